Context: an optimization exercise on an open-source flow, tuned for small area. The choices shown serve that exercise and are no tape-out recipe. Where RTL was checked, it was by simulation tests only, not by an equivalence proof against the original. The runs stand in the order in which they began. Some may have run side by side, so a run need not build on the results above it, and the first need not be the original design. Not every run is shown, and edits may drop behaviour that the tests do not exercise. For run 2, only the layout was checked, not whether the RTL still works. In run 14 the design's own scripts or RTL, not TritonCTS, make the clock network. The flow treats the clock pin as an ideal source. Dropping or thinning the clock tree relies on that and would not hold on a real chip. Power figures rest on the tool's default switching activity, not on a simulated workload.

==> design/flow/design.v <==
`default_nettype none
`timescale 1ns/1ns
module clkdivider (
    input clk, rst,
    output clk_en
    );
parameter terminalcount = (3);
parameter counter_width = 16;
reg [counter_width-1:0] count;
reg clk_div;
wire tc;
assign tc = (count == terminalcount);	 
assign clk_en = tc & !clk_div;
always @ (posedge(clk))
begin
    if (rst) count <= 0;
    else if (tc) count <= 0;		 
    else count <= count + 1;
end
always @ (posedge(clk))
begin
    if (rst) clk_div <= 0;
    else if (tc) clk_div <= !clk_div;	 
end
endmodule
`default_nettype none
`timescale 1ns/1ns
module debounce #(
    parameter HIST_LEN = 8
    )(
    input wire clk,
    input wire en,
    input wire reset,
    input wire button,
    output reg debounced
     );
    localparam on_value = 2 ** HIST_LEN - 1;
    reg [HIST_LEN-1:0] button_hist;
    always @(posedge clk) begin
        if(reset) begin
            button_hist <= 0;
            debounced <= 1'b0;
        end else if(en) begin
            button_hist <= {button_hist[HIST_LEN-2:0], button};
            if(button_hist == on_value)
                debounced <= 1'b1;
            else if(button_hist == {HIST_LEN{1'b0}})
                debounced <= 1'b0;
       end
    end
endmodule
`default_nettype none
`timescale 1ns/1ns
module encoder #(
    parameter WIDTH = 8,
    parameter INCREMENT = 1'b1
    )(
    input clk,
    input en,
    input reset,
    input a,
    input b,
    output reg [WIDTH-1:0] value
    );
    reg old_a;
    reg old_b;
    always @(posedge clk) 
     begin
        if(reset) 
         begin
            old_a <= 0;
            old_b <= 0;
            value <= 0;
         end 
        else if (en)
         begin
            old_a <= a;
            old_b <= b;
           if ((value > 8'b00000000) && (value < 8'b11111111))
            begin         
             case ({a,old_a,b,old_b})
                4'b1000: value <= value + INCREMENT;
                4'b0111: value <= value + INCREMENT;
                4'b0010: value <= value - INCREMENT;
                4'b1101: value <= value - INCREMENT;
                default: value <= value;
             endcase
            end 
            if (value == 8'b00000000)
            begin         
             case ({a,old_a,b,old_b})
                4'b1000: value <= value + INCREMENT;
                4'b0111: value <= value + INCREMENT;
                default: value <= value;
             endcase
            end 
            if (value == 8'b11111111)
            begin         
             case ({a,old_a,b,old_b})
                4'b0010: value <= value - INCREMENT;
                4'b1101: value <= value - INCREMENT;   
                default: value <= value;
             endcase
            end 
         end
    end
endmodule
`default_nettype none
`timescale 1ns/1ns
module pwm #(
    parameter WIDTH = 8,
    parameter INVERT = 0
    ) 
    (
    input wire clk,
    input wire en,
    input wire reset,
    output wire out,
    input wire [WIDTH-1:0] level
    );
    reg [WIDTH-1:0] count;
    wire pwm_on = count < level;
    always @(posedge clk) begin
        if(reset)
            count <= 1'b0;
        else if(en)
            count <= count + 1'b1;
    end
    assign out = reset ? 1'b0:
        INVERT == 1'b0 ? pwm_on : ! pwm_on;
endmodule
`default_nettype none
`timescale 1ns/1ns
module rgb_mixer (
    input clk,
    input reset,
    input enc0_a,
    input enc0_b,
    input enc1_a,
    input enc1_b,
    input enc2_a,
    input enc2_b,
    output pwm0_out,
    output pwm1_out,
    output pwm2_out
);
    wire clk_en;
    wire enc0_a_db, enc0_b_db;
    wire enc1_a_db, enc1_b_db;
    wire enc2_a_db, enc2_b_db;
    wire [7:0] enc0, enc1, enc2;
    debounce #(.HIST_LEN(8)) debounce0_a(.clk(clk), .en(clk_en), .reset(reset), .button(enc0_a), .debounced(enc0_a_db));
    debounce #(.HIST_LEN(8)) debounce0_b(.clk(clk), .en(clk_en), .reset(reset), .button(enc0_b), .debounced(enc0_b_db));
    debounce #(.HIST_LEN(8)) debounce1_a(.clk(clk), .en(clk_en), .reset(reset), .button(enc1_a), .debounced(enc1_a_db));
    debounce #(.HIST_LEN(8)) debounce1_b(.clk(clk), .en(clk_en), .reset(reset), .button(enc1_b), .debounced(enc1_b_db));
    debounce #(.HIST_LEN(8)) debounce2_a(.clk(clk), .en(clk_en), .reset(reset), .button(enc2_a), .debounced(enc2_a_db));
    debounce #(.HIST_LEN(8)) debounce2_b(.clk(clk), .en(clk_en), .reset(reset), .button(enc2_b), .debounced(enc2_b_db));
    encoder #(.WIDTH(8)) encoder0(.clk(clk), .en(clk_en), .reset(reset), .a(enc0_a_db), .b(enc0_b_db), .value(enc0));
    encoder #(.WIDTH(8)) encoder1(.clk(clk), .en(clk_en), .reset(reset), .a(enc1_a_db), .b(enc1_b_db), .value(enc1));
    encoder #(.WIDTH(8)) encoder2(.clk(clk), .en(clk_en), .reset(reset), .a(enc2_a_db), .b(enc2_b_db), .value(enc2));
    pwm #(.WIDTH(8)) pwm0(.clk(clk), .en(clk_en), .reset(reset), .out(pwm0_out), .level(enc0));
    pwm #(.WIDTH(8)) pwm1(.clk(clk), .en(clk_en), .reset(reset), .out(pwm1_out), .level(enc1));
    pwm #(.WIDTH(8)) pwm2(.clk(clk), .en(clk_en), .reset(reset), .out(pwm2_out), .level(enc2));
    clkdivider #(.counter_width(16)) clkdivider0(.clk(clk), .rst(reset), .clk_en(clk_en));
endmodule
==> design/flow/run.sh <==
#!/bin/bash
# synth_recipe.tcl (not shown) runs the flow's synth.tcl, then flattens the netlist and writes it again
# the make line also repeats each setting of config.mk as NAME=value (left out here)
make -C /OpenROAD-flow-scripts/flow DESIGN_CONFIG=/design/flow/config.mk WORK_HOME=/design/flow/orfs CLKGATE_MAP_FILE= SYNTH_SCRIPT=/design/flow/synth_recipe.tcl finish
==> design/flow/config.mk <==
export PLATFORM = sky130hd
export DESIGN_NAME = rgb_mixer
export DESIGN_NICKNAME = rgb_mixer
export VERILOG_FILES = /design/flow/design.v
export SDC_FILE = /design/flow/constraint.sdc
export NUM_CORES = 4
export LEC_CHECK = 0
export CAP_MARGIN = 20
export CORE_MARGIN = 2
export CORE_UTILIZATION = 40
export SLEW_MARGIN = 20
==> design/flow/constraint.sdc <==
create_clock -name core_clock -period 10.0 [get_ports {clk}]
set_input_delay 2.0000 -clock core_clock [delete_from_list [all_inputs] [get_ports {clk}]]
set_output_delay 2.0000 -clock core_clock [all_outputs]
set_load 0.01 [all_outputs]
==> results of run 1 <==
==> logic make-up (layout without fill, tap and decap cells) <==
group                    Yosys count  in the layout  share of synthesized area [%]
AO/OA/AOI/OAI                    156            156                           14.5
AND/OR/NAND/NOR                  372            372                           28.0
adder cells (fa/ha/maj)           34             34                           6.65
multiplexers                      14             14                           2.47
buffers and inverters             66             73                           4.13
XOR/XNOR                          37             37                           5.07
flip-flops                       125            125                           39.1
==> state kept, by name, indices dropped and copies added, names as in the netlist, 8 cells and up <==
| signal | count |
|---|---|
| clkdivider0.count | 16 |
| debounce0_a.button_hist | 8 |
| debounce0_b.button_hist | 8 |
| debounce1_a.button_hist | 8 |
| debounce1_b.button_hist | 8 |
| debounce2_a.button_hist | 8 |
| debounce2_b.button_hist | 8 |
| encoder0.value | 8 |
| encoder1.value | 8 |
| encoder2.value | 8 |
| pwm0.count | 8 |
| pwm1.count | 8 |
| pwm2.count | 8 |
==> where the power goes <==
part           leakage, nW  total, mW  internal, mW  switching [mW]
logic                 1.16     0.0376       0.00995          0.0276
registers             1.01      0.508         0.502         0.00521
clock network        0.273      0.581         0.368           0.213
total                 2.44       1.13         0.880           0.246
==> routing by layer <==
layer  vias to the layer above  part of all wire, %
met5                         -                    0
met2                        40                   45
li1                       2837                    -
met1                      2460                   52
met4                         0                  1.1
met3                         9                  2.3
==> synth_stat cells (2+ instances only) <==
library cell,instances
sky130_fd_sc_hd__a21o_1,8
sky130_fd_sc_hd__mux2_2,10
sky130_fd_sc_hd__nor2b_1,4
sky130_fd_sc_hd__a32oi_1,2
sky130_fd_sc_hd__nand4_1,31
sky130_fd_sc_hd__a21oi_1,82
sky130_fd_sc_hd__o2111ai_1,3
sky130_fd_sc_hd__o21ai_0,29
sky130_fd_sc_hd__o211ai_1,7
sky130_fd_sc_hd__nor2_1,70
sky130_fd_sc_hd__o22ai_1,3
sky130_fd_sc_hd__ha_1,34
sky130_fd_sc_hd__buf_6,2
sky130_fd_sc_hd__nor4_2,2
sky130_fd_sc_hd__dfxtp_1,125
sky130_fd_sc_hd__clkbuf_1,34
sky130_fd_sc_hd__o21a_1,2
sky130_fd_sc_hd__and2_1,3
sky130_fd_sc_hd__nand2b_1,5
sky130_fd_sc_hd__or4b_1,2
sky130_fd_sc_hd__xor2_1,17
sky130_fd_sc_hd__and4_1,4
sky130_fd_sc_hd__or2_2,2
sky130_fd_sc_hd__or3_1,12
sky130_fd_sc_hd__nand2_1,143
sky130_fd_sc_hd__xnor2_1,20
sky130_fd_sc_hd__inv_1,28
sky130_fd_sc_hd__or4_1,7
sky130_fd_sc_hd__a211oi_1,3
sky130_fd_sc_hd__mux2i_1,3
sky130_fd_sc_hd__nor3_1,24
sky130_fd_sc_hd__nor4b_1,2
sky130_fd_sc_hd__o31ai_1,3
sky130_fd_sc_hd__and3_1,8
sky130_fd_sc_hd__nand3_1,30
sky130_fd_sc_hd__o311ai_0,3
sky130_fd_sc_hd__nand4b_1,2
sky130_fd_sc_hd__nor4_1,16
==> critical path: stages <==
cell and delay [ps]:
sky130_fd_sc_hd__buf_4 260, sky130_fd_sc_hd__or4_1 560, sky130_fd_sc_hd__o311ai_0 100, sky130_fd_sc_hd__clkdlybuf4s50_1 600
==> layout make-up <==
type                    count  area [µm²]
well taps                 216         270
fillers                  1639        8580
multi-input cells         613        3630
repair buffers             14         128
clock inverters             8        93.8
flip-flops and latches    125        2500
clock buffers              22         454
inverters                  29         109
==> through the flow <==
stage	util, %	worst slack (ps)	hold slack (ps)	std cells
4_1_cts	45.6	4450	465	1027
2_1_floorplan	-	5090	440	804
5_1_grt	45.6	4410	482	1027
6_report	45.6	4480	463	1027
3_3_place_gp	42.1	4490	453	997
3_5_place_dp	42.1	4450	458	997
==> worst min path at each step <==
stage	start	end	slack (ps)
3_3_place_gp	debounce2_a.button_hist[7]	debounce2_a.button_hist[7]	450
3_5_place_dp	encoder2.old_b	encoder2.old_b	460
6_report	encoder2.old_b	encoder2.old_b	460
2_1_floorplan	encoder2.old_a	encoder2.old_a	440
4_1_cts	encoder2.old_b	encoder2.old_b	470
5_1_grt	debounce2_a.button_hist[7]	debounce2_a.button_hist[7]	480
==> tab_implementation.tex, run 1 <==
\begin{tabular}{lr}
\hline
Metric & Value \\
\hline
\multicolumn{2}{l}{\textbf{Final layout}} \\
Most common cell after layout, fill and taps aside & sky130\_fd\_sc\_hd\_\_nand2\_1 \\
Non-Filler Cell Area, Final & 7190 µm² \\
Highest-count cells in the layout ignoring fill and taps & 143 x sky130\_fd\_sc\_hd\_\_nand2\_1, 125 x sky130\_fd\_sc\_hd\_\_dfxtp\_1, 82 x sky130\_fd\_sc\_hd\_\_a21oi\_1, 69 x sky130\_fd\_sc\_hd\_\_nor2\_1, 34 x sky130\_fd\_sc\_hd\_\_ha\_1 \\
Fraction of final layout cells sized beyond drive strength 1 & 6.41\% \\
Layout area overhead & 12.5\% \\
Final antenna diode count & 0 \\
Final-stage net count & 842 \\
\multicolumn{2}{l}{\textbf{Routing}} \\
Number of DRC violations after detailed-routing iteration 0 & 345 \\
Routed length per placed instance & 12.6 µm \\
Drt total wl & 13000 µm \\
Number of vias after detailed routing & 5346 \\
Vias per inst & 5.21 \\
Drt drc & 0 \\
Post-DRT Antenna Nets & 0 \\
Number of detailed-route iterations in the first pass & 5 \\
\multicolumn{2}{l}{\textbf{STA}} \\
Final Critical Period & 5520 ps \\
Setup repair after global routing missed its margin & no \\
Final slew viol count & 0 \\
Worst max-slew margin expressed relative to the limit & 43.1\% \\
Fin Setup TNS & 0 ps \\
Achievable clock frequency & 181 MHz \\
Number of setup violations in the final report & 0 \\
Final hold viol count & 0 \\
Actual transition at the worst max-transition pin & 854 ps \\
Maximum clock skew at final layout & 4.96 ps \\
Share of the clock period used by the worst path & 55.2\% \\
\multicolumn{2}{l}{\textbf{Global route}} \\
Initial antenna violation count & 0 \\
Global routing usage on met3 & 3.66\% \\
Vias in the first global route & 4881 \\
Peak-usage layer in the global routing report & met2 \\
Global routing usage on met1 & 21.7\% \\
Maximum number of pins on one net before global-route repair & 82 \\
Global routing met2 resource utilization & 26.1\% \\
First-pass GRT wire length & 22500 µm \\
Remaining global-route overflow & 0 \\
Global-route usage over all layers & 16.3\% \\
\multicolumn{2}{l}{\textbf{Floorplanning}} \\
Area inside the core boundary & 15800 µm² \\
Chip height & 130 µm \\
I/O pins & 11 \\
Std-Cell Rows & 46 \\
Starting density of the core & 40.5\% \\
Total Die Area & 17000 µm² \\
Die X-Extent & 130 µm \\
\multicolumn{2}{l}{\textbf{Power}} \\
Largest vdd supply drop & 0.128 mV \\
Leakage dissipation & 2.44 nW \\
Total Power Consumption & 1.13 mW \\
Power per standard cell area & 157 nW/µm² \\
\multicolumn{2}{l}{\textbf{Critical path}} \\
Required time at the worst-slack endpoint & 8000 ps \\
Sort of element at the start of the critical path & input port \\
Maximum net fanout on the critical path & 47 \\
Launching element of the worst setup path & reset \\
Worst reg2reg setup slack & 6330 ps \\
Worst Reg2Reg Path Length in Cells & 9 \\
R2R Path Start & clkdivider0.count[0] \\
Worst Path Arrival & 3520 ps \\
Endpoint kind of the worst setup timing path & primary output \\
Path type of the worst setup path & input port to primary output \\
Critical path endpoint & pwm0\_out \\
Endpoint of the worst register-to-register path & encoder0.value[4] \\
\multicolumn{2}{l}{\textbf{Clock tree}} \\
Number of buffers added by the clock tree synthesis step & 17 \\
Buffer levels on the longest clock path & 2 \\
Clock Latency Late Sink & 410 ps \\
Htree depth & 4 \\
Post-CTS Setup Bufs & 0 \\
Clk pin slew, worst setup/hold paths & 50 ps \\
Clock Tree Root & sky130\_fd\_sc\_hd\_\_clkbuf\_16 \\
Post-cts sizing count & 0 \\
TritonCTS clock tree & built \\
Total clock sinks & 125 \\
Hold Buf Count CTS & 0 \\
\multicolumn{2}{l}{\textbf{Worst hold path}} \\
Hold path cells & 2 \\
Worst hold path class & register to register \\
\multicolumn{2}{l}{\textbf{Synthesis}} \\
Number of enable flip-flop cells after synthesis & 0 \\
Count of mapped cells out of synthesis & 804 \\
Asr flop ratio synth & 0\% \\
Combined area of all synthesized cells & 6390 µm² \\
Synthesized area per cell & 7.95 µm² \\
Number of nets produced by synthesis & 846 \\
Count of different cell masters after synthesis & 57 \\
Most area-consuming cells after synthesis & sky130\_fd\_sc\_hd\_\_dfxtp\_1 39\%, sky130\_fd\_sc\_hd\_\_nand2\_1 8.4\%, sky130\_fd\_sc\_hd\_\_ha\_1 6.7\% \\
Most used DFF post-synth & sky130\_fd\_sc\_hd\_\_dfxtp\_1 \\
Biggest area consumer among synthesized cells & sky130\_fd\_sc\_hd\_\_dfxtp\_1 \\
Yosys top cell area share & 39.1\% \\
Post-synthesis sequential element count & 125 \\
Register area share after synthesis & 39.1\% \\
Yosys warnings & 4 \\
\multicolumn{2}{l}{\textbf{Run status}} \\
Run status & finished clean \\
\multicolumn{2}{l}{\textbf{Placed design}} \\
HPWL after DPL & 8330 µm \\
Cell area reported after detailed placement & 6640 µm² \\
Number of input and output port buffers inserted & 10 \\
Weighted congestion at the end of routability-driven global placement & 0.788 \\
\multicolumn{2}{l}{\textbf{Run}} \\
Max-capacitance violation count & 0 \\
\hline
\end{tabular}
==> run 2, diff against run 1 <==
==> design/flow/design.v (replaced) <==
`default_nettype none
`timescale 1ns/1ns
module clkdivider (
    input wire clk,
    input wire rst,
    output wire st,
    output wire tick,
    output reg z,
    output wire cbit
    );
    reg [2:0] ph;
    reg [7:0] c;
    reg cy;
    assign st = (ph == 3'd0);
    assign tick = (ph == 3'd7);
    wire cin = st | cy;
    assign cbit = c[0] ^ cin;
    always @(posedge clk) begin
        if (rst) begin
            ph <= 3'd4;
            c <= 8'b0001_0000;
            cy <= 1'b0;
            z <= 1'b1;
        end else begin
            ph <= ph + 1'b1;
            c <= {cbit, c[7:1]};
            cy <= cin & c[0];
            if (ph == 3'd3) z <= 1'b0;
        end
    end
endmodule
`default_nettype none
`timescale 1ns/1ns
module debounce (
    input wire clk,
    input wire en,
    input wire reset,
    input wire button,
    output reg debounced,
    output wire ch,
    output wire flip
    );
    reg f;
    reg [2:0] k;
    wire full = &k;
    wire m = button ^ debounced;
    assign flip = f & full;
    assign ch = f & !full;
    always @(posedge clk) begin
        if (reset) begin
            debounced <= 1'b0;
            f <= 1'b0;
            k <= 3'd0;
        end else if (en) begin
            if (flip) begin
                debounced <= !debounced;
                f <= 1'b1;
                k <= {2'b00, !m};
            end else begin
                f <= m & full;
                if (!m) k <= 3'd0;
                else if (!full) k <= k + 1'b1;
            end
        end
    end
endmodule
`default_nettype none
`timescale 1ns/1ns
module encoder (
    input wire a,
    input wire b,
    input wire ch_a,
    input wire ch_b,
    output wire step,
    output wire up
    );
    assign step = (ch_a ^ ch_b) & (a ^ b);
    assign up = ch_a;
endmodule
`default_nettype none
`timescale 1ns/1ns
module pwm (
    input wire clk,
    input wire reset,
    input wire st,
    input wire tick,
    input wire z,
    input wire cbit,
    input wire step,
    input wire up,
    input wire up_next,
    output wire out
    );
    reg [7:0] l;
    reg k, sat, lt, o;
    wire lb = l[0] & !z;
    wire kin = st ? (step & !sat) : k;
    wire nb = lb ^ kin;
    wire sin = st | sat;
    wire ltin = !st & lt;
    wire ltn = (cbit ^ nb) ? nb : ltin;
    always @(posedge clk) begin
        l <= {nb, l[7:1]};
        if (reset) begin
            k <= 1'b0;
            sat <= 1'b1;
            lt <= 1'b0;
            o <= 1'b0;
        end else begin
            k <= kin & (lb ~^ up);
            sat <= sin & (nb ~^ up_next);
            lt <= ltn;
            if (tick) o <= ltn;
        end
    end
    assign out = !reset & o;
endmodule
`default_nettype none
`timescale 1ns/1ns
module rgb_mixer (
    input clk,
    input reset,
    input enc0_a,
    input enc0_b,
    input enc1_a,
    input enc1_b,
    input enc2_a,
    input enc2_b,
    output pwm0_out,
    output pwm1_out,
    output pwm2_out
);
    wire st, tick, z, cbit;
    clkdivider clkdivider0(.clk(clk), .rst(reset), .st(st), .tick(tick), .z(z), .cbit(cbit));
    wire a0, b0, a0_ch, b0_ch, a0_flip, b0_flip;
    wire a1, b1, a1_ch, b1_ch, a1_flip, b1_flip;
    wire a2, b2, a2_ch, b2_ch, a2_flip, b2_flip;
    debounce debounce0_a(.clk(clk), .en(tick), .reset(reset), .button(enc0_a), .debounced(a0), .ch(a0_ch), .flip(a0_flip));
    debounce debounce0_b(.clk(clk), .en(tick), .reset(reset), .button(enc0_b), .debounced(b0), .ch(b0_ch), .flip(b0_flip));
    debounce debounce1_a(.clk(clk), .en(tick), .reset(reset), .button(enc1_a), .debounced(a1), .ch(a1_ch), .flip(a1_flip));
    debounce debounce1_b(.clk(clk), .en(tick), .reset(reset), .button(enc1_b), .debounced(b1), .ch(b1_ch), .flip(b1_flip));
    debounce debounce2_a(.clk(clk), .en(tick), .reset(reset), .button(enc2_a), .debounced(a2), .ch(a2_ch), .flip(a2_flip));
    debounce debounce2_b(.clk(clk), .en(tick), .reset(reset), .button(enc2_b), .debounced(b2), .ch(b2_ch), .flip(b2_flip));
    wire step0, up0, step1, up1, step2, up2;
    encoder encoder0(.a(a0), .b(b0), .ch_a(a0_ch), .ch_b(b0_ch), .step(step0), .up(up0));
    encoder encoder1(.a(a1), .b(b1), .ch_a(a1_ch), .ch_b(b1_ch), .step(step1), .up(up1));
    encoder encoder2(.a(a2), .b(b2), .ch_a(a2_ch), .ch_b(b2_ch), .step(step2), .up(up2));
    pwm pwm0(.clk(clk), .reset(reset), .st(st), .tick(tick), .z(z), .cbit(cbit), .step(step0), .up(up0), .up_next(a0_flip), .out(pwm0_out));
    pwm pwm1(.clk(clk), .reset(reset), .st(st), .tick(tick), .z(z), .cbit(cbit), .step(step1), .up(up1), .up_next(a1_flip), .out(pwm1_out));
    pwm pwm2(.clk(clk), .reset(reset), .st(st), .tick(tick), .z(z), .cbit(cbit), .step(step2), .up(up2), .up_next(a2_flip), .out(pwm2_out));
endmodule
--- a/design/flow/config.mk
+++ b/design/flow/config.mk
@@ -5,7 +5,11 @@
 export SDC_FILE = /design/flow/constraint.sdc
 export NUM_CORES = 4
 export LEC_CHECK = 0
+export ABC_AREA = 1
 export CAP_MARGIN = 20
 export CORE_MARGIN = 2
-export CORE_UTILIZATION = 40
+export CORE_UTILIZATION = 60
+export CTS_BUF_LIST = sky130_fd_sc_hd__clkbuf_8
+export CTS_CLUSTER_DIAMETER = 200
+export CTS_CLUSTER_SIZE = 50
 export SLEW_MARGIN = 20
==> run 2 against run 1 <==
- sequential share of layout area grew 9.1 points
- global-route usage is 4.4 points higher
- via count shrank 54%
- combinational power down 8.5%
- die area fell by 65%
- non-clock buffer count is 3 lower
- fmax up 2.3%
- clock skew is 5.6 ps higher
- critical endpoint is now pwm1_out
- utilization up 24 points
- largest power group is now registers
- sequential power fell by 36%
- highest routed layer unchanged
- critical path type unchanged
- synthesized cell count is 48% lower
- area after synthesis is 50% lower
==> tab_implementation.tex, run 2 <==
\begin{tabular}{lr}
\hline
Metric & Value \\
\hline
\multicolumn{2}{l}{\textbf{Critical path}} \\
Maximum net fanout on the critical path & 32 \\
Path type of the worst setup path & input port to primary output \\
Worst Path Arrival & 3400 ps \\
Endpoint kind of the worst setup timing path & primary output \\
Worst reg2reg setup slack & 8060 ps \\
Endpoint of the worst register-to-register path & pwm1.o \\
Worst Reg2Reg Path Length in Cells & 11 \\
Required time at the worst-slack endpoint & 8000 ps \\
R2R Path Start & clkdivider0.ph[0] \\
Sort of element at the start of the critical path & input port \\
\multicolumn{2}{l}{\textbf{Floorplanning}} \\
Std-Cell Rows & 26 \\
Starting density of the core & 62.6\% \\
Die X-Extent & 77.2 µm \\
I/O pins & 11 \\
Area inside the core boundary & 5140 µm² \\
Chip height & 77.2 µm \\
Total Die Area & 5960 µm² \\
\multicolumn{2}{l}{\textbf{Synthesis}} \\
Yosys top cell area share & 49.2\% \\
Biggest area consumer among synthesized cells & sky130\_fd\_sc\_hd\_\_dfxtp\_1 \\
Synthesized area per cell & 7.75 µm² \\
Most used DFF post-synth & sky130\_fd\_sc\_hd\_\_dfxtp\_1 \\
Ranking of synthesized cells by instance count & 95 x sky130\_fd\_sc\_hd\_\_nand2\_1, 79 x sky130\_fd\_sc\_hd\_\_dfxtp\_1, 58 x sky130\_fd\_sc\_hd\_\_inv\_1 \\
Post-synthesis sequential element count & 79 \\
Count of different cell masters after synthesis & 26 \\
Most area-consuming cells after synthesis & sky130\_fd\_sc\_hd\_\_dfxtp\_1 49\%, sky130\_fd\_sc\_hd\_\_nand2\_1 11\%, sky130\_fd\_sc\_hd\_\_inv\_1 6.8\% \\
Asr flop ratio synth & 0\% \\
Yosys warnings & 3 \\
Number of enable flip-flop cells after synthesis & 0 \\
Cell with the most instances after synthesis & sky130\_fd\_sc\_hd\_\_nand2\_1 \\
Combined area of all synthesized cells & 3220 µm² \\
Number of nets produced by synthesis & 440 \\
Register area share after synthesis & 49.2\% \\
Count of mapped cells out of synthesis & 415 \\
\multicolumn{2}{l}{\textbf{Global route}} \\
Global routing usage on met1 & 24.4\% \\
Global routing usage on met3 & 6.82\% \\
Remaining global-route overflow & 0 \\
Global-route usage over all layers & 20.7\% \\
Maximum number of pins on one net before global-route repair & 33 \\
Peak-usage layer in the global routing report & met2 \\
Initial antenna violation count & 0 \\
First-pass GRT wire length & 9710 µm \\
Vias in the first global route & 2301 \\
Global routing met2 resource utilization & 35.0\% \\
\multicolumn{2}{l}{\textbf{Power}} \\
Sequential fraction of design power & 52.1\% \\
Fraction of power spent switching nets & 23.4\% \\
Design internal power & 478 µW \\
Clock network fraction of design power & 42.4\% \\
Logic gate share of total power & 5.5\% \\
Largest vdd supply drop & 0.0944 mV \\
Leakage dissipation & 1.67 nW \\
Total net switching power & 146 µW \\
Power per standard cell area & 173 nW/µm² \\
\multicolumn{2}{l}{\textbf{STA}} \\
Final Critical Period & 5400 ps \\
Maximum clock skew at final layout & 10.6 ps \\
Share of the clock period used by the worst path & 54.0\% \\
Number of setup violations in the final report & 0 \\
Worst max-slew margin expressed relative to the limit & 45.1\% \\
Achievable clock frequency & 185 MHz \\
Final slew viol count & 0 \\
Fin Setup TNS & 0 ps \\
Actual transition at the worst max-transition pin & 822 ps \\
Final hold viol count & 0 \\
Setup repair after global routing missed its margin & no \\
\multicolumn{2}{l}{\textbf{Final layout}} \\
Fraction of final layout cells sized beyond drive strength 1 & 8.31\% \\
Layout filler cell count & 444 \\
Final antenna diode count & 0 \\
Most common cell after layout, fill and taps aside & sky130\_fd\_sc\_hd\_\_nand2\_1 \\
Final-stage net count & 453 \\
Highest-count cells in the layout ignoring fill and taps & 95 x sky130\_fd\_sc\_hd\_\_nand2\_1, 79 x sky130\_fd\_sc\_hd\_\_dfxtp\_1, 58 x sky130\_fd\_sc\_hd\_\_inv\_1, 43 x sky130\_fd\_sc\_hd\_\_nor2\_1, 29 x sky130\_fd\_sc\_hd\_\_a21oi\_1 \\
Layout area overhead & 12.0\% \\
Non-Filler Cell Area, Final & 3600 µm² \\
\multicolumn{2}{l}{\textbf{Clock tree}} \\
Post-CTS Setup Bufs & 0 \\
Clk pin slew, worst setup/hold paths & 80 ps \\
Number of buffers added by the clock tree synthesis step & 9 \\
Hold Buf Count CTS & 0 \\
Post-cts sizing count & 0 \\
Clock Latency Late Sink & 360 ps \\
Htree depth & 3 \\
Total clock sinks & 79 \\
TritonCTS clock tree & built \\
Buffer levels on the longest clock path & 2 \\
Clock Tree Root & sky130\_fd\_sc\_hd\_\_clkbuf\_8 \\
\multicolumn{2}{l}{\textbf{Worst hold path}} \\
Hold path cells & 0 \\
Origin of the worst min-delay path & pwm1.l[7] \\
Worst hold path class & register to register \\
Hold Crit Endpoint & pwm1.l[6] \\
\multicolumn{2}{l}{\textbf{Routing}} \\
Number of DRC violations after detailed-routing iteration 0 & 139 \\
Drt drc & 0 \\
Drt total wl & 5620 µm \\
Number of vias after detailed routing & 2459 \\
Post-DRT Antenna Nets & 0 \\
Number of detailed-route iterations in the first pass & 4 \\
Routed length per placed instance & 11.2 µm \\
Vias per inst & 4.89 \\
\multicolumn{2}{l}{\textbf{Run status}} \\
Run status & finished clean \\
\multicolumn{2}{l}{\textbf{Placed design}} \\
Weighted congestion at the end of routability-driven global placement & 0.790 \\
Number of input and output port buffers inserted & 10 \\
HPWL after DPL & 3730 µm \\
Cell area reported after detailed placement & 3370 µm² \\
\multicolumn{2}{l}{\textbf{Run}} \\
Max-capacitance violation count & 0 \\
\hline
\end{tabular}
run 2: worst max path at each step:
stage,slack (ps),from,endpoint
floorplan,5630,reset,pwm0_out
global placement,4640,reset,pwm0_out
detailed placement,4590,reset,pwm1_out
CTS,4600,reset,pwm1_out
global route,4560,reset,pwm1_out
finish,4600,reset,pwm1_out
run 2: power by group through the flow:
stage	logic, mW	registers (mW)	clock network, mW
after global routing	0.0400	0.326	0.280
final	0.0344	0.325	0.265
after CTS	0.0346	0.325	0.271
after floorplan	0.0252	0.331	0
after global placement	0.0334	0.332	0
after detailed placement	0.0344	0.332	0
run 2: cell families after synthesis:
logic type,Yosys count,share of synthesized area (%)
and+or+nand+nor,175,22.6
DFF,79,49.2
AOI/OAI and AO/OA,73,12.6
buffers and inverters,69,8.21
adders and majority gates,17,6.61
xor gates and xnor gates,2,0.778
run 2: final cells by class:
cell class / count / area [µm²] / share of cell area, %
clock buffer: 9 / 124 / 3.44
clock inverter: 7 / 103 / 2.85
inverter: 60 / 225 / 6.25
multi-input combinational: 267 / 1370 / 38.1
sequential: 79 / 1580 / 43.9
tap: 70 / 87.6 / 2.43
timing repair buffer: 11 / 108 / 2.99
run 2: layer usage:
layer / part of all wire (%) / wire length [µm] / vias up
met1: 48 / 2720 / 1083
met5: 0 / 0 / -
met3: 2.6 / 145 / 10
met4: 1.3 / 74 / 0
li1: - / - / 1333
met2: 48 / 2680 / 33
run 2: metrics by stage:
stage	hold WS [ps]	std cells	total power [mW]	utilization (%)	worst slack [ps]
3_5_place_dp	313	487	0.367	65.6	4590
3_3_place_gp	310	487	0.365	65.6	4640
4_1_cts	333	503	0.631	70.0	4600
5_1_grt	334	503	0.645	70.1	4560
2_1_floorplan	310	415	0.357	-	5630
6_report	332	503	0.624	70.1	4600
run 2: critical path: stages:
cell and delay [ps]:
sky130_fd_sc_hd__clkdlybuf4s50_1 460, sky130_fd_sc_hd__buf_4 330, sky130_fd_sc_hd__nor2_1 100, sky130_fd_sc_hd__clkdlybuf4s50_1 500
==> run 3, diff against run 2 <==
--- a/design/flow/design.v
+++ b/design/flow/design.v
@@ -14,23 +14,23 @@
     assign st = (ph == 3'd0);
     assign tick = (ph == 3'd7);
     wire cin = st | cy;
-    assign cbit = c[0] ^ cin;
+    wire cb = z ? st : c[0];
+    assign cbit = cb ^ cin;
+    always @(posedge clk)
+        c <= {cbit, c[7:1]};
     always @(posedge clk) begin
         if (rst) begin
             ph <= 3'd4;
-            c <= 8'b0001_0000;
             cy <= 1'b0;
             z <= 1'b1;
         end else begin
             ph <= ph + 1'b1;
-            c <= {cbit, c[7:1]};
-            cy <= cin & c[0];
+            cy <= cin & cb;
             if (ph == 3'd3) z <= 1'b0;
         end
     end
 endmodule
 `default_nettype none
-`timescale 1ns/1ns
 module debounce (
     input wire clk,
     input wire en,
@@ -46,21 +46,18 @@
     wire m = button ^ debounced;
     assign flip = f & full;
     assign ch = f & !full;
+    wire mm = m ^ flip;
     always @(posedge clk) begin
         if (reset) begin
             debounced <= 1'b0;
             f <= 1'b0;
             k <= 3'd0;
         end else if (en) begin
-            if (flip) begin
-                debounced <= !debounced;
-                f <= 1'b1;
-                k <= {2'b00, !m};
-            end else begin
-                f <= m & full;
-                if (!m) k <= 3'd0;
-                else if (!full) k <= k + 1'b1;
-            end
+            debounced <= debounced ^ flip;
+            f <= full & (f | m);
+            k[0] <= mm & (!k[0] | full);
+            k[1] <= mm & !flip & ((k[1] ^ k[0]) | full);
+            k[2] <= mm & !flip & ((k[2] ^ (k[1] & k[0])) | full);
         end
     end
 endmodule
==> design/flow/flow/run.sh (new file) <==
#!/bin/bash
# Standard layout, with CTS not adding dummy loads and the ports buffered with
# the smallest buffer. Each tool's output goes to the ORFS logs under orfs/.
bash standard.sh "CTS_ARGS=-sink_clustering_enable -repair_clock_nets -dont_use_dummy_load -buf_list sky130_fd_sc_hd__clkbuf_8 -sink_clustering_size 50 -sink_clustering_max_diameter 200" "BUFFER_PORTS_ARGS=-buffer_cell sky130_fd_sc_hd__buf_1" finish > standard.log 2>&1
==> design/flow/standard.sh (new file) <==
#!/bin/bash
# synth_recipe.tcl (not shown) runs the flow's synth.tcl, then flattens the netlist and writes it again
# the make line also repeats each setting of config.mk as NAME=value (left out here)
make -C /OpenROAD-flow-scripts/flow DESIGN_CONFIG=/design/flow/config.mk WORK_HOME=/design/flow/orfs CLKGATE_MAP_FILE= SYNTH_SCRIPT=/design/flow/synth_recipe.tcl "${@:-finish}"
--- a/design/flow/config.mk
+++ b/design/flow/config.mk
@@ -9,7 +9,4 @@
 export CAP_MARGIN = 20
 export CORE_MARGIN = 2
 export CORE_UTILIZATION = 60
-export CTS_BUF_LIST = sky130_fd_sc_hd__clkbuf_8
-export CTS_CLUSTER_DIAMETER = 200
-export CTS_CLUSTER_SIZE = 50
 export SLEW_MARGIN = 20
removed: design/flow/run.sh
==> run 3 against run 2 <==
- still clean
- wire length down 5.6%
- setup slack better by 810 ps
- final area down 7.7%
- critical path depth unchanged
- cell count down 13%
- global-route usage up 0.11 points
==> tab_implementation.tex, run 3 <==
\begin{tabular}{lr}
\hline
Metric & Value \\
\hline
\multicolumn{2}{l}{\textbf{Run status}} \\
Run status & finished clean \\
\multicolumn{2}{l}{\textbf{Worst hold path}} \\
Hold Crit Endpoint & pwm1.l[3] \\
Worst hold path class & register to register \\
Hold path cells & 0 \\
Origin of the worst min-delay path & pwm1.l[4] \\
\multicolumn{2}{l}{\textbf{Floorplanning}} \\
Die X-Extent & 76.4 µm \\
I/O pins & 11 \\
Area inside the core boundary & 5070 µm² \\
Starting density of the core & 61.9\% \\
Total Die Area & 5830 µm² \\
Chip height & 76.4 µm \\
Std-Cell Rows & 26 \\
\multicolumn{2}{l}{\textbf{Global route}} \\
Remaining global-route overflow & 0 \\
Global-route usage over all layers & 20.8\% \\
Maximum number of pins on one net before global-route repair & 39 \\
First-pass GRT wire length & 9630 µm \\
Vias in the first global route & 2190 \\
Initial antenna violation count & 0 \\
\multicolumn{2}{l}{\textbf{Synthesis}} \\
Number of nets produced by synthesis & 383 \\
Most used DFF post-synth & sky130\_fd\_sc\_hd\_\_dfxtp\_1 \\
Asr flop ratio synth & 0\% \\
Synthesized area per cell & 8.78 µm² \\
Cell with the most instances after synthesis & sky130\_fd\_sc\_hd\_\_dfxtp\_1 \\
Adder and majority cell fraction of the synthesized area & 6.77\% \\
Post-synthesis sequential element count & 79 \\
Biggest area consumer among synthesized cells & sky130\_fd\_sc\_hd\_\_dfxtp\_1 \\
Combined area of all synthesized cells & 3140 µm² \\
Multiplexer fraction of the synthesized cell area & 0\% \\
Count of different cell masters after synthesis & 24 \\
Ranking of synthesized cells by instance count & 79 x sky130\_fd\_sc\_hd\_\_dfxtp\_1, 60 x sky130\_fd\_sc\_hd\_\_nand2\_1, 37 x sky130\_fd\_sc\_hd\_\_inv\_1 \\
Xor/xnor cell area share of the yosys netlist & 1.67\% \\
Number of enable flip-flop cells after synthesis & 0 \\
Count of mapped cells out of synthesis & 358 \\
Fraction of the mapped netlist area in simple logic gates & 21.4\% \\
Largest family of logic cells by synthesized area & simple AND/OR/NAND/NOR gates \\
Share of the synthesized area in compound gates (AO/OA/AOI/OAI) & 12.0\% \\
Register area share after synthesis & 50.3\% \\
Most area-consuming cells after synthesis & sky130\_fd\_sc\_hd\_\_dfxtp\_1 50\%, sky130\_fd\_sc\_hd\_\_nand2\_1 7.2\%, sky130\_fd\_sc\_hd\_\_ha\_1 6.8\% \\
Yosys top cell area share & 50.3\% \\
Yosys warnings & 3 \\
\multicolumn{2}{l}{\textbf{Clock tree}} \\
TritonCTS clock tree & built \\
Clk pin slew, worst setup/hold paths & 70 ps \\
Htree depth & 3 \\
Hold Buf Count CTS & 0 \\
Number of buffers added by the clock tree synthesis step & 9 \\
Buffer levels on the longest clock path & 2 \\
Total clock sinks & 79 \\
Clock Latency Late Sink & 340 ps \\
Clock Tree Root & sky130\_fd\_sc\_hd\_\_clkbuf\_8 \\
Post-CTS Setup Bufs & 0 \\
Post-cts sizing count & 0 \\
\multicolumn{2}{l}{\textbf{Final layout}} \\
Non-Filler Cell Area, Final & 3320 µm² \\
Most common cell after layout, fill and taps aside & sky130\_fd\_sc\_hd\_\_dfxtp\_1 \\
Layout area overhead & 5.73\% \\
Final antenna diode count & 0 \\
Final Instance Count excl. Fillers & 437 \\
Final-stage net count & 394 \\
Highest-count cells in the layout ignoring fill and taps & 79 x sky130\_fd\_sc\_hd\_\_dfxtp\_1, 60 x sky130\_fd\_sc\_hd\_\_nand2\_1, 37 x sky130\_fd\_sc\_hd\_\_inv\_1, 27 x sky130\_fd\_sc\_hd\_\_nor2\_1, 18 x sky130\_fd\_sc\_hd\_\_nor3\_1 \\
Fraction of final layout cells sized beyond drive strength 1 & 13.4\% \\
\multicolumn{2}{l}{\textbf{Critical path}} \\
Required time at the worst-slack endpoint & 8000 ps \\
Launching element of the worst setup path & reset \\
Path type of the worst setup path & input port to primary output \\
Crit-path max cell delay & 210 ps \\
Endpoint kind of the worst setup timing path & primary output \\
R2R Path Start & clkdivider0.ph[0] \\
Dominant cell type by count on the critical path & sky130\_fd\_sc\_hd\_\_buf\_1 \\
Worst reg2reg setup slack & 7940 ps \\
CP max stage cell & sky130\_fd\_sc\_hd\_\_buf\_4 \\
Endpoint of the worst register-to-register path & pwm2.o \\
Maximum net fanout on the critical path & 22 \\
Cell Chain, Critical Path & buf\_1, buf\_4, nor2\_1, buf\_1 \\
Worst Path Arrival & 2590 ps \\
Worst Reg2Reg Path Length in Cells & 10 \\
Sort of element at the start of the critical path & input port \\
\multicolumn{2}{l}{\textbf{Routing}} \\
Number of vias after detailed routing & 2197 \\
Routed length per placed instance & 12.1 µm \\
Drt total wl & 5310 µm \\
Drt drc & 0 \\
Vias per inst & 5.03 \\
Number of DRC violations after detailed-routing iteration 0 & 85 \\
Number of detailed-route iterations in the first pass & 4 \\
Post-DRT Antenna Nets & 0 \\
\multicolumn{2}{l}{\textbf{Placed design}} \\
Cell area reported after detailed placement & 3200 µm² \\
Placement Setup Slack & 5410 ps \\
Placed Instances & 428 \\
Weighted congestion at the end of routability-driven global placement & 0.734 \\
HPWL after DPL & 3630 µm \\
Number of input and output port buffers inserted & 10 \\
\multicolumn{2}{l}{\textbf{STA}} \\
Actual transition at the worst max-transition pin & 709 ps \\
Final slew viol count & 0 \\
Maximum clock skew at final layout & 24.3 ps \\
Smallest setup slack after layout & 5410 ps \\
Final hold viol count & 0 \\
Fin Setup TNS & 0 ps \\
Worst max-slew margin expressed relative to the limit & 52.7\% \\
Setup repair after global routing missed its margin & no \\
Achievable clock frequency & 218 MHz \\
Number of setup violations in the final report & 0 \\
Final Critical Period & 4590 ps \\
Share of the clock period used by the worst path & 45.9\% \\
\multicolumn{2}{l}{\textbf{Power}} \\
Largest vdd supply drop & 0.0981 mV \\
Leakage dissipation & 1.41 nW \\
Power per standard cell area & 160 nW/µm² \\
Total Power Consumption & 531 µW \\
\multicolumn{2}{l}{\textbf{Run}} \\
Max-capacitance violation count & 0 \\
\hline
\end{tabular}
## run 3: worst max-delay path: cells and delay by family
family / cells / cell delay, ps
buffers and inverters: 3 / 440
AND/OR/NAND/NOR: 1 / 140
## run 3: cells by family (layout without fill, tap and decap cells)
kind of cell    count (synthesis)  in the layout
buf+inv                        55             64
simple gates                  142            142
compound gates                 59             59
flops                          79             79
xor+xnor                        6              6
fa+ha+maj                      17             17
## run 3: how the worst max path moves through the flow
stage	end	slack, ps	cells after the start
3_3_place_gp	pwm1_out	5440	4
2_1_floorplan	pwm0_out	5630	2
4_1_cts	pwm0_out	5410	4
6_report	pwm1_out	5410	4
5_1_grt	pwm1_out	5370	4
3_5_place_dp	pwm0_out	5410	4
## run 3: stage by stage
stage,utilization (%),hold WS (ps)
final,65.5,328
after global routing,65.5,329
after CTS,65.5,328
after detailed placement,63.0,312
after global placement,63.0,310
after floorplan,-,310
## run 3: where the power goes
group | total [mW] | internal [mW] | switching (mW)
Clock | 0.174 | 0.0802 | 0.0938
Combinational | 0.0302 | 0.0101 | 0.0201
Sequential | 0.326 | 0.323 | 0.00381
Total | 0.531 | 0.413 | 0.118
## run 3: per-layer routing
metal	routed length [µm]	vias to the layer above	part of all wire (%)	GRT usage (%)
li1	-	1196	-	-
met1	2710	978	51	27.7
met2	2370	18	45	31.7
met3	178	5	3.4	7.11
met4	48	0	0.90	7.09
met5	0	-	0	0
## run 3: cell type report
cell class                      instances  area (µm²)
Tap cell                               70        87.6
Clock buffer                            9         124
Sequential cell                        79        1580
Multi-Input combinational cell        224        1320
Fill cell                             451        1750
Timing Repair Buffer                   12        52.6
Inverter                               43         161
==> run 4, diff against run 3 <==
==> design/flow/flow/run.sh (replaced) <==
#!/bin/bash
# Standard layout, with CTS not adding dummy loads and the ports buffered with
# the smallest buffer. Each tool's output goes to the ORFS logs under orfs/.
bash standard.sh "CTS_ARGS=-sink_clustering_enable -repair_clock_nets -dont_use_dummy_load -buf_list sky130_fd_sc_hd__clkbuf_4 -sink_clustering_size 30 -sink_clustering_max_diameter 100" "BUFFER_PORTS_ARGS=-buffer_cell sky130_fd_sc_hd__buf_1" finish > standard.log 2>&1
==> run 4 against run 3 <==
- wire length fell by 0.47%
- total power fell by 8.6%
- largest power group unchanged
- count of clock-buffer cells in the layout did not move
- sequential power barely moved
- fmax barely moved
- final area fell by 1.7%
- first-iteration DRC count rose by 11%
==> tab_implementation.tex, run 4 <==
\begin{tabular}{lr}
\hline
Metric & Value \\
\hline
\multicolumn{2}{l}{\textbf{Run}} \\
Max-capacitance violation count & 0 \\
\multicolumn{2}{l}{\textbf{Synthesis}} \\
Most area-consuming cells after synthesis & sky130\_fd\_sc\_hd\_\_dfxtp\_1 50\%, sky130\_fd\_sc\_hd\_\_nand2\_1 7.2\%, sky130\_fd\_sc\_hd\_\_ha\_1 6.8\% \\
Count of mapped cells out of synthesis & 358 \\
Most used DFF post-synth & sky130\_fd\_sc\_hd\_\_dfxtp\_1 \\
Cell with the most instances after synthesis & sky130\_fd\_sc\_hd\_\_dfxtp\_1 \\
Number of nets produced by synthesis & 383 \\
Asr flop ratio synth & 0\% \\
Number of enable flip-flop cells after synthesis & 0 \\
Combined area of all synthesized cells & 3140 µm² \\
Post-synthesis sequential element count & 79 \\
Ranking of synthesized cells by instance count & 79 x sky130\_fd\_sc\_hd\_\_dfxtp\_1, 60 x sky130\_fd\_sc\_hd\_\_nand2\_1, 37 x sky130\_fd\_sc\_hd\_\_inv\_1 \\
Yosys warnings & 3 \\
Biggest area consumer among synthesized cells & sky130\_fd\_sc\_hd\_\_dfxtp\_1 \\
Synthesized area per cell & 8.78 µm² \\
Count of different cell masters after synthesis & 24 \\
Register area share after synthesis & 50.3\% \\
Yosys top cell area share & 50.3\% \\
\multicolumn{2}{l}{\textbf{Critical path}} \\
Cell Chain, Critical Path & buf\_1, buf\_4, nor2\_1, buf\_1 \\
Sort of element at the start of the critical path & input port \\
Dominant cell type by count on the critical path & sky130\_fd\_sc\_hd\_\_buf\_1 \\
Maximum net fanout on the critical path & 22 \\
Endpoint kind of the worst setup timing path & primary output \\
Path type of the worst setup path & input port to primary output \\
Required time at the worst-slack endpoint & 8000 ps \\
Gate family responsible for the most delay along the worst path & buffers and inverters \\
Bufs and invs on worst path & 3 \\
CP max stage cell & sky130\_fd\_sc\_hd\_\_buf\_4 \\
Crit-path max cell delay & 210 ps \\
Worst Path Arrival & 2590 ps \\
\multicolumn{2}{l}{\textbf{Clock tree}} \\
Buffer levels on the longest clock path & 2 \\
Post-cts sizing count & 0 \\
Post-CTS Setup Bufs & 0 \\
Clk pin slew, worst setup/hold paths & 120 ps \\
Total clock sinks & 79 \\
TritonCTS clock tree & built \\
Clock Latency Late Sink & 400 ps \\
Hold Buf Count CTS & 0 \\
Number of buffers added by the clock tree synthesis step & 9 \\
Htree depth & 3 \\
Clock Tree Root & sky130\_fd\_sc\_hd\_\_clkbuf\_4 \\
\multicolumn{2}{l}{\textbf{Power}} \\
Leakage dissipation & 1.38 nW \\
Power per standard cell area & 149 nW/µm² \\
Total Power Consumption & 485 µW \\
Largest vdd supply drop & 0.0877 mV \\
\multicolumn{2}{l}{\textbf{Worst hold path}} \\
Worst hold path class & register to register \\
\multicolumn{2}{l}{\textbf{Placed design}} \\
Number of input and output port buffers inserted & 10 \\
Weighted congestion at the end of routability-driven global placement & 0.734 \\
Placement Setup Slack & 5410 ps \\
Placed Instances & 428 \\
HPWL after DPL & 3630 µm \\
\multicolumn{2}{l}{\textbf{Floorplanning}} \\
Std-Cell Rows & 26 \\
Area inside the core boundary & 5070 µm² \\
Starting density of the core & 61.9\% \\
I/O pins & 11 \\
Die X-Extent & 76.4 µm \\
Total Die Area & 5830 µm² \\
Chip height & 76.4 µm \\
\multicolumn{2}{l}{\textbf{Routing}} \\
Highest routed layer & met4 \\
Number of detailed-route iterations in the first pass & 4 \\
Vias per inst & 5.05 \\
Drt drc & 0 \\
Amount of wire on met3 after detailed routing & 190 µm \\
M1 wire length & 2720 µm \\
Number of DRC violations after detailed-routing iteration 0 & 94 \\
Post-DRT Antenna Nets & 0 \\
Drt total wl & 5280 µm \\
Routed length per placed instance & 12.1 µm \\
Number of vias after detailed routing & 2205 \\
Amount of wire on met2 after detailed routing & 2320 µm \\
\multicolumn{2}{l}{\textbf{Global route}} \\
Remaining global-route overflow & 0 \\
Global-route usage over all layers & 20.6\% \\
Maximum number of pins on one net before global-route repair & 39 \\
Initial antenna violation count & 0 \\
First-pass GRT wire length & 9620 µm \\
Vias in the first global route & 2158 \\
\multicolumn{2}{l}{\textbf{STA}} \\
Maximum clock skew at final layout & 42.8 ps \\
Final hold viol count & 0 \\
Number of setup violations in the final report & 0 \\
Worst max-slew margin expressed relative to the limit & 53.1\% \\
Actual transition at the worst max-transition pin & 703 ps \\
Share of the clock period used by the worst path & 45.9\% \\
Fin Setup TNS & 0 ps \\
Achievable clock frequency & 218 MHz \\
Setup repair after global routing missed its margin & no \\
Smallest setup slack after layout & 5410 ps \\
Final Critical Period & 4590 ps \\
Final slew viol count & 0 \\
\multicolumn{2}{l}{\textbf{Final layout}} \\
Most common cell after layout, fill and taps aside & sky130\_fd\_sc\_hd\_\_dfxtp\_1 \\
Layout area overhead & 3.94\% \\
Final-stage net count & 394 \\
Final antenna diode count & 0 \\
Highest-count cells in the layout ignoring fill and taps & 79 x sky130\_fd\_sc\_hd\_\_dfxtp\_1, 60 x sky130\_fd\_sc\_hd\_\_nand2\_1, 37 x sky130\_fd\_sc\_hd\_\_inv\_1, 27 x sky130\_fd\_sc\_hd\_\_nor2\_1, 18 x sky130\_fd\_sc\_hd\_\_nor3\_1 \\
Utilization of the core after routing & 64.3\% \\
Fraction of final layout cells sized beyond drive strength 1 & 13.4\% \\
Final Instance Count excl. Fillers & 437 \\
\multicolumn{2}{l}{\textbf{Run status}} \\
Run status & finished clean \\
\hline
\end{tabular}
run 4: cell counts after synthesis:
No cell type changed its count.
run 4: metal layers:
layer  vias up  GRT usage (%)
li1       1198              -
met4         0           5.45
met2        27           31.9
met5         -              0
met1       976           27.7
met3         4           7.11
run 4: cell families after synthesis:
logic type | count (synthesis) | synth area share (%)
and+or+nand+nor | 142 | 21.4
DFF | 79 | 50.3
AOI/OAI and AO/OA | 59 | 12.0
buffers and inverters | 55 | 7.81
adders and majority gates | 17 | 6.77
xor gates and xnor gates | 6 | 1.67
run 4: final timing paths:
path              slack [ps]          endpoint              start  depth (start not counted)
setup reg to reg        7920            pwm2.o  clkdivider0.ph[0]                         10
setup / recovery        5410          pwm1_out              reset                          4
hold / removal           340  clkdivider0.c[5]   clkdivider0.c[6]                          0
hold reg to reg          340  clkdivider0.c[5]   clkdivider0.c[6]                          0
run 4: per-stage QoR:
step,hold WS [ps],area [µm²]
2_1_floorplan,310,3140
3_3_place_gp,310,3200
3_5_place_dp,312,3200
4_1_cts,331,3270
5_1_grt,336,3270
6_report,335,3270
run 4: power by group:
| group | internal (mW) | switching (mW) |
|---|---|---|
| combinational | 0.0101 | 0.0201 |
| sequential | 0.323 | 0.00382 |
| clock | 0.0419 | 0.0868 |
| total | 0.374 | 0.111 |
run 4: final cells by class:
type	count	area (µm²)
Clock buffer	9	67.6
Fill cell	464	1810
Inverter	43	161
Multi-Input combinational cell	224	1320
Sequential cell	79	1580
Tap cell	70	87.6
Timing Repair Buffer	12	52.6
==> run 5, diff against run 4 <==
==> design/flow/flow/run.sh (replaced) <==
#!/bin/bash
# Standard layout, with CTS not adding dummy loads and the ports buffered with
# the smallest buffer. Each tool's output goes to the ORFS logs under orfs/.
bash standard.sh "CTS_ARGS=-sink_clustering_enable -repair_clock_nets -dont_use_dummy_load -root_buf sky130_fd_sc_hd__clkbuf_16 -buf_list sky130_fd_sc_hd__clkbuf_16 -sink_clustering_size 100 -sink_clustering_max_diameter 500" "BUFFER_PORTS_ARGS=-buffer_cell sky130_fd_sc_hd__buf_1" finish > standard.log 2>&1
==> run 5 against run 4 <==
- register-to-register slack hardly changed
- die area stayed put
- cell count stayed put
- still clean on timing, DRC and antenna
- largest cell class unchanged
==> tab_implementation.tex, run 5 <==
\begin{tabular}{lr}
\hline
Metric & Value \\
\hline
\multicolumn{2}{l}{\textbf{Run status}} \\
Run status & finished clean \\
\multicolumn{2}{l}{\textbf{Routing}} \\
Drt drc & 0 \\
Post-DRT Antenna Nets & 0 \\
Drt total wl & 5410 µm \\
Number of detailed-route iterations in the first pass & 4 \\
Number of vias after detailed routing & 2224 \\
Routed length per placed instance & 12.4 µm \\
Vias per inst & 5.09 \\
Number of DRC violations after detailed-routing iteration 0 & 96 \\
\multicolumn{2}{l}{\textbf{Power}} \\
Logic gate share of total power & 4.9\% \\
Leakage dissipation & 1.45 nW \\
Clock network fraction of design power & 42.3\% \\
Total net switching power & 129 µW \\
Total Power Consumption & 619 µW \\
Fraction of power spent switching nets & 20.8\% \\
Design internal power & 491 µW \\
Sequential fraction of design power & 52.8\% \\
Power per standard cell area & 181 nW/µm² \\
Largest vdd supply drop & 0.117 mV \\
\multicolumn{2}{l}{\textbf{Final layout}} \\
Final antenna diode count & 0 \\
Area of combinational cells with multiple inputs & 1320 µm² \\
Fraction of final layout cells sized beyond drive strength 1 & 13.4\% \\
Final-stage net count & 394 \\
FF/Latch Area & 1580 µm² \\
Most common cell after layout, fill and taps aside & sky130\_fd\_sc\_hd\_\_dfxtp\_1 \\
Highest-count cells in the layout ignoring fill and taps & 79 x sky130\_fd\_sc\_hd\_\_dfxtp\_1, 60 x sky130\_fd\_sc\_hd\_\_nand2\_1, 37 x sky130\_fd\_sc\_hd\_\_inv\_1, 27 x sky130\_fd\_sc\_hd\_\_nor2\_1, 18 x sky130\_fd\_sc\_hd\_\_nor3\_1 \\
Layout area overhead & 8.96\% \\
Layout filler cell count & 444 \\
\multicolumn{2}{l}{\textbf{Synthesis}} \\
Fraction of the mapped netlist area in simple logic gates & 21.4\% \\
Number of enable flip-flop cells after synthesis & 0 \\
Share of the synthesized area in compound gates (AO/OA/AOI/OAI) & 12.0\% \\
Cell with the most instances after synthesis & sky130\_fd\_sc\_hd\_\_dfxtp\_1 \\
Multiplexer fraction of the synthesized cell area & 0\% \\
Asr flop ratio synth & 0\% \\
Biggest area consumer among synthesized cells & sky130\_fd\_sc\_hd\_\_dfxtp\_1 \\
Yosys warnings & 3 \\
Synthesized area per cell & 8.78 µm² \\
Most area-consuming cells after synthesis & sky130\_fd\_sc\_hd\_\_dfxtp\_1 50\%, sky130\_fd\_sc\_hd\_\_nand2\_1 7.2\%, sky130\_fd\_sc\_hd\_\_ha\_1 6.8\% \\
Number of nets produced by synthesis & 383 \\
Ranking of synthesized cells by instance count & 79 x sky130\_fd\_sc\_hd\_\_dfxtp\_1, 60 x sky130\_fd\_sc\_hd\_\_nand2\_1, 37 x sky130\_fd\_sc\_hd\_\_inv\_1 \\
Combined area of all synthesized cells & 3140 µm² \\
Xor/xnor cell area share of the yosys netlist & 1.67\% \\
Register area share after synthesis & 50.3\% \\
Yosys top cell area share & 50.3\% \\
Count of mapped cells out of synthesis & 358 \\
Adder and majority cell fraction of the synthesized area & 6.77\% \\
Most used DFF post-synth & sky130\_fd\_sc\_hd\_\_dfxtp\_1 \\
Largest family of logic cells by synthesized area & simple AND/OR/NAND/NOR gates \\
Post-synthesis sequential element count & 79 \\
Count of different cell masters after synthesis & 24 \\
\multicolumn{2}{l}{\textbf{Placed design}} \\
HPWL after DPL & 3630 µm \\
Weighted congestion at the end of routability-driven global placement & 0.734 \\
Number of input and output port buffers inserted & 10 \\
\multicolumn{2}{l}{\textbf{STA}} \\
Fin Setup TNS & 0 ps \\
Maximum clock skew at final layout & 16.5 ps \\
Share of the clock period used by the worst path & 45.9\% \\
Number of setup violations in the final report & 0 \\
Final Critical Period & 4590 ps \\
Setup repair after global routing missed its margin & no \\
Actual transition at the worst max-transition pin & 732 ps \\
Worst max-slew margin expressed relative to the limit & 51.1\% \\
Achievable clock frequency & 218 MHz \\
Final hold viol count & 0 \\
Final slew viol count & 0 \\
\multicolumn{2}{l}{\textbf{Critical path}} \\
Required time at the worst-slack endpoint & 8000 ps \\
Maximum net fanout on the critical path & 22 \\
Dominant cell type by count on the critical path & sky130\_fd\_sc\_hd\_\_buf\_1 \\
CP max stage cell & sky130\_fd\_sc\_hd\_\_buf\_4 \\
Endpoint kind of the worst setup timing path & primary output \\
Path type of the worst setup path & input port to primary output \\
Cell Chain, Critical Path & buf\_1, buf\_4, nor2\_1, buf\_1 \\
Crit-path max cell delay & 220 ps \\
Worst Path Arrival & 2590 ps \\
Launching element of the worst setup path & reset \\
R2R Path Start & clkdivider0.ph[0] \\
Sort of element at the start of the critical path & input port \\
\multicolumn{2}{l}{\textbf{Worst hold path}} \\
Worst hold path class & register to register \\
Origin of the worst min-delay path & pwm0.l[6] \\
\multicolumn{2}{l}{\textbf{Floorplanning}} \\
I/O pins & 11 \\
Std-Cell Rows & 26 \\
Area inside the core boundary & 5070 µm² \\
Chip height & 76.4 µm \\
Total Die Area & 5830 µm² \\
Die X-Extent & 76.4 µm \\
Starting density of the core & 61.9\% \\
\multicolumn{2}{l}{\textbf{Global route}} \\
Remaining global-route overflow & 0 \\
First-pass GRT wire length & 9720 µm \\
Vias in the first global route & 2189 \\
Global-route usage over all layers & 20.9\% \\
Initial antenna violation count & 0 \\
Maximum number of pins on one net before global-route repair & 39 \\
\multicolumn{2}{l}{\textbf{Clock tree}} \\
Clk pin slew, worst setup/hold paths & 50 ps \\
Post-CTS Setup Bufs & 0 \\
Post-cts sizing count & 0 \\
Hold Buf Count CTS & 0 \\
Buffer levels on the longest clock path & 2 \\
Clock Latency Late Sink & 330 ps \\
TritonCTS clock tree & built \\
Htree depth & 3 \\
Number of buffers added by the clock tree synthesis step & 9 \\
Total clock sinks & 79 \\
Clock Tree Root & sky130\_fd\_sc\_hd\_\_clkbuf\_16 \\
\multicolumn{2}{l}{\textbf{Run}} \\
Max-capacitance violation count & 0 \\
\hline
\end{tabular}
## run 5: layout make-up
class                   count  area share (%)
multi-input cells         224            38.4
well taps                  70            2.56
clock buffers               9            6.58
inverters                  43            4.71
flip-flops and latches     79            46.2
repair buffers             12            1.54
## run 5: path summary, 6_finish.rpt
path | cells past startpoint | endpoint | slack, ps
setup / recovery | 4 | pwm1_out | 5410
hold / removal | 0 | pwm0.l[5] | 320
setup reg to reg | 10 | pwm2.o | 7920
hold reg to reg | 0 | pwm0.l[5] | 320
## run 5: cells by family after synthesis
logic type / count (synthesis)
AND/OR/NAND/NOR: 142
flip-flops: 79
AO/OA/AOI/OAI: 59
buffers and inverters: 55
adder cells (fa/ha/maj): 17
XOR/XNOR: 6
## run 5: power groups by stage
| stage | Clock [mW] | Sequential, mW | Combinational, mW |
|---|---|---|---|
| floorplan | 0 | 0.333 | 0.0246 |
| global placement | 0 | 0.333 | 0.0297 |
| detailed placement | 0 | 0.334 | 0.0305 |
| CTS | 0.269 | 0.327 | 0.0308 |
| global route | 0.280 | 0.328 | 0.0355 |
| finish | 0.262 | 0.327 | 0.0304 |
## run 5: metal layers
layer / share of wire (%) / vias up / global-route usage [%]
met5: 0 / - / 0
met4: 1.3 / 0 / 7.64
met3: 2.7 / 9 / 6.75
met2: 45 / 16 / 31.9
met1: 51 / 1003 / 27.9
li1: - / 1196 / -
## run 5: metrics by stage
step	worst slack (ps)	instance area, µm²	hold WS (ps)	std cells	util [%]
3_5_place_dp	5410	3200	312	428	63.0
2_1_floorplan	5630	3140	310	358	-
5_1_grt	5360	3420	325	437	67.5
3_3_place_gp	5440	3200	310	428	63.0
4_1_cts	5410	3420	325	437	67.5
6_report	5410	3420	323	437	67.5
## run 5: critical path, delay by kind of cell
family,cells,cell delay [ps]
buffers and inverters,3,450
and+or+nand+nor,1,140
==> run 6, diff against run 5 <==
==> design/flow/flow/run.sh (replaced) <==
#!/bin/bash
# Standard layout, with CTS not adding dummy loads and the ports buffered with
# the smallest buffer. Each tool's output goes to the ORFS logs under orfs/.
bash standard.sh "CTS_ARGS=-repair_clock_nets -dont_use_dummy_load -root_buf sky130_fd_sc_hd__clkbuf_8 -buf_list sky130_fd_sc_hd__clkbuf_8" "BUFFER_PORTS_ARGS=-buffer_cell sky130_fd_sc_hd__buf_1" finish > standard.log 2>&1
==> run 6 against run 5 <==
- largest power group unchanged
- total power is 14% lower
- utilization shrank 2.0 points
- non-clock buffer count unchanged
- sequential power about the same
- final area shrank 3.0%
- count of clock-buffer cells in the layout is the same
- cell count unchanged
==> tab_implementation.tex, run 6 <==
\begin{tabular}{lr}
\hline
Metric & Value \\
\hline
\multicolumn{2}{l}{\textbf{Final layout}} \\
Utilization of the core after routing & 65.5\% \\
Final antenna diode count & 0 \\
Final-stage net count & 394 \\
Area of combinational cells with multiple inputs & 1320 µm² \\
Layout area overhead & 5.73\% \\
Highest-count cells in the layout ignoring fill and taps & 79 x sky130\_fd\_sc\_hd\_\_dfxtp\_1, 60 x sky130\_fd\_sc\_hd\_\_nand2\_1, 37 x sky130\_fd\_sc\_hd\_\_inv\_1, 27 x sky130\_fd\_sc\_hd\_\_nor2\_1, 18 x sky130\_fd\_sc\_hd\_\_nor3\_1 \\
FF/Latch Area & 1580 µm² \\
Fraction of final layout cells sized beyond drive strength 1 & 13.4\% \\
Layout filler cell count & 451 \\
Most common cell after layout, fill and taps aside & sky130\_fd\_sc\_hd\_\_dfxtp\_1 \\
\multicolumn{2}{l}{\textbf{Placed design}} \\
HPWL after DPL & 3630 µm \\
Number of input and output port buffers inserted & 10 \\
Weighted congestion at the end of routability-driven global placement & 0.734 \\
\multicolumn{2}{l}{\textbf{Routing}} \\
Routed length per placed instance & 12.1 µm \\
Post-DRT Antenna Nets & 0 \\
Drt total wl & 5310 µm \\
Number of DRC violations after detailed-routing iteration 0 & 85 \\
Number of detailed-route iterations in the first pass & 4 \\
Number of vias after detailed routing & 2197 \\
Drt drc & 0 \\
Vias per inst & 5.03 \\
\multicolumn{2}{l}{\textbf{Floorplanning}} \\
Chip height & 76.4 µm \\
Die X-Extent & 76.4 µm \\
I/O pins & 11 \\
Std-Cell Rows & 26 \\
Area inside the core boundary & 5070 µm² \\
Starting density of the core & 61.9\% \\
Total Die Area & 5830 µm² \\
\multicolumn{2}{l}{\textbf{STA}} \\
Achievable clock frequency & 218 MHz \\
Final slew viol count & 0 \\
Actual transition at the worst max-transition pin & 709 ps \\
Final hold viol count & 0 \\
Maximum clock skew at final layout & 24.3 ps \\
Final Critical Period & 4590 ps \\
Share of the clock period used by the worst path & 45.9\% \\
Fin Setup TNS & 0 ps \\
Number of setup violations in the final report & 0 \\
Setup repair after global routing missed its margin & no \\
Worst max-slew margin expressed relative to the limit & 52.7\% \\
\multicolumn{2}{l}{\textbf{Critical path}} \\
Endpoint kind of the worst setup timing path & primary output \\
Path type of the worst setup path & input port to primary output \\
Sort of element at the start of the critical path & input port \\
Worst Path Arrival & 2590 ps \\
Launching element of the worst setup path & reset \\
Worst reg2reg setup slack & 7940 ps \\
Maximum net fanout on the critical path & 22 \\
R2R Path Start & clkdivider0.ph[0] \\
Required time at the worst-slack endpoint & 8000 ps \\
\multicolumn{2}{l}{\textbf{Power}} \\
Largest vdd supply drop & 0.0981 mV \\
Leakage dissipation & 1.41 nW \\
Power per standard cell area & 160 nW/µm² \\
\multicolumn{2}{l}{\textbf{Worst hold path}} \\
Origin of the worst min-delay path & pwm1.l[4] \\
Worst hold path class & register to register \\
\multicolumn{2}{l}{\textbf{Global route}} \\
Remaining global-route overflow & 0 \\
Global routing usage on met1 & 27.7\% \\
Initial antenna violation count & 0 \\
Peak-usage layer in the global routing report & met2 \\
Vias in the first global route & 2190 \\
Maximum number of pins on one net before global-route repair & 39 \\
Global-route usage over all layers & 20.8\% \\
Global routing usage on met3 & 7.11\% \\
Global routing met2 resource utilization & 31.7\% \\
First-pass GRT wire length & 9630 µm \\
\multicolumn{2}{l}{\textbf{Run}} \\
Max-capacitance violation count & 0 \\
\multicolumn{2}{l}{\textbf{Synthesis}} \\
Fraction of the mapped netlist area in simple logic gates & 21.4\% \\
Count of mapped cells out of synthesis & 358 \\
Xor/xnor cell area share of the yosys netlist & 1.67\% \\
Biggest area consumer among synthesized cells & sky130\_fd\_sc\_hd\_\_dfxtp\_1 \\
Synthesized area per cell & 8.78 µm² \\
Post-synthesis sequential element count & 79 \\
Most used DFF post-synth & sky130\_fd\_sc\_hd\_\_dfxtp\_1 \\
Combined area of all synthesized cells & 3140 µm² \\
Yosys top cell area share & 50.3\% \\
Most area-consuming cells after synthesis & sky130\_fd\_sc\_hd\_\_dfxtp\_1 50\%, sky130\_fd\_sc\_hd\_\_nand2\_1 7.2\%, sky130\_fd\_sc\_hd\_\_ha\_1 6.8\% \\
Share of the synthesized area in compound gates (AO/OA/AOI/OAI) & 12.0\% \\
Register area share after synthesis & 50.3\% \\
Count of different cell masters after synthesis & 24 \\
Multiplexer fraction of the synthesized cell area & 0\% \\
Adder and majority cell fraction of the synthesized area & 6.77\% \\
Largest family of logic cells by synthesized area & simple AND/OR/NAND/NOR gates \\
Number of nets produced by synthesis & 383 \\
Ranking of synthesized cells by instance count & 79 x sky130\_fd\_sc\_hd\_\_dfxtp\_1, 60 x sky130\_fd\_sc\_hd\_\_nand2\_1, 37 x sky130\_fd\_sc\_hd\_\_inv\_1 \\
Cell with the most instances after synthesis & sky130\_fd\_sc\_hd\_\_dfxtp\_1 \\
Yosys warnings & 3 \\
Number of enable flip-flop cells after synthesis & 0 \\
Asr flop ratio synth & 0\% \\
\multicolumn{2}{l}{\textbf{Clock tree}} \\
Htree depth & 3 \\
Clock Latency Late Sink & 340 ps \\
Clk pin slew, worst setup/hold paths & 70 ps \\
Number of buffers added by the clock tree synthesis step & 9 \\
Clock Tree Root & sky130\_fd\_sc\_hd\_\_clkbuf\_8 \\
Buffer levels on the longest clock path & 2 \\
Post-CTS Setup Bufs & 0 \\
Hold Buf Count CTS & 0 \\
Post-cts sizing count & 0 \\
TritonCTS clock tree & built \\
Total clock sinks & 79 \\
\multicolumn{2}{l}{\textbf{Run status}} \\
Run status & finished clean \\
\hline
\end{tabular}
-- run 6: final timing paths --
path / endpoint / cells after the start
worst min-delay path: pwm1.l[3] / 0
worst max-delay path: pwm1_out / 4
worst max register to register: pwm2.o / 10
worst min register to register: pwm1.l[3] / 0
-- run 6: per-layer routing --
layer  vias to the layer above  part of all wire [%]
met3                         5                   3.4
met4                         0                  0.90
met5                         -                     0
met2                        18                    45
met1                       978                    51
li1                       1196                     -
-- run 6: cell type report --
cell class                 instances  area share (%)
clock buffer                       9            3.73
inverter                          43            4.86
multi-input combinational        224            39.6
sequential                        79            47.6
tap                               70            2.64
timing repair buffer              12            1.58
-- run 6: cells by family (layout without fill, tap and decap cells) --
kind of cell	Yosys count	count (layout)
adders and majority gates	17	17
DFF	79	79
and+or+nand+nor	142	142
buffers and inverters	55	64
AOI/OAI and AO/OA	59	59
xor gates and xnor gates	6	6
-- run 6: power breakdown --
| part | switching [mW] | internal, mW | total, mW |
|---|---|---|---|
| clock network | 0.0938 | 0.0802 | 0.174 |
| logic | 0.0201 | 0.0101 | 0.0302 |
| registers | 0.00381 | 0.323 | 0.326 |
| total | 0.118 | 0.413 | 0.531 |
-- run 6: stage by stage --
| stage | worst slack (ps) | area, µm² | power (mW) | hold slack (ps) | instances |
|---|---|---|---|---|---|
| 2_1_floorplan | 5630 | 3140 | 0.357 | 310 | 358 |
| 3_3_place_gp | 5440 | 3200 | 0.363 | 310 | 428 |
| 3_5_place_dp | 5410 | 3200 | 0.364 | 312 | 428 |
| 4_1_cts | 5410 | 3320 | 0.538 | 328 | 437 |
| 5_1_grt | 5370 | 3320 | 0.555 | 329 | 437 |
| 6_report | 5410 | 3320 | 0.531 | 328 | 437 |
-- run 6: worst max-delay path, stage by stage --
cell and delay [ps]:
sky130_fd_sc_hd__buf_1 70, sky130_fd_sc_hd__buf_4 210, sky130_fd_sc_hd__nor2_1 140, sky130_fd_sc_hd__buf_1 160
==> run 7, diff against run 6 <==
==> design/flow/flow/run.sh (replaced) <==
#!/bin/bash
# Standard synthesis, then its combinational logic re-mapped for area by ABC
# (flip-flops untouched), then the standard layout with CTS not adding dummy
# loads and the ports buffered with the smallest buffer.
set -euo pipefail
R=orfs/results/sky130hd/rgb_mixer/base
bash standard.sh synth > synth.log 2>&1
mkdir -p remap
cp $R/1_2_yosys.v remap/in.v
cp flow/remap.ys remap/remap.ys
ln -sf $FLOW_HOME/platforms/sky130hd/lib/sky130_fd_sc_hd__tt_025C_1v80.lib remap/lib.lib
(cd remap && yosys -s remap.ys) > remap.log 2>&1
grep -c dfxtp remap/in.v > remap/flops_in.txt
grep -c dfxtp remap/out.v > remap/flops_out.txt
cmp remap/flops_in.txt remap/flops_out.txt
cp remap/out.v $R/1_2_yosys.v
rm -f $R/1_synth.odb $R/1_synth.sdc
bash standard.sh \
  "CTS_ARGS=-sink_clustering_enable -repair_clock_nets -dont_use_dummy_load -buf_list sky130_fd_sc_hd__clkbuf_4" \
  "BUFFER_PORTS_ARGS=-buffer_cell sky130_fd_sc_hd__buf_1" finish > finish.log 2>&1
==> design/flow/flow/remap.ys (new file) <==
# Re-map the combinational logic of the standard synthesis netlist for area.
# The flip-flops are kept as they are (same instances, names and cells).
read_liberty -ignore_miss_func lib.lib
read_verilog in.v
hierarchy -top rgb_mixer
setattr -mod -set keep_hierarchy 1 sky130_fd_sc_hd__dfxtp_1
flatten
delete t:$scopeinfo
opt_clean -purge
abc -liberty lib.lib -dont_use *lpflow* -dont_use *probe* -script +&get,-n;&dch,-f;&nf,-R,1000;&put
opt_clean -purge
hilomap -singleton -hicell sky130_fd_sc_hd__conb_1 HI -locell sky130_fd_sc_hd__conb_1 LO
insbuf -buf sky130_fd_sc_hd__buf_4 A X
splitnets
opt_clean -purge
select rgb_mixer
stat -liberty lib.lib
write_verilog -noattr -nohex -nodec -selected out.v
==> run 7 against run 6 <==
- still clean on timing, DRC and antenna
- sequential power is essentially flat
- first-iteration DRC count increased by 75%
- via count is 9.1% lower
- total power down 9.4%
- global-route usage is 0.53 points lower
- critical endpoint unchanged
- largest cell class unchanged
==> tab_implementation.tex, run 7 <==
\begin{tabular}{lr}
\hline
Metric & Value \\
\hline
\multicolumn{2}{l}{\textbf{STA}} \\
Final Critical Period & 4690 ps \\
Actual transition at the worst max-transition pin & 906 ps \\
Maximum clock skew at final layout & 37.9 ps \\
Share of the clock period used by the worst path & 46.9\% \\
Number of setup violations in the final report & 0 \\
Final slew viol count & 0 \\
Smallest setup slack after layout & 5310 ps \\
Final hold viol count & 0 \\
Worst hold margin & 326 ps \\
Fin Setup TNS & 0 ps \\
Setup repair after global routing missed its margin & no \\
Worst max-slew margin expressed relative to the limit & 39.1\% \\
Achievable clock frequency & 213 MHz \\
\multicolumn{2}{l}{\textbf{Synthesis}} \\
Combined area of all synthesized cells & 2740 µm² \\
Number of nets produced by synthesis & 290 \\
Synthesized area per cell & 9.71 µm² \\
Count of mapped cells out of synthesis & 282 \\
Yosys warnings & 3 \\
\multicolumn{2}{l}{\textbf{Clock tree}} \\
TritonCTS clock tree & built \\
Post-cts sizing count & 0 \\
Hold Buf Count CTS & 0 \\
Clock Tree Root & sky130\_fd\_sc\_hd\_\_clkbuf\_4 \\
Clk pin slew, worst setup/hold paths & 120 ps \\
Total clock sinks & 79 \\
Number of buffers added by the clock tree synthesis step & 9 \\
Post-CTS Setup Bufs & 0 \\
Clock Latency Late Sink & 410 ps \\
Buffer levels on the longest clock path & 2 \\
Htree depth & 3 \\
\multicolumn{2}{l}{\textbf{Placed design}} \\
Number of input and output port buffers inserted & 10 \\
Weighted congestion at the end of routability-driven global placement & 0.794 \\
Placement Setup Slack & 5300 ps \\
Placed Instances & 346 \\
HPWL after DPL & 2950 µm \\
\multicolumn{2}{l}{\textbf{Routing}} \\
Number of vias after detailed routing & 1997 \\
Post-DRT Antenna Nets & 0 \\
Drt drc & 0 \\
Vias per inst & 5.63 \\
Drt total wl & 4590 µm \\
Number of detailed-route iterations in the first pass & 4 \\
Routed length per placed instance & 12.9 µm \\
Number of DRC violations after detailed-routing iteration 0 & 149 \\
\multicolumn{2}{l}{\textbf{Final layout}} \\
Area of combinational cells with multiple inputs & 1160 µm² \\
Layout filler cell count & 370 \\
Final Instance Count excl. Fillers & 355 \\
Fraction of final layout cells sized beyond drive strength 1 & 3.96\% \\
Highest-count cells in the layout ignoring fill and taps & 79 x sky130\_fd\_sc\_hd\_\_dfxtp\_1, 41 x sky130\_fd\_sc\_hd\_\_a21oi\_1, 32 x sky130\_fd\_sc\_hd\_\_nor2\_1, 20 x sky130\_fd\_sc\_hd\_\_nor3\_1, 18 x sky130\_fd\_sc\_hd\_\_nand2\_1 \\
Final antenna diode count & 0 \\
FF/Latch Area & 1580 µm² \\
Most common cell after layout, fill and taps aside & sky130\_fd\_sc\_hd\_\_dfxtp\_1 \\
Final-stage net count & 313 \\
Layout area overhead & 6.81\% \\
\multicolumn{2}{l}{\textbf{Floorplanning}} \\
Die X-Extent & 71.6 µm \\
Total Die Area & 5120 µm² \\
Starting density of the core & 62.5\% \\
Std-Cell Rows & 24 \\
Chip height & 71.6 µm \\
Area inside the core boundary & 4380 µm² \\
I/O pins & 11 \\
\multicolumn{2}{l}{\textbf{Power}} \\
Total net switching power & 109 µW \\
Sequential fraction of design power & 67.9\% \\
Largest vdd supply drop & 0.138 mV \\
Power per standard cell area & 164 nW/µm² \\
Design internal power & 372 µW \\
Total Power Consumption & 481 µW \\
Fraction of power spent switching nets & 22.6\% \\
Logic gate share of total power & 5.0\% \\
Clock network fraction of design power & 27.1\% \\
Leakage dissipation & 1.05 nW \\
\multicolumn{2}{l}{\textbf{Critical path}} \\
Worst reg2reg setup slack & 7420 ps \\
Path type of the worst setup path & input port to primary output \\
Sort of element at the start of the critical path & input port \\
Required time at the worst-slack endpoint & 8000 ps \\
CP max stage cell & sky130\_fd\_sc\_hd\_\_buf\_4 \\
Cell Chain, Critical Path & clkbuf\_2, buf\_4, nor2b\_1, buf\_1 \\
Endpoint kind of the worst setup timing path & primary output \\
Worst Path Arrival & 2690 ps \\
Crit-path max cell delay & 370 ps \\
Maximum net fanout on the critical path & 45 \\
\multicolumn{2}{l}{\textbf{Global route}} \\
Global-route usage over all layers & 20.2\% \\
Global routing met2 resource utilization & 31.5\% \\
Remaining global-route overflow & 0 \\
Peak-usage layer in the global routing report & met2 \\
Vias in the first global route & 1812 \\
Initial antenna violation count & 0 \\
Global routing usage on met1 & 26.0\% \\
First-pass GRT wire length & 8000 µm \\
Maximum number of pins on one net before global-route repair & 46 \\
Global routing usage on met3 & 7.59\% \\
\multicolumn{2}{l}{\textbf{Worst hold path}} \\
Worst hold path class & register to register \\
\multicolumn{2}{l}{\textbf{Run status}} \\
Run status & finished clean \\
\multicolumn{2}{l}{\textbf{Run}} \\
Max-capacitance violation count & 0 \\
\hline
\end{tabular}
-- run 7: area by class of cell --
cell class	instances	area share, %
Tap cell	52	2.22
Clock buffer	9	2.31
Timing Repair Buffer	12	1.84
Sequential cell	79	54.1
Multi-Input combinational cell	203	39.6
-- run 7: worst max-delay path: cells and delay by family --
family	cells	cell delay, ps
buffers and inverters	3	580
AND/OR/NAND/NOR	1	90
-- run 7: power by group through the flow --
stage | clock [mW] | combinational, mW | sequential (mW)
2_1_floorplan | 0 | 0.0162 | 0.332
3_3_place_gp | 0 | 0.0236 | 0.334
3_5_place_dp | 0 | 0.0242 | 0.334
4_1_cts | 0.135 | 0.0243 | 0.327
5_1_grt | 0.151 | 0.0272 | 0.328
6_report | 0.130 | 0.0240 | 0.327
-- run 7: path summary, 6_finish.rpt --
path,to,startpoint,cells past startpoint
max,pwm1_out,reset,4
min,pwm1.l[2],pwm1.l[3],0
max reg2reg,pwm2.o,clkdivider0.ph[0],7
min reg2reg,pwm1.l[2],pwm1.l[3],0
-- run 7: routing by layer --
layer | routed length [µm] | up-vias
met3 | 191 | 4
li1 | - | 1052
met5 | 0 | -
met4 | 42 | 0
met1 | 2270 | 908
met2 | 2090 | 33
-- run 7: stage by stage --
stage	instance area, µm²	utilization, %
floorplan	2740	-
global placement	2860	65.2
detailed placement	2860	65.2
CTS	2930	66.7
global route	2930	66.7
finish	2930	66.7
==> run 8, diff against run 7 <==
--- a/design/flow/design.v
+++ b/design/flow/design.v
@@ -31,6 +31,7 @@
     end
 endmodule
 `default_nettype none
+`timescale 1ns/1ns
 module debounce (
     input wire clk,
     input wire en,
@@ -43,22 +44,19 @@
     reg f;
     reg [2:0] k;
     wire full = &k;
-    wire m = button ^ debounced;
+    wire m = button ^ debounced;    
     assign flip = f & full;
     assign ch = f & !full;
-    wire mm = m ^ flip;
+    wire mm = m ^ flip;             
+    wire clr = reset | (en & (!mm | flip));
+    wire inc = en & mm & !full;
+    wire set0 = !reset & en & flip & mm;
     always @(posedge clk) begin
-        if (reset) begin
-            debounced <= 1'b0;
-            f <= 1'b0;
-            k <= 3'd0;
-        end else if (en) begin
-            debounced <= debounced ^ flip;
-            f <= full & (f | m);
-            k[0] <= mm & (!k[0] | full);
-            k[1] <= mm & !flip & ((k[1] ^ k[0]) | full);
-            k[2] <= mm & !flip & ((k[2] ^ (k[1] & k[0])) | full);
-        end
+        debounced <= !reset & (debounced ^ (en & flip));
+        f <= !reset & (en ? full & (f | m) : f);
+        k[0] <= set0 | (!clr & (k[0] ^ inc));
+        k[1] <= !clr & (k[1] ^ (inc & k[0]));
+        k[2] <= !clr & (k[2] ^ (inc & k[0] & k[1]));
     end
 endmodule
 `default_nettype none
==> run 8 against run 7 <==
- first-iteration DRC count fell by 7.4%
- setup slack hardly changed
- largest cell class unchanged
- combinational power decreased by 14%
- hold slack worse by 2.1 ps
- wire length shrank 0.44%
- highest routed layer unchanged
- still clean
- largest power group unchanged
- flip-flop and latch count did not move
==> tab_implementation.tex, run 8 <==
\begin{tabular}{lr}
\hline
Metric & Value \\
\hline
\multicolumn{2}{l}{\textbf{Critical path}} \\
Dominant cell type by count on the critical path & sky130\_fd\_sc\_hd\_\_buf\_1 \\
Crit-path max cell delay & 240 ps \\
Required time at the worst-slack endpoint & 8000 ps \\
CP max stage cell & sky130\_fd\_sc\_hd\_\_buf\_4 \\
Path type of the worst setup path & input port to primary output \\
Worst reg2reg setup slack & 7410 ps \\
Cell Chain, Critical Path & buf\_1, buf\_4, nor2b\_1, buf\_1 \\
Worst Path Arrival & 2690 ps \\
Maximum net fanout on the critical path & 39 \\
Bufs and invs on worst path & 3 \\
Sort of element at the start of the critical path & input port \\
Gate family responsible for the most delay along the worst path & buffers and inverters \\
Endpoint kind of the worst setup timing path & primary output \\
\multicolumn{2}{l}{\textbf{STA}} \\
Fin Setup TNS & 0 ps \\
Worst max-slew margin expressed relative to the limit & 32.7\% \\
Final slew viol count & 0 \\
Actual transition at the worst max-transition pin & 1000 ps \\
Final hold viol count & 0 \\
Achievable clock frequency & 213 MHz \\
Setup repair after global routing missed its margin & no \\
Final Critical Period & 4690 ps \\
Share of the clock period used by the worst path & 46.9\% \\
Number of setup violations in the final report & 0 \\
Maximum clock skew at final layout & 23.9 ps \\
\multicolumn{2}{l}{\textbf{Routing}} \\
Number of vias after detailed routing & 1924 \\
Vias per inst & 5.63 \\
Post-DRT Antenna Nets & 0 \\
Number of detailed-route iterations in the first pass & 4 \\
Drt total wl & 4570 µm \\
Drt drc & 0 \\
Routed length per placed instance & 13.4 µm \\
Number of DRC violations after detailed-routing iteration 0 & 138 \\
\multicolumn{2}{l}{\textbf{Placed design}} \\
HPWL after DPL & 3020 µm \\
Weighted congestion at the end of routability-driven global placement & 0.793 \\
Number of input and output port buffers inserted & 10 \\
\multicolumn{2}{l}{\textbf{Clock tree}} \\
Clk pin slew, worst setup/hold paths & 100 ps \\
Post-CTS Setup Bufs & 0 \\
Clock Latency Late Sink & 410 ps \\
Clock Tree Root & sky130\_fd\_sc\_hd\_\_clkbuf\_4 \\
TritonCTS clock tree & built \\
Htree depth & 3 \\
Total clock sinks & 79 \\
Hold Buf Count CTS & 0 \\
Post-cts sizing count & 0 \\
Buffer levels on the longest clock path & 2 \\
Number of buffers added by the clock tree synthesis step & 9 \\
\multicolumn{2}{l}{\textbf{Final layout}} \\
FF/Latch Area & 1580 µm² \\
Highest-count cells in the layout ignoring fill and taps & 79 x sky130\_fd\_sc\_hd\_\_dfxtp\_1, 44 x sky130\_fd\_sc\_hd\_\_nor2\_1, 23 x sky130\_fd\_sc\_hd\_\_a21oi\_1, 16 x sky130\_fd\_sc\_hd\_\_xnor2\_1 \\
Final-stage net count & 300 \\
Final antenna diode count & 0 \\
Fraction of final layout cells sized beyond drive strength 1 & 3.45\% \\
Most common cell after layout, fill and taps aside & sky130\_fd\_sc\_hd\_\_dfxtp\_1 \\
Utilization of the core after routing & 66.0\% \\
Layout area overhead & 6.59\% \\
Area of combinational cells with multiple inputs & 1110 µm² \\
Layout filler cell count & 361 \\
\multicolumn{2}{l}{\textbf{Floorplanning}} \\
Std-Cell Rows & 24 \\
Starting density of the core & 61.9\% \\
Die X-Extent & 71.0 µm \\
Total Die Area & 5050 µm² \\
Chip height & 71.0 µm \\
I/O pins & 11 \\
Area inside the core boundary & 4350 µm² \\
\multicolumn{2}{l}{\textbf{Global route}} \\
First-pass GRT wire length & 7760 µm \\
Remaining global-route overflow & 0 \\
Global-route usage over all layers & 20.1\% \\
Vias in the first global route & 1664 \\
Maximum number of pins on one net before global-route repair & 40 \\
Initial antenna violation count & 0 \\
\multicolumn{2}{l}{\textbf{Synthesis}} \\
Synthesized area per cell & 9.99 µm² \\
Count of mapped cells out of synthesis & 270 \\
Yosys warnings & 3 \\
Combined area of all synthesized cells & 2700 µm² \\
Number of nets produced by synthesis & 278 \\
\multicolumn{2}{l}{\textbf{Power}} \\
Leakage dissipation & 1.03 nW \\
Largest vdd supply drop & 0.117 mV \\
Power per standard cell area & 165 nW/µm² \\
Total Power Consumption & 474 µW \\
\multicolumn{2}{l}{\textbf{Run}} \\
Max-capacitance violation count & 0 \\
\multicolumn{2}{l}{\textbf{Worst hold path}} \\
Worst hold path class & register to register \\
\multicolumn{2}{l}{\textbf{Run status}} \\
Run status & finished clean \\
\hline
\end{tabular}
[run 8: worst paths after layout]
path                     startpoint        end  cells past startpoint
setup / recovery              reset   pwm2_out                      4
hold / removal            pwm0.l[7]  pwm0.l[6]                      0
setup reg to reg  clkdivider0.ph[0]     pwm0.o                      7
hold reg to reg           pwm0.l[7]  pwm0.l[6]                      0
[run 8: area by class of cell]
class	instances	share of cell area, %
Clock buffer	9	2.35
Multi-Input combinational cell	191	38.8
Sequential cell	79	55.0
Tap cell	52	2.26
Timing Repair Buffer	11	1.57
[run 8: stage by stage]
| step | setup WS, ps | hold WS (ps) | area (µm²) | std cells |
|---|---|---|---|---|
| 2_1_floorplan | 5790 | 310 | 2700 | 270 |
| 3_3_place_gp | 5320 | 309 | 2810 | 333 |
| 3_5_place_dp | 5310 | 312 | 2810 | 333 |
| 4_1_cts | 5310 | 326 | 2870 | 342 |
| 5_1_grt | 5260 | 329 | 2870 | 342 |
| 6_report | 5310 | 324 | 2870 | 342 |
[run 8: per-layer routing]
layer  share of wire [%]  global-route usage, %  wire [µm]
met2                  46                   29.7       2080
met3                 3.8                   8.55        174
met4                 1.3                   7.55         61
met1                  49                   26.3       2250
met5                   0                      0          0
[run 8: report_power, final]
group / switching, mW / internal (mW) / leakage, nW / total (mW)
combinational: 0.0131 / 0.00757 / 0.354 / 0.0207
clock: 0.0865 / 0.0419 / 0.0414 / 0.128
sequential: 0.00410 / 0.321 / 0.638 / 0.325
total: 0.104 / 0.370 / 1.03 / 0.474
==> run 9, diff against run 8 <==
==> design/flow/flow/run.sh (replaced) <==
#!/bin/bash
# Standard synthesis, then its combinational logic re-mapped for area by ABC
# with a few scripts, keeping the smallest (flip-flops untouched), then the
# standard layout with CTS not adding dummy loads and the ports buffered with
# the smallest buffer. Each tool writes its own log here.
set -euo pipefail
R=orfs/results/sky130hd/rgb_mixer/base
bash standard.sh synth > synth.log 2>&1
mkdir -p remap
cp $R/1_2_yosys.v remap/in.v
ln -sf $FLOW_HOME/platforms/sky130hd/lib/sky130_fd_sc_hd__tt_025C_1v80.lib remap/lib.lib
scripts=(
  '&get,-n;&dch,-f;&nf,-R,1000;&put'
  'strash;dc2;&get,-n;&dch,-f;&nf,-R,1000;&put'
  '&get,-n;&deepsyn,-T,20;&dch,-f;&nf,-R,1000;&put'
  'strash;dc2;&get,-n;&deepsyn,-T,20;&dch,-f;&nf,-R,1000;&put'
)
best=""; besta=1e9
for i in "${!scripts[@]}"; do
  sed -e "s|ABC_SCRIPT|${scripts[$i]//&/\\&}|" -e "s|OUT_V|out$i.v|" flow/remap.ys > remap/remap$i.ys
  (cd remap && timeout 600 yosys -s remap$i.ys > remap$i.log 2>&1) || continue
  a=$(grep 'Chip area' remap/remap$i.log | tail -1 | awk '{print $NF}')
  n=$(grep -c 'sky130_fd_sc_hd__dfxtp' remap/out$i.v || true)
  echo "script $i area $a flops $n" >> remap/summary.log
  if [[ "$n" == "$(grep -c 'sky130_fd_sc_hd__dfxtp' remap/in.v)" ]] && python3 -c "import sys; sys.exit(0 if $a < $besta else 1)"; then
    best=$i; besta=$a
  fi
done
echo "best $best $besta" >> remap/summary.log
[[ -n "$best" ]]
cp remap/out$best.v $R/1_2_yosys.v
rm -f $R/1_synth.odb $R/1_synth.sdc
bash standard.sh \
  "CTS_ARGS=-sink_clustering_enable -repair_clock_nets -dont_use_dummy_load -buf_list sky130_fd_sc_hd__clkbuf_4" \
  "BUFFER_PORTS_ARGS=-buffer_cell sky130_fd_sc_hd__buf_1" finish > finish.log 2>&1
==> design/flow/flow/remap.ys (replaced) <==
# Re-map the combinational logic of the standard synthesis netlist for area.
# run.sh fills in ABC_SCRIPT and OUT_V.
# The flip-flops are kept as they are (same instances, names and cells).
read_liberty -ignore_miss_func lib.lib
read_verilog in.v
hierarchy -top rgb_mixer
setattr -mod -set keep_hierarchy 1 sky130_fd_sc_hd__dfxtp_1
flatten
delete t:$scopeinfo
opt_clean -purge
abc -liberty lib.lib -dont_use *lpflow* -dont_use *probe* -script +ABC_SCRIPT
opt_clean -purge
hilomap -singleton -hicell sky130_fd_sc_hd__conb_1 HI -locell sky130_fd_sc_hd__conb_1 LO
insbuf -buf sky130_fd_sc_hd__buf_4 A X
splitnets
opt_clean -purge
select rgb_mixer
stat -liberty lib.lib
write_verilog -noattr -nohex -nodec -selected OUT_V
==> run 9 against run 8 <==
- still clean on timing, DRC and antenna
- global-route usage is 0.94 points lower
- utilization decreased by 0.21 points
- first-iteration DRC count shrank 20%
==> tab_implementation.tex, run 9 <==
\begin{tabular}{lr}
\hline
Metric & Value \\
\hline
\multicolumn{2}{l}{\textbf{Critical path}} \\
Endpoint of the worst register-to-register path & pwm2.o \\
Required time at the worst-slack endpoint & 8000 ps \\
Worst Reg2Reg Path Length in Cells & 10 \\
Worst reg2reg setup slack & 7610 ps \\
Endpoint kind of the worst setup timing path & primary output \\
R2R Path Start & clkdivider0.ph[0] \\
Sort of element at the start of the critical path & input port \\
Worst Path Arrival & 2690 ps \\
Path type of the worst setup path & input port to primary output \\
Maximum net fanout on the critical path & 35 \\
\multicolumn{2}{l}{\textbf{Final layout}} \\
Final-stage net count & 303 \\
Layout filler cell count & 375 \\
Non-Filler Cell Area, Final & 2850 µm² \\
Final antenna diode count & 0 \\
Fraction of final layout cells sized beyond drive strength 1 & 3.75\% \\
Most common cell after layout, fill and taps aside & sky130\_fd\_sc\_hd\_\_dfxtp\_1 \\
Highest-count cells in the layout ignoring fill and taps & 79 x sky130\_fd\_sc\_hd\_\_dfxtp\_1, 43 x sky130\_fd\_sc\_hd\_\_nor2\_1, 29 x sky130\_fd\_sc\_hd\_\_a21oi\_1, 20 x sky130\_fd\_sc\_hd\_\_xnor2\_1, 17 x sky130\_fd\_sc\_hd\_\_nand2\_1 \\
Layout area overhead & 6.96\% \\
Utilization of the core after routing & 65.8\% \\
Final Instance Count excl. Fillers & 345 \\
\multicolumn{2}{l}{\textbf{Routing}} \\
Routed length per placed instance & 12.9 µm \\
Number of DRC violations after detailed-routing iteration 0 & 110 \\
Number of vias after detailed routing & 1924 \\
Number of detailed-route iterations in the first pass & 4 \\
Drt total wl & 4440 µm \\
Drt drc & 0 \\
Post-DRT Antenna Nets & 0 \\
Vias per inst & 5.58 \\
\multicolumn{2}{l}{\textbf{Clock tree}} \\
Total clock sinks & 79 \\
Clock Tree Root & sky130\_fd\_sc\_hd\_\_clkbuf\_4 \\
TritonCTS clock tree & built \\
Clk pin slew, worst setup/hold paths & 100 ps \\
Number of buffers added by the clock tree synthesis step & 9 \\
Buffer levels on the longest clock path & 2 \\
Post-CTS Setup Bufs & 0 \\
Post-cts sizing count & 0 \\
Htree depth & 3 \\
Clock Latency Late Sink & 400 ps \\
Hold Buf Count CTS & 0 \\
\multicolumn{2}{l}{\textbf{Run}} \\
Max-capacitance violation count & 0 \\
\multicolumn{2}{l}{\textbf{Floorplanning}} \\
Area inside the core boundary & 4320 µm² \\
Starting density of the core & 61.5\% \\
Die X-Extent & 70.6 µm \\
Chip height & 70.6 µm \\
I/O pins & 11 \\
Std-Cell Rows & 24 \\
Total Die Area & 4980 µm² \\
\multicolumn{2}{l}{\textbf{Power}} \\
Largest vdd supply drop & 0.0969 mV \\
Power per standard cell area & 166 nW/µm² \\
Leakage dissipation & 0.976 nW \\
\multicolumn{2}{l}{\textbf{Synthesis}} \\
Count of mapped cells out of synthesis & 272 \\
Synthesized area per cell & 9.78 µm² \\
Combined area of all synthesized cells & 2660 µm² \\
Number of nets produced by synthesis & 280 \\
Yosys warnings & 3 \\
\multicolumn{2}{l}{\textbf{STA}} \\
Fin Setup TNS & 0 ps \\
Worst hold margin & 322 ps \\
Number of setup violations in the final report & 0 \\
Final hold viol count & 0 \\
Worst max-slew margin expressed relative to the limit & 37.6\% \\
Actual transition at the worst max-transition pin & 932 ps \\
Share of the clock period used by the worst path & 46.9\% \\
Final Critical Period & 4690 ps \\
Achievable clock frequency & 213 MHz \\
Maximum clock skew at final layout & 27.2 ps \\
Setup repair after global routing missed its margin & no \\
Final slew viol count & 0 \\
\multicolumn{2}{l}{\textbf{Placed design}} \\
HPWL after DPL & 2920 µm \\
Weighted congestion at the end of routability-driven global placement & 0.754 \\
Placed Instances & 336 \\
Cell area reported after detailed placement & 2780 µm² \\
Number of input and output port buffers inserted & 10 \\
\multicolumn{2}{l}{\textbf{Global route}} \\
Maximum number of pins on one net before global-route repair & 36 \\
First-pass GRT wire length & 7340 µm \\
Initial antenna violation count & 0 \\
Vias in the first global route & 1715 \\
Global-route usage over all layers & 19.1\% \\
Remaining global-route overflow & 0 \\
\multicolumn{2}{l}{\textbf{Worst hold path}} \\
Hold Crit Endpoint & pwm2.l[6] \\
Origin of the worst min-delay path & pwm2.l[7] \\
Hold path cells & 0 \\
Worst hold path class & register to register \\
\multicolumn{2}{l}{\textbf{Run status}} \\
Run status & finished clean \\
\hline
\end{tabular}
run 9: final cells by class:
| type | instances | area (µm²) | share of cell area, % |
|---|---|---|---|
| flip-flops and latches | 79 | 1580 | 55.6 |
| multi-input cells | 190 | 1070 | 37.5 |
| clock buffers | 9 | 67.6 | 2.37 |
| well taps | 52 | 65.1 | 2.29 |
| repair buffers | 12 | 52.6 | 1.85 |
| inverters | 3 | 11.3 | 0.396 |
run 9: metrics by stage:
| stage | power [mW] | worst slack, ps |
|---|---|---|
| after CTS | 0.478 | 5330 |
| after global routing | 0.491 | 5270 |
| after global placement | 0.350 | 5340 |
| final | 0.471 | 5310 |
| after detailed placement | 0.350 | 5330 |
| after floorplan | 0.342 | 5790 |
run 9: worst max-delay path: stages:
cell and delay [ps]:
sky130_fd_sc_hd__buf_1 70, sky130_fd_sc_hd__buf_4 230, sky130_fd_sc_hd__nor2b_1 200, sky130_fd_sc_hd__buf_1 170
run 9: where the power goes:
part           internal, mW  switching [mW]  total, mW  leakage, nW
Sequential            0.319         0.00390      0.323        0.638
Clock                0.0419          0.0864      0.128       0.0414
Combinational       0.00705          0.0123     0.0194        0.296
Total                 0.368           0.103      0.471        0.976
run 9: routing by layer:
layer	track usage, %	wire length, µm	vias up
met5	0	0	-
met4	6.92	53	0
met3	8.26	229	5
met2	29.9	2010	39
met1	23.9	2140	883
li1	-	-	997
run 9: worst max path at each step:
stage               endpoint  startpoint  slack, ps
finish              pwm1_out       reset       5310
global route        pwm1_out       reset       5270
CTS                 pwm1_out       reset       5330
detailed placement  pwm1_out       reset       5330
global placement    pwm1_out       reset       5340
floorplan           pwm0_out       reset       5790
==> run 10, diff against run 9 <==
--- a/design/flow/design.v
+++ b/design/flow/design.v
@@ -53,7 +53,7 @@
     wire set0 = !reset & en & flip & mm;
     always @(posedge clk) begin
         debounced <= !reset & (debounced ^ (en & flip));
-        f <= !reset & (en ? full & (f | m) : f);
+        f <= (en & full & (f | m)) | (!en & f);
         k[0] <= set0 | (!clr & (k[0] ^ inc));
         k[1] <= !clr & (k[1] ^ (inc & k[0]));
         k[2] <= !clr & (k[2] ^ (inc & k[0] & k[1]));
@@ -96,16 +96,14 @@
     wire ltn = (cbit ^ nb) ? nb : ltin;
     always @(posedge clk) begin
         l <= {nb, l[7:1]};
+        sat <= sin & (nb ~^ up_next);
+        lt <= ltn;
         if (reset) begin
             k <= 1'b0;
-            sat <= 1'b1;
-            lt <= 1'b0;
             o <= 1'b0;
         end else begin
             k <= kin & (lb ~^ up);
-            sat <= sin & (nb ~^ up_next);
-            lt <= ltn;
-            if (tick) o <= ltn;
+            if (tick) o <= ltn & !z;
         end
     end
     assign out = !reset & o;
==> run 10 against run 9 <==
- sequential share of layout area rose by 0.89 points
- global-route usage rose by 0.35 points
- area after synthesis fell by 1.4%
- largest power group unchanged
- first-iteration DRC count fell by 41%
- register-to-register slack improved by 30 ps
- still clean on timing, DRC and antenna
==> tab_implementation.tex, run 10 <==
\begin{tabular}{lr}
\hline
Metric & Value \\
\hline
\multicolumn{2}{l}{\textbf{Critical path}} \\
Dominant cell type by count on the critical path & sky130\_fd\_sc\_hd\_\_buf\_1 \\
Crit-path max cell delay & 200 ps \\
Bufs and invs on worst path & 3 \\
Gate family responsible for the most delay along the worst path & buffers and inverters \\
Worst Path Arrival & 2620 ps \\
Maximum net fanout on the critical path & 24 \\
CP max stage cell & sky130\_fd\_sc\_hd\_\_buf\_4 \\
Required time at the worst-slack endpoint & 8000 ps \\
Endpoint kind of the worst setup timing path & primary output \\
Sort of element at the start of the critical path & input port \\
Path type of the worst setup path & input port to primary output \\
Cell Chain, Critical Path & buf\_1, buf\_4, nor2b\_1, buf\_1 \\
\multicolumn{2}{l}{\textbf{STA}} \\
Share of the clock period used by the worst path & 46.2\% \\
Final slew viol count & 0 \\
Final Critical Period & 4620 ps \\
Final hold viol count & 0 \\
Maximum clock skew at final layout & 31.5 ps \\
Smallest setup slack after layout & 5380 ps \\
Actual transition at the worst max-transition pin & 941 ps \\
Fin Setup TNS & 0 ps \\
Worst max-slew margin expressed relative to the limit & 37.2\% \\
Achievable clock frequency & 216 MHz \\
Number of setup violations in the final report & 0 \\
Setup repair after global routing missed its margin & no \\
\multicolumn{2}{l}{\textbf{Routing}} \\
Number of vias after detailed routing & 1845 \\
Drt drc & 0 \\
Post-DRT Antenna Nets & 0 \\
Vias per inst & 5.54 \\
Number of detailed-route iterations in the first pass & 4 \\
Number of DRC violations after detailed-routing iteration 0 & 65 \\
Routed length per placed instance & 13.2 µm \\
Drt total wl & 4380 µm \\
\multicolumn{2}{l}{\textbf{Power}} \\
Largest vdd supply drop & 0.105 mV \\
Power per standard cell area & 182 nW/µm² \\
Logic gate share of total power & 7.7\% \\
Design internal power & 389 µW \\
Total net switching power & 121 µW \\
Leakage dissipation & 0.997 nW \\
Clock network fraction of design power & 25.5\% \\
Fraction of power spent switching nets & 23.8\% \\
Sequential fraction of design power & 66.7\% \\
\multicolumn{2}{l}{\textbf{Run status}} \\
Run status & finished clean \\
\multicolumn{2}{l}{\textbf{Final layout}} \\
Fraction of final layout cells sized beyond drive strength 1 & 3.56\% \\
Layout area overhead & 6.77\% \\
Most common cell after layout, fill and taps aside & sky130\_fd\_sc\_hd\_\_dfxtp\_1 \\
Layout filler cell count & 366 \\
Final antenna diode count & 0 \\
Highest-count cells in the layout ignoring fill and taps & 79 x sky130\_fd\_sc\_hd\_\_dfxtp\_1, 42 x sky130\_fd\_sc\_hd\_\_nor2\_1, 20 x sky130\_fd\_sc\_hd\_\_a21oi\_1, 16 x sky130\_fd\_sc\_hd\_\_xnor2\_1, 12 x sky130\_fd\_sc\_hd\_\_nand2\_1 \\
Final-stage net count & 291 \\
\multicolumn{2}{l}{\textbf{Floorplanning}} \\
Chip height & 70.1 µm \\
Die X-Extent & 70.1 µm \\
I/O pins & 11 \\
Total Die Area & 4920 µm² \\
Starting density of the core & 61.1\% \\
Area inside the core boundary & 4290 µm² \\
Std-Cell Rows & 24 \\
\multicolumn{2}{l}{\textbf{Synthesis}} \\
Synthesized area per cell & 10.0 µm² \\
Count of mapped cells out of synthesis & 261 \\
Combined area of all synthesized cells & 2620 µm² \\
Yosys warnings & 3 \\
Number of nets produced by synthesis & 269 \\
\multicolumn{2}{l}{\textbf{Placed design}} \\
Number of input and output port buffers inserted & 10 \\
Placement Setup Slack & 5380 ps \\
HPWL after DPL & 2950 µm \\
Weighted congestion at the end of routability-driven global placement & 0.744 \\
\multicolumn{2}{l}{\textbf{Clock tree}} \\
Htree depth & 3 \\
Total clock sinks & 79 \\
Clock Latency Late Sink & 410 ps \\
Hold Buf Count CTS & 0 \\
Post-CTS Setup Bufs & 0 \\
Clock Tree Root & sky130\_fd\_sc\_hd\_\_clkbuf\_4 \\
TritonCTS clock tree & built \\
Post-cts sizing count & 0 \\
Buffer levels on the longest clock path & 2 \\
Clk pin slew, worst setup/hold paths & 130 ps \\
Number of buffers added by the clock tree synthesis step & 9 \\
\multicolumn{2}{l}{\textbf{Global route}} \\
First-pass GRT wire length & 7240 µm \\
Maximum number of pins on one net before global-route repair & 30 \\
Initial antenna violation count & 0 \\
Global-route usage over all layers & 19.5\% \\
Remaining global-route overflow & 0 \\
Vias in the first global route & 1636 \\
\multicolumn{2}{l}{\textbf{Worst hold path}} \\
Worst hold path class & register to register \\
\multicolumn{2}{l}{\textbf{Run}} \\
Max-capacitance violation count & 0 \\
\hline
\end{tabular}
run 10: metal layers:
| metal | track usage (%) | vias up | wire [µm] |
|---|---|---|---|
| li1 | - | 963 | - |
| met1 | 23.8 | 842 | 2130 |
| met2 | 30.3 | 34 | 2010 |
| met3 | 9.09 | 6 | 181 |
| met4 | 7.05 | 0 | 61 |
| met5 | 0 | - | 0 |
run 10: layout make-up:
cell class | count | area [µm²] | area share, %
timing repair buffer | 11 | 45.0 | 1.61
sequential | 79 | 1580 | 56.5
multi-input combinational | 181 | 1040 | 37.0
tap | 52 | 65.1 | 2.32
clock buffer | 9 | 67.6 | 2.41
inverter | 1 | 3.75 | 0.134
run 10: worst paths after layout:
| kind | startpoint | endpoint | slack (ps) | cells past startpoint |
|---|---|---|---|---|
| worst max-delay path | reset | pwm1_out | 5380 | 4 |
| worst min-delay path | pwm1.l[5] | pwm1.l[4] | 300 | 0 |
| worst max register to register | clkdivider0.ph[0] | debounce1_b.k[0] | 7640 | 4 |
| worst min register to register | pwm1.l[5] | pwm1.l[4] | 300 | 0 |
run 10: stage by stage:
stage,instances,total power [mW],hold WS (ps),utilization (%),area (µm²)
detailed placement,324,0.387,312,63.6,2730
global route,333,0.535,294,65.2,2800
floorplan,261,0.375,310,-,2620
global placement,324,0.386,310,63.6,2730
CTS,333,0.516,292,65.2,2800
finish,333,0.510,297,65.2,2800
run 10: power by group through the flow:
stage / Combinational [mW] / Sequential (mW) / Clock (mW)
6_report: 0.0395 / 0.340 / 0.130
5_1_grt: 0.0458 / 0.342 / 0.147
4_1_cts: 0.0400 / 0.340 / 0.136
3_5_place_dp: 0.0397 / 0.347 / 0
3_3_place_gp: 0.0392 / 0.347 / 0
2_1_floorplan: 0.0308 / 0.345 / 0
==> run 11, diff against run 10 <==
--- a/design/flow/flow/run.sh
+++ b/design/flow/flow/run.sh
@@ -2,7 +2,8 @@
 # Standard synthesis, then its combinational logic re-mapped for area by ABC
 # with a few scripts, keeping the smallest (flip-flops untouched), then the
 # standard layout with CTS not adding dummy loads and the ports buffered with
-# the smallest buffer. Each tool writes its own log here.
+# the smallest buffer; after CTS, clock buffers driving a clock pin with a slow
+# slew are upsized (clock_fix.tcl). Each tool writes its own log here.
 set -euo pipefail
 R=orfs/results/sky130hd/rgb_mixer/base
 bash standard.sh synth > synth.log 2>&1
@@ -30,6 +31,8 @@
 [[ -n "$best" ]]
 cp remap/out$best.v $R/1_2_yosys.v
 rm -f $R/1_synth.odb $R/1_synth.sdc
-bash standard.sh \
-  "CTS_ARGS=-sink_clustering_enable -repair_clock_nets -dont_use_dummy_load -buf_list sky130_fd_sc_hd__clkbuf_4" \
-  "BUFFER_PORTS_ARGS=-buffer_cell sky130_fd_sc_hd__buf_1" finish > finish.log 2>&1
+ARGS=("CTS_ARGS=-sink_clustering_enable -repair_clock_nets -dont_use_dummy_load -buf_list sky130_fd_sc_hd__clkbuf_4"
+      "BUFFER_PORTS_ARGS=-buffer_cell sky130_fd_sc_hd__buf_1")
+bash standard.sh "${ARGS[@]}" cts > cts.log 2>&1
+CF_DIR=$R CF_MAX_SLEW=0.105 openroad -no_init -exit flow/clock_fix.tcl > clock_fix.log 2>&1
+bash standard.sh "${ARGS[@]}" finish > finish.log 2>&1
==> design/flow/flow/clock_fix.tcl (new file) <==
set R $::env(CF_DIR)
read_liberty $::env(FLOW_HOME)/platforms/sky130hd/lib/sky130_fd_sc_hd__tt_025C_1v80.lib
read_db $R/4_cts.odb
read_sdc $R/4_cts.sdc
source $::env(FLOW_HOME)/platforms/sky130hd/setRC.tcl
set_propagated_clock [all_clocks]
set limit $::env(CF_MAX_SLEW)
set bigger [dict create \
  sky130_fd_sc_hd__clkbuf_1 sky130_fd_sc_hd__clkbuf_2 \
  sky130_fd_sc_hd__clkbuf_2 sky130_fd_sc_hd__clkbuf_4 \
  sky130_fd_sc_hd__clkbuf_4 sky130_fd_sc_hd__clkbuf_8 \
  sky130_fd_sc_hd__clkbuf_8 sky130_fd_sc_hd__clkbuf_16]
for {set round 0} {$round < 4} {incr round} {
  estimate_parasitics -placement
  set worst 0
  set drivers {}
  foreach p [get_pins -hierarchical */CLK] {
    set s [get_property $p slew_max]
    if {$s > $worst} { set worst $s }
    if {$s > $limit} {
      set net [get_nets -of_objects $p]
      foreach d [get_pins -of_objects $net -filter "direction == output"] {
        set inst [get_cells -of_objects $d]
        set name [get_full_name $inst]
        if {[lsearch $drivers $name] < 0} { lappend drivers $name }
      }
    }
  }
  puts "round $round: worst clock pin slew $worst, drivers to upsize: $drivers"
  if {[llength $drivers] == 0} { break }
  set changed 0
  foreach name $drivers {
    set inst [get_cells $name]
    set master [get_property [get_lib_cells -of_objects $inst] name]
    set full [get_full_name [get_lib_cells -of_objects $inst]]
    set m [lindex [split $full /] end]
    if {[dict exists $bigger $m]} {
      puts "upsize $name $m -> [dict get $bigger $m]"
      replace_cell $inst [dict get $bigger $m]
      set changed 1
    }
  }
  if {!$changed} { break }
  detailed_placement
}
check_placement -verbose
estimate_parasitics -placement
report_worst_slack -max
report_worst_slack -min
write_db $R/4_1_cts.odb
write_db $R/4_cts.odb
write_sdc $R/4_cts.sdc
==> run 11 against run 10 <==
- utilization is 0.44 points higher
- area after synthesis unchanged
- critical path type unchanged
- final area grew 0.67%
- sequential power is essentially flat
- critical endpoint unchanged
- die area unchanged
==> tab_implementation.tex, run 11 <==
\begin{tabular}{lr}
\hline
Metric & Value \\
\hline
\multicolumn{2}{l}{\textbf{Run status}} \\
Run status & finished clean \\
\multicolumn{2}{l}{\textbf{Critical path}} \\
Maximum net fanout on the critical path & 24 \\
Endpoint kind of the worst setup timing path & primary output \\
Required time at the worst-slack endpoint & 8000 ps \\
Sort of element at the start of the critical path & input port \\
Worst Path Arrival & 2620 ps \\
Path type of the worst setup path & input port to primary output \\
\multicolumn{2}{l}{\textbf{Synthesis}} \\
Yosys warnings & 3 \\
Combined area of all synthesized cells & 2620 µm² \\
Number of nets produced by synthesis & 269 \\
Synthesized area per cell & 10.0 µm² \\
Count of mapped cells out of synthesis & 261 \\
\multicolumn{2}{l}{\textbf{Floorplanning}} \\
Die X-Extent & 70.1 µm \\
I/O pins & 11 \\
Starting density of the core & 61.1\% \\
Total Die Area & 4920 µm² \\
Area inside the core boundary & 4290 µm² \\
Std-Cell Rows & 24 \\
Chip height & 70.1 µm \\
\multicolumn{2}{l}{\textbf{Routing}} \\
Drt drc & 0 \\
Drt total wl & 4380 µm \\
Number of DRC violations after detailed-routing iteration 0 & 65 \\
M1 wire length & 2160 µm \\
Routed length per placed instance & 13.2 µm \\
Vias per inst & 5.54 \\
Amount of wire on met3 after detailed routing & 155 µm \\
Amount of wire on met2 after detailed routing & 2010 µm \\
Highest routed layer & met4 \\
Number of detailed-route iterations in the first pass & 4 \\
Post-DRT Antenna Nets & 0 \\
Number of vias after detailed routing & 1845 \\
\multicolumn{2}{l}{\textbf{Power}} \\
Sequential fraction of design power & 64.9\% \\
Total net switching power & 123 µW \\
Logic gate share of total power & 7.5\% \\
Leakage dissipation & 1.00 nW \\
Largest vdd supply drop & 0.119 mV \\
Power per standard cell area & 186 nW/µm² \\
Design internal power & 401 µW \\
Clock network fraction of design power & 27.5\% \\
Fraction of power spent switching nets & 23.4\% \\
Total Power Consumption & 524 µW \\
\multicolumn{2}{l}{\textbf{Clock tree}} \\
Clock Latency Late Sink & 400 ps \\
Buffer levels on the longest clock path & 2 \\
Post-cts sizing count & 0 \\
Hold Buf Count CTS & 0 \\
Htree depth & 3 \\
Total clock sinks & 79 \\
Post-CTS Setup Bufs & 0 \\
Clock Tree Root & sky130\_fd\_sc\_hd\_\_clkbuf\_4 \\
Clk pin slew, worst setup/hold paths & 90 ps \\
Number of buffers added by the clock tree synthesis step & 9 \\
TritonCTS clock tree & built \\
\multicolumn{2}{l}{\textbf{STA}} \\
Setup repair after global routing missed its margin & no \\
Maximum clock skew at final layout & 27.7 ps \\
Number of setup violations in the final report & 0 \\
Fin Setup TNS & 0 ps \\
Final hold viol count & 0 \\
Final slew viol count & 0 \\
Worst max-slew margin expressed relative to the limit & 37.3\% \\
Share of the clock period used by the worst path & 46.2\% \\
Achievable clock frequency & 216 MHz \\
Final Critical Period & 4620 ps \\
Actual transition at the worst max-transition pin & 941 ps \\
Worst hold margin & 308 ps \\
\multicolumn{2}{l}{\textbf{Global route}} \\
Global-route usage over all layers & 19.4\% \\
Maximum number of pins on one net before global-route repair & 30 \\
First-pass GRT wire length & 7230 µm \\
Remaining global-route overflow & 0 \\
Initial antenna violation count & 0 \\
Vias in the first global route & 1640 \\
\multicolumn{2}{l}{\textbf{Final layout}} \\
Fraction of final layout cells sized beyond drive strength 1 & 3.56\% \\
Layout area overhead & 7.49\% \\
Most common cell after layout, fill and taps aside & sky130\_fd\_sc\_hd\_\_dfxtp\_1 \\
Highest-count cells in the layout ignoring fill and taps & 79 x sky130\_fd\_sc\_hd\_\_dfxtp\_1, 42 x sky130\_fd\_sc\_hd\_\_nor2\_1, 20 x sky130\_fd\_sc\_hd\_\_a21oi\_1, 16 x sky130\_fd\_sc\_hd\_\_xnor2\_1, 12 x sky130\_fd\_sc\_hd\_\_nand2\_1 \\
Non-Filler Cell Area, Final & 2820 µm² \\
Final-stage net count & 291 \\
Utilization of the core after routing & 65.6\% \\
Final antenna diode count & 0 \\
\multicolumn{2}{l}{\textbf{Placed design}} \\
Number of input and output port buffers inserted & 10 \\
Weighted congestion at the end of routability-driven global placement & 0.744 \\
HPWL after DPL & 2950 µm \\
Cell area reported after detailed placement & 2730 µm² \\
\multicolumn{2}{l}{\textbf{Worst hold path}} \\
Worst hold path class & register to register \\
\multicolumn{2}{l}{\textbf{Run}} \\
Max-capacitance violation count & 0 \\
\hline
\end{tabular}
-- run 11: power by group through the flow --
stage	Combinational [mW]	Sequential, mW	Clock [mW]
finish	0.0395	0.340	0.144
global route	0.0458	0.342	0.161
CTS	0.0400	0.340	0.136
detailed placement	0.0397	0.347	0
global placement	0.0392	0.347	0
floorplan	0.0308	0.345	0
-- run 11: path summary, 6_finish.rpt --
kind                          start                to  slack, ps  cells after the start
setup / recovery              reset          pwm1_out       5380                      4
hold / removal            pwm2.l[1]         pwm2.l[0]        310                      0
setup reg to reg  clkdivider0.ph[0]  debounce1_b.k[0]       7600                      4
hold reg to reg           pwm2.l[1]         pwm2.l[0]        310                      0
-- run 11: final cells by class --
class,instances,area [µm²]
flip-flops and latches,79,1580
repair buffers,11,45.0
well taps,52,65.1
inverters,1,3.75
fillers,363,1480
clock buffers,9,86.3
multi-input cells,181,1040
-- run 11: metal layers --
layer	vias to the layer above	track usage [%]
li1	960	-
met1	851	23.8
met2	28	30.3
met3	6	8.66
met4	0	7.05
met5	-	0
-- run 11: metrics by stage --
| step | cells | setup slack, ps |
|---|---|---|
| floorplan | 261 | 5790 |
| global placement | 324 | 5400 |
| detailed placement | 324 | 5380 |
| CTS | 333 | 5370 |
| global route | 333 | 5300 |
| finish | 333 | 5380 |
-- run 11: critical path, stage by stage --
cell                      delay, ps
sky130_fd_sc_hd__buf_1           70
sky130_fd_sc_hd__buf_4          200
sky130_fd_sc_hd__nor2b_1        180
sky130_fd_sc_hd__buf_1          170
==> run 12, diff against run 11 <==
--- a/design/flow/config.mk
+++ b/design/flow/config.mk
@@ -8,5 +8,5 @@
 export ABC_AREA = 1
 export CAP_MARGIN = 20
 export CORE_MARGIN = 2
-export CORE_UTILIZATION = 60
+export CORE_UTILIZATION = 85
 export SLEW_MARGIN = 20
==> run 12 against run 11 <==
- critical endpoint is now pwm2_out
- sequential power barely moved
- total power is 1.9% higher
- clock skew is 3.7 ps lower
- synthesized cell count unchanged
- register-to-register slack got worse by 40 ps
- global-route usage up 20 points
- wire length increased by 43%
- area after synthesis stayed put
- critical path depth fell by 1
- clock power barely moved
- cell count decreased by 6.0%
- critical path type unchanged
- hold slack gained 24 ps
==> tab_implementation.tex, run 12 <==
\begin{tabular}{lr}
\hline
Metric & Value \\
\hline
\multicolumn{2}{l}{\textbf{Final layout}} \\
Fraction of final layout cells sized beyond drive strength 1 & 3.21\% \\
Final-stage net count & 290 \\
Most common cell after layout, fill and taps aside & sky130\_fd\_sc\_hd\_\_dfxtp\_1 \\
Highest-count cells in the layout ignoring fill and taps & 79 x sky130\_fd\_sc\_hd\_\_dfxtp\_1, 42 x sky130\_fd\_sc\_hd\_\_nor2\_1, 20 x sky130\_fd\_sc\_hd\_\_a21oi\_1, 16 x sky130\_fd\_sc\_hd\_\_xnor2\_1, 12 x sky130\_fd\_sc\_hd\_\_nand2\_1 \\
Layout area overhead & 6.30\% \\
Final antenna diode count & 0 \\
\multicolumn{2}{l}{\textbf{STA}} \\
Worst max-slew margin expressed relative to the limit & 31.1\% \\
Maximum clock skew at final layout & 23.9 ps \\
Share of the clock period used by the worst path & 51.1\% \\
Actual transition at the worst max-transition pin & 1030 ps \\
Final hold viol count & 0 \\
Number of setup violations in the final report & 0 \\
Fin Setup TNS & 0 ps \\
Worst hold margin & 332 ps \\
Achievable clock frequency & 196 MHz \\
Final Critical Period & 5110 ps \\
Final slew viol count & 0 \\
Smallest setup slack after layout & 4890 ps \\
Setup repair after global routing missed its margin & no \\
\multicolumn{2}{l}{\textbf{Critical path}} \\
Endpoint kind of the worst setup timing path & primary output \\
Path type of the worst setup path & input port to primary output \\
Maximum net fanout on the critical path & 24 \\
Sort of element at the start of the critical path & input port \\
Required time at the worst-slack endpoint & 8000 ps \\
Worst Path Arrival & 3110 ps \\
\multicolumn{2}{l}{\textbf{Routing}} \\
Vias per inst & 6.68 \\
Number of vias after detailed routing & 2091 \\
Routed length per placed instance & 20.0 µm \\
Post-DRT Antenna Nets & 0 \\
Number of DRC violations after detailed-routing iteration 0 & 171 \\
Drt total wl & 6250 µm \\
Drt drc & 0 \\
Number of detailed-route iterations in the first pass & 4 \\
\multicolumn{2}{l}{\textbf{Clock tree}} \\
Clock Tree Root & sky130\_fd\_sc\_hd\_\_clkbuf\_4 \\
Clock Latency Late Sink & 430 ps \\
Clk pin slew, worst setup/hold paths & 80 ps \\
Buffer levels on the longest clock path & 2 \\
Number of buffers added by the clock tree synthesis step & 9 \\
Total clock sinks & 79 \\
TritonCTS clock tree & built \\
Post-cts sizing count & 0 \\
Htree depth & 3 \\
Hold Buf Count CTS & 0 \\
Post-CTS Setup Bufs & 0 \\
\multicolumn{2}{l}{\textbf{Run}} \\
Max-capacitance violation count & 0 \\
\multicolumn{2}{l}{\textbf{Global route}} \\
Initial antenna violation count & 0 \\
Vias in the first global route & 2075 \\
Maximum number of pins on one net before global-route repair & 30 \\
First-pass GRT wire length & 9870 µm \\
Global-route usage over all layers & 39.7\% \\
Remaining global-route overflow & 0 \\
\multicolumn{2}{l}{\textbf{Run status}} \\
Run status & finished clean \\
\multicolumn{2}{l}{\textbf{Power}} \\
Power per standard cell area & 191 nW/µm² \\
Largest vdd supply drop & 0.139 mV \\
Leakage dissipation & 1.00 nW \\
\multicolumn{2}{l}{\textbf{Placed design}} \\
Weighted congestion at the end of routability-driven global placement & 0.850 \\
Number of input and output port buffers inserted & 10 \\
HPWL after DPL & 3950 µm \\
Placement Setup Slack & 4920 ps \\
\multicolumn{2}{l}{\textbf{Synthesis}} \\
Synthesized area per cell & 10.0 µm² \\
Count of mapped cells out of synthesis & 261 \\
Yosys warnings & 3 \\
Number of nets produced by synthesis & 269 \\
Combined area of all synthesized cells & 2620 µm² \\
\multicolumn{2}{l}{\textbf{Worst hold path}} \\
Worst hold path class & register to register \\
\multicolumn{2}{l}{\textbf{Floorplanning}} \\
Area inside the core boundary & 3000 µm² \\
I/O pins & 11 \\
Die X-Extent & 59.5 µm \\
Total Die Area & 3550 µm² \\
Chip height & 59.5 µm \\
Starting density of the core & 87.3\% \\
Std-Cell Rows & 20 \\
\hline
\end{tabular}
[run 12: layout make-up]
type / count / area [µm²]
Multi-Input combinational cell: 181 / 1040
Fill cell: 105 / 215
Sequential cell: 79 / 1580
Inverter: 1 / 3.75
Clock buffer: 9 / 86.3
Tap cell: 33 / 41.3
Timing Repair Buffer: 10 / 37.5
[run 12: worst max-delay path, cell delays in order]
cell and delay (ps):
sky130_fd_sc_hd__buf_1 740, sky130_fd_sc_hd__nor2b_1 180, sky130_fd_sc_hd__buf_1 180
[run 12: final timing paths]
check,from,endpoint,slack (ps),cells after the start
setup / recovery,reset,pwm2_out,4890,3
hold reg to reg,pwm0.l[5],pwm0.l[4],330,0
hold / removal,pwm0.l[5],pwm0.l[4],330,0
setup reg to reg,clkdivider0.ph[0],pwm2.o,7560,7
[run 12: per-stage QoR]
step	instance area, µm²	power [mW]	cells	util (%)
3_5_place_dp	2700	0.390	304	90.0
3_3_place_gp	2700	0.384	304	90.0
2_1_floorplan	2620	0.375	261	-
5_1_grt	2790	0.547	313	92.8
6_report	2790	0.534	313	92.8
4_1_cts	2770	0.514	313	92.2
[run 12: power by group]
| part | total (mW) | switching [mW] | internal (mW) |
|---|---|---|---|
| Combinational | 0.0446 | 0.0277 | 0.0169 |
| Sequential | 0.342 | 0.0130 | 0.329 |
| Clock | 0.147 | 0.0924 | 0.0544 |
| Total | 0.534 | 0.133 | 0.401 |
[run 12: layer usage]
metal	vias up	part of all wire (%)	global-route usage, %	routed length (µm)
li1	961	-	-	-
met1	994	36	41.9	2280
met2	116	53	70.3	3290
met3	20	7.8	13.5	490
met4	0	3.1	19.0	193
met5	-	0	0	0
==> run 13, diff against run 12 <==
--- a/design/flow/config.mk
+++ b/design/flow/config.mk
@@ -8,5 +8,5 @@
 export ABC_AREA = 1
 export CAP_MARGIN = 20
 export CORE_MARGIN = 2
-export CORE_UTILIZATION = 85
+export CORE_UTILIZATION = 75
 export SLEW_MARGIN = 20
==> run 13 against run 12 <==
- still clean on timing, DRC and antenna
- area after synthesis unchanged
- utilization down 9.0 points
- die area up 12%
- flip-flop and latch count unchanged
- sequential power about the same
- global-route usage down 12 points
- critical path depth unchanged
==> tab_implementation.tex, run 13 <==
\begin{tabular}{lr}
\hline
Metric & Value \\
\hline
\multicolumn{2}{l}{\textbf{Run status}} \\
Run status & finished clean \\
\multicolumn{2}{l}{\textbf{Clock tree}} \\
Buffer levels on the longest clock path & 2 \\
Total clock sinks & 79 \\
Hold Buf Count CTS & 0 \\
Post-cts sizing count & 0 \\
Post-CTS Setup Bufs & 0 \\
Clk pin slew, worst setup/hold paths & 100 ps \\
Number of buffers added by the clock tree synthesis step & 9 \\
TritonCTS clock tree & built \\
Clock Latency Late Sink & 410 ps \\
Htree depth & 3 \\
Clock Tree Root & sky130\_fd\_sc\_hd\_\_clkbuf\_4 \\
\multicolumn{2}{l}{\textbf{Global route}} \\
Vias in the first global route & 1890 \\
Global-route usage over all layers & 27.3\% \\
Remaining global-route overflow & 0 \\
First-pass GRT wire length & 8200 µm \\
Maximum number of pins on one net before global-route repair & 30 \\
Initial antenna violation count & 0 \\
\multicolumn{2}{l}{\textbf{Power}} \\
Total net switching power & 122 µW \\
Total Power Consumption & 519 µW \\
Clock network fraction of design power & 26.5\% \\
Leakage dissipation & 0.997 nW \\
Logic gate share of total power & 7.8\% \\
Largest vdd supply drop & 0.144 mV \\
Power per standard cell area & 186 nW/µm² \\
Design internal power & 397 µW \\
Fraction of power spent switching nets & 23.6\% \\
Sequential fraction of design power & 65.7\% \\
\multicolumn{2}{l}{\textbf{Placed design}} \\
Weighted congestion at the end of routability-driven global placement & 0.805 \\
Placement Setup Slack & 5000 ps \\
Number of input and output port buffers inserted & 10 \\
HPWL after DPL & 3290 µm \\
\multicolumn{2}{l}{\textbf{Critical path}} \\
Dominant cell type by count on the critical path & sky130\_fd\_sc\_hd\_\_buf\_1 \\
Sort of element at the start of the critical path & input port \\
Endpoint of the worst register-to-register path & debounce1\_b.k[0] \\
Crit-path max cell delay & 690 ps \\
Worst reg2reg setup slack & 7600 ps \\
Cell Chain, Critical Path & buf\_1, nor2b\_1, buf\_1 \\
Gate family responsible for the most delay along the worst path & buffers and inverters \\
CP max stage cell & sky130\_fd\_sc\_hd\_\_buf\_1 \\
Bufs and invs on worst path & 2 \\
Endpoint kind of the worst setup timing path & primary output \\
Maximum net fanout on the critical path & 24 \\
Worst Path Arrival & 3020 ps \\
Worst Reg2Reg Path Length in Cells & 4 \\
R2R Path Start & clkdivider0.ph[0] \\
Path type of the worst setup path & input port to primary output \\
Required time at the worst-slack endpoint & 8000 ps \\
\multicolumn{2}{l}{\textbf{STA}} \\
Fin Setup TNS & 0 ps \\
Smallest setup slack after layout & 4980 ps \\
Share of the clock period used by the worst path & 50.2\% \\
Worst max-slew margin expressed relative to the limit & 28.3\% \\
Number of setup violations in the final report & 0 \\
Actual transition at the worst max-transition pin & 1070 ps \\
Achievable clock frequency & 199 MHz \\
Final Critical Period & 5020 ps \\
Final hold viol count & 0 \\
Maximum clock skew at final layout & 30.0 ps \\
Final slew viol count & 0 \\
Setup repair after global routing missed its margin & no \\
\multicolumn{2}{l}{\textbf{Synthesis}} \\
Synthesized area per cell & 10.0 µm² \\
Count of mapped cells out of synthesis & 261 \\
Number of nets produced by synthesis & 269 \\
Yosys warnings & 3 \\
Combined area of all synthesized cells & 2620 µm² \\
\multicolumn{2}{l}{\textbf{Worst hold path}} \\
Worst hold path class & register to register \\
Hold Crit Endpoint & pwm2.l[4] \\
Origin of the worst min-delay path & pwm2.l[5] \\
Hold path cells & 0 \\
\multicolumn{2}{l}{\textbf{Floorplanning}} \\
Area inside the core boundary & 3340 µm² \\
Std-Cell Rows & 21 \\
Chip height & 63.1 µm \\
Starting density of the core & 78.6\% \\
Total Die Area & 3990 µm² \\
I/O pins & 11 \\
Die X-Extent & 63.1 µm \\
\multicolumn{2}{l}{\textbf{Run}} \\
Max-capacitance violation count & 0 \\
\multicolumn{2}{l}{\textbf{Routing}} \\
Routed length per placed instance & 15.2 µm \\
Number of detailed-route iterations in the first pass & 5 \\
Number of vias after detailed routing & 1956 \\
Drt drc & 0 \\
Vias per inst & 6.00 \\
Drt total wl & 4950 µm \\
Number of DRC violations after detailed-routing iteration 0 & 121 \\
Post-DRT Antenna Nets & 0 \\
\multicolumn{2}{l}{\textbf{Final layout}} \\
Fraction of final layout cells sized beyond drive strength 1 & 3.21\% \\
Highest-count cells in the layout ignoring fill and taps & 79 x sky130\_fd\_sc\_hd\_\_dfxtp\_1, 42 x sky130\_fd\_sc\_hd\_\_nor2\_1, 20 x sky130\_fd\_sc\_hd\_\_a21oi\_1, 16 x sky130\_fd\_sc\_hd\_\_xnor2\_1, 12 x sky130\_fd\_sc\_hd\_\_nand2\_1 \\
Layout area overhead & 6.68\% \\
Layout filler cell count & 207 \\
Utilization of the core after routing & 83.8\% \\
Final-stage net count & 290 \\
Final antenna diode count & 0 \\
Most common cell after layout, fill and taps aside & sky130\_fd\_sc\_hd\_\_dfxtp\_1 \\
\hline
\end{tabular}
run 13: cell type report:
cell class	instances	area, µm²	share of cell area, %
multi-input combinational	181	1040	37.1
inverter	1	3.75	0.134
timing repair buffer	10	37.5	1.34
tap	46	57.6	2.06
clock buffer	9	80.1	2.86
sequential	79	1580	56.5
run 13: power by group through the flow:
stage	clock network (mW)	registers (mW)	logic (mW)
3_5_place_dp	0	0.348	0.0400
4_1_cts	0.131	0.341	0.0403
6_report	0.138	0.341	0.0403
3_3_place_gp	0	0.347	0.0380
2_1_floorplan	0	0.345	0.0308
5_1_grt	0.153	0.343	0.0455
run 13: worst max path at each step:
stage,start,end,cells after the start
after global routing,reset,pwm0_out,3
after detailed placement,reset,pwm0_out,3
after CTS,reset,pwm0_out,3
after floorplan,reset,pwm0_out,1
after global placement,reset,pwm1_out,3
final,reset,pwm0_out,3
run 13: per-stage QoR:
step           cell area, µm²  hold slack, ps  std cells
2_1_floorplan            2620             310        261
3_3_place_gp             2720             310        317
3_5_place_dp             2720             314        317
4_1_cts                  2790             313        326
5_1_grt                  2800             323        326
6_report                 2800             320        326
run 13: worst register-to-register path, cell delays in order (launching register included):
cell and delay [ps]:
sky130_fd_sc_hd__dfxtp_1 430, sky130_fd_sc_hd__and3_1 830, sky130_fd_sc_hd__nand2b_1 470, sky130_fd_sc_hd__o21ai_0 410
sky130_fd_sc_hd__o32ai_1 140
run 13: layer usage:
metal / up-vias / share of wire (%) / global-route usage [%]
met5: - / 0 / 0
met4: 0 / 1.5 / 11.4
met3: 7 / 3.3 / 11.4
met2: 37 / 51 / 46.0
met1: 951 / 44 / 30.3
li1: 961 / - / -
==> run 14, diff against run 13 <==
--- a/design/flow/flow/run.sh
+++ b/design/flow/flow/run.sh
@@ -1,9 +1,11 @@
 #!/bin/bash
 # Standard synthesis, then its combinational logic re-mapped for area by ABC
 # with a few scripts, keeping the smallest (flip-flops untouched), then the
-# standard layout with CTS not adding dummy loads and the ports buffered with
-# the smallest buffer; after CTS, clock buffers driving a clock pin with a slow
-# slew are upsized (clock_fix.tcl). Each tool writes its own log here.
+# standard layout with the ports buffered with the smallest buffer, except
+# that the clock tree is made by ctree.tcl in place of ORFS's CTS: the clock
+# port drives four clock buffers, each driving a quarter of the flip-flops;
+# clock buffers driving a clock pin with a slow slew are then upsized
+# (clock_fix.tcl). Each tool writes its own log here.
 set -euo pipefail
 R=orfs/results/sky130hd/rgb_mixer/base
 bash standard.sh synth > synth.log 2>&1
@@ -31,8 +33,11 @@
 [[ -n "$best" ]]
 cp remap/out$best.v $R/1_2_yosys.v
 rm -f $R/1_synth.odb $R/1_synth.sdc
-ARGS=("CTS_ARGS=-sink_clustering_enable -repair_clock_nets -dont_use_dummy_load -buf_list sky130_fd_sc_hd__clkbuf_4"
-      "BUFFER_PORTS_ARGS=-buffer_cell sky130_fd_sc_hd__buf_1")
-bash standard.sh "${ARGS[@]}" cts > cts.log 2>&1
-CF_DIR=$R CF_MAX_SLEW=0.105 openroad -no_init -exit flow/clock_fix.tcl > clock_fix.log 2>&1
+ARGS=("BUFFER_PORTS_ARGS=-buffer_cell sky130_fd_sc_hd__buf_1")
+bash standard.sh "${ARGS[@]}" place > place.log 2>&1
+CT_K=4 CT_ROOT=none CT_LEAF=sky130_fd_sc_hd__clkbuf_8 \
+  CT_IN_ODB=$R/3_place.odb CT_IN_SDC=$R/3_place.sdc \
+  CT_OUT_ODB=$R/4_1_cts.odb CT_OUT_ODB2=$R/4_cts.odb CT_OUT_SDC=$R/4_cts.sdc \
+  openroad -no_init -exit flow/ctree.tcl > ctree.log 2>&1
+CF_DIR=$R CF_MAX_SLEW=0.110 openroad -no_init -exit flow/clock_fix.tcl > clock_fix.log 2>&1
 bash standard.sh "${ARGS[@]}" finish > finish.log 2>&1
==> design/flow/flow/ctree.tcl (new file) <==
# Clock tree: the clock port drives one root clock buffer (CT_ROOT, or none:
# then the port drives the leaves) at the centre of the flip-flops; it drives
# CT_K leaf buffers (CT_LEAF), each
# at the centre of a cluster of about equal size (capacitated k-means on the
# placed flip-flops) and driving that cluster's clock pins.
read_liberty $::env(FLOW_HOME)/platforms/sky130hd/lib/sky130_fd_sc_hd__tt_025C_1v80.lib
read_db $::env(CT_IN_ODB)
read_sdc $::env(CT_IN_SDC)
source $::env(FLOW_HOME)/platforms/sky130hd/setRC.tcl
set K $::env(CT_K)
set block [ord::get_db_block]
set clknet [$block findNet clk]
set db [ord::get_db]
set sinks {}
foreach it [$clknet getITerms] {
  set inst [$it getInst]
  set box [$inst getBBox]
  set x [expr {([$box xMin] + [$box xMax]) / 2}]
  set y [expr {([$box yMin] + [$box yMax]) / 2}]
  lappend sinks [list $it $x $y]
}
set n [llength $sinks]
set cap [expr {int(ceil(double($n) / $K))}]
# seeds: sinks spread along a sort by x then y within strips
set sorted [lsort -integer -index 1 $sinks]
set cx {}; set cy {}
for {set k 0} {$k < $K} {incr k} {
  set s [lindex $sorted [expr {int(($k + 0.5) * $n / $K)}]]
  lappend cx [lindex $s 1]; lappend cy [lindex $s 2]
}
for {set iter 0} {$iter < 30} {incr iter} {
  # all sink-centre distances, assigned shortest first within capacity
  set pairs {}
  set i 0
  foreach s $sinks {
    for {set k 0} {$k < $K} {incr k} {
      set d [expr {abs([lindex $s 1] - [lindex $cx $k]) + abs([lindex $s 2] - [lindex $cy $k])}]
      lappend pairs [list $d $i $k]
    }
    incr i
  }
  set pairs [lsort -integer -index 0 $pairs]
  for {set k 0} {$k < $K} {incr k} { set cnt($k) 0; set ax($k) 0; set ay($k) 0 }
  array unset asg
  foreach p $pairs {
    lassign $p d i k
    if {[info exists asg($i)] || $cnt($k) >= $cap} continue
    set asg($i) $k
    incr cnt($k)
    set s [lindex $sinks $i]
    set ax($k) [expr {$ax($k) + [lindex $s 1]}]
    set ay($k) [expr {$ay($k) + [lindex $s 2]}]
  }
  for {set k 0} {$k < $K} {incr k} {
    if {$cnt($k) > 0} {
      lset cx $k [expr {$ax($k) / $cnt($k)}]
      lset cy $k [expr {$ay($k) / $cnt($k)}]
    }
  }
}
set leafm [$db findMaster $::env(CT_LEAF)]
if {$::env(CT_ROOT) eq "none"} {
  set rootnet $clknet
} else {
  set rootm [$db findMaster $::env(CT_ROOT)]
  set root [odb::dbInst_create $block $rootm clkbuf_root]
  set rootnet [odb::dbNet_create $block clknet_root]
  $rootnet setSigType CLOCK
  [$root findITerm A] connect $clknet
  [$root findITerm X] connect $rootnet
  set sx 0; set sy 0
  for {set k 0} {$k < $K} {incr k} { set sx [expr {$sx + [lindex $cx $k]}]; set sy [expr {$sy + [lindex $cy $k]}] }
  $root setLocation [expr {$sx / $K}] [expr {$sy / $K}]
  $root setPlacementStatus PLACED
}
for {set k 0} {$k < $K} {incr k} {
  set buf($k) [odb::dbInst_create $block $leafm clkbuf_leaf_$k]
  set net($k) [odb::dbNet_create $block clknet_leaf_$k]
  $net($k) setSigType CLOCK
  [$buf($k) findITerm A] connect $rootnet
  [$buf($k) findITerm X] connect $net($k)
  $buf($k) setLocation [lindex $cx $k] [lindex $cy $k]
  $buf($k) setPlacementStatus PLACED
  puts "cluster $k: $cnt($k) sinks"
}
set i 0
foreach s $sinks {
  set it [lindex $s 0]
  $it disconnect
  $it connect $net($asg($i))
  incr i
}
detailed_placement
check_placement -verbose
set_propagated_clock [all_clocks]
estimate_parasitics -placement
repair_timing -hold -hold_margin 0.05
detailed_placement
check_placement -verbose
estimate_parasitics -placement
report_clock_skew
report_worst_slack -max
report_worst_slack -min
set sl {}
foreach p [get_pins -hierarchical */CLK] { lappend sl [get_property $p slew_max] }
puts "max clk slew: [lindex [lsort -real $sl] end]"
write_db $::env(CT_OUT_ODB)
write_db $::env(CT_OUT_ODB2)
write_sdc $::env(CT_OUT_SDC)
--- a/design/flow/config.mk
+++ b/design/flow/config.mk
@@ -8,5 +8,5 @@
 export ABC_AREA = 1
 export CAP_MARGIN = 20
 export CORE_MARGIN = 2
-export CORE_UTILIZATION = 75
+export CORE_UTILIZATION = 85
 export SLEW_MARGIN = 20
==> run 14 against run 13 <==
- critical path depth is the same
- cell count shrank 5.5%
- register-to-register slack lost 20 ps
- clock skew shrank 12 ps
- wire length grew 18%
- largest power group unchanged
- critical path type unchanged
==> tab_implementation.tex, run 14 <==
\begin{tabular}{lr}
\hline
Metric & Value \\
\hline
\multicolumn{2}{l}{\textbf{Routing}} \\
Post-DRT Antenna Nets & 0 \\
Vias per inst & 6.63 \\
Amount of wire on met2 after detailed routing & 3110 µm \\
Number of vias after detailed routing & 2041 \\
Amount of wire on met3 after detailed routing & 341 µm \\
Number of DRC violations after detailed-routing iteration 0 & 183 \\
Number of detailed-route iterations in the first pass & 4 \\
Drt drc & 0 \\
Highest routed layer & met4 \\
Routed length per placed instance & 18.9 µm \\
Drt total wl & 5820 µm \\
M1 wire length & 2180 µm \\
\multicolumn{2}{l}{\textbf{Global route}} \\
Vias in the first global route & 2004 \\
Remaining global-route overflow & 0 \\
Initial antenna violation count & 0 \\
Maximum number of pins on one net before global-route repair & 30 \\
Global-route usage over all layers & 34.7\% \\
First-pass GRT wire length & 9350 µm \\
\multicolumn{2}{l}{\textbf{Floorplanning}} \\
I/O pins & 11 \\
Std-Cell Rows & 20 \\
Chip height & 59.5 µm \\
Die X-Extent & 59.5 µm \\
Total Die Area & 3550 µm² \\
Starting density of the core & 87.3\% \\
Area inside the core boundary & 3000 µm² \\
\multicolumn{2}{l}{\textbf{Critical path}} \\
Gate family responsible for the most delay along the worst path & buffers and inverters \\
Crit-path max cell delay & 750 ps \\
Cell Chain, Critical Path & buf\_1, nor2b\_1, buf\_1 \\
Maximum net fanout on the critical path & 24 \\
Bufs and invs on worst path & 2 \\
Worst Path Arrival & 3120 ps \\
Dominant cell type by count on the critical path & sky130\_fd\_sc\_hd\_\_buf\_1 \\
Worst reg2reg setup slack & 7580 ps \\
Endpoint kind of the worst setup timing path & primary output \\
Required time at the worst-slack endpoint & 8000 ps \\
Path type of the worst setup path & input port to primary output \\
Sort of element at the start of the critical path & input port \\
CP max stage cell & sky130\_fd\_sc\_hd\_\_buf\_1 \\
\multicolumn{2}{l}{\textbf{STA}} \\
Final Critical Period & 5120 ps \\
Final hold viol count & 0 \\
Setup repair after global routing missed its margin & no \\
Fin Setup TNS & 0 ps \\
Share of the clock period used by the worst path & 51.2\% \\
Final slew viol count & 0 \\
Worst hold margin & 331 ps \\
Worst max-slew margin expressed relative to the limit & 30.6\% \\
Achievable clock frequency & 195 MHz \\
Number of setup violations in the final report & 0 \\
Maximum clock skew at final layout & 18.0 ps \\
Actual transition at the worst max-transition pin & 1040 ps \\
\multicolumn{2}{l}{\textbf{Clock tree}} \\
Clk pin slew, worst setup/hold paths & 110 ps \\
Clock Latency Late Sink & 160 ps \\
\multicolumn{2}{l}{\textbf{Final layout}} \\
Layout filler cell count & 114 \\
Layout area overhead & 5.53\% \\
Fraction of final layout cells sized beyond drive strength 1 & 1.45\% \\
Final-stage net count & 285 \\
Highest-count cells in the layout ignoring fill and taps & 79 x sky130\_fd\_sc\_hd\_\_dfxtp\_1, 42 x sky130\_fd\_sc\_hd\_\_nor2\_1, 20 x sky130\_fd\_sc\_hd\_\_a21oi\_1, 16 x sky130\_fd\_sc\_hd\_\_xnor2\_1, 12 x sky130\_fd\_sc\_hd\_\_nand2\_1 \\
Final antenna diode count & 0 \\
Most common cell after layout, fill and taps aside & sky130\_fd\_sc\_hd\_\_dfxtp\_1 \\
\multicolumn{2}{l}{\textbf{Power}} \\
Largest vdd supply drop & 0.178 mV \\
Power per standard cell area & 183 nW/µm² \\
Design internal power & 393 µW \\
Total net switching power & 114 µW \\
Logic gate share of total power & 8.4\% \\
Sequential fraction of design power & 67.5\% \\
Leakage dissipation & 0.985 nW \\
Fraction of power spent switching nets & 22.5\% \\
Clock network fraction of design power & 24.0\% \\
\multicolumn{2}{l}{\textbf{Placed design}} \\
HPWL after DPL & 3950 µm \\
Weighted congestion at the end of routability-driven global placement & 0.850 \\
Number of input and output port buffers inserted & 10 \\
\multicolumn{2}{l}{\textbf{Synthesis}} \\
Yosys warnings & 3 \\
Synthesized area per cell & 10.0 µm² \\
Number of nets produced by synthesis & 269 \\
Count of mapped cells out of synthesis & 261 \\
Combined area of all synthesized cells & 2620 µm² \\
\multicolumn{2}{l}{\textbf{Worst hold path}} \\
Worst hold path class & register to register \\
\multicolumn{2}{l}{\textbf{Run status}} \\
Run status & finished clean \\
\multicolumn{2}{l}{\textbf{Run}} \\
Max-capacitance violation count & 0 \\
\hline
\end{tabular}
==> run 14: path summary, 6_finish.rpt <==
kind,start,to,depth (start not counted)
max,reset,pwm2_out,3
min,pwm0.l[6],pwm0.l[5],0
max reg2reg,clkdivider0.ph[0],pwm0.o,7
min reg2reg,pwm0.l[6],pwm0.l[5],0
==> run 14: cell type report <==
cell class	count	area (µm²)	area share, %
buffer	4	66.3	2.40
sequential	79	1580	57.1
tap	33	41.3	1.49
multi-input combinational	181	1040	37.5
timing repair buffer	10	37.5	1.36
inverter	1	3.75	0.136
==> run 14: power groups by stage <==
stage | registers, mW | clock network (mW) | logic, mW
after floorplan | 0.345 | 0 | 0.0308
after global placement | 0.347 | 0 | 0.0377
after detailed placement | 0.348 | 0 | 0.0415
after global routing | 0.343 | 0.130 | 0.0480
final | 0.342 | 0.122 | 0.0427
==> run 14: stage by stage <==
stage               setup WS (ps)  instance area [µm²]  power (mW)  std cells  util (%)
finish                       4880                 2770       0.506        308      92.2
global route                 4750                 2770       0.521        308      92.2
detailed placement           4920                 2700       0.390        304      90.0
global placement             5030                 2700       0.384        304      90.0
floorplan                    5790                 2620       0.375        261         -
==> run 14: layer usage <==
metal | track usage (%) | vias up
met3 | 3.06 | 24
met2 | 67.7 | 102
met4 | 9.21 | 0
li1 | - | 943
met1 | 40.1 | 972
met5 | 0 | -
==> run 15, diff against run 14 <==
--- a/design/flow/config.mk
+++ b/design/flow/config.mk
@@ -8,5 +8,5 @@
 export ABC_AREA = 1
 export CAP_MARGIN = 20
 export CORE_MARGIN = 2
-export CORE_UTILIZATION = 85
+export CORE_UTILIZATION = 90
 export SLEW_MARGIN = 20
==> run 15 against run 14 <==
- area after synthesis is the same
- the run now fails in global placement without I/O (3_1_place_gp_skip_io)
- synthesized cell count unchanged
==> tab_implementation.tex, run 15 <==
\begin{tabular}{lr}
\hline
Metric & Value \\
\hline
\multicolumn{2}{l}{\textbf{Run status}} \\
First error & [ERROR GPL-0301] Utilization 103.597 \% exceeds 100\%. \\
Stage where the flow stopped & global placement without I/O (3\_1\_place\_gp\_skip\_io) \\
Run status & stopped before the end \\
\multicolumn{2}{l}{\textbf{Synthesis}} \\
Yosys warnings & 3 \\
Count of mapped cells out of synthesis & 261 \\
Combined area of all synthesized cells & 2620 µm² \\
Synthesized area per cell & 10.0 µm² \\
Number of nets produced by synthesis & 269 \\
\multicolumn{2}{l}{\textbf{Floorplanning}} \\
Die X-Extent & 58.0 µm \\
Starting density of the core & 95.1\% \\
Chip height & 58.0 µm \\
Std-Cell Rows & 19 \\
\hline
\end{tabular}

[afterwards: timing with drivers on the ports]
Ports are ideal in the flow. The routed layouts listed here were re-timed in OpenROAD.
Step 1: set_driving_cell puts a clkbuf_16 on clk and a buf_2 on each other input, an assumption about the parent block.
Step 2 moves the port delays by t, midway between the first and last clock arrival at a register: inputs arrive t later, outputs are due t later. That takes back most of the time a late clock gives input paths.
Slacks: ideal / step 1 / step 2; pairs: ideal / step 1.
run	shift t [ns]	slack for setup (ns)	hold slack, ns	slew at the worst register clock pin (ns)
run 1	0.451	4.479 / 4.458 / 4.458	0.463 / 0.463 / 0.463	0.05 / 0.05
run 2	0.378	4.601 / 4.568 / 4.568	0.332 / 0.332 / 0.332	0.09 / 0.09
run 3	0.358	5.412 / 5.391 / 5.391	0.328 / 0.328 / 0.328	0.07 / 0.07
run 4	0.407	5.414 / 5.393 / 5.393	0.335 / 0.335 / 0.335	0.12 / 0.12
run 5	0.352	5.412 / 5.391 / 5.391	0.323 / 0.323 / 0.323	0.06 / 0.06
run 6	0.358	5.412 / 5.391 / 5.391	0.328 / 0.328 / 0.328	0.07 / 0.07
run 7	0.413	5.309 / 5.287 / 5.287	0.326 / 0.326 / 0.326	0.12 / 0.12
run 8	0.419	5.310 / 5.289 / 5.289	0.324 / 0.324 / 0.324	0.11 / 0.11
run 9	0.410	5.314 / 5.295 / 5.295	0.322 / 0.322 / 0.322	0.11 / 0.11
run 10	0.417	5.377 / 5.358 / 5.358	0.297 / 0.297 / 0.297	0.13 / 0.13
run 11	0.409	5.378 / 5.358 / 5.358	0.308 / 0.308 / 0.308	0.09 / 0.09
run 12	0.439	4.890 / 4.859 / 4.859	0.332 / 0.332 / 0.332	0.09 / 0.09
run 13	0.417	4.984 / 4.959 / 4.959	0.320 / 0.320 / 0.320	0.10 / 0.10
run 14	0.213	4.877 / 4.844 / 4.844	0.331 / 0.331 / 0.331	0.11 / 0.11
After both steps setup and hold are still met in every run listed.
